What follows belongs to an exercise in optimizing a design on an open flow for small area and a short achievable clock period; a production flow would make more cautious choices. At most, simulation tests tie the RTL to the original design; equivalence was not proved. Runs are listed by start time; runs that overlapped did not see each other's results, and the first one shown may already differ from the original design. Some runs may be left out. An edit can pass the tests and still lose a function that they never use. Only the layout flow was run in runs 1, 3, 5 and 7; the RTL was not checked for function there. Power and IR drop assume default switching activity.

**design/flow/run.sh**
```bash
#!/bin/bash
# synth_recipe.tcl (not shown) runs the flow's synth.tcl, then flattens the netlist and writes it again
# the make line also repeats each setting of config.mk as NAME=value (left out here)
make -C /OpenROAD-flow-scripts/flow DESIGN_CONFIG=/design/flow/config.mk WORK_HOME=/design/flow/orfs CLKGATE_MAP_FILE= SYNTH_SCRIPT=/design/flow/synth_recipe.tcl finish
```
**design/flow/config.mk**
```make
export PLATFORM = sky130hd
export DESIGN_NAME = mac
export DESIGN_NICKNAME = mac
export VERILOG_FILES = /design/flow/design.v
export SDC_FILE = /design/flow/constraint.sdc
export NUM_CORES = 4
export LEC_CHECK = 0
export CAP_MARGIN = 20
export CORE_MARGIN = 2
export CORE_UTILIZATION = 45
export PLACE_DENSITY = 0.6
export SLEW_MARGIN = 20
```
**design/flow/constraint.sdc**
```tcl
create_clock -name core_clock -period 5.5 [get_ports {clk}]
set_input_delay 1.1000 -clock core_clock [delete_from_list [all_inputs] [get_ports {clk}]]
set_output_delay 1.1000 -clock core_clock [all_outputs]
set_load 0.01 [all_outputs]
```
**design/flow/design.v**
```verilog
module mul9 (
    input  [ 8:0] a,
    input  [ 8:0] b,
    output [17:0] p
);
assign p = $signed(a) * $signed(b);
endmodule
module macu #(parameter DW = 8,
                        OW=19                   
)(
    input [DW-1:0]          xi          , 
    input [DW-1:0]          wi          ,
    input                   w_en        ,
    input [OW-1:0]          ci          , 
    output reg [OW-1 :0]    co          ,
    input clk,
    input rst_n
);
localparam SE =OW-16 ;
reg [DW-1 : 0] s_x;
reg  [DW-1 : 0] s_w;
wire [ 8 : 0] x,w;
wire [17 : 0] p;
wire [OW-1 : 0] p_e;
reg [OW-1   : 0] s_p;
reg [OW-1   : 0] s_c;
wire [  OW : 0] co_w;
always @(posedge clk or negedge rst_n) begin
    if(!rst_n)
        s_w <= 0;
    else if(w_en)
        s_w <= wi;
    else
        s_w <= s_w;
end
always @(posedge clk or negedge rst_n) begin
    if(!rst_n)
        s_x <= 0;
    else
        s_x <= xi;
end
assign x={s_x[7],s_x};
assign w={s_w[7],s_w};
mul9 i_mul (
.a ( x ),
.b ( w ),
.p ( p )
);
assign p_e = {{SE{p[15]}},p[15:0]};
always @(posedge clk or negedge rst_n) begin
    if(!rst_n) begin
        s_p <= 0;
    end
    else begin
        s_p <= p_e;
    end    
end
assign co_w= s_p+ci;
always @(posedge clk or negedge rst_n) begin
    if(!rst_n)
        co <= 0;
    else
        co <= co_w;
end
endmodule
module mac_row #(parameter DW=8,OW=19,COLUMN=7
) (
    input  [      DW-1 : 0]     xi,
    input  [  COLUMN*DW-1 : 0]  wi,
    input  [  COLUMN*OW-1 : 0]  ci,
    input                     w_en,
    output [ COLUMN*OW-1 : 0] co,
    input clk,
    input rst_n
);
genvar i;
generate
    for (i=0;i<COLUMN;i=i+1) begin: mac_row_gen
        macu #(.DW(DW),.OW(OW)) i_macu(
            .xi(xi),
            .wi(wi[i*DW +: DW]),
            .w_en(w_en),
            .ci(ci[i*OW +: OW]),
            .co(co[i*(OW) +: OW]),
            .clk(clk),
            .rst_n(rst_n)
        );
    end
endgenerate
endmodule
module mac #(parameter DW=8,CW=19,ROW=7,COLUMN=7,OW=26
) (
    input [ROW*DW-1     : 0]        mac_m_data  ,
    input [COLUMN*DW-1  : 0]        w           ,
    input [ROW-1        : 0]        w_en        ,
    input [COLUMN*CW-1  : 0]        ci          ,
    output [COLUMN*OW-1 : 0]        mac_s_data  ,     
    input clk,
    input rst_n
);
localparam EW = OW-CW;
wire [COLUMN*(CW)-1 : 0] co0;
wire [COLUMN*(CW)-1 : 0] co1;
wire [COLUMN*(CW)-1 : 0] co2;
wire [COLUMN*(CW)-1 : 0] co3;
wire [COLUMN*(CW)-1 : 0] co4;
wire [COLUMN*(CW)-1 : 0] co5;
wire [COLUMN*(CW)-1 : 0] co6;
mac_row #(.DW(DW),.OW(CW),.COLUMN(COLUMN)) i_mac_row0(
    .xi(mac_m_data[0*DW +: DW]),
    .wi(w),
    .ci(ci),
    .w_en(w_en[0]),
    .co(co0),
    .clk(clk),
    .rst_n(rst_n)
);
mac_row #(.DW(DW),.OW(CW),.COLUMN(COLUMN)) i_mac_row1(
    .xi(mac_m_data[1*DW +: DW]),
    .wi(w),
    .ci(co0),
    .w_en(w_en[1]),
    .co(co1),
    .clk(clk),
    .rst_n(rst_n)
);
mac_row #(.DW(DW),.OW(CW),.COLUMN(COLUMN)) i_mac_row2(
    .xi(mac_m_data[2*DW +: DW]),
    .wi(w),
    .ci(co1),
    .w_en(w_en[2]),
    .co(co2),
    .clk(clk),
    .rst_n(rst_n)
);
mac_row #(.DW(DW),.OW(CW),.COLUMN(COLUMN)) i_mac_row3(
    .xi(mac_m_data[3*DW +: DW]),
    .wi(w),
    .ci(co2),
    .w_en(w_en[3]),
    .co(co3),
    .clk(clk),
    .rst_n(rst_n)
);
mac_row #(.DW(DW),.OW(CW),.COLUMN(COLUMN)) i_mac_row4(
    .xi(mac_m_data[4*DW +: DW]),
    .wi(w),
    .ci(co3),
    .w_en(w_en[4]),
    .co(co4),
    .clk(clk),
    .rst_n(rst_n)
);
mac_row #(.DW(DW),.OW(CW),.COLUMN(COLUMN)) i_mac_row5(
    .xi(mac_m_data[5*DW +: DW]),
    .wi(w),
    .ci(co4),
    .w_en(w_en[5]),
    .co(co5),
    .clk(clk),
    .rst_n(rst_n)
);
mac_row #(.DW(DW),.OW(CW),.COLUMN(COLUMN)) i_mac_row6(
    .xi(mac_m_data[6*DW +: DW]),
    .wi(w),
    .ci(co5),
    .w_en(w_en[6]),
    .co(co6),
    .clk(clk),
    .rst_n(rst_n)
);
genvar i;
generate
    for (i = 0;i<COLUMN ;i=i+1 ) begin
        assign mac_s_data[i*OW +: OW] = {{EW{co6[(i+1)*CW-1]}},co6[i*CW +: CW]};
    end
endgenerate
endmodule
```
==> out/qor.yml, run 1 <==
timing:
  max_freq_mhz: 195
  timing.final.crit_share_pct: 93.1
  hold_violations: 0
  setup_viol: 0
  rsz0062_at_grt: "no"
  period_needed_ns: 5.12
  clock_skew_ns: 0.0451
  fin_setup_tns_ns: 0
  final_max_slew_viol_count: 0
  worst_slew_pin_slew_ns: 1.29
  relSlewSlack_pct: 13.7
drt:
  drt_pass1_iterations: 7
  viasPerCell: 5.10
  drt_iter0_drc: 8942
  wl_per_cell_um: 18.5
  num_vias: 150000
  wirelength_mm: 543
  drc: 0
  ant_nets: 0
setup_path:
  cp.arrival_ns: 5.93
  start_kind: "flop"
  crit_path_end_kind: "flop"
  worst-setup-path-type: "reg2reg"
  required_ns: 6.31
  worst-path-max-fanout: 16
synthesis:
  synth-async-reset-ratio_pct: 100
  dominantRegCellSynth: "dfrtp_1"
  synth_edf_count: 0
  synth_cell_types: 78
  syn_nets: 27500
  synth_seq_area_share_pct: 24.5
  yosysWarnings: 1
  synth_area_per_cell_sq_um: 9.97
  synth_area_sq_um: 221000
  syn_inst: 22200
  synth_seq_cells: 2163
finish:
  final_area_sq_um: 244000
  fin_nets: 28000
  area_growth_syn_to_layout_pct: 10.3
  drive_above_1_share_pct: 5.97
clocking:
  cts_resized: 0
  cts_tree: "yes"
  cts_root_buffer: "clkbuf_16"
  clock-sinks: 2163
  worstSkewPairLatency_ns: 0.96
  htreeDepth: 5
  clock_path_buffers: 4
  cts_setup_buffers: 0
  hold_buffers: 0
  cts.reportedPaths.clkPinSlew_ns: 0.06
  cts_buffers: 277
flow_run:
  drv_cap: 0
floorplanning:
  die_area_sq_um: 497000
  pin_count: 436
  core_sq_um: 490000
  start_util_pct: 45.1
  die_w_um: 705
  die_h_um: 705
  num_rows: 257
grt:
  first_global_vias: 155000
  use_met3_pct: 3.33
  antenna_found_initial: 76
  grt_pass1_wl_mm: 872
  grt_use_met2_pct: 34.3
  grt_max_degree: 149
  met1_usage_pct: 33.2
  grt_usage_pct: 22.3
  busiest_layer: "met2"
  grt_overflow_total: 0
placement:
  dp.final_hpwl_mm: 442
  routabilityCongestion: 0.881
  placed_area_sq_um: 234000
  port_buffers: 435
outcome:
  status: "no timing/DRC/antenna violations"
worst_hold_path:
  worstHoldPathType: "in2async"
## synth_stat cells, drive strengths merged, types with 15 or more instances
cell	count	area share, %
nand4	56	0.16
nor2b	531	1.5
o31ai	53	0.20
nor2	792	1.3
buf	68	0.20
mux2i	29	0.13
a221oi	48	0.19
nand2b	152	0.43
a21oi	931	2.1
a2111oi	16	0.086
o21ai	417	0.94
a41oi	15	0.059
a311oi	27	0.11
fa	2744	25
o21ba	22	0.10
xor2	251	0.99
and3	134	0.38
or3	43	0.12
a31oi	57	0.16
o2111ai	33	0.13
nor4	46	0.13
o31a	61	0.24
a21o	202	0.69
dfrtp	2163	24
mux2	439	2.2
a21boi	82	0.28
or4	33	0.11
or2	60	0.17
inv	4274	7.3
xnor2	1253	5.0
nand2	1133	1.9
nand3	226	0.51
a211oi	130	0.45
ha	2303	13
o21bai	143	0.49
clkbuf	397	0.67
nor3	246	0.56
o211ai	79	0.27
o21a	208	0.71
and2	2097	5.9
## through the flow
stage	hold slack (ns)	util (%)	setup WS [ns]	cells
detailed placement	0.456	47.8	0.408	28900
finish	0.194	49.8	0.379	29400
global placement	0.453	47.8	0.387	28900
floorplan	0.443	-	0.425	22200
CTS	0.130	49.8	0.374	29400
global route	0.175	49.8	0.0876	29400
## registers in the layout, summed over array words and instances, names as in the netlist, 112 cells and up
| name | count |
|---|---|
| i_mac_row0.mac_row_gen.i_macu.co | 133 |
| i_mac_row1.mac_row_gen.i_macu.co | 133 |
| i_mac_row2.mac_row_gen.i_macu.co | 133 |
| i_mac_row3.mac_row_gen.i_macu.co | 133 |
| i_mac_row4.mac_row_gen.i_macu.co | 133 |
| i_mac_row5.mac_row_gen.i_macu.co | 133 |
| i_mac_row6.mac_row_gen.i_macu.co | 133 |
| i_mac_row0.mac_row_gen.i_macu.s_p | 112 |
| i_mac_row1.mac_row_gen.i_macu.s_p | 112 |
| i_mac_row2.mac_row_gen.i_macu.s_p | 112 |
| i_mac_row3.mac_row_gen.i_macu.s_p | 112 |
| i_mac_row4.mac_row_gen.i_macu.s_p | 112 |
| i_mac_row5.mac_row_gen.i_macu.s_p | 112 |
| i_mac_row6.mac_row_gen.i_macu.s_p | 112 |
## final cells by class
cell class	instances	area, sq um
inverter	4276	16100
clock buffer	357	7910
multi-input combinational	15300	149000
antenna	29	72.6
clock inverter	149	1900
tap	6475	8100
sequential	2163	54200
timing repair buffer	691	6710
fill	45000	246000
## critical path, stage by stage (launching register included)
cell and delay [ns]:
dfrtp_2 0.45, buf_4 0.22, and2_1 0.17, fa_1 0.49
inv_1 0.05, fa_1 0.52, inv_1 0.05, fa_1 0.49
inv_1 0.06, fa_1 0.48, inv_1 0.04, ha_1 0.31
nand2_1 0.09, a2bb2oi_1 0.25, a21oi_1 0.13, and4_1 0.22
a2111oi_0 0.62, a21oi_1 0.17, xnor2_1 0.17
## cell families (layout without fill, tap and decap cells)
kind of cell	after synthesis	count (layout)	synth area share, %
compound gates	2633	2633	7.66
xor+xnor	1504	1504	5.96
fa+ha+maj	5047	5047	37.9
buf+inv	4741	5473	8.13
flops	2163	2163	24.5
mux	468	468	2.37
other cells	0	29	0
simple gates	5610	5610	13.5
## routing by layer
layer,share of wire [%],vias to the layer above
met5,0.0063,-
met4,2.4,6
met3,6.2,577
met2,44,3073
met1,48,75300
li1,-,70900
## final timing paths
path                                                          from                                       end  slack, ns  cells after the start
max                        i_mac_row5.mac_row_gen[4].i_macu.s_x[4]  i_mac_row5.mac_row_gen[1].i_macu.s_p[15]       0.38                     18
max reg2reg                i_mac_row5.mac_row_gen[4].i_macu.s_x[4]  i_mac_row5.mac_row_gen[1].i_macu.s_p[15]       0.38                     18
min reg2reg                i_mac_row0.mac_row_gen[2].i_macu.s_p[0]    i_mac_row0.mac_row_gen[2].i_macu.co[0]       0.47                      1
min                                                          rst_n    i_mac_row3.mac_row_gen[5].i_macu.co[2]       0.19                      1
min in group core_clock    i_mac_row0.mac_row_gen[2].i_macu.s_p[0]    i_mac_row0.mac_row_gen[2].i_macu.co[0]       0.47                      1
max in group asynchronous                                    rst_n   i_mac_row1.mac_row_gen[0].i_macu.s_x[3]       3.58                      2
## placed cells by master (no fill, tap or decap), types with 61 or more instances in the layout
cell type,n
a21oi_1,931
a21o_1,202
buf_4,217
clkbuf_16,291
clkdlybuf4s50_1,420
nand3_1,226
fa_1,2744
o21a_1,208
a21boi_0,82
o21bai_1,143
mux2_2,439
nor3_1,246
o21ai_0,413
o31a_1,61
nand2_1,1133
inv_1,4274
nor2_1,792
ha_1,2303
and2_1,2097
nand2b_1,152
xnor2_1,1253
xor2_1,251
and3_1,134
a211oi_1,128
dfrtp_1,2107
nor2b_1,531
o211ai_1,79
Power of run 1 is not shown: the default activity estimate is doubtful for this run.
==> run 2, diff against run 1 <==
==> design/flow/design.v (replaced) <==
module mac_fin (
    input  [18:0] si,
    input  [18:0] ci,
    input  [18:0] pi,
    input  [18:0] qi,
    output [18:0] sum
);
    wire s0 = si[0] ^ ci[0];
    wire c0 = si[0] & ci[0];
    wire s1 = si[1] ^ ci[1] ^ pi[1];
    wire c1 = (si[1] & ci[1]) | (si[1] & pi[1]) | (ci[1] & pi[1]);
    wire s2 = si[2] ^ ci[2] ^ pi[2];
    wire c2 = (si[2] & ci[2]) | (si[2] & pi[2]) | (ci[2] & pi[2]);
    wire s3 = si[3] ^ ci[3] ^ pi[3];
    wire c3 = (si[3] & ci[3]) | (si[3] & pi[3]) | (ci[3] & pi[3]);
    wire s4 = si[4] ^ ci[4] ^ pi[4];
    wire c4 = (si[4] & ci[4]) | (si[4] & pi[4]) | (ci[4] & pi[4]);
    wire s5 = si[5] ^ ci[5] ^ pi[5];
    wire c5 = (si[5] & ci[5]) | (si[5] & pi[5]) | (ci[5] & pi[5]);
    wire s6 = si[6] ^ ci[6] ^ pi[6];
    wire c6 = (si[6] & ci[6]) | (si[6] & pi[6]) | (ci[6] & pi[6]);
    wire s7 = si[7] ^ ci[7] ^ pi[7];
    wire c7 = (si[7] & ci[7]) | (si[7] & pi[7]) | (ci[7] & pi[7]);
    wire s8 = si[8] ^ ci[8] ^ pi[8];
    wire c8 = (si[8] & ci[8]) | (si[8] & pi[8]) | (ci[8] & pi[8]);
    wire s9 = si[9] ^ ci[9] ^ pi[9];
    wire c9 = (si[9] & ci[9]) | (si[9] & pi[9]) | (ci[9] & pi[9]);
    wire s10 = si[10] ^ ci[10] ^ pi[10];
    wire c10 = (si[10] & ci[10]) | (si[10] & pi[10]) | (ci[10] & pi[10]);
    wire s11 = si[11] ^ ci[11] ^ pi[11];
    wire c11 = (si[11] & ci[11]) | (si[11] & pi[11]) | (ci[11] & pi[11]);
    wire s12 = si[12] ^ ci[12] ^ pi[12];
    wire c12 = (si[12] & ci[12]) | (si[12] & pi[12]) | (ci[12] & pi[12]);
    wire s13 = si[13] ^ ci[13] ^ pi[13];
    wire c13 = (si[13] & ci[13]) | (si[13] & pi[13]) | (ci[13] & pi[13]);
    wire s14 = si[14] ^ ci[14] ^ pi[14];
    wire c14 = (si[14] & ci[14]) | (si[14] & pi[14]) | (ci[14] & pi[14]);
    wire s15 = si[15] ^ ci[15] ^ pi[15];
    wire c15 = (si[15] & ci[15]) | (si[15] & pi[15]) | (ci[15] & pi[15]);
    wire s16 = si[16] ^ ci[16] ^ pi[16];
    wire c16 = (si[16] & ci[16]) | (si[16] & pi[16]) | (ci[16] & pi[16]);
    wire s17 = si[17] ^ ci[17] ^ pi[17];
    wire c17 = (si[17] & ci[17]) | (si[17] & pi[17]) | (ci[17] & pi[17]);
    wire s18 = si[18] ^ ci[18] ^ pi[18];
    wire s19 = pi[0] ^ qi[0];
    wire c19 = pi[0] & qi[0];
    wire s20 = qi[1] ^ c0 ^ s1;
    wire c20 = (qi[1] & c0) | (qi[1] & s1) | (c0 & s1);
    wire s21 = qi[2] ^ c1 ^ s2;
    wire c21 = (qi[2] & c1) | (qi[2] & s2) | (c1 & s2);
    wire s22 = qi[3] ^ c2 ^ s3;
    wire c22 = (qi[3] & c2) | (qi[3] & s3) | (c2 & s3);
    wire s23 = qi[4] ^ c3 ^ s4;
    wire c23 = (qi[4] & c3) | (qi[4] & s4) | (c3 & s4);
    wire s24 = qi[5] ^ c4 ^ s5;
    wire c24 = (qi[5] & c4) | (qi[5] & s5) | (c4 & s5);
    wire s25 = qi[6] ^ c5 ^ s6;
    wire c25 = (qi[6] & c5) | (qi[6] & s6) | (c5 & s6);
    wire s26 = qi[7] ^ c6 ^ s7;
    wire c26 = (qi[7] & c6) | (qi[7] & s7) | (c6 & s7);
    wire s27 = qi[8] ^ c7 ^ s8;
    wire c27 = (qi[8] & c7) | (qi[8] & s8) | (c7 & s8);
    wire s28 = qi[9] ^ c8 ^ s9;
    wire c28 = (qi[9] & c8) | (qi[9] & s9) | (c8 & s9);
    wire s29 = qi[10] ^ c9 ^ s10;
    wire c29 = (qi[10] & c9) | (qi[10] & s10) | (c9 & s10);
    wire s30 = qi[11] ^ c10 ^ s11;
    wire c30 = (qi[11] & c10) | (qi[11] & s11) | (c10 & s11);
    wire s31 = qi[12] ^ c11 ^ s12;
    wire c31 = (qi[12] & c11) | (qi[12] & s12) | (c11 & s12);
    wire s32 = qi[13] ^ c12 ^ s13;
    wire c32 = (qi[13] & c12) | (qi[13] & s13) | (c12 & s13);
    wire s33 = qi[14] ^ c13 ^ s14;
    wire c33 = (qi[14] & c13) | (qi[14] & s14) | (c13 & s14);
    wire s34 = qi[15] ^ c14 ^ s15;
    wire c34 = (qi[15] & c14) | (qi[15] & s15) | (c14 & s15);
    wire s35 = qi[16] ^ c15 ^ s16;
    wire c35 = (qi[16] & c15) | (qi[16] & s16) | (c15 & s16);
    wire s36 = qi[17] ^ c16 ^ s17;
    wire c36 = (qi[17] & c16) | (qi[17] & s17) | (c16 & s17);
    wire s37 = qi[18] ^ c17 ^ s18;
    wire [18:0] ra = {c36, c35, c34, c33, c32, c31, c30, c29, c28, c27, c26, c25, c24, c23, c22, c21, c20, c19, s0};
    wire [18:0] rb = {s37, s36, s35, s34, s33, s32, s31, s30, s29, s28, s27, s26, s25, s24, s23, s22, s21, s20, s19};
    assign sum = ra + rb;
endmodule
module mac_cs (
    input  [3:0]  one,
    input  [3:0]  two,
    input  [3:0]  neg,
    input  [7:0]  w,
    input  [18:0] si,
    input  [18:0] ci,
    output [18:0] so,
    output [18:0] co
);
    wire pp0_0 = ((one[0] & w[0]) | (two[0] & 1'b0)) ^ neg[0];
    wire pp0_1 = ((one[0] & w[1]) | (two[0] & w[0])) ^ neg[0];
    wire pp0_2 = ((one[0] & w[2]) | (two[0] & w[1])) ^ neg[0];
    wire pp0_3 = ((one[0] & w[3]) | (two[0] & w[2])) ^ neg[0];
    wire pp0_4 = ((one[0] & w[4]) | (two[0] & w[3])) ^ neg[0];
    wire pp0_5 = ((one[0] & w[5]) | (two[0] & w[4])) ^ neg[0];
    wire pp0_6 = ((one[0] & w[6]) | (two[0] & w[5])) ^ neg[0];
    wire pp0_7 = ((one[0] & w[7]) | (two[0] & w[6])) ^ neg[0];
    wire pp0_8 = ~(((one[0] | two[0]) & w[7]) ^ neg[0]);
    wire pp1_0 = ((one[1] & w[0]) | (two[1] & 1'b0)) ^ neg[1];
    wire pp1_1 = ((one[1] & w[1]) | (two[1] & w[0])) ^ neg[1];
    wire pp1_2 = ((one[1] & w[2]) | (two[1] & w[1])) ^ neg[1];
    wire pp1_3 = ((one[1] & w[3]) | (two[1] & w[2])) ^ neg[1];
    wire pp1_4 = ((one[1] & w[4]) | (two[1] & w[3])) ^ neg[1];
    wire pp1_5 = ((one[1] & w[5]) | (two[1] & w[4])) ^ neg[1];
    wire pp1_6 = ((one[1] & w[6]) | (two[1] & w[5])) ^ neg[1];
    wire pp1_7 = ((one[1] & w[7]) | (two[1] & w[6])) ^ neg[1];
    wire pp1_8 = ~(((one[1] | two[1]) & w[7]) ^ neg[1]);
    wire pp2_0 = ((one[2] & w[0]) | (two[2] & 1'b0)) ^ neg[2];
    wire pp2_1 = ((one[2] & w[1]) | (two[2] & w[0])) ^ neg[2];
    wire pp2_2 = ((one[2] & w[2]) | (two[2] & w[1])) ^ neg[2];
    wire pp2_3 = ((one[2] & w[3]) | (two[2] & w[2])) ^ neg[2];
    wire pp2_4 = ((one[2] & w[4]) | (two[2] & w[3])) ^ neg[2];
    wire pp2_5 = ((one[2] & w[5]) | (two[2] & w[4])) ^ neg[2];
    wire pp2_6 = ((one[2] & w[6]) | (two[2] & w[5])) ^ neg[2];
    wire pp2_7 = ((one[2] & w[7]) | (two[2] & w[6])) ^ neg[2];
    wire pp2_8 = ~(((one[2] | two[2]) & w[7]) ^ neg[2]);
    wire pp3_0 = ((one[3] & w[0]) | (two[3] & 1'b0)) ^ neg[3];
    wire pp3_1 = ((one[3] & w[1]) | (two[3] & w[0])) ^ neg[3];
    wire pp3_2 = ((one[3] & w[2]) | (two[3] & w[1])) ^ neg[3];
    wire pp3_3 = ((one[3] & w[3]) | (two[3] & w[2])) ^ neg[3];
    wire pp3_4 = ((one[3] & w[4]) | (two[3] & w[3])) ^ neg[3];
    wire pp3_5 = ((one[3] & w[5]) | (two[3] & w[4])) ^ neg[3];
    wire pp3_6 = ((one[3] & w[6]) | (two[3] & w[5])) ^ neg[3];
    wire pp3_7 = ((one[3] & w[7]) | (two[3] & w[6])) ^ neg[3];
    wire pp3_8 = ~(((one[3] | two[3]) & w[7]) ^ neg[3]);
    wire s0 = si[6] ^ ci[6];
    wire c0 = si[6] & ci[6];
    wire s1 = si[7] ^ ci[7];
    wire c1 = si[7] & ci[7];
    wire s2 = si[8] ^ ci[8];
    wire c2 = si[8] & ci[8];
    wire s3 = si[2] ^ ci[2];
    wire c3 = si[2] & ci[2];
    wire s4 = si[3] ^ ci[3];
    wire c4 = si[3] & ci[3];
    wire s5 = si[4] ^ ci[4] ^ neg[2];
    wire c5 = (si[4] & ci[4]) | (si[4] & neg[2]) | (ci[4] & neg[2]);
    wire s6 = pp0_4 ^ pp1_2;
    wire c6 = pp0_4 & pp1_2;
    wire s7 = si[5] ^ ci[5] ^ pp0_5;
    wire c7 = (si[5] & ci[5]) | (si[5] & pp0_5) | (ci[5] & pp0_5);
    wire s8 = pp1_3 ^ pp2_1;
    wire c8 = pp1_3 & pp2_1;
    wire s9 = neg[3] ^ s0 ^ pp0_6;
    wire c9 = (neg[3] & s0) | (neg[3] & pp0_6) | (s0 & pp0_6);
    wire s10 = pp1_4 ^ pp2_2 ^ pp3_0;
    wire c10 = (pp1_4 & pp2_2) | (pp1_4 & pp3_0) | (pp2_2 & pp3_0);
    wire s11 = c0 ^ s1 ^ pp0_7;
    wire c11 = (c0 & s1) | (c0 & pp0_7) | (s1 & pp0_7);
    wire s12 = pp1_5 ^ pp2_3 ^ pp3_1;
    wire c12 = (pp1_5 & pp2_3) | (pp1_5 & pp3_1) | (pp2_3 & pp3_1);
    wire s13 = c1 ^ s2 ^ pp0_8;
    wire c13 = (c1 & s2) | (c1 & pp0_8) | (s2 & pp0_8);
    wire s14 = pp1_6 ^ pp2_4 ^ pp3_2;
    wire c14 = (pp1_6 & pp2_4) | (pp1_6 & pp3_2) | (pp2_4 & pp3_2);
    wire s15 = si[9] ^ ci[9] ^ c2;
    wire c15 = (si[9] & ci[9]) | (si[9] & c2) | (ci[9] & c2);
    wire s16 = pp1_7 ^ pp2_5 ^ pp3_3;
    wire c16 = (pp1_7 & pp2_5) | (pp1_7 & pp3_3) | (pp2_5 & pp3_3);
    wire s17 = si[10] ^ ci[10] ^ pp1_8;
    wire c17 = (si[10] & ci[10]) | (si[10] & pp1_8) | (ci[10] & pp1_8);
    wire s18 = pp2_6 ^ pp3_4;
    wire c18 = pp2_6 & pp3_4;
    wire s19 = si[11] ^ ci[11] ^ pp2_7;
    wire c19 = (si[11] & ci[11]) | (si[11] & pp2_7) | (ci[11] & pp2_7);
    wire s20 = si[12] ^ ci[12];
    wire c20 = si[12] & ci[12];
    wire s21 = si[0] ^ ci[0];
    wire c21 = si[0] & ci[0];
    wire s22 = si[1] ^ ci[1];
    wire c22 = si[1] & ci[1];
    wire s23 = neg[1] ^ s3 ^ pp0_2;
    wire c23 = (neg[1] & s3) | (neg[1] & pp0_2) | (s3 & pp0_2);
    wire s24 = c3 ^ s4 ^ pp0_3;
    wire c24 = (c3 & s4) | (c3 & pp0_3) | (s4 & pp0_3);
    wire s25 = c4 ^ pp2_0 ^ s5;
    wire c25 = (c4 & pp2_0) | (c4 & s5) | (pp2_0 & s5);
    wire s26 = c5 ^ c6 ^ s8;
    wire c26 = (c5 & c6) | (c5 & s8) | (c6 & s8);
    wire s27 = c8 ^ c7 ^ s9;
    wire c27 = (c8 & c7) | (c8 & s9) | (c7 & s9);
    wire s28 = c9 ^ c10 ^ s11;
    wire c28 = (c9 & c10) | (c9 & s11) | (c10 & s11);
    wire s29 = c11 ^ c12 ^ s13;
    wire c29 = (c11 & c12) | (c11 & s13) | (c12 & s13);
    wire s30 = s15 ^ c13 ^ c14;
    wire c30 = (s15 & c13) | (s15 & c14) | (c13 & c14);
    wire s31 = c15 ^ s18 ^ c16;
    wire c31 = (c15 & s18) | (c15 & c16) | (s18 & c16);
    wire s32 = pp3_5 ^ c18 ^ c17;
    wire c32 = (pp3_5 & c18) | (pp3_5 & c17) | (c18 & c17);
    wire s33 = s20 ^ pp2_8 ^ pp3_6;
    wire c33 = (s20 & pp2_8) | (s20 & pp3_6) | (pp2_8 & pp3_6);
    wire s34 = si[13] ^ ci[13] ^ c20;
    wire c34 = (si[13] & ci[13]) | (si[13] & c20) | (ci[13] & c20);
    wire s35 = si[14] ^ ci[14];
    wire c35 = si[14] & ci[14];
    wire s36 = neg[0] ^ s21;
    wire c36 = neg[0] & s21;
    wire s37 = c21 ^ s22 ^ pp0_1;
    wire c37 = (c21 & s22) | (c21 & pp0_1) | (s22 & pp0_1);
    wire s38 = c22 ^ pp1_0 ^ s23;
    wire c38 = (c22 & pp1_0) | (c22 & s23) | (pp1_0 & s23);
    wire s39 = pp1_1 ^ c23 ^ s24;
    wire c39 = (pp1_1 & c23) | (pp1_1 & s24) | (c23 & s24);
    wire s40 = s6 ^ c24 ^ s25;
    wire c40 = (s6 & c24) | (s6 & s25) | (c24 & s25);
    wire s41 = s7 ^ c25 ^ s26;
    wire c41 = (s7 & c25) | (s7 & s26) | (c25 & s26);
    wire s42 = s10 ^ c26 ^ s27;
    wire c42 = (s10 & c26) | (s10 & s27) | (c26 & s27);
    wire s43 = s12 ^ c27 ^ s28;
    wire c43 = (s12 & c27) | (s12 & s28) | (c27 & s28);
    wire s44 = s14 ^ c28 ^ s29;
    wire c44 = (s14 & c28) | (s14 & s29) | (c28 & s29);
    wire s45 = s16 ^ s30 ^ c29;
    wire c45 = (s16 & s30) | (s16 & c29) | (s30 & c29);
    wire s46 = s17 ^ c30 ^ s31;
    wire c46 = (s17 & c30) | (s17 & s31) | (c30 & s31);
    wire s47 = s19 ^ c31 ^ s32;
    wire c47 = (s19 & c31) | (s19 & s32) | (c31 & s32);
    wire s48 = c19 ^ s33 ^ c32;
    wire c48 = (c19 & s33) | (c19 & c32) | (s33 & c32);
    wire s49 = pp3_7 ^ s34 ^ c33;
    wire c49 = (pp3_7 & s34) | (pp3_7 & c33) | (s34 & c33);
    wire s50 = s35 ^ pp3_8 ^ c34;
    wire c50 = (s35 & pp3_8) | (s35 & c34) | (pp3_8 & c34);
    wire s51 = si[15] ^ ci[15] ^ c35;
    wire c51 = (si[15] & ci[15]) | (si[15] & c35) | (ci[15] & c35);
    wire s52 = si[16] ^ ci[16];
    wire c52 = si[16] & ci[16];
    wire s53 = si[17] ^ ci[17];
    wire c53 = si[17] & ci[17];
    wire s54 = si[18] ^ ci[18];
    assign so = {c53, c52, s52, s51, s50, s49, c47, c46, c45, c44, c43, c42, c41, c40, c39, c38, c37, c36, pp0_0};
    assign co = {s54, s53, c51, c50, c49, c48, s48, s47, s46, s45, s44, s43, s42, s41, s40, s39, s38, s37, s36};
endmodule
module mac_cs0 (
    input  [3:0]  one,
    input  [3:0]  two,
    input  [3:0]  neg,
    input  [7:0]  w,
    input  [18:0] ci,
    output [18:0] so,
    output [18:0] co
);
    wire pp0_0 = ((one[0] & w[0]) | (two[0] & 1'b0)) ^ neg[0];
    wire pp0_1 = ((one[0] & w[1]) | (two[0] & w[0])) ^ neg[0];
    wire pp0_2 = ((one[0] & w[2]) | (two[0] & w[1])) ^ neg[0];
    wire pp0_3 = ((one[0] & w[3]) | (two[0] & w[2])) ^ neg[0];
    wire pp0_4 = ((one[0] & w[4]) | (two[0] & w[3])) ^ neg[0];
    wire pp0_5 = ((one[0] & w[5]) | (two[0] & w[4])) ^ neg[0];
    wire pp0_6 = ((one[0] & w[6]) | (two[0] & w[5])) ^ neg[0];
    wire pp0_7 = ((one[0] & w[7]) | (two[0] & w[6])) ^ neg[0];
    wire pp0_8 = ~(((one[0] | two[0]) & w[7]) ^ neg[0]);
    wire pp1_0 = ((one[1] & w[0]) | (two[1] & 1'b0)) ^ neg[1];
    wire pp1_1 = ((one[1] & w[1]) | (two[1] & w[0])) ^ neg[1];
    wire pp1_2 = ((one[1] & w[2]) | (two[1] & w[1])) ^ neg[1];
    wire pp1_3 = ((one[1] & w[3]) | (two[1] & w[2])) ^ neg[1];
    wire pp1_4 = ((one[1] & w[4]) | (two[1] & w[3])) ^ neg[1];
    wire pp1_5 = ((one[1] & w[5]) | (two[1] & w[4])) ^ neg[1];
    wire pp1_6 = ((one[1] & w[6]) | (two[1] & w[5])) ^ neg[1];
    wire pp1_7 = ((one[1] & w[7]) | (two[1] & w[6])) ^ neg[1];
    wire pp1_8 = ~(((one[1] | two[1]) & w[7]) ^ neg[1]);
    wire pp2_0 = ((one[2] & w[0]) | (two[2] & 1'b0)) ^ neg[2];
    wire pp2_1 = ((one[2] & w[1]) | (two[2] & w[0])) ^ neg[2];
    wire pp2_2 = ((one[2] & w[2]) | (two[2] & w[1])) ^ neg[2];
    wire pp2_3 = ((one[2] & w[3]) | (two[2] & w[2])) ^ neg[2];
    wire pp2_4 = ((one[2] & w[4]) | (two[2] & w[3])) ^ neg[2];
    wire pp2_5 = ((one[2] & w[5]) | (two[2] & w[4])) ^ neg[2];
    wire pp2_6 = ((one[2] & w[6]) | (two[2] & w[5])) ^ neg[2];
    wire pp2_7 = ((one[2] & w[7]) | (two[2] & w[6])) ^ neg[2];
    wire pp2_8 = ~(((one[2] | two[2]) & w[7]) ^ neg[2]);
    wire pp3_0 = ((one[3] & w[0]) | (two[3] & 1'b0)) ^ neg[3];
    wire pp3_1 = ((one[3] & w[1]) | (two[3] & w[0])) ^ neg[3];
    wire pp3_2 = ((one[3] & w[2]) | (two[3] & w[1])) ^ neg[3];
    wire pp3_3 = ((one[3] & w[3]) | (two[3] & w[2])) ^ neg[3];
    wire pp3_4 = ((one[3] & w[4]) | (two[3] & w[3])) ^ neg[3];
    wire pp3_5 = ((one[3] & w[5]) | (two[3] & w[4])) ^ neg[3];
    wire pp3_6 = ((one[3] & w[6]) | (two[3] & w[5])) ^ neg[3];
    wire pp3_7 = ((one[3] & w[7]) | (two[3] & w[6])) ^ neg[3];
    wire pp3_8 = ~(((one[3] | two[3]) & w[7]) ^ neg[3]);
    wire s0 = ci[4] ^ neg[2];
    wire c0 = ci[4] & neg[2];
    wire s1 = ci[5] ^ pp0_5;
    wire c1 = ci[5] & pp0_5;
    wire s2 = ci[6] ^ neg[3] ^ pp0_6;
    wire c2 = (ci[6] & neg[3]) | (ci[6] & pp0_6) | (neg[3] & pp0_6);
    wire s3 = pp1_4 ^ pp2_2;
    wire c3 = pp1_4 & pp2_2;
    wire s4 = ci[7] ^ pp0_7 ^ pp1_5;
    wire c4 = (ci[7] & pp0_7) | (ci[7] & pp1_5) | (pp0_7 & pp1_5);
    wire s5 = pp2_3 ^ pp3_1;
    wire c5 = pp2_3 & pp3_1;
    wire s6 = 1'b1 ^ ci[8] ^ pp0_8;
    wire c6 = (1'b1 & ci[8]) | (1'b1 & pp0_8) | (ci[8] & pp0_8);
    wire s7 = pp1_6 ^ pp2_4 ^ pp3_2;
    wire c7 = (pp1_6 & pp2_4) | (pp1_6 & pp3_2) | (pp2_4 & pp3_2);
    wire s8 = ci[9] ^ pp1_7 ^ pp2_5;
    wire c8 = (ci[9] & pp1_7) | (ci[9] & pp2_5) | (pp1_7 & pp2_5);
    wire s9 = 1'b1 ^ ci[10] ^ pp1_8;
    wire c9 = (1'b1 & ci[10]) | (1'b1 & pp1_8) | (ci[10] & pp1_8);
    wire s10 = 1'b1 ^ ci[11];
    wire c10 = 1'b1 & ci[11];
    wire s11 = ci[2] ^ neg[1];
    wire c11 = ci[2] & neg[1];
    wire s12 = ci[3] ^ pp0_3;
    wire c12 = ci[3] & pp0_3;
    wire s13 = s0 ^ pp0_4 ^ pp1_2;
    wire c13 = (s0 & pp0_4) | (s0 & pp1_2) | (pp0_4 & pp1_2);
    wire s14 = c0 ^ pp1_3 ^ pp2_1;
    wire c14 = (c0 & pp1_3) | (c0 & pp2_1) | (pp1_3 & pp2_1);
    wire s15 = pp3_0 ^ c1 ^ s3;
    wire c15 = (pp3_0 & c1) | (pp3_0 & s3) | (c1 & s3);
    wire s16 = c3 ^ s5 ^ c2;
    wire c16 = (c3 & s5) | (c3 & c2) | (s5 & c2);
    wire s17 = c5 ^ c4 ^ s6;
    wire c17 = (c5 & c4) | (c5 & s6) | (c4 & s6);
    wire s18 = pp3_3 ^ c6 ^ c7;
    wire c18 = (pp3_3 & c6) | (pp3_3 & c7) | (c6 & c7);
    wire s19 = pp2_6 ^ pp3_4 ^ c8;
    wire c19 = (pp2_6 & pp3_4) | (pp2_6 & c8) | (pp3_4 & c8);
    wire s20 = s10 ^ pp2_7 ^ pp3_5;
    wire c20 = (s10 & pp2_7) | (s10 & pp3_5) | (pp2_7 & pp3_5);
    wire s21 = ci[12] ^ c10 ^ pp2_8;
    wire c21 = (ci[12] & c10) | (ci[12] & pp2_8) | (c10 & pp2_8);
    wire s22 = 1'b1 ^ ci[13];
    wire c22 = 1'b1 & ci[13];
    wire s23 = ci[0] ^ neg[0];
    wire c23 = ci[0] & neg[0];
    wire s24 = ci[1] ^ pp0_1;
    wire c24 = ci[1] & pp0_1;
    wire s25 = s11 ^ pp0_2 ^ pp1_0;
    wire c25 = (s11 & pp0_2) | (s11 & pp1_0) | (pp0_2 & pp1_0);
    wire s26 = c11 ^ pp1_1 ^ s12;
    wire c26 = (c11 & pp1_1) | (c11 & s12) | (pp1_1 & s12);
    wire s27 = pp2_0 ^ c12 ^ s13;
    wire c27 = (pp2_0 & c12) | (pp2_0 & s13) | (c12 & s13);
    wire s28 = s1 ^ c13 ^ s14;
    wire c28 = (s1 & c13) | (s1 & s14) | (c13 & s14);
    wire s29 = c14 ^ s2 ^ s15;
    wire c29 = (c14 & s2) | (c14 & s15) | (s2 & s15);
    wire s30 = s4 ^ c15 ^ s16;
    wire c30 = (s4 & c15) | (s4 & s16) | (c15 & s16);
    wire s31 = s7 ^ c16 ^ s17;
    wire c31 = (s7 & c16) | (s7 & s17) | (c16 & s17);
    wire s32 = s8 ^ s18 ^ c17;
    wire c32 = (s8 & s18) | (s8 & c17) | (s18 & c17);
    wire s33 = s9 ^ c18 ^ s19;
    wire c33 = (s9 & c18) | (s9 & s19) | (c18 & s19);
    wire s34 = c9 ^ s20 ^ c19;
    wire c34 = (c9 & s20) | (c9 & c19) | (s20 & c19);
    wire s35 = pp3_6 ^ c20 ^ s21;
    wire c35 = (pp3_6 & c20) | (pp3_6 & s21) | (c20 & s21);
    wire s36 = s22 ^ pp3_7 ^ c21;
    wire c36 = (s22 & pp3_7) | (s22 & c21) | (pp3_7 & c21);
    wire s37 = ci[14] ^ c22 ^ pp3_8;
    wire c37 = (ci[14] & c22) | (ci[14] & pp3_8) | (c22 & pp3_8);
    wire s38 = 1'b1 ^ ci[15];
    wire c38 = 1'b1 & ci[15];
    wire s39 = 1'b1 ^ ci[16];
    wire c39 = 1'b1 & ci[16];
    assign so = {1'b1, ci[17], c38, s38, s37, s36, s35, c33, c32, c31, c30, c29, c28, c27, c26, c25, c24, c23, s23};
    assign co = {ci[18], c39, s39, c37, c36, c35, c34, s34, s33, s32, s31, s30, s29, s28, s27, s26, s25, s24, pp0_0};
endmodule
module mac_p6 (
    input  [3:0]  one,
    input  [3:0]  two,
    input  [3:0]  neg,
    input  [7:0]  w,
    output [18:0] so,
    output [18:0] co
);
    wire pp0_0 = ((one[0] & w[0]) | (two[0] & 1'b0)) ^ neg[0];
    wire pp0_1 = ((one[0] & w[1]) | (two[0] & w[0])) ^ neg[0];
    wire pp0_2 = ((one[0] & w[2]) | (two[0] & w[1])) ^ neg[0];
    wire pp0_3 = ((one[0] & w[3]) | (two[0] & w[2])) ^ neg[0];
    wire pp0_4 = ((one[0] & w[4]) | (two[0] & w[3])) ^ neg[0];
    wire pp0_5 = ((one[0] & w[5]) | (two[0] & w[4])) ^ neg[0];
    wire pp0_6 = ((one[0] & w[6]) | (two[0] & w[5])) ^ neg[0];
    wire pp0_7 = ((one[0] & w[7]) | (two[0] & w[6])) ^ neg[0];
    wire pp0_8 = ~(((one[0] | two[0]) & w[7]) ^ neg[0]);
    wire pp1_0 = ((one[1] & w[0]) | (two[1] & 1'b0)) ^ neg[1];
    wire pp1_1 = ((one[1] & w[1]) | (two[1] & w[0])) ^ neg[1];
    wire pp1_2 = ((one[1] & w[2]) | (two[1] & w[1])) ^ neg[1];
    wire pp1_3 = ((one[1] & w[3]) | (two[1] & w[2])) ^ neg[1];
    wire pp1_4 = ((one[1] & w[4]) | (two[1] & w[3])) ^ neg[1];
    wire pp1_5 = ((one[1] & w[5]) | (two[1] & w[4])) ^ neg[1];
    wire pp1_6 = ((one[1] & w[6]) | (two[1] & w[5])) ^ neg[1];
    wire pp1_7 = ((one[1] & w[7]) | (two[1] & w[6])) ^ neg[1];
    wire pp1_8 = ~(((one[1] | two[1]) & w[7]) ^ neg[1]);
    wire pp2_0 = ((one[2] & w[0]) | (two[2] & 1'b0)) ^ neg[2];
    wire pp2_1 = ((one[2] & w[1]) | (two[2] & w[0])) ^ neg[2];
    wire pp2_2 = ((one[2] & w[2]) | (two[2] & w[1])) ^ neg[2];
    wire pp2_3 = ((one[2] & w[3]) | (two[2] & w[2])) ^ neg[2];
    wire pp2_4 = ((one[2] & w[4]) | (two[2] & w[3])) ^ neg[2];
    wire pp2_5 = ((one[2] & w[5]) | (two[2] & w[4])) ^ neg[2];
    wire pp2_6 = ((one[2] & w[6]) | (two[2] & w[5])) ^ neg[2];
    wire pp2_7 = ((one[2] & w[7]) | (two[2] & w[6])) ^ neg[2];
    wire pp2_8 = ~(((one[2] | two[2]) & w[7]) ^ neg[2]);
    wire pp3_0 = ((one[3] & w[0]) | (two[3] & 1'b0)) ^ neg[3];
    wire pp3_1 = ((one[3] & w[1]) | (two[3] & w[0])) ^ neg[3];
    wire pp3_2 = ((one[3] & w[2]) | (two[3] & w[1])) ^ neg[3];
    wire pp3_3 = ((one[3] & w[3]) | (two[3] & w[2])) ^ neg[3];
    wire pp3_4 = ((one[3] & w[4]) | (two[3] & w[3])) ^ neg[3];
    wire pp3_5 = ((one[3] & w[5]) | (two[3] & w[4])) ^ neg[3];
    wire pp3_6 = ((one[3] & w[6]) | (two[3] & w[5])) ^ neg[3];
    wire pp3_7 = ((one[3] & w[7]) | (two[3] & w[6])) ^ neg[3];
    wire pp3_8 = ~(((one[3] | two[3]) & w[7]) ^ neg[3]);
    wire s0 = neg[3] ^ pp0_6;
    wire c0 = neg[3] & pp0_6;
    wire s1 = pp0_7 ^ pp1_5;
    wire c1 = pp0_7 & pp1_5;
    wire s2 = pp0_8 ^ pp1_6;
    wire c2 = pp0_8 & pp1_6;
    wire s3 = neg[2] ^ pp0_4;
    wire c3 = neg[2] & pp0_4;
    wire s4 = pp0_5 ^ pp1_3;
    wire c4 = pp0_5 & pp1_3;
    wire s5 = pp1_4 ^ pp2_2 ^ pp3_0;
    wire c5 = (pp1_4 & pp2_2) | (pp1_4 & pp3_0) | (pp2_2 & pp3_0);
    wire s6 = pp2_3 ^ pp3_1 ^ c0;
    wire c6 = (pp2_3 & pp3_1) | (pp2_3 & c0) | (pp3_1 & c0);
    wire s7 = pp2_4 ^ pp3_2 ^ c1;
    wire c7 = (pp2_4 & pp3_2) | (pp2_4 & c1) | (pp3_2 & c1);
    wire s8 = pp1_7 ^ pp2_5 ^ pp3_3;
    wire c8 = (pp1_7 & pp2_5) | (pp1_7 & pp3_3) | (pp2_5 & pp3_3);
    wire s9 = pp1_8 ^ pp2_6;
    wire c9 = pp1_8 & pp2_6;
    wire s10 = neg[1] ^ pp0_2;
    wire c10 = neg[1] & pp0_2;
    wire s11 = pp0_3 ^ pp1_1;
    wire c11 = pp0_3 & pp1_1;
    wire s12 = pp1_2 ^ pp2_0 ^ s3;
    wire c12 = (pp1_2 & pp2_0) | (pp1_2 & s3) | (pp2_0 & s3);
    wire s13 = pp2_1 ^ c3 ^ s4;
    wire c13 = (pp2_1 & c3) | (pp2_1 & s4) | (c3 & s4);
    wire s14 = c4 ^ s0 ^ s5;
    wire c14 = (c4 & s0) | (c4 & s5) | (s0 & s5);
    wire s15 = s1 ^ c5 ^ s6;
    wire c15 = (s1 & c5) | (s1 & s6) | (c5 & s6);
    wire s16 = s2 ^ c6 ^ s7;
    wire c16 = (s2 & c6) | (s2 & s7) | (c6 & s7);
    wire s17 = c2 ^ s8 ^ c7;
    wire c17 = (c2 & s8) | (c2 & c7) | (s8 & c7);
    wire s18 = pp3_4 ^ s9 ^ c8;
    wire c18 = (pp3_4 & s9) | (pp3_4 & c8) | (s9 & c8);
    wire s19 = pp2_7 ^ pp3_5 ^ c9;
    wire c19 = (pp2_7 & pp3_5) | (pp2_7 & c9) | (pp3_5 & c9);
    wire s20 = pp2_8 ^ pp3_6;
    wire c20 = pp2_8 & pp3_6;
    assign so = {1'b0, 1'b0, 1'b0, 1'b0, pp3_8, pp3_7, s20, s19, s18, c16, c15, c14, c13, c12, c11, c10, pp1_0, pp0_1, neg[0]};
    assign co = {1'b0, 1'b0, 1'b0, 1'b0, 1'b0, c20, c19, c18, c17, s17, s16, s15, s14, s13, s12, s11, s10, 1'b0, pp0_0};
endmodule
module mac #(parameter DW=8,CW=19,ROW=7,COLUMN=7,OW=26
) (
    input [ROW*DW-1     : 0]        mac_m_data  ,
    input [COLUMN*DW-1  : 0]        w           ,
    input [ROW-1        : 0]        w_en        ,
    input [COLUMN*CW-1  : 0]        ci          ,
    output [COLUMN*OW-1 : 0]        mac_s_data  ,
    input clk,
    input rst_n
);
localparam [113:0] RV = {19'd502528, 19'd480768, 19'd459008, 19'd437248, 19'd415488, 19'd393728};
localparam [18:0]  RP = 19'd21760;
reg  [47:0]  xd1;        
reg  [55:0]  wd;         
reg  [5:0]   wed;        
reg  [6:0]   ld;         
reg  [27:0]  one, two, neg;   
reg  [391:0] wq;         
reg  [797:0] ss, sc;     
reg  [132:0] p6s, p6c;   
reg  [132:0] so;         
wire [797:0] ssn, scn;
wire [132:0] p6sn, p6cn, son;
always @(posedge clk) begin
    xd1 <= mac_m_data[47:0];
    wd  <= w;
end
always @(posedge clk or negedge rst_n) begin
    if (!rst_n) begin
        wed <= 6'd0;
        ld  <= 7'd0;
    end else begin
        wed <= w_en[5:0];
        ld  <= ld | {w_en[6], wed};
    end
end
genvar r, c, j;
generate
for (r = 0; r < 7; r = r + 1) begin : row
    wire       v  = (r < 6) ? (ld[r] | wed[r % 6]) : (ld[6] | w_en[6]);
    wire [8:0] xe = (r < 6) ? {xd1[8*(r % 6) +: 8], 1'b0} : {mac_m_data[55:48], 1'b0};
    for (j = 0; j < 4; j = j + 1) begin : dg
        wire b2 = xe[2*j+2], b1 = xe[2*j+1], b0 = xe[2*j];
        always @(posedge clk or negedge rst_n) begin
            if (!rst_n) begin
                one[4*r+j] <= 1'b0;
                two[4*r+j] <= 1'b0;
                neg[4*r+j] <= 1'b0;
            end else begin
                one[4*r+j] <= v & (b1 ^ b0);
                two[4*r+j] <= v & ((b2 & ~b1 & ~b0) | (~b2 & b1 & b0));
                neg[4*r+j] <= v & b2;
            end
        end
    end
    always @(posedge clk) begin
        if (r < 6) begin
            if (wed[r % 6]) wq[56*r +: 56] <= wd;
        end else begin
            if (w_en[6]) wq[56*r +: 56] <= w;
        end
    end
    for (c = 0; c < 7; c = c + 1) begin : col
        if (r == 0) begin : g0
            mac_cs0 u (.one(one[4*r +: 4]), .two(two[4*r +: 4]), .neg(neg[4*r +: 4]), .w(wq[56*r + 8*c +: 8]),
                       .ci(ci[19*c +: 19]), .so(ssn[133*r + 19*c +: 19]), .co(scn[133*r + 19*c +: 19]));
        end else if (r < 6) begin : gm
            mac_cs u (.one(one[4*r +: 4]), .two(two[4*r +: 4]), .neg(neg[4*r +: 4]), .w(wq[56*r + 8*c +: 8]),
                      .si(ss[133*(r-1) + 19*c +: 19]), .ci(sc[133*(r-1) + 19*c +: 19]),
                      .so(ssn[133*r + 19*c +: 19]), .co(scn[133*r + 19*c +: 19]));
        end else begin : gl
            mac_p6 u (.one(one[4*r +: 4]), .two(two[4*r +: 4]), .neg(neg[4*r +: 4]), .w(wq[56*r + 8*c +: 8]),
                      .so(p6sn[19*c +: 19]), .co(p6cn[19*c +: 19]));
            mac_fin f (.si(ss[133*5 + 19*c +: 19]), .ci(sc[133*5 + 19*c +: 19]),
                       .pi(p6s[19*c +: 19]), .qi(p6c[19*c +: 19]), .sum(son[19*c +: 19]));
        end
        if (r < 6) begin : acc
            always @(posedge clk or negedge rst_n) begin
                if (!rst_n) begin
                    ss[133*r + 19*c +: 19] <= RV[19*r +: 19];
                    sc[133*r + 19*c +: 19] <= 19'd0;
                end else begin
                    ss[133*r + 19*c +: 19] <= ssn[133*r + 19*c +: 19];
                    sc[133*r + 19*c +: 19] <= scn[133*r + 19*c +: 19];
                end
            end
        end else begin : res
            always @(posedge clk or negedge rst_n) begin
                if (!rst_n) begin
                    p6s[19*c +: 19] <= RP;
                    p6c[19*c +: 19] <= 19'd0;
                    so[19*c +: 19]  <= 19'd0;
                end else begin
                    p6s[19*c +: 19] <= p6sn[19*c +: 19];
                    p6c[19*c +: 19] <= p6cn[19*c +: 19];
                    so[19*c +: 19]  <= son[19*c +: 19];
                end
            end
        end
    end
end
for (c = 0; c < 7; c = c + 1) begin : outp
    assign mac_s_data[26*c +: 26] = {{7{so[19*c + 18]}}, so[19*c +: 19]};
end
endgenerate
endmodule
--- a/design/flow/config.mk
+++ b/design/flow/config.mk
@@ -11,2 +11,3 @@
 export PLACE_DENSITY = 0.6
+export SETUP_SLACK_MARGIN = 2.0
 export SLEW_MARGIN = 20
==> run 2 against run 1 <==
Die area down 29%. Final cell count is 41% lower. Largest cell class unchanged. Setup slack better by 1.5 ns. Synthesized cell count decreased by 43%. Flip-flop and latch count increased by 342. Highest routed layer unchanged. Routed wire length grew 1.6%. Global-route usage is 9.4 points higher. Via count shrank 36%. Critical endpoint is now so[93]. First-iteration DRC count decreased by 9.3%. Clock skew increased by 0.043 ns.
==> out/qor.yml, run 2 <==
placement:
  port_buffers: 435
  routabilityCongestion: 0.970
  placed_area_sq_um: 164000
  pre_cts_slack_ns: 1.48
  dp.final_hpwl_mm: 432
timing:
  timing.final.crit_share_pct: 66.3
  rsz0062_at_grt: "yes"
  hold_violations: 0
  setup_viol: 0
  clock_skew_ns: 0.0886
  fin_setup_tns_ns: 0
  period_needed_ns: 3.65
  relSlewSlack_pct: 24.2
  setup_ws_ns: 1.85
  final_max_slew_viol_count: 0
  worst_slew_pin_slew_ns: 1.13
  max_freq_mhz: 274
drt:
  drt_iter0_drc: 8109
  wl_per_cell_um: 31.6
  drt_pass1_iterations: 8
  viasPerCell: 5.50
  ant_nets: 0
  drc: 0
  num_vias: 96000
  wirelength_mm: 552
floorplanning:
  start_util_pct: 45.1
  num_rows: 216
  pin_count: 436
  die_w_um: 593
  die_area_sq_um: 351000
  die_h_um: 593
  core_sq_um: 345000
finish:
  final_common_cell: "inv_1"
  fin_nets: 15500
  area_growth_syn_to_layout_pct: 12.8
  largest_register_ffs: 798
  largest-register: "sc"
  multi_input_area_sq_um: 80800
  seq_area_sq_um: 64600
  drive_above_1_share_pct: 9.60
  final_area_sq_um: 176000
  layout_common_cells: "inv_1 (1936), fa_1 (1819), dfrtp_1 (1677), xnor2_1 (1621), a22oi_1 (1372)"
  largestRegisters: "sc x798, ss x791, wq x392"
  fill_cells: 29800
grt:
  antenna_found_initial: 70
  grt_max_degree: 138
  first_global_vias: 105000
  grt_pass1_wl_mm: 785
  grt_overflow_total: 0
  grt_usage_pct: 31.7
synthesis:
  syn_nets: 15500
  syn_inst: 12600
  yosysMostFrequentCell: "inv_1"
  synth_area_leader_cell: "dfrtp_1"
  netlist_top_cells_count: "inv_1 (1949), fa_1 (1820), dfrtp_1 (1743)"
  synth_seq_area_share_pct: 41.4
  synth_area_sq_um: 156000
  yosysWarnings: 1
  dominantRegCellSynth: "dfrtp_1"
  yosysTopAreaCellShare_pct: 28.0
  synth_edf_count: 392
  synth_area_per_cell_sq_um: 12.4
  synth_seq_cells: 2505
  synth-async-reset-ratio_pct: 80.2
  yosys-top-cells-area: "dfrtp_1 (28%), fa_1 (23%), xnor2_1 (9.1%), edfxtp_1 (7.6%), ha_1 (6.9%)"
  synth_cell_types: 73
clocking:
  worstSkewPairLatency_ns: 0.97
  htreeDepth: 5
  hold_buffers: 0
  cts_tree: "yes"
  clock-sinks: 2505
  clock_path_buffers: 4
  cts_root_buffer: "clkbuf_16"
  cts_buffers: 300
  cts.reportedPaths.clkPinSlew_ns: 0.06
setup_path:
  reg2reg_slack_ns: 1.85
  critical_path.slowest_cell: "o31ai_4"
  required_ns: 6.36
  path_delay_family: "compound AO/OA/AOI/OAI gates"
  critical_path.max_stage_delay_ns: 0.75
  worstPathCellList: "inv_2, fa_1, inv_2, fa_1, ha_4, o211ai_1, o211a_1, o31ai_4, a21oi_2, o21ai_2, a311o_1, xor2_1"
  worst-setup-path-type: "reg2reg"
  worst-path-max-fanout: 2
  crit_path_end_kind: "flop"
  start_kind: "flop"
  cp.arrival_ns: 4.50
  path_buf_inv: 2
worst_hold_path:
  worstHoldPathType: "in2async"
outcome:
  status: "no timing/DRC/antenna violations"
flow_run:
  drv_cap: 0
run 2: changes by cell type in the layout (fill, tap and decap cells not counted), moves of 392 or more:
cell / delta
a21oi_1: -832
a22oi_1: +1367
and2_1: -2092
dfrtp_1: -430
edfxtp_1: +392
fa_1: -925
ha_1: -1477
inv_1: -2338
mux2_2: -439
nand2_1: -676
nor2_1: -627
nor2b_1: -475
o21ai_0: -392
run 2: path summary, 6_finish.rpt:
path / from / cells past startpoint / end
min reg2reg: sc[75] / 1 / sc[208]
min: rst_n / 1 / sc[686]
max reg2reg: p6s[80] / 12 / so[93]
max: p6s[80] / 12 / so[93]
min in group core_clock: sc[75] / 1 / sc[208]
max in group asynchronous: rst_n / 2 / one[0]
run 2: layer usage:
layer	vias up	part of all wire (%)	GRT usage (%)	routed length, um
met1	51000	39	40.0	215000
met2	4132	48	52.5	265000
met4	18	7.1	18.7	39300
li1	39700	-	-	-
met3	1129	5.7	4.15	31400
met5	-	0.074	0	408
run 2: area by class of cell:
type                            instances  area share, %
Timing Repair Buffer                  699           3.90
Tap cell                             4578           3.26
Inverter                             1950           4.16
Multi-Input combinational cell       7112           45.9
Clock buffer                          416           4.94
Clock inverter                        139          0.957
Sequential cell                      2505           36.8
Antenna cell                           40         0.0569
run 2: cells by family (layout without fill, tap and decap cells):
logic type / after synthesis / in the layout / synth area share [%]
other: 0 / 40 / 0
XOR/XNOR: 1937 / 1937 / 10.9
multiplexers: 5 / 5 / 0.0321
buffers and inverters: 2938 / 3204 / 7.34
flip-flops: 2505 / 2505 / 41.4
AND/OR/NAND/NOR: 813 / 813 / 2.24
AO/OA/AOI/OAI: 1683 / 1683 / 7.91
adder cells (fa/ha/maj): 2674 / 2674 / 30.2
run 2: timing repair:
item | in CTS | in global routing
setup endpoints to repair | 46 | 35
resized for setup | 80 | 49
setup buffers | 21 | 23
pin swaps | 48 | 66
run 2: stage by stage:
step	cells	hold WS (ns)	util, %
4_1_cts	17400	0.127	50.7
2_1_floorplan	12600	0.352	-
3_3_place_gp	16800	0.372	47.5
3_5_place_dp	16800	0.375	47.5
5_1_grt	17400	0.152	50.9
6_report	17400	0.163	50.9
Power of run 2 is not shown: the default activity estimate is doubtful for this run.
==> run 3, diff against run 2 <==
--- a/design/flow/design.v
+++ b/design/flow/design.v
@@ -3,4 +3,3 @@
     input  [18:0] ci,
-    input  [18:0] pi,
-    input  [18:0] qi,
+    input  [15:0] pi,
     output [18:0] sum
@@ -39,46 +38,9 @@
     wire c15 = (si[15] & ci[15]) | (si[15] & pi[15]) | (ci[15] & pi[15]);
-    wire s16 = si[16] ^ ci[16] ^ pi[16];
-    wire c16 = (si[16] & ci[16]) | (si[16] & pi[16]) | (ci[16] & pi[16]);
-    wire s17 = si[17] ^ ci[17] ^ pi[17];
-    wire c17 = (si[17] & ci[17]) | (si[17] & pi[17]) | (ci[17] & pi[17]);
-    wire s18 = si[18] ^ ci[18] ^ pi[18];
-    wire s19 = pi[0] ^ qi[0];
-    wire c19 = pi[0] & qi[0];
-    wire s20 = qi[1] ^ c0 ^ s1;
-    wire c20 = (qi[1] & c0) | (qi[1] & s1) | (c0 & s1);
-    wire s21 = qi[2] ^ c1 ^ s2;
-    wire c21 = (qi[2] & c1) | (qi[2] & s2) | (c1 & s2);
-    wire s22 = qi[3] ^ c2 ^ s3;
-    wire c22 = (qi[3] & c2) | (qi[3] & s3) | (c2 & s3);
-    wire s23 = qi[4] ^ c3 ^ s4;
-    wire c23 = (qi[4] & c3) | (qi[4] & s4) | (c3 & s4);
-    wire s24 = qi[5] ^ c4 ^ s5;
-    wire c24 = (qi[5] & c4) | (qi[5] & s5) | (c4 & s5);
-    wire s25 = qi[6] ^ c5 ^ s6;
-    wire c25 = (qi[6] & c5) | (qi[6] & s6) | (c5 & s6);
-    wire s26 = qi[7] ^ c6 ^ s7;
-    wire c26 = (qi[7] & c6) | (qi[7] & s7) | (c6 & s7);
-    wire s27 = qi[8] ^ c7 ^ s8;
-    wire c27 = (qi[8] & c7) | (qi[8] & s8) | (c7 & s8);
-    wire s28 = qi[9] ^ c8 ^ s9;
-    wire c28 = (qi[9] & c8) | (qi[9] & s9) | (c8 & s9);
-    wire s29 = qi[10] ^ c9 ^ s10;
-    wire c29 = (qi[10] & c9) | (qi[10] & s10) | (c9 & s10);
-    wire s30 = qi[11] ^ c10 ^ s11;
-    wire c30 = (qi[11] & c10) | (qi[11] & s11) | (c10 & s11);
-    wire s31 = qi[12] ^ c11 ^ s12;
-    wire c31 = (qi[12] & c11) | (qi[12] & s12) | (c11 & s12);
-    wire s32 = qi[13] ^ c12 ^ s13;
-    wire c32 = (qi[13] & c12) | (qi[13] & s13) | (c12 & s13);
-    wire s33 = qi[14] ^ c13 ^ s14;
-    wire c33 = (qi[14] & c13) | (qi[14] & s14) | (c13 & s14);
-    wire s34 = qi[15] ^ c14 ^ s15;
-    wire c34 = (qi[15] & c14) | (qi[15] & s15) | (c14 & s15);
-    wire s35 = qi[16] ^ c15 ^ s16;
-    wire c35 = (qi[16] & c15) | (qi[16] & s16) | (c15 & s16);
-    wire s36 = qi[17] ^ c16 ^ s17;
-    wire c36 = (qi[17] & c16) | (qi[17] & s17) | (c16 & s17);
-    wire s37 = qi[18] ^ c17 ^ s18;
-    wire [18:0] ra = {c36, c35, c34, c33, c32, c31, c30, c29, c28, c27, c26, c25, c24, c23, c22, c21, c20, c19, s0};
-    wire [18:0] rb = {s37, s36, s35, s34, s33, s32, s31, s30, s29, s28, s27, s26, s25, s24, s23, s22, s21, s20, s19};
+    wire s16 = si[16] ^ ci[16];
+    wire c16 = si[16] & ci[16];
+    wire s17 = si[17] ^ ci[17];
+    wire c17 = si[17] & ci[17];
+    wire s18 = si[18] ^ ci[18];
+    wire [18:0] ra = {c17, c16, s16, c14, c13, c12, c11, c10, c9, c8, c7, c6, c5, c4, c3, c2, c1, c0, pi[0]};
+    wire [18:0] rb = {s18, s17, c15, s15, s14, s13, s12, s11, s10, s9, s8, s7, s6, s5, s4, s3, s2, s1, s0};
     assign sum = ra + rb;
@@ -372,5 +334,3 @@
 module mac_p6 (
-    input  [3:0]  one,
-    input  [3:0]  two,
-    input  [3:0]  neg,
+    input  [7:0]  x,
     input  [7:0]  w,
@@ -379,2 +339,16 @@
 );
+    wire [8:0] xe = {x, 1'b0};
+    wire [3:0] one, two, neg;
+    assign one[0] = xe[1] ^ xe[0];
+    assign two[0] = (xe[2] & ~xe[1] & ~xe[0]) | (~xe[2] & xe[1] & xe[0]);
+    assign neg[0] = xe[2];
+    assign one[1] = xe[3] ^ xe[2];
+    assign two[1] = (xe[4] & ~xe[3] & ~xe[2]) | (~xe[4] & xe[3] & xe[2]);
+    assign neg[1] = xe[4];
+    assign one[2] = xe[5] ^ xe[4];
+    assign two[2] = (xe[6] & ~xe[5] & ~xe[4]) | (~xe[6] & xe[5] & xe[4]);
+    assign neg[2] = xe[6];
+    assign one[3] = xe[7] ^ xe[6];
+    assign two[3] = (xe[8] & ~xe[7] & ~xe[6]) | (~xe[8] & xe[7] & xe[6]);
+    assign neg[3] = xe[8];
     wire pp0_0 = ((one[0] & w[0]) | (two[0] & 1'b0)) ^ neg[0];
@@ -476,3 +450,3 @@
 reg  [6:0]   ld;         
-reg  [27:0]  one, two, neg;   
+reg  [71:0]  one, two, neg;   
 reg  [391:0] wq;         
@@ -480,2 +454,3 @@
 reg  [132:0] p6s, p6c;   
+reg  [111:0] p6r;        
 reg  [132:0] so;         
@@ -483,2 +458,3 @@
 wire [132:0] p6sn, p6cn, son;
+wire [132:0] p6rn;
 always @(posedge clk) begin
@@ -496,18 +472,21 @@
 end
-genvar r, c, j;
+wire [55:0] w6 = w_en[6] ? w : (wq[391:336] & {56{ld[6]}});
+genvar r, c, j, g;
 generate
-for (r = 0; r < 7; r = r + 1) begin : row
-    wire       v  = (r < 6) ? (ld[r] | wed[r % 6]) : (ld[6] | w_en[6]);
-    wire [8:0] xe = (r < 6) ? {xd1[8*(r % 6) +: 8], 1'b0} : {mac_m_data[55:48], 1'b0};
-    for (j = 0; j < 4; j = j + 1) begin : dg
-        wire b2 = xe[2*j+2], b1 = xe[2*j+1], b0 = xe[2*j];
-        always @(posedge clk or negedge rst_n) begin
-            if (!rst_n) begin
-                one[4*r+j] <= 1'b0;
-                two[4*r+j] <= 1'b0;
-                neg[4*r+j] <= 1'b0;
-            end else begin
-                one[4*r+j] <= v & (b1 ^ b0);
-                two[4*r+j] <= v & ((b2 & ~b1 & ~b0) | (~b2 & b1 & b0));
-                neg[4*r+j] <= v & b2;
+for (r = 0; r < 6; r = r + 1) begin : row
+    wire       v  = ld[r] | wed[r];
+    wire [8:0] xe = {xd1[8*r +: 8], 1'b0};
+    for (g = 0; g < 3; g = g + 1) begin : grp
+        for (j = 0; j < 4; j = j + 1) begin : dg
+            wire b2 = xe[2*j+2], b1 = xe[2*j+1], b0 = xe[2*j];
+            always @(posedge clk or negedge rst_n) begin
+                if (!rst_n) begin
+                    one[12*r+4*g+j] <= 1'b0;
+                    two[12*r+4*g+j] <= 1'b0;
+                    neg[12*r+4*g+j] <= 1'b0;
+                end else begin
+                    one[12*r+4*g+j] <= v & (b1 ^ b0);
+                    two[12*r+4*g+j] <= v & ((b2 & ~b1 & ~b0) | (~b2 & b1 & b0));
+                    neg[12*r+4*g+j] <= v & b2;
+                end
             end
@@ -516,43 +495,23 @@
     always @(posedge clk) begin
-        if (r < 6) begin
-            if (wed[r % 6]) wq[56*r +: 56] <= wd;
-        end else begin
-            if (w_en[6]) wq[56*r +: 56] <= w;
-        end
+        if (wed[r]) wq[56*r +: 56] <= wd;
     end
     for (c = 0; c < 7; c = c + 1) begin : col
+        localparam integer G = (c < 3) ? 0 : (c < 5) ? 1 : 2;
         if (r == 0) begin : g0
-            mac_cs0 u (.one(one[4*r +: 4]), .two(two[4*r +: 4]), .neg(neg[4*r +: 4]), .w(wq[56*r + 8*c +: 8]),
+            mac_cs0 u (.one(one[12*r+4*G +: 4]), .two(two[12*r+4*G +: 4]), .neg(neg[12*r+4*G +: 4]),
+                       .w(wq[56*r + 8*c +: 8]),
                        .ci(ci[19*c +: 19]), .so(ssn[133*r + 19*c +: 19]), .co(scn[133*r + 19*c +: 19]));
-        end else if (r < 6) begin : gm
-            mac_cs u (.one(one[4*r +: 4]), .two(two[4*r +: 4]), .neg(neg[4*r +: 4]), .w(wq[56*r + 8*c +: 8]),
+        end else begin : gm
+            mac_cs u (.one(one[12*r+4*G +: 4]), .two(two[12*r+4*G +: 4]), .neg(neg[12*r+4*G +: 4]),
+                      .w(wq[56*r + 8*c +: 8]),
                       .si(ss[133*(r-1) + 19*c +: 19]), .ci(sc[133*(r-1) + 19*c +: 19]),
                       .so(ssn[133*r + 19*c +: 19]), .co(scn[133*r + 19*c +: 19]));
-        end else begin : gl
-            mac_p6 u (.one(one[4*r +: 4]), .two(two[4*r +: 4]), .neg(neg[4*r +: 4]), .w(wq[56*r + 8*c +: 8]),
-                      .so(p6sn[19*c +: 19]), .co(p6cn[19*c +: 19]));
-            mac_fin f (.si(ss[133*5 + 19*c +: 19]), .ci(sc[133*5 + 19*c +: 19]),
-                       .pi(p6s[19*c +: 19]), .qi(p6c[19*c +: 19]), .sum(son[19*c +: 19]));
         end
-        if (r < 6) begin : acc
-            always @(posedge clk or negedge rst_n) begin
-                if (!rst_n) begin
-                    ss[133*r + 19*c +: 19] <= RV[19*r +: 19];
-                    sc[133*r + 19*c +: 19] <= 19'd0;
-                end else begin
-                    ss[133*r + 19*c +: 19] <= ssn[133*r + 19*c +: 19];
-                    sc[133*r + 19*c +: 19] <= scn[133*r + 19*c +: 19];
-                end
-            end
-        end else begin : res
-            always @(posedge clk or negedge rst_n) begin
-                if (!rst_n) begin
-                    p6s[19*c +: 19] <= RP;
-                    p6c[19*c +: 19] <= 19'd0;
-                    so[19*c +: 19]  <= 19'd0;
-                end else begin
-                    p6s[19*c +: 19] <= p6sn[19*c +: 19];
-                    p6c[19*c +: 19] <= p6cn[19*c +: 19];
-                    so[19*c +: 19]  <= son[19*c +: 19];
-                end
+        always @(posedge clk or negedge rst_n) begin
+            if (!rst_n) begin
+                ss[133*r + 19*c +: 19] <= RV[19*r +: 19];
+                sc[133*r + 19*c +: 19] <= 19'd0;
+            end else begin
+                ss[133*r + 19*c +: 19] <= ssn[133*r + 19*c +: 19];
+                sc[133*r + 19*c +: 19] <= scn[133*r + 19*c +: 19];
             end
@@ -561,3 +520,23 @@
 end
-for (c = 0; c < 7; c = c + 1) begin : outp
+always @(posedge clk) begin
+    if (w_en[6]) wq[391:336] <= w;
+end
+for (c = 0; c < 7; c = c + 1) begin : last
+    mac_p6 u (.x(mac_m_data[55:48]), .w(w6[8*c +: 8]), .so(p6sn[19*c +: 19]), .co(p6cn[19*c +: 19]));
+    assign p6rn[19*c +: 19] = p6s[19*c +: 19] + p6c[19*c +: 19];
+    mac_fin f (.si(ss[133*5 + 19*c +: 19]), .ci(sc[133*5 + 19*c +: 19]), .pi(p6r[16*c +: 16]),
+               .sum(son[19*c +: 19]));
+    always @(posedge clk or negedge rst_n) begin
+        if (!rst_n) begin
+            p6s[19*c +: 19] <= RP;
+            p6c[19*c +: 19] <= 19'd0;
+            p6r[16*c +: 16] <= RP[15:0];
+            so[19*c +: 19]  <= 19'd0;
+        end else begin
+            p6s[19*c +: 19] <= p6sn[19*c +: 19];
+            p6c[19*c +: 19] <= p6cn[19*c +: 19];
+            p6r[16*c +: 16] <= p6rn[19*c +: 16];
+            so[19*c +: 19]  <= son[19*c +: 19];
+        end
+    end
     assign mac_s_data[26*c +: 26] = {{7{so[19*c + 18]}}, so[19*c +: 19]};
--- a/design/flow/config.mk
+++ b/design/flow/config.mk
@@ -11,3 +11,3 @@
 export PLACE_DENSITY = 0.6
-export SETUP_SLACK_MARGIN = 2.0
+export SETUP_SLACK_MARGIN = 2.3
 export SLEW_MARGIN = 20
==> run 3 against run 2 <==
Still clean on timing, DRC and antenna. Clock-buffer cell count grew 15. Design area is 5.2% higher. Hold slack lost 0.028 ns. Synthesized cell count grew 7.9%. First-iteration DRC count is 62% higher. Global-route usage fell by 1.0 points. Non-clock buffer count rose by 224. Routed wire length grew 2.5%. Final cell count grew 8.0%. Sequential share of layout area decreased by 0.42 points. Critical path depth shrank 5. Via count increased by 11%.
==> out/qor.yml, run 3 <==
finish:
  largest_register_ffs: 798
  area_growth_syn_to_layout_pct: 13.8
  largest-register: "sc"
  final_common_cell: "fa_1"
  fill_cells: 31400
  drive_above_1_share_pct: 11.3
  layout_common_cells: "fa_1 (1739), dfrtp_1 (1738), inv_1 (1720), a22oi_1 (1299), xnor2_1 (979)"
  largestRegisters: "sc x798, ss x791, wq x392"
  fin_nets: 16600
synthesis:
  synthAdderAreaFrac_pct: 28.5
  synth_edf_count: 392
  synth_area_sq_um: 163000
  yosys.area_share.simple_pct: 3.03
  yosysMostFrequentCell: "dfrtp_1"
  synth_seq_cells: 2605
  netlist_top_cells_count: "dfrtp_1 (1815), fa_1 (1743), inv_1 (1722)"
  yosysTopAreaCellShare_pct: 27.9
  synth_area_leader_cell: "dfrtp_1"
  yosys-top-cells-area: "dfrtp_1 (28%), fa_1 (21%), edfxtp_1 (7.2%), ha_1 (6.9%), a22oi_1 (6.2%)"
  dominantRegCellSynth: "dfrtp_1"
  synth-compound-area-share_pct: 10.8
  synth_seq_area_share_pct: 41.2
  synth_mux_area_share_pct: 0.0931
  syn_nets: 16400
  syn_inst: 13500
  synth_top_family_by_area: "adder cells"
  synth_area_per_cell_sq_um: 12.0
  synth-async-reset-ratio_pct: 81.0
  synth_xor_area_share_pct: 9.64
  synth_cell_types: 85
  yosysWarnings: 1
timing:
  max_freq_mhz: 313
  worst_slew_pin_slew_ns: 1.37
  fin_setup_tns_ns: 0
  final_max_slew_viol_count: 0
  setup_viol: 0
  clock_skew_ns: 0.0435
  timing.final.crit_share_pct: 58.0
  relSlewSlack_pct: 8.19
  hold_violations: 0
  rsz0062_at_grt: "yes"
  period_needed_ns: 3.19
setup_path:
  reg2reg_slack_ns: 2.31
  crit_path_end_kind: "flop"
  reg2reg_to: "sc[711]"
  rr_worst_depth: 7
  r2r-start: "one[61]"
  start_kind: "flop"
  cp.arrival_ns: 3.98
  required_ns: 6.29
  worst-path-max-fanout: 35
  worst-setup-path-type: "reg2reg"
drt:
  num_vias: 107000
  drc: 0
  ant_nets: 0
  drt_pass1_iterations: 6
  wirelength_mm: 565
  drt_iter0_drc: 13200
  wl_per_cell_um: 30.0
  viasPerCell: 5.67
floorplanning:
  die_w_um: 605
  start_util_pct: 45.2
  pin_count: 436
  die_area_sq_um: 366000
  num_rows: 220
  die_h_um: 605
  core_sq_um: 359000
flow_run:
  drv_cap: 0
grt:
  grt_max_degree: 181
  antenna_found_initial: 117
  first_global_vias: 106000
  grt_pass1_wl_mm: 801
  grt_usage_pct: 30.7
  grt_overflow_total: 0
outcome:
  status: "no timing/DRC/antenna violations"
clocking:
  cts_root_buffer: "clkbuf_16"
  clock_path_buffers: 4
  cts_tree: "yes"
  cts.reportedPaths.clkPinSlew_ns: 0.06
  hold_buffers: 0
  htreeDepth: 5
  cts_buffers: 304
  clock-sinks: 2605
  worstSkewPairLatency_ns: 0.96
placement:
  routabilityCongestion: 0.944
  port_buffers: 435
  dp.final_hpwl_mm: 424
worst_hold_path:
  worstHoldPathType: "in2async"
-- run 3: cells by family (layout without fill, tap and decap cells) --
group / count (synthesis) / count (layout)
other: 0 / 127
DFF: 2605 / 2605
muxes: 14 / 14
and+or+nand+nor: 1155 / 1155
buffers and inverters: 2822 / 3212
adders and majority gates: 2655 / 2655
xor gates and xnor gates: 1789 / 1789
AOI/OAI and AO/OA: 2502 / 2503
-- run 3: layout make-up --
type                    count  area (sq um)  share of cell area [%]
multi-input cells        8116         85700                    46.3
flip-flops and latches   2605         67200                    36.3
repair buffers            923          9160                    4.95
clock buffers             431          8930                    4.83
inverters                1725          6480                    3.50
well taps                4773          5970                    3.23
clock inverters           133          1230                   0.664
diodes                    127           318                   0.172
-- run 3: critical path, stage by stage, from the launching register on --
cell     delay (ns)
dfrtp_4        0.66
buf_12         0.29
a22oi_1        0.13
xor2_1         0.19
fa_1           0.55
fa_1           0.55
inv_1          0.12
fa_1           0.52
-- run 3: worst max path at each step --
stage / from / end / cells past startpoint
finish: one[61] / sc[711] / 7
global route: ld[6] / p6c[122] / 10
CTS: p6s[0] / p6r[93] / 8
detailed placement: w_en[6] / p6c[27] / 13
global placement: w_en[6] / p6c[65] / 13
floorplan: w_en[6] / p6c[121] / 15
-- run 3: layer usage --
| layer | GRT usage [%] | vias to the layer above | routed length, um |
|---|---|---|---|
| met5 | 0 | - | 193 |
| met4 | 13.8 | 30 | 29100 |
| met3 | 6.67 | 997 | 58400 |
| met2 | 44.1 | 6027 | 242000 |
| met1 | 44.6 | 55100 | 236000 |
| li1 | - | 44600 | - |
-- run 3: what timing repair did --
action / in CTS / in global routing
setup endpoints to repair: 400 / 162
gates resized for setup: 109 / 70
gates cloned: 0 / 4
pin swaps: 26 / 39
buffers inserted: 50 / 99
endpoints found under the hold margin: 0 / 0
-- run 3: per-stage QoR --
step                      hold slack, ns  util (%)  instance area (sq um)  std cells  setup slack (ns)
final                              0.135      51.5                 185000      18800              2.31
after global routing               0.144      51.4                 185000      18700              2.22
after CTS                          0.118      51.0                 183000      18600              2.18
after detailed placement           0.374      47.8                 172000      18000             0.821
after global placement             0.373      47.8                 172000      18000             0.760
after floorplan                    0.370         -                 163000      13500              2.02
Power of run 3 is not shown: the default activity estimate is doubtful for this run.
==> run 4, diff against run 3 <==
--- a/design/flow/design.v
+++ b/design/flow/design.v
@@ -450,3 +450,3 @@
 reg  [6:0]   ld;         
-reg  [71:0]  one, two, neg;   
+reg  [47:0]  one, two, neg;   
 reg  [391:0] wq;         
@@ -478,14 +478,17 @@
     wire [8:0] xe = {xd1[8*r +: 8], 1'b0};
-    for (g = 0; g < 3; g = g + 1) begin : grp
+    for (g = 0; g < 2; g = g + 1) begin : grp
         for (j = 0; j < 4; j = j + 1) begin : dg
             wire b2 = xe[2*j+2], b1 = xe[2*j+1], b0 = xe[2*j];
+            wire d1 = v & (b1 ^ b0);
+            wire d2 = v & ((b2 & ~b1 & ~b0) | (~b2 & b1 & b0));
+            wire d3 = v & b2;
             always @(posedge clk or negedge rst_n) begin
                 if (!rst_n) begin
-                    one[12*r+4*g+j] <= 1'b0;
-                    two[12*r+4*g+j] <= 1'b0;
-                    neg[12*r+4*g+j] <= 1'b0;
+                    one[8*r+4*g+j] <= g[0];
+                    two[8*r+4*g+j] <= g[0];
+                    neg[8*r+4*g+j] <= g[0];
                 end else begin
-                    one[12*r+4*g+j] <= v & (b1 ^ b0);
-                    two[12*r+4*g+j] <= v & ((b2 & ~b1 & ~b0) | (~b2 & b1 & b0));
-                    neg[12*r+4*g+j] <= v & b2;
+                    one[8*r+4*g+j] <= d1 ^ g[0];
+                    two[8*r+4*g+j] <= d2 ^ g[0];
+                    neg[8*r+4*g+j] <= d3 ^ g[0];
                 end
@@ -498,5 +501,8 @@
     for (c = 0; c < 7; c = c + 1) begin : col
-        localparam integer G = (c < 3) ? 0 : (c < 5) ? 1 : 2;
+        localparam integer G = (c < 4) ? 0 : 1;
+        wire [3:0] d_one = one[8*r+4*G +: 4] ^ {4{G[0]}};
+        wire [3:0] d_two = two[8*r+4*G +: 4] ^ {4{G[0]}};
+        wire [3:0] d_neg = neg[8*r+4*G +: 4] ^ {4{G[0]}};
         if (r == 0) begin : g0
-            mac_cs0 u (.one(one[12*r+4*G +: 4]), .two(two[12*r+4*G +: 4]), .neg(neg[12*r+4*G +: 4]),
+            mac_cs0 u (.one(d_one), .two(d_two), .neg(d_neg),
                        .w(wq[56*r + 8*c +: 8]),
@@ -504,3 +510,3 @@
         end else begin : gm
-            mac_cs u (.one(one[12*r+4*G +: 4]), .two(two[12*r+4*G +: 4]), .neg(neg[12*r+4*G +: 4]),
+            mac_cs u (.one(d_one), .two(d_two), .neg(d_neg),
                       .w(wq[56*r + 8*c +: 8]),
--- a/design/flow/config.mk
+++ b/design/flow/config.mk
@@ -11,3 +11,3 @@
 export PLACE_DENSITY = 0.6
-export SETUP_SLACK_MARGIN = 2.3
+export SETUP_SLACK_MARGIN = 2.5
 export SLEW_MARGIN = 20
==> run 4 against run 3 <==
Still clean on timing, DRC and antenna. Routed wire length decreased by 15%. Register-to-register slack improved by 0.09 ns. Final cell count increased by 3.4%. Synthesized area increased by 1.9%. Synthesized cell count increased by 3.6%. Via count decreased by 2.1%. Design area increased by 2.6%. Setup slack improved by 0.085 ns. Flip-flop and latch count increased by 72. Hold slack improved by 0.010 ns. Critical endpoint is now p6c[65]. Highest routed layer unchanged.
==> out/qor.yml, run 4 <==
outcome:
  status: "no timing/DRC/antenna violations"
clocking:
  hold_buffers: 0
  clock_path_buffers: 4
  cts_tree: "yes"
  cts_root_buffer: "clkbuf_16"
  worstSkewPairLatency_ns: 0.94
  cts_buffers: 311
  clock-sinks: 2677
  htreeDepth: 5
  cts.reportedPaths.clkPinSlew_ns: 0.06
grt:
  grt_max_degree: 177
  grt_pass1_wl_mm: 711
  antenna_found_initial: 60
  met1_usage_pct: 38.3
  grt_overflow_total: 0
  first_global_vias: 106000
  busiest_layer: "met1"
  use_met3_pct: 3.69
  grt_use_met2_pct: 37.9
  grt_usage_pct: 25.4
drt:
  drt_pass1_iterations: 5
  num_vias: 104000
  drt_iter0_drc: 10600
  viasPerCell: 5.36
  ant_nets: 0
  wl_per_cell_um: 24.5
  wirelength_mm: 478
  drc: 0
synthesis:
  synth-async-reset-ratio_pct: 81.5
  dominantRegCellSynth: "dfrtp_1"
  yosysMostFrequentCell: "inv_1"
  syn_nets: 16900
  yosysWarnings: 1
  synth_area_per_cell_sq_um: 11.8
  synth_cell_types: 76
  yosysTopAreaCellShare_pct: 27.4
  yosys-top-cells-area: "dfrtp_1 (27%), fa_1 (21%), edfxtp_1 (7.1%), ha_1 (6.8%), dfstp_2 (5.8%)"
  synth_area_sq_um: 166000
  synth_seq_area_share_pct: 41.6
  synth_seq_cells: 2677
  synth_edf_count: 392
  syn_inst: 14000
  synth_area_leader_cell: "dfrtp_1"
  netlist_top_cells_count: "inv_1 (2024), dfrtp_1 (1815), fa_1 (1743)"
timing:
  rsz0062_at_grt: "yes"
  hold_violations: 0
  timing.final.crit_share_pct: 56.4
  setup_viol: 0
  whs_ns: 0.145
  relSlewSlack_pct: 17.7
  setup_ws_ns: 2.40
  period_needed_ns: 3.10
  final_max_slew_viol_count: 0
  fin_setup_tns_ns: 0
  clock_skew_ns: 0.0428
  worst_slew_pin_slew_ns: 1.23
  max_freq_mhz: 322
floorplanning:
  start_util_pct: 45.3
  core_sq_um: 366000
  num_rows: 222
  die_area_sq_um: 373000
  die_w_um: 611
  pin_count: 436
  die_h_um: 611
finish:
  layout_common_cells: "inv_1 (2005), dfrtp_1 (1737), fa_1 (1712), xnor2_1 (1055), ha_1 (864)"
  seq_area_sq_um: 69400
  multi_input_area_sq_um: 87000
  largest-register: "sc"
  largestRegisters: "sc x798, ss x791, wq x392"
  final_common_cell: "inv_1"
  fill_cells: 31700
  drive_above_1_share_pct: 12.4
  fin_nets: 17200
  largest_register_ffs: 798
  area_growth_syn_to_layout_pct: 14.5
setup_path:
  reg2reg_slack_ns: 2.40
  start_kind: "flop"
  crit_path_end_kind: "flop"
  cp.arrival_ns: 3.97
  critical_path.slowest_cell: "fa_1"
  worstPathCellList: "nor2b_4, buf_12, buf_4, buf_8, a22oi_2, nor2_1, a21oi_1, o22ai_1, a21oi_1, ha_2, inv_2, fa_1, inv_2, fa_2"
  worst-setup-path-type: "reg2reg"
  worst-path-max-fanout: 9
  required_ns: 6.36
  critical_path.max_stage_delay_ns: 0.52
placement:
  routabilityCongestion: 0.876
  pre_cts_slack_ns: 1.17
  dp.final_hpwl_mm: 351
  port_buffers: 435
worst_hold_path:
  worstHoldPathType: "in2async"
flow_run:
  drv_cap: 0
[run 4: cell types whose count changed after synthesis, moves of 98 or more]
cell	change
o22ai_1	+553
maj3_1	+138
inv_1	+302
nor2_1	+126
buf_1	-98
a22oi_1	-625
a21oi_1	+123
[run 4: logic make-up (layout without fill, tap and decap cells)]
kind of cell / Yosys count / count (layout) / synth area share (%)
AO/OA/AOI/OAI: 2540 / 2540 / 10.1
XOR/XNOR: 1803 / 1803 / 9.53
adder cells (fa/ha/maj): 2793 / 2793 / 28.8
buffers and inverters: 2952 / 3518 / 6.91
flip-flops: 2677 / 2677 / 41.6
multiplexers: 7 / 7 / 0.0423
other: 0 / 67 / 0
AND/OR/NAND/NOR: 1257 / 1257 / 3.12
[run 4: through the flow]
| stage | utilization, % | std cells | cell area [sq um] |
|---|---|---|---|
| floorplan | - | 14000 | 167000 |
| global placement | 47.7 | 18600 | 175000 |
| detailed placement | 47.7 | 18600 | 175000 |
| CTS | 51.2 | 19300 | 187000 |
| global route | 51.8 | 19500 | 190000 |
| finish | 51.9 | 19500 | 190000 |
[run 4: area by class of cell]
type                    count  share of cell area [%]
repair buffers            901                    4.63
diodes                     67                  0.0883
clock buffers             431                    4.75
multi-input cells        8400                    45.8
clock inverters           150                   0.928
flip-flops and latches   2677                    36.5
well taps                4816                    3.17
inverters                2036                    4.04
[run 4: metal layers]
layer  share of wire, %  vias up
met2                 44     4045
li1                   -    46300
met5             0.0048        -
met1                 46    53600
met3                6.8      633
met4                3.4        4
[run 4: repair_timing]
action / in CTS / in global routing
buffers inserted: 103 / 144
endpoints found under the setup margin: 644 / 261
resized for setup: 311 / 223
pin swaps: 82 / 110
cloned: 1 / 2
[run 4: path summary, 6_finish.rpt]
check                      startpoint  cells after the start      end
max                             ld[6]                     14  p6c[65]
min                             rst_n                      1   so[85]
min in group core_clock       sc[132]                      1  sc[265]
max reg2reg                     ld[6]                     14  p6c[65]
min reg2reg                   sc[132]                      1  sc[265]
max in group asynchronous       rst_n                      3  one[19]
[run 4: worst max-delay path: cells and delay by family (launching register included)]
family          cells  cell delay (ns)
buf+inv             5             0.52
fa+ha+maj           3             1.24
simple gates        2             0.24
compound gates      4             0.65
flops               1             0.38
Power of run 4 is not shown: the default activity estimate is doubtful for this run.
==> run 5, diff against run 4 <==
--- a/design/flow/design.v
+++ b/design/flow/design.v
@@ -527,3 +527,3 @@
 always @(posedge clk) begin
-    if (w_en[6]) wq[391:336] <= w;
+    wq[391:336] <= w6;
 end
==> design/flow/flow/run.sh (new file) <==
#!/bin/bash
# Own layout flow: the standard synthesis, then the full adders of the
# netlist are re-polarised to drop inverters (flow/polopt.py), then the standard flow's
# standard layout of that netlist, with plain buffers on the ports.
set -euo pipefail
cd "$(dirname "$0")/.."
RES=orfs/results/${FLOW_PLATFORM:-sky130hd}/mac/base
bash standard.sh synth > synth.log 2>&1
cp "$RES/1_2_yosys.v" "$RES/1_2_yosys_std.v"
python3 flow/polopt.py "$RES/1_2_yosys_std.v" "$RES/1_2_yosys.v" > polopt.log 2>&1
touch "$RES/1_2_yosys.v"
rm -f "$RES/1_synth.odb" "$RES/1_synth.sdc"
bash standard.sh synth > synth_odb.log 2>&1
bash standard.sh "BUFFER_PORTS_ARGS=-buffer_cell sky130_fd_sc_hd__buf_2" finish > layout.log 2>&1
test -s out/final.def
==> design/flow/flow/polopt.py (new file) <==
#!/usr/bin/env python3
"""Re-polarise the full adders of a mapped sky130 netlist to remove inverters.

A full adder with all three inputs inverted gives both outputs inverted, so
each fa_* cell may be fed complemented inputs, and its outputs then carry the
complement of the original signals.  This picks, per full adder, whether to do
so (greedy local search) to minimise the number of inverters, then rewires:
every inverter chain is replaced by at most one inv_1 per driving net.
Usage: polopt.py IN.v OUT.v
"""
import re, sys, collections

src = open(sys.argv[1]).read()
INST = re.compile(r'^(\s*)(sky130_fd_sc_hd__\w+)\s+(\S+)\s*\((.*?)\);\n', re.M | re.S)
PIN = re.compile(r'\.(\w+)\(([^()]*)\)')
OUTP = {'X', 'Y', 'Q', 'Q_N', 'SUM', 'COUT', 'HI', 'LO'}

m0 = re.search(r'^module\s+(\w+)\s*\((.*?)\);', src, re.M | re.S)
ports = set()
for d in re.finditer(r'^\s*(input|output)\s*(\[[^\]]*\])?\s*([^;]+);', src, re.M):
    for nm in d.group(3).split(','):
        nm = nm.strip()
        if d.group(2):
            hi, lo = [int(x) for x in d.group(2)[1:-1].split(':')]
            for i in range(min(hi, lo), max(hi, lo) + 1):
                ports.add(f"{nm}[{i}]")
        else:
            ports.add(nm)

insts = []
for m in INST.finditer(src):
    pins = [(p, n.strip()) for p, n in PIN.findall(m.group(4))]
    insts.append([m.group(2), m.group(3), pins])
first = INST.search(src).start()
last = list(INST.finditer(src))[-1].end()
head, tail = src[:first], src[last:]

def isinv(t): return re.match(r'sky130_fd_sc_hd__(inv|clkinv)_\d+$', t) is not None
def isfa(t): return re.match(r'sky130_fd_sc_hd__fa_\d+$', t) is not None

drv = {}
for i, (t, nm, pins) in enumerate(insts):
    for p, n in pins:
        if p in OUTP and n:
            drv[n] = (i, p)

def root(n):
    par = 0
    seen = 0
    while n in drv and isinv(insts[drv[n][0]][0]):
        n = dict(insts[drv[n][0]][2])['A']
        par ^= 1
        seen += 1
        assert seen < 100
    return n, par

fas = [i for i, x in enumerate(insts) if isfa(x[0])]
flip = {i: 0 for i in fas}
conns = []   # (root, sink inst, pin, parity)
locked = set()
for i, (t, nm, pins) in enumerate(insts):
    if isinv(t):
        y = dict(pins)['Y']
        if y in ports:       # keep inverters that drive ports: lock the chain's source
            r, _ = root(y)
            if r in drv: locked.add(drv[r][0])
        continue
    for p, n in pins:
        if p in OUTP or not n:
            continue
        r, par = root(n)
        conns.append((r, i, p, par))

def srcfa(r):
    if r in drv and drv[r][0] in flip:
        return drv[r][0]
    return None

rootsinks = collections.defaultdict(list)
byfa = collections.defaultdict(set)
for k, (r, i, p, par) in enumerate(conns):
    rootsinks[r].append(k)
    s = srcfa(r)
    if s is not None: byfa[s].add(r)
    if i in flip: byfa[i].add(r)

def eff(k):
    r, i, p, par = conns[k]
    s = srcfa(r)
    return par ^ (flip[s] if s is not None else 0) ^ (flip[i] if i in flip else 0)

def rootcost(r):
    return 1 if any(eff(k) for k in rootsinks[r]) else 0

def total():
    return sum(rootcost(r) for r in rootsinks)

before = sum(1 for x in insts if isinv(x[0]))
for it in range(30):
    changed = 0
    for f in fas:
        if f in locked: continue
        rs = byfa[f]
        b = sum(rootcost(r) for r in rs)
        flip[f] ^= 1
        a = sum(rootcost(r) for r in rs)
        if a < b: changed += 1
        else: flip[f] ^= 1
    if not changed: break

# rebuild
out_insts = []
invnet = {}
newwires = []
k_of = {}
for k, (r, i, p, par) in enumerate(conns):
    k_of[(i, p)] = k
nid = 0
for i, (t, nm, pins) in enumerate(insts):
    if isinv(t) and dict(pins)['Y'] not in ports:
        continue
    newpins = []
    for p, n in pins:
        if (i, p) in k_of:
            k = k_of[(i, p)]
            r = conns[k][0]
            if eff(k):
                if r not in invnet:
                    w = f"_polinv_{nid}_"; nid += 1
                    invnet[r] = w
                    newwires.append(w)
                    out_insts.append(("sky130_fd_sc_hd__inv_1", f"_polinvc_{nid}_", [("A", r), ("Y", w)]))
                n = invnet[r]
            else:
                n = r
        newpins.append((p, n))
    out_insts.append((t, nm, newpins))

def fmt(t, nm, pins):
    esc = lambda n: n + " " if n.startswith("\\") else n
    return f"  {t} {esc(nm)} (\n" + ",\n".join(f"    .{p}({esc(n)})" for p, n in pins) + "\n  );\n"

head = head.rstrip('\n') + "\n" + "".join(f"  wire {w};\n" for w in newwires)
open(sys.argv[2], 'w').write(head + "".join(fmt(*x) for x in out_insts) + tail)
after = len(invnet) + sum(1 for x in insts if isinv(x[0]) and dict(x[2])['Y'] in ports)
print(f"polopt: {before} inverters -> {after}; {sum(flip.values())} of {len(fas)} full adders flipped", file=sys.stderr)
==> design/flow/standard.sh (new file) <==
#!/bin/bash
# synth_recipe.tcl (not shown) runs the flow's synth.tcl, then flattens the netlist and writes it again
# the make line also repeats each setting of config.mk as NAME=value (left out here)
make -C /OpenROAD-flow-scripts/flow DESIGN_CONFIG=/design/flow/config.mk WORK_HOME=/design/flow/orfs CLKGATE_MAP_FILE= SYNTH_SCRIPT=/design/flow/synth_recipe.tcl "${@:-finish}"
--- a/design/flow/config.mk
+++ b/design/flow/config.mk
@@ -9,4 +9,4 @@
 export CORE_MARGIN = 2
-export CORE_UTILIZATION = 45
-export PLACE_DENSITY = 0.6
+export CORE_UTILIZATION = 60
+export PLACE_DENSITY = 0.72
 export SETUP_SLACK_MARGIN = 2.5
removed: design/flow/run.sh
==> run 5 against run 4 <==
The layout now fails its checks (antenna rules). Sequential share of layout area grew 1.4 points. Utilization grew 16 points. Design area shrank 4.5%. Global-route usage grew 6.9 points. Synthesized area shrank 3.2%. Non-clock buffer count grew 72. Largest cell class unchanged. First-iteration DRC count grew 8.9%.
==> out/qor.yml, run 5 <==
outcome:
  status: "finished with violations"
  so_faults: "antenna rules"
grt:
  grt_overflow_total: 0
  grt_usage_pct: 32.3
  first_global_vias: 105000
  grt_max_degree: 138
  grt_pass1_wl_mm: 663
  antenna_found_initial: 46
timing:
  final_max_slew_viol_count: 0
  relSlewSlack_pct: 29.5
  clock_skew_ns: 0.0621
  rsz0062_at_grt: "yes"
  timing.final.crit_share_pct: 57.6
  worst_slew_pin_slew_ns: 1.06
  hold_violations: 0
  max_freq_mhz: 316
  period_needed_ns: 3.17
  fin_setup_tns_ns: 0
  setup_viol: 0
setup_path:
  cp_common_cell: "buf_12"
  critical_path.slowest_cell: "fa_2"
  worst-path-max-fanout: 8
  required_ns: 6.33
  cp.arrival_ns: 4.00
  critical_path.max_stage_delay_ns: 0.53
  worstPathCellList: "nor2b_4, buf_12, buf_12, buf_16, buf_12, a22oi_4, buf_6, nor3_2, a311o_1, o21ai_2, o21ai_2, inv_1, fa_2, fa_2"
  start_kind: "flop"
  crit_path_end_kind: "flop"
  worst-setup-path-type: "reg2reg"
placement:
  port_buffers: 435
  routabilityCongestion: 0.920
  dp.final_hpwl_mm: 312
finish:
  area_growth_syn_to_layout_pct: 13.0
  fin_nets: 15900
  fill_cells: 18800
  largestRegisters: "sc x798, ss x791, wq x392"
  layout_common_cells: "dfrtp_1 (1754), fa_1 (1713), xnor2_1 (1109), inv_1 (934), ha_1 (871)"
  largest-register: "sc"
  largest_register_ffs: 798
  final_common_cell: "dfrtp_1"
  drive_above_1_share_pct: 17.8
synthesis:
  syn_nets: 15500
  syn_inst: 12600
  synth_area_sq_um: 160000
  synth_area_per_cell_sq_um: 12.7
  yosysWarnings: 1
clocking:
  cts_root_buffer: "clkbuf_16"
  hold_buffers: 0
  clock-sinks: 2677
  worstSkewPairLatency_ns: 0.95
  clock_path_buffers: 4
  cts_tree: "yes"
  cts_buffers: 298
  cts.reportedPaths.clkPinSlew_ns: 0.06
  htreeDepth: 5
drt:
  drc: 0
  viasPerCell: 6.04
  ant_nets: 1
  drt_iter0_drc: 11500
  drt_pass1_iterations: 7
  wirelength_mm: 438
  num_vias: 101000
  wl_per_cell_um: 26.1
floorplanning:
  start_util_pct: 60.4
  pin_count: 436
  die_w_um: 521
  num_rows: 189
  die_h_um: 521
  core_sq_um: 266000
  die_area_sq_um: 272000
flow_run:
  drv_cap: 0
worst_hold_path:
  worstHoldPathType: "in2reg"
## run 5: worst paths after layout
check | startpoint | to | slack, ns | cells after the start
max in group asynchronous | rst_n | sc[203] | 3.78 | 2
worst max register to register | ld[6] | p6c[46] | 2.33 | 14
min in group asynchronous | rst_n | so[84] | 0.30 | 1
worst min register to register | sc[132] | sc[265] | 0.38 | 1
worst min-delay path | mac_m_data[0] | xd1[0] | 0.25 | 1
worst max-delay path | ld[6] | p6c[46] | 2.33 | 14
## run 5: metrics by stage
stage	std cells	cell area, sq um	hold WS [ns]	setup WS [ns]	utilization [%]
CTS	16600	179000	0.187	2.35	67.4
finish	16800	181000	0.245	2.33	68.2
floorplan	12600	161000	0.364	1.99	-
global placement	15800	165000	0.373	1.03	62.2
global route	16800	181000	0.209	2.24	68.2
detailed placement	15800	165000	0.374	0.962	62.2
## run 5: what timing repair did
action | 4_1_cts | 5_1_grt
setup buffers | 228 | 120
resized for setup | 347 | 258
setup endpoints to repair | 738 | 249
cloned | 2 | 4
pin swaps | 128 | 139
## run 5: layer usage
layer  wire length [um]  vias to the layer above  part of all wire [%]  track usage [%]
met2             190000                     5245                    43             46.8
met3              41100                      864                   9.4             5.80
met1             190000                    52200                    43             49.5
met4              17400                       10                   4.0             11.1
met5                 63                        -                 0.014                0
li1                   -                    43000                     -                -
## run 5: critical path, delay by kind of cell, from the launching register on
family | cells | cell delay, ns
adder cells (fa/ha/maj) | 2 | 0.98
buffers and inverters | 6 | 0.79
AO/OA/AOI/OAI | 4 | 0.71
flip-flops | 1 | 0.41
AND/OR/NAND/NOR | 2 | 0.19
## run 5: layout make-up
class	instances	area, sq um	share of cell area [%]
Sequential cell	2677	68700	37.9
Tap cell	3533	4420	2.44
Timing Repair Buffer	973	7480	4.13
Timing Repair inverter	4	30.0	0.0166
Clock inverter	139	1910	1.05
Multi-Input combinational cell	8013	86200	47.6
Inverter	1002	3880	2.14
Clock buffer	413	8580	4.74
Antenna cell	19	47.5	0.0262
Power of run 5 is not shown: the default activity estimate is doubtful for this run.
==> run 6, diff against run 5 <==
--- a/design/flow/design.v
+++ b/design/flow/design.v
@@ -527,3 +527,3 @@
 always @(posedge clk) begin
-    wq[391:336] <= w6;
+    if (w_en[6]) wq[391:336] <= w;
 end
==> design/flow/run.sh (new file) <==
#!/bin/bash
# synth_recipe.tcl (not shown) runs the flow's synth.tcl, then flattens the netlist and writes it again
# the make line also repeats each setting of config.mk as NAME=value (left out here)
make -C /OpenROAD-flow-scripts/flow DESIGN_CONFIG=/design/flow/config.mk WORK_HOME=/design/flow/orfs CLKGATE_MAP_FILE= SYNTH_SCRIPT=/design/flow/synth_recipe.tcl finish
removed: design/flow/flow/run.sh
removed: design/flow/flow/polopt.py
removed: design/flow/standard.sh
==> run 6 against run 5 <==
Now clean on timing, DRC and antenna. Critical path depth is the same. Routed wire length grew 8.6%. Clock-buffer cell count grew 18. Non-clock buffer count shrank 68. Fmax grew 1.5%. Utilization grew 0.44 points. Critical path type unchanged. Largest cell class unchanged.
==> out/qor.yml, run 6 <==
synthesis:
  syn_inst: 14000
  synth_seq_area_share_pct: 41.6
  synth-compound-area-share_pct: 10.1
  synth_area_leader_cell: "dfrtp_1"
  yosysWarnings: 1
  synth_cell_types: 76
  synth_seq_cells: 2677
  yosysMostFrequentCell: "inv_1"
  yosysTopAreaCellShare_pct: 27.4
  synth-async-reset-ratio_pct: 81.5
  syn_nets: 16900
  dominantRegCellSynth: "dfrtp_1"
  synthAdderAreaFrac_pct: 28.8
  synth_area_sq_um: 166000
  yosys.area_share.simple_pct: 3.12
  synth_area_per_cell_sq_um: 11.8
  synth_mux_area_share_pct: 0.0423
  yosys-top-cells-area: "dfrtp_1 (27%), fa_1 (21%), edfxtp_1 (7.1%), ha_1 (6.8%), dfstp_2 (5.8%)"
  synth_xor_area_share_pct: 9.53
  synth_top_family_by_area: "adder cells"
  synth_edf_count: 392
  netlist_top_cells_count: "inv_1 (2024), dfrtp_1 (1815), fa_1 (1743)"
setup_path:
  worst-setup-path-type: "reg2reg"
  start_kind: "flop"
  worst-path-max-fanout: 6
  r2r-start: "ld[6]"
  crit_path_end_kind: "flop"
  required_ns: 6.27
  critPathLaunch: "ld[6]"
  cp.arrival_ns: 3.89
finish:
  drive_above_1_share_pct: 12.2
  final_area_sq_um: 188000
  largest-register: "sc"
  fin_nets: 17200
  final_util_pct: 68.7
  layout_common_cells: "inv_1 (2006), dfrtp_1 (1734), fa_1 (1714), xnor2_1 (1058), ha_1 (873)"
  largestRegisters: "sc x798, ss x791, wq x392"
  largest_register_ffs: 798
  final_common_cell: "inv_1"
  area_growth_syn_to_layout_pct: 13.6
drt:
  num_vias: 108000
  drc: 0
  viasPerCell: 5.89
  wirelength_mm: 476
  wl_per_cell_um: 26.0
  drt_iter0_drc: 11300
  drt_pass1_iterations: 7
  ant_nets: 0
clocking:
  hold_buffers: 0
  cts_buffers: 299
  cts_root_buffer: "clkbuf_16"
  worstSkewPairLatency_ns: 0.93
  htreeDepth: 5
  cts.reportedPaths.clkPinSlew_ns: 0.06
  cts_tree: "yes"
  clock_path_buffers: 4
  clock-sinks: 2677
placement:
  pre_cts_slack_ns: 0.975
  dp.final_hpwl_mm: 338
  routabilityCongestion: 0.936
  port_buffers: 435
  placed_area_sq_um: 173000
grt:
  grt_pass1_wl_mm: 709
  grt_overflow_total: 0
  grt_max_degree: 167
  grt_usage_pct: 33.8
  first_global_vias: 111000
  antenna_found_initial: 61
timing:
  hold_violations: 0
  final_max_slew_viol_count: 0
  timing.final.crit_share_pct: 56.8
  setup_ws_ns: 2.38
  period_needed_ns: 3.12
  rsz0062_at_grt: "yes"
  worst_slew_pin_slew_ns: 1.17
  fin_setup_tns_ns: 0
  max_freq_mhz: 320
  clock_skew_ns: 0.0392
  relSlewSlack_pct: 22.1
  setup_viol: 0
floorplanning:
  core_sq_um: 274000
  die_h_um: 530
  num_rows: 192
  die_w_um: 530
  start_util_pct: 60.5
  pin_count: 436
  die_area_sq_um: 280000
worst_hold_path:
  worstHoldPathType: "in2async"
flow_run:
  drv_cap: 0
outcome:
  status: "no timing/DRC/antenna violations"
## run 6: area by class of cell
type | instances | area (sq um)
multi-input cells | 8402 | 87000
fillers | 19500 | 85800
flip-flops and latches | 2677 | 69400
repair buffers | 905 | 9070
clock buffers | 431 | 8830
inverters | 2036 | 7670
well taps | 3686 | 4610
clock inverters | 125 | 1680
diodes | 32 | 80.1
## run 6: worst max-delay path, cell delays in order, from the launching register on
cell and delay [ns]:
dfrtp_1 0.36, nor2b_4 0.33, buf_12 0.19, buf_4 0.13
clkbuf_16 0.18, a22oi_2 0.07, buf_6 0.16, buf_4 0.14
nand2_1 0.05, o21ai_0 0.07, nand2_1 0.09, o221ai_1 0.13
fa_1 0.56, inv_1 0.05, fa_1 0.43
## run 6: path summary, 6_finish.rpt
| path | endpoint | slack [ns] | depth (start not counted) |
|---|---|---|---|
| worst min-delay path | p6s[96] | 0.16 | 1 |
| min in group core_clock | sc[265] | 0.38 | 1 |
| worst max register to register | p6c[27] | 2.38 | 14 |
| worst max-delay path | p6c[27] | 2.38 | 14 |
| max in group asynchronous | ss[48] | 3.68 | 3 |
| worst min register to register | sc[265] | 0.38 | 1 |
## run 6: metal layers
layer | up-vias | part of all wire (%) | wire length [um] | global-route usage [%]
met5 | - | 0.032 | 153 | 0
met4 | 24 | 4.3 | 20500 | 11.9
met2 | 5601 | 45 | 213000 | 50.8
met3 | 1010 | 8.9 | 42600 | 6.24
li1 | 46200 | - | - | -
met1 | 55000 | 42 | 200000 | 49.6
## run 6: stage by stage
step                instances  hold WS (ns)
floorplan               14000         0.364
global placement        17400         0.371
detailed placement      17400         0.374
CTS                     18100         0.136
global route            18300         0.171
finish                  18300         0.157
## run 6: what timing repair did
action / 4_1_cts / 5_1_grt
cloned: 10 / 9
buffers inserted: 132 / 125
pin swaps: 61 / 105
endpoints found under the setup margin: 713 / 220
resized for setup: 354 / 200
hold endpoints to repair: 0 / 0
## run 6: cell families after synthesis
logic type	after synthesis
AND/OR/NAND/NOR	1257
adder cells (fa/ha/maj)	2793
multiplexers	7
flip-flops	2677
AO/OA/AOI/OAI	2540
buffers and inverters	2952
XOR/XNOR	1803
Power of run 6 is not shown: the default activity estimate is doubtful for this run.
==> run 7, diff against run 6 <==
--- a/design/flow/design.v
+++ b/design/flow/design.v
@@ -3,4 +3,8 @@
     input  [18:0] ci,
-    input  [15:0] pi,
-    output [18:0] sum
+    input  [18:0] pi,
+    input  [18:0] qi,
+    output [9:0]  lo,
+    output [8:0]  h0,
+    output [8:0]  h1,
+    output        cy
 );
@@ -38,10 +42,49 @@
     wire c15 = (si[15] & ci[15]) | (si[15] & pi[15]) | (ci[15] & pi[15]);
-    wire s16 = si[16] ^ ci[16];
-    wire c16 = si[16] & ci[16];
-    wire s17 = si[17] ^ ci[17];
-    wire c17 = si[17] & ci[17];
-    wire s18 = si[18] ^ ci[18];
-    wire [18:0] ra = {c17, c16, s16, c14, c13, c12, c11, c10, c9, c8, c7, c6, c5, c4, c3, c2, c1, c0, pi[0]};
-    wire [18:0] rb = {s18, s17, c15, s15, s14, s13, s12, s11, s10, s9, s8, s7, s6, s5, s4, s3, s2, s1, s0};
-    assign sum = ra + rb;
+    wire s16 = si[16] ^ ci[16] ^ pi[16];
+    wire c16 = (si[16] & ci[16]) | (si[16] & pi[16]) | (ci[16] & pi[16]);
+    wire s17 = si[17] ^ ci[17] ^ pi[17];
+    wire c17 = (si[17] & ci[17]) | (si[17] & pi[17]) | (ci[17] & pi[17]);
+    wire s18 = si[18] ^ ci[18] ^ pi[18];
+    wire s19 = pi[0] ^ qi[0];
+    wire c19 = pi[0] & qi[0];
+    wire s20 = qi[1] ^ c0 ^ s1;
+    wire c20 = (qi[1] & c0) | (qi[1] & s1) | (c0 & s1);
+    wire s21 = qi[2] ^ c1 ^ s2;
+    wire c21 = (qi[2] & c1) | (qi[2] & s2) | (c1 & s2);
+    wire s22 = qi[3] ^ c2 ^ s3;
+    wire c22 = (qi[3] & c2) | (qi[3] & s3) | (c2 & s3);
+    wire s23 = qi[4] ^ c3 ^ s4;
+    wire c23 = (qi[4] & c3) | (qi[4] & s4) | (c3 & s4);
+    wire s24 = qi[5] ^ c4 ^ s5;
+    wire c24 = (qi[5] & c4) | (qi[5] & s5) | (c4 & s5);
+    wire s25 = qi[6] ^ c5 ^ s6;
+    wire c25 = (qi[6] & c5) | (qi[6] & s6) | (c5 & s6);
+    wire s26 = qi[7] ^ c6 ^ s7;
+    wire c26 = (qi[7] & c6) | (qi[7] & s7) | (c6 & s7);
+    wire s27 = qi[8] ^ c7 ^ s8;
+    wire c27 = (qi[8] & c7) | (qi[8] & s8) | (c7 & s8);
+    wire s28 = qi[9] ^ c8 ^ s9;
+    wire c28 = (qi[9] & c8) | (qi[9] & s9) | (c8 & s9);
+    wire s29 = qi[10] ^ c9 ^ s10;
+    wire c29 = (qi[10] & c9) | (qi[10] & s10) | (c9 & s10);
+    wire s30 = qi[11] ^ c10 ^ s11;
+    wire c30 = (qi[11] & c10) | (qi[11] & s11) | (c10 & s11);
+    wire s31 = qi[12] ^ c11 ^ s12;
+    wire c31 = (qi[12] & c11) | (qi[12] & s12) | (c11 & s12);
+    wire s32 = qi[13] ^ c12 ^ s13;
+    wire c32 = (qi[13] & c12) | (qi[13] & s13) | (c12 & s13);
+    wire s33 = qi[14] ^ c13 ^ s14;
+    wire c33 = (qi[14] & c13) | (qi[14] & s14) | (c13 & s14);
+    wire s34 = qi[15] ^ c14 ^ s15;
+    wire c34 = (qi[15] & c14) | (qi[15] & s15) | (c14 & s15);
+    wire s35 = qi[16] ^ c15 ^ s16;
+    wire c35 = (qi[16] & c15) | (qi[16] & s16) | (c15 & s16);
+    wire s36 = qi[17] ^ c16 ^ s17;
+    wire c36 = (qi[17] & c16) | (qi[17] & s17) | (c16 & s17);
+    wire s37 = qi[18] ^ c17 ^ s18;
+    wire [18:0] ra = {c36, c35, c34, c33, c32, c31, c30, c29, c28, c27, c26, c25, c24, c23, c22, c21, c20, c19, s0};
+    wire [18:0] rb = {s37, s36, s35, s34, s33, s32, s31, s30, s29, s28, s27, s26, s25, s24, s23, s22, s21, s20, s19};
+    assign {cy, lo} = ra[9:0] + rb[9:0];
+    assign h0 = ra[18:10] + rb[18:10];
+    assign h1 = ra[18:10] + rb[18:10] + 9'd1;
 endmodule
@@ -334,3 +377,5 @@
 module mac_p6 (
-    input  [7:0]  x,
+    input  [3:0]  one,
+    input  [3:0]  two,
+    input  [3:0]  neg,
     input  [7:0]  w,
@@ -339,16 +384,2 @@
 );
-    wire [8:0] xe = {x, 1'b0};
-    wire [3:0] one, two, neg;
-    assign one[0] = xe[1] ^ xe[0];
-    assign two[0] = (xe[2] & ~xe[1] & ~xe[0]) | (~xe[2] & xe[1] & xe[0]);
-    assign neg[0] = xe[2];
-    assign one[1] = xe[3] ^ xe[2];
-    assign two[1] = (xe[4] & ~xe[3] & ~xe[2]) | (~xe[4] & xe[3] & xe[2]);
-    assign neg[1] = xe[4];
-    assign one[2] = xe[5] ^ xe[4];
-    assign two[2] = (xe[6] & ~xe[5] & ~xe[4]) | (~xe[6] & xe[5] & xe[4]);
-    assign neg[2] = xe[6];
-    assign one[3] = xe[7] ^ xe[6];
-    assign two[3] = (xe[8] & ~xe[7] & ~xe[6]) | (~xe[8] & xe[7] & xe[6]);
-    assign neg[3] = xe[8];
     wire pp0_0 = ((one[0] & w[0]) | (two[0] & 1'b0)) ^ neg[0];
@@ -449,4 +480,4 @@
 reg  [5:0]   wed;        
-reg  [6:0]   ld;         
-reg  [47:0]  one, two, neg;   
+reg  [5:0]   ld;         
+reg  [55:0]  one, two, neg;   
 reg  [391:0] wq;         
@@ -454,7 +485,10 @@
 reg  [132:0] p6s, p6c;   
-reg  [111:0] p6r;        
-reg  [132:0] so;         
+reg  [69:0]  slo;        
+reg  [62:0]  sh0, sh1;   
+reg  [6:0]   scy;        
 wire [797:0] ssn, scn;
-wire [132:0] p6sn, p6cn, son;
-wire [132:0] p6rn;
+wire [132:0] p6sn, p6cn;
+wire [69:0]  slon;
+wire [62:0]  sh0n, sh1n;
+wire [6:0]   scyn;
 always @(posedge clk) begin
@@ -466,14 +500,13 @@
         wed <= 6'd0;
-        ld  <= 7'd0;
+        ld  <= 6'd0;
     end else begin
         wed <= w_en[5:0];
-        ld  <= ld | {w_en[6], wed};
+        ld  <= ld | wed;
     end
 end
-wire [55:0] w6 = w_en[6] ? w : (wq[391:336] & {56{ld[6]}});
 genvar r, c, j, g;
 generate
-for (r = 0; r < 6; r = r + 1) begin : row
-    wire       v  = ld[r] | wed[r];
-    wire [8:0] xe = {xd1[8*r +: 8], 1'b0};
+for (r = 0; r < 7; r = r + 1) begin : dig
+    wire       v  = (r < 6) ? (ld[r % 6] | wed[r % 6]) : 1'b1;
+    wire [8:0] xe = (r < 6) ? {xd1[8*(r % 6) +: 8], 1'b0} : {mac_m_data[55:48], 1'b0};
     for (g = 0; g < 2; g = g + 1) begin : grp
@@ -497,2 +530,4 @@
     end
+end
+for (r = 0; r < 6; r = r + 1) begin : row
     always @(posedge clk) begin
@@ -526,10 +561,18 @@
 end
-always @(posedge clk) begin
-    if (w_en[6]) wq[391:336] <= w;
+always @(posedge clk or negedge rst_n) begin
+    if (!rst_n)
+        wq[391:336] <= 56'd0;
+    else if (w_en[6])
+        wq[391:336] <= w;
 end
 for (c = 0; c < 7; c = c + 1) begin : last
-    mac_p6 u (.x(mac_m_data[55:48]), .w(w6[8*c +: 8]), .so(p6sn[19*c +: 19]), .co(p6cn[19*c +: 19]));
-    assign p6rn[19*c +: 19] = p6s[19*c +: 19] + p6c[19*c +: 19];
-    mac_fin f (.si(ss[133*5 + 19*c +: 19]), .ci(sc[133*5 + 19*c +: 19]), .pi(p6r[16*c +: 16]),
-               .sum(son[19*c +: 19]));
+    localparam integer G = (c < 4) ? 0 : 1;
+    wire [3:0] d_one = one[8*6+4*G +: 4] ^ {4{G[0]}};
+    wire [3:0] d_two = two[8*6+4*G +: 4] ^ {4{G[0]}};
+    wire [3:0] d_neg = neg[8*6+4*G +: 4] ^ {4{G[0]}};
+    mac_p6 u (.one(d_one), .two(d_two), .neg(d_neg), .w(wq[336 + 8*c +: 8]),
+              .so(p6sn[19*c +: 19]), .co(p6cn[19*c +: 19]));
+    mac_fin f (.si(ss[133*5 + 19*c +: 19]), .ci(sc[133*5 + 19*c +: 19]),
+               .pi(p6s[19*c +: 19]), .qi(p6c[19*c +: 19]),
+               .lo(slon[10*c +: 10]), .h0(sh0n[9*c +: 9]), .h1(sh1n[9*c +: 9]), .cy(scyn[c]));
     always @(posedge clk or negedge rst_n) begin
@@ -538,4 +581,6 @@
             p6c[19*c +: 19] <= 19'd0;
-            p6r[16*c +: 16] <= RP[15:0];
-            so[19*c +: 19]  <= 19'd0;
+            slo[10*c +: 10] <= 10'd0;
+            sh0[9*c +: 9]   <= 9'd0;
+            sh1[9*c +: 9]   <= 9'd0;
+            scy[c]          <= 1'b0;
         end else begin
@@ -543,7 +588,10 @@
             p6c[19*c +: 19] <= p6cn[19*c +: 19];
-            p6r[16*c +: 16] <= p6rn[19*c +: 16];
-            so[19*c +: 19]  <= son[19*c +: 19];
+            slo[10*c +: 10] <= slon[10*c +: 10];
+            sh0[9*c +: 9]   <= sh0n[9*c +: 9];
+            sh1[9*c +: 9]   <= sh1n[9*c +: 9];
+            scy[c]          <= scyn[c];
         end
     end
-    assign mac_s_data[26*c +: 26] = {{7{so[19*c + 18]}}, so[19*c +: 19]};
+    wire [18:0] res = {scy[c] ? sh1[9*c +: 9] : sh0[9*c +: 9], slo[10*c +: 10]};
+    assign mac_s_data[26*c +: 26] = {{7{res[18]}}, res};
 end
==> design/flow/flow/run.sh (new file) <==
#!/bin/bash
# Own layout flow: the standard synthesis, then the full adders of the
# netlist are re-polarised to drop inverters (flow/polopt.py), then the standard flow's
# standard layout of that netlist, with plain buffers on the ports.
set -euo pipefail
cd "$(dirname "$0")/.."
RES=orfs/results/${FLOW_PLATFORM:-sky130hd}/mac/base
bash standard.sh synth > synth.log 2>&1
cp "$RES/1_2_yosys.v" "$RES/1_2_yosys_std.v"
python3 flow/polopt.py "$RES/1_2_yosys_std.v" "$RES/1_2_yosys.v" > polopt.log 2>&1
touch "$RES/1_2_yosys.v"
rm -f "$RES/1_synth.odb" "$RES/1_synth.sdc"
bash standard.sh synth > synth_odb.log 2>&1
bash standard.sh "BUFFER_PORTS_ARGS=-buffer_cell sky130_fd_sc_hd__buf_2" finish > layout.log 2>&1
test -s out/final.def
==> design/flow/flow/polopt.py: back to that of run 5 <==
==> design/flow/standard.sh (new file) <==
#!/bin/bash
# synth_recipe.tcl (not shown) runs the flow's synth.tcl, then flattens the netlist and writes it again
# the make line also repeats each setting of config.mk as NAME=value (left out here)
make -C /OpenROAD-flow-scripts/flow DESIGN_CONFIG=/design/flow/config.mk WORK_HOME=/design/flow/orfs CLKGATE_MAP_FILE= SYNTH_SCRIPT=/design/flow/synth_recipe.tcl "${@:-finish}"
--- a/design/flow/config.mk
+++ b/design/flow/config.mk
@@ -9,5 +9,5 @@
 export CORE_MARGIN = 2
-export CORE_UTILIZATION = 60
-export PLACE_DENSITY = 0.72
-export SETUP_SLACK_MARGIN = 2.5
+export CORE_UTILIZATION = 50
+export PLACE_DENSITY = 0.65
+export SETUP_SLACK_MARGIN = 2.6
 export SLEW_MARGIN = 20
removed: design/flow/run.sh
==> run 7 against run 6 <==
Global-route usage shrank 6.0 points. Design area shrank 6.6%. Sequential share of layout area grew 2.2 points. Flip-flop and latch count shrank 18. Critical path depth shrank 4. Setup slack lost 0.25 ns. First-iteration DRC count shrank 13%. Routed wire length shrank 7.5%. Die area grew 12%. Critical path type unchanged. Fmax shrank 7.4%.
==> out/qor.yml, run 7 <==
floorplanning:
  die_area_sq_um: 314000
  die_h_um: 560
  pin_count: 436
  die_w_um: 560
  num_rows: 204
  start_util_pct: 50.1
  core_sq_um: 308000
clocking:
  worstSkewPairLatency_ns: 0.93
  cts_root_buffer: "clkbuf_16"
  cts_tree: "yes"
  cts.reportedPaths.clkPinSlew_ns: 0.06
  clock_path_buffers: 4
  cts_buffers: 296
  htreeDepth: 5
  clock-sinks: 2659
synthesis:
  synth_area_sq_um: 155000
  syn_inst: 11300
  synth_area_per_cell_sq_um: 13.7
  yosysWarnings: 1
  syn_nets: 14200
drt:
  drt_pass1_iterations: 7
  viasPerCell: 5.74
  ant_nets: 0
  wl_per_cell_um: 27.5
  num_vias: 92100
  wirelength_mm: 440
  drt_iter0_drc: 9886
  drc: 0
finish:
  largest_register_ffs: 798
  layout_common_cells: "fa_1 (1807), dfrtp_1 (1782), xnor2_1 (1658), ha_1 (833), a22oi_1 (784)"
  fin_nets: 14600
  largest-register: "sc"
  area_growth_syn_to_layout_pct: 13.8
  fill_cells: 24700
  final_cells: 16000
  multi_input_area_sq_um: 82000
  seq_area_sq_um: 68700
  final_common_cell: "fa_1"
  largestRegisters: "sc x798, ss x791, wq x392"
  final_area_sq_um: 176000
  final_util_pct: 57.0
  drive_above_1_share_pct: 17.8
setup_path:
  start_kind: "flop"
  cp.arrival_ns: 4.15
  cp.depth: 10
  required_ns: 6.28
  worst-setup-path-type: "reg2reg"
  path_buf_inv: 0
  worst-path-max-fanout: 4
  rr_worst_depth: 10
  critical_path.slowest_cell: "dfstp_2"
  worstPathCellList: "fa_1, fa_2, ha_4, fa_2, a211o_4, a2111oi_4, nand3b_1, and2_4, nand4_1, xnor2_1"
  critical_path.max_stage_delay_ns: 0.53
  crit_path_end_kind: "flop"
  path_delay_family: "adder cells"
  cp_common_cell: "fa_2"
timing:
  max_freq_mhz: 297
  rsz0062_at_grt: "yes"
  fin_setup_tns_ns: 0
  setup_viol: 0
  hold_violations: 0
  timing.final.crit_share_pct: 61.3
  relSlewSlack_pct: 32.5
  period_needed_ns: 3.37
  clock_skew_ns: 0.0515
  worst_slew_pin_slew_ns: 1.01
  final_max_slew_viol_count: 0
grt:
  antenna_found_initial: 51
  grt_max_degree: 166
  grt_pass1_wl_mm: 650
  grt_use_met2_pct: 41.8
  grt_usage_pct: 27.8
  use_met3_pct: 3.88
  met1_usage_pct: 42.4
  grt_overflow_total: 0
  first_global_vias: 97700
  busiest_layer: "met1"
placement:
  dp_cells: 15200
  dp.final_hpwl_mm: 320
  routabilityCongestion: 0.911
  placed_area_sq_um: 160000
  port_buffers: 435
worst_hold_path:
  worstHoldPathType: "in2async"
outcome:
  status: "no timing/DRC/antenna violations"
flow_run:
  drv_cap: 0
-- run 7: cell types whose count changed in the layout (fill, tap and decap cells not counted), sizes merged, moves of 324 or more --
cell,before,now
nand2,705,381
clkdlybuf4s50,344,0
a21oi,430,60
xnor2,1072,1684
inv,2051,678
buf,463,868
xor2,731,286
-- run 7: per-layer routing --
metal | wire length (um) | share of wire, % | vias to the layer above
met4 | 14900 | 3.4 | 26
met5 | 147 | 0.033 | -
met2 | 197000 | 45 | 4292
met1 | 195000 | 44 | 48700
met3 | 33500 | 7.6 | 811
li1 | - | - | 38300
-- run 7: final cells by class --
type	instances	area share (%)
Antenna cell	7	0.00996
Multi-Input combinational cell	7170	46.6
Tap cell	4120	2.93
Sequential cell	2659	39.1
Clock buffer	408	4.83
Inverter	662	1.43
Clock inverter	141	1.04
Timing Repair Buffer	869	4.06
-- run 7: final timing paths --
check | start | endpoint | slack (ns)
setup / recovery | last[3].f.pi[10] | sh1[35] | 2.13
hold / removal | rst_n | wq[338] | 0.11
setup reg to reg | last[3].f.pi[10] | sh1[35] | 2.13
hold reg to reg | sc[132] | sc[265] | 0.38
max in group asynchronous | rst_n | sc[132] | 3.81
min in group core_clock | mac_m_data[44] | xd1[44] | 0.27
-- run 7: what timing repair did --
action / 4_1_cts / 5_1_grt
gates resized for setup: 413 / 188
pin swaps: 84 / 99
setup endpoints to repair: 919 / 449
gates cloned: 0 / 0
setup buffers: 133 / 153
hold buffers: 0 / 0
-- run 7: worst register-to-register path, cell delays in order, from the launching register on --
cell and delay, ns:
dfstp_2 0.53, fa_1 0.40, fa_2 0.46, ha_4 0.21, fa_2 0.39, a211o_4 0.40
a2111oi_4 0.28, nand3b_1 0.18, and2_4 0.16, nand4_1 0.11, xnor2_1 0.14
-- run 7: metrics by stage --
| stage | setup WS [ns] | hold slack, ns |
|---|---|---|
| after global placement | 1.93 | 0.371 |
| after global routing | 2.04 | 0.109 |
| final | 2.13 | 0.113 |
| after floorplan | 2.26 | 0.352 |
| after detailed placement | 1.91 | 0.376 |
| after CTS | 2.16 | 0.0709 |
Power of run 7 is not shown: the default activity estimate is doubtful for this run.
==> run 8, diff against run 7 <==
--- a/design/flow/design.v
+++ b/design/flow/design.v
@@ -3,8 +3,4 @@
     input  [18:0] ci,
-    input  [18:0] pi,
-    input  [18:0] qi,
-    output [9:0]  lo,
-    output [8:0]  h0,
-    output [8:0]  h1,
-    output        cy
+    input  [15:0] pi,
+    output [18:0] sum
 );
@@ -42,49 +38,10 @@
     wire c15 = (si[15] & ci[15]) | (si[15] & pi[15]) | (ci[15] & pi[15]);
-    wire s16 = si[16] ^ ci[16] ^ pi[16];
-    wire c16 = (si[16] & ci[16]) | (si[16] & pi[16]) | (ci[16] & pi[16]);
-    wire s17 = si[17] ^ ci[17] ^ pi[17];
-    wire c17 = (si[17] & ci[17]) | (si[17] & pi[17]) | (ci[17] & pi[17]);
-    wire s18 = si[18] ^ ci[18] ^ pi[18];
-    wire s19 = pi[0] ^ qi[0];
-    wire c19 = pi[0] & qi[0];
-    wire s20 = qi[1] ^ c0 ^ s1;
-    wire c20 = (qi[1] & c0) | (qi[1] & s1) | (c0 & s1);
-    wire s21 = qi[2] ^ c1 ^ s2;
-    wire c21 = (qi[2] & c1) | (qi[2] & s2) | (c1 & s2);
-    wire s22 = qi[3] ^ c2 ^ s3;
-    wire c22 = (qi[3] & c2) | (qi[3] & s3) | (c2 & s3);
-    wire s23 = qi[4] ^ c3 ^ s4;
-    wire c23 = (qi[4] & c3) | (qi[4] & s4) | (c3 & s4);
-    wire s24 = qi[5] ^ c4 ^ s5;
-    wire c24 = (qi[5] & c4) | (qi[5] & s5) | (c4 & s5);
-    wire s25 = qi[6] ^ c5 ^ s6;
-    wire c25 = (qi[6] & c5) | (qi[6] & s6) | (c5 & s6);
-    wire s26 = qi[7] ^ c6 ^ s7;
-    wire c26 = (qi[7] & c6) | (qi[7] & s7) | (c6 & s7);
-    wire s27 = qi[8] ^ c7 ^ s8;
-    wire c27 = (qi[8] & c7) | (qi[8] & s8) | (c7 & s8);
-    wire s28 = qi[9] ^ c8 ^ s9;
-    wire c28 = (qi[9] & c8) | (qi[9] & s9) | (c8 & s9);
-    wire s29 = qi[10] ^ c9 ^ s10;
-    wire c29 = (qi[10] & c9) | (qi[10] & s10) | (c9 & s10);
-    wire s30 = qi[11] ^ c10 ^ s11;
-    wire c30 = (qi[11] & c10) | (qi[11] & s11) | (c10 & s11);
-    wire s31 = qi[12] ^ c11 ^ s12;
-    wire c31 = (qi[12] & c11) | (qi[12] & s12) | (c11 & s12);
-    wire s32 = qi[13] ^ c12 ^ s13;
-    wire c32 = (qi[13] & c12) | (qi[13] & s13) | (c12 & s13);
-    wire s33 = qi[14] ^ c13 ^ s14;
-    wire c33 = (qi[14] & c13) | (qi[14] & s14) | (c13 & s14);
-    wire s34 = qi[15] ^ c14 ^ s15;
-    wire c34 = (qi[15] & c14) | (qi[15] & s15) | (c14 & s15);
-    wire s35 = qi[16] ^ c15 ^ s16;
-    wire c35 = (qi[16] & c15) | (qi[16] & s16) | (c15 & s16);
-    wire s36 = qi[17] ^ c16 ^ s17;
-    wire c36 = (qi[17] & c16) | (qi[17] & s17) | (c16 & s17);
-    wire s37 = qi[18] ^ c17 ^ s18;
-    wire [18:0] ra = {c36, c35, c34, c33, c32, c31, c30, c29, c28, c27, c26, c25, c24, c23, c22, c21, c20, c19, s0};
-    wire [18:0] rb = {s37, s36, s35, s34, s33, s32, s31, s30, s29, s28, s27, s26, s25, s24, s23, s22, s21, s20, s19};
-    assign {cy, lo} = ra[9:0] + rb[9:0];
-    assign h0 = ra[18:10] + rb[18:10];
-    assign h1 = ra[18:10] + rb[18:10] + 9'd1;
+    wire s16 = si[16] ^ ci[16];
+    wire c16 = si[16] & ci[16];
+    wire s17 = si[17] ^ ci[17];
+    wire c17 = si[17] & ci[17];
+    wire s18 = si[18] ^ ci[18];
+    wire [18:0] ra = {c17, c16, s16, c14, c13, c12, c11, c10, c9, c8, c7, c6, c5, c4, c3, c2, c1, c0, pi[0]};
+    wire [18:0] rb = {s18, s17, c15, s15, s14, s13, s12, s11, s10, s9, s8, s7, s6, s5, s4, s3, s2, s1, s0};
+    assign sum = ra + rb;
 endmodule
@@ -377,5 +334,3 @@
 module mac_p6 (
-    input  [3:0]  one,
-    input  [3:0]  two,
-    input  [3:0]  neg,
+    input  [7:0]  x,
     input  [7:0]  w,
@@ -384,2 +339,16 @@
 );
+    wire [8:0] xe = {x, 1'b0};
+    wire [3:0] one, two, neg;
+    assign one[0] = xe[1] ^ xe[0];
+    assign two[0] = (xe[2] & ~xe[1] & ~xe[0]) | (~xe[2] & xe[1] & xe[0]);
+    assign neg[0] = xe[2];
+    assign one[1] = xe[3] ^ xe[2];
+    assign two[1] = (xe[4] & ~xe[3] & ~xe[2]) | (~xe[4] & xe[3] & xe[2]);
+    assign neg[1] = xe[4];
+    assign one[2] = xe[5] ^ xe[4];
+    assign two[2] = (xe[6] & ~xe[5] & ~xe[4]) | (~xe[6] & xe[5] & xe[4]);
+    assign neg[2] = xe[6];
+    assign one[3] = xe[7] ^ xe[6];
+    assign two[3] = (xe[8] & ~xe[7] & ~xe[6]) | (~xe[8] & xe[7] & xe[6]);
+    assign neg[3] = xe[8];
     wire pp0_0 = ((one[0] & w[0]) | (two[0] & 1'b0)) ^ neg[0];
@@ -481,3 +450,3 @@
 reg  [5:0]   ld;         
-reg  [55:0]  one, two, neg;   
+reg  [47:0]  one, two, neg;   
 reg  [391:0] wq;         
@@ -485,10 +454,7 @@
 reg  [132:0] p6s, p6c;   
-reg  [69:0]  slo;        
-reg  [62:0]  sh0, sh1;   
-reg  [6:0]   scy;        
+reg  [111:0] p6r;        
+reg  [132:0] so;         
 wire [797:0] ssn, scn;
-wire [132:0] p6sn, p6cn;
-wire [69:0]  slon;
-wire [62:0]  sh0n, sh1n;
-wire [6:0]   scyn;
+wire [132:0] p6sn, p6cn, son;
+wire [132:0] p6rn;
 always @(posedge clk) begin
@@ -506,7 +472,8 @@
 end
+wire [55:0] w6 = w_en[6] ? w : wq[391:336];
 genvar r, c, j, g;
 generate
-for (r = 0; r < 7; r = r + 1) begin : dig
-    wire       v  = (r < 6) ? (ld[r % 6] | wed[r % 6]) : 1'b1;
-    wire [8:0] xe = (r < 6) ? {xd1[8*(r % 6) +: 8], 1'b0} : {mac_m_data[55:48], 1'b0};
+for (r = 0; r < 6; r = r + 1) begin : row
+    wire       v  = ld[r] | wed[r];
+    wire [8:0] xe = {xd1[8*r +: 8], 1'b0};
     for (g = 0; g < 2; g = g + 1) begin : grp
@@ -530,4 +497,2 @@
     end
-end
-for (r = 0; r < 6; r = r + 1) begin : row
     always @(posedge clk) begin
@@ -564,15 +529,10 @@
         wq[391:336] <= 56'd0;
-    else if (w_en[6])
-        wq[391:336] <= w;
+    else
+        wq[391:336] <= w6;
 end
 for (c = 0; c < 7; c = c + 1) begin : last
-    localparam integer G = (c < 4) ? 0 : 1;
-    wire [3:0] d_one = one[8*6+4*G +: 4] ^ {4{G[0]}};
-    wire [3:0] d_two = two[8*6+4*G +: 4] ^ {4{G[0]}};
-    wire [3:0] d_neg = neg[8*6+4*G +: 4] ^ {4{G[0]}};
-    mac_p6 u (.one(d_one), .two(d_two), .neg(d_neg), .w(wq[336 + 8*c +: 8]),
-              .so(p6sn[19*c +: 19]), .co(p6cn[19*c +: 19]));
-    mac_fin f (.si(ss[133*5 + 19*c +: 19]), .ci(sc[133*5 + 19*c +: 19]),
-               .pi(p6s[19*c +: 19]), .qi(p6c[19*c +: 19]),
-               .lo(slon[10*c +: 10]), .h0(sh0n[9*c +: 9]), .h1(sh1n[9*c +: 9]), .cy(scyn[c]));
+    mac_p6 u (.x(mac_m_data[55:48]), .w(w6[8*c +: 8]), .so(p6sn[19*c +: 19]), .co(p6cn[19*c +: 19]));
+    assign p6rn[19*c +: 19] = p6s[19*c +: 19] + p6c[19*c +: 19];
+    mac_fin f (.si(ss[133*5 + 19*c +: 19]), .ci(sc[133*5 + 19*c +: 19]), .pi(p6r[16*c +: 16]),
+               .sum(son[19*c +: 19]));
     always @(posedge clk or negedge rst_n) begin
@@ -581,6 +541,4 @@
             p6c[19*c +: 19] <= 19'd0;
-            slo[10*c +: 10] <= 10'd0;
-            sh0[9*c +: 9]   <= 9'd0;
-            sh1[9*c +: 9]   <= 9'd0;
-            scy[c]          <= 1'b0;
+            p6r[16*c +: 16] <= RP[15:0];
+            so[19*c +: 19]  <= 19'd0;
         end else begin
@@ -588,10 +546,7 @@
             p6c[19*c +: 19] <= p6cn[19*c +: 19];
-            slo[10*c +: 10] <= slon[10*c +: 10];
-            sh0[9*c +: 9]   <= sh0n[9*c +: 9];
-            sh1[9*c +: 9]   <= sh1n[9*c +: 9];
-            scy[c]          <= scyn[c];
+            p6r[16*c +: 16] <= p6rn[19*c +: 16];
+            so[19*c +: 19]  <= son[19*c +: 19];
         end
     end
-    wire [18:0] res = {scy[c] ? sh1[9*c +: 9] : sh0[9*c +: 9], slo[10*c +: 10]};
-    assign mac_s_data[26*c +: 26] = {{7{res[18]}}, res};
+    assign mac_s_data[26*c +: 26] = {{7{so[19*c + 18]}}, so[19*c +: 19]};
 end
--- a/design/flow/config.mk
+++ b/design/flow/config.mk
@@ -9,4 +9,4 @@
 export CORE_MARGIN = 2
-export CORE_UTILIZATION = 50
-export PLACE_DENSITY = 0.65
+export CORE_UTILIZATION = 55
+export PLACE_DENSITY = 0.68
 export SETUP_SLACK_MARGIN = 2.6
==> run 8 against run 7 <==
Still clean on timing, DRC and antenna. Critical path depth fell by 1. Clock-buffer cell count rose by 3. Fmax rose by 8.9%. Die area fell by 5.2%. Setup slack improved by 0.27 ns. Non-clock buffer count rose by 76. Design area rose by 3.7%. Critical path type unchanged. Largest cell class unchanged.
==> out/qor.yml, run 8 <==
timing:
  setup_viol: 0
  final_max_slew_viol_count: 0
  period_needed_ns: 3.10
  relSlewSlack_pct: 19.1
  hold_violations: 0
  rsz0062_at_grt: "yes"
  max_freq_mhz: 323
  worst_slew_pin_slew_ns: 1.21
  clock_skew_ns: 0.0479
  timing.final.crit_share_pct: 56.3
  fin_setup_tns_ns: 0
  setup_ws_ns: 2.40
flow_run:
  drv_cap: 0
worst_hold_path:
  worstHoldPathType: "in2async"
finish:
  drive_above_1_share_pct: 16.8
  final_util_pct: 62.7
  fill_cells: 22200
  fin_nets: 16200
  largestRegisters: "sc x798, ss x791, wq x392"
  final_area_sq_um: 182000
  largest-register: "sc"
  largest_register_ffs: 798
  area_growth_syn_to_layout_pct: 13.3
  layout_common_cells: "dfrtp_1 (1801), fa_1 (1710), xnor2_1 (1044), inv_1 (942), ha_1 (877)"
  final_common_cell: "dfrtp_1"
drt:
  drc: 0
  wl_per_cell_um: 26.3
  ant_nets: 0
  num_vias: 103000
  drt_pass1_iterations: 9
  wirelength_mm: 459
  viasPerCell: 5.89
  drt_iter0_drc: 10700
power:
  internal-power_mw: 71.2
  p_switching_mw: 51.4
  p_per_area_nw_per_um2: 672
  sw_frac_of_total_pct: 41.9
  leakage_nw: 79.1
  finalPower_mw: 123
  pwr-share-comb_pct: 55.0
  peakVddDrop_uv: 566
  power_frac_seq_pct: 27.9
  clkPwrFrac_pct: 17.1
placement:
  routabilityCongestion: 0.932
  port_buffers: 435
  dp.final_hpwl_mm: 330
  pre_cts_slack_ns: 1.11
  placed_area_sq_um: 167000
setup_path:
  start_kind: "flop"
  worst-setup-path-type: "reg2reg"
  required_ns: 6.26
  cp.arrival_ns: 3.86
  crit_path_end_kind: "flop"
  worst-path-max-fanout: 5
grt:
  antenna_found_initial: 41
  grt_pass1_wl_mm: 688
  grt_usage_pct: 30.6
  first_global_vias: 106000
  grt_overflow_total: 0
  grt_max_degree: 174
synthesis:
  synth_area_sq_um: 161000
  syn_nets: 15800
  yosysWarnings: 1
  syn_inst: 12900
  synth_area_per_cell_sq_um: 12.5
floorplanning:
  pin_count: 436
  die_w_um: 545
  die_h_um: 545
  core_sq_um: 291000
  start_util_pct: 55.3
  die_area_sq_um: 297000
  num_rows: 198
clocking:
  cts_root_buffer: "clkbuf_16"
  htreeDepth: 5
  worstSkewPairLatency_ns: 0.92
  cts_buffers: 300
  cts_tree: "yes"
  clock_path_buffers: 4
  cts.reportedPaths.clkPinSlew_ns: 0.06
  hold_buffers: 0
  clock-sinks: 2676
outcome:
  status: "no timing/DRC/antenna violations"
==> run 8: through the flow <==
stage	hold WS, ns	std cells
after floorplan	0.364	12900
after global placement	0.370	16500
final	0.0935	17400
after global routing	0.102	17400
after CTS	0.0510	17200
after detailed placement	0.377	16500
==> run 8: power by group through the flow <==
stage / logic, mW / clock network [mW] / registers (mW)
final: 67.5 / 21.0 / 34.2
after global placement: 61.3 / 0 / 34.4
after CTS: 65.6 / 21.4 / 34.2
after detailed placement: 63.2 / 0 / 34.5
after global routing: 75.2 / 22.2 / 34.8
after floorplan: 42.1 / 0 / 32.3
==> run 8: final cells by class <==
cell class	instances	area [sq um]	share of cell area, %
Tap cell	3900	4880	2.68
Clock inverter	144	1810	0.994
Multi-Input combinational cell	8335	86900	47.7
Timing Repair Buffer	945	7310	4.01
Antenna cell	8	20.0	0.0110
Inverter	996	3860	2.12
Sequential cell	2676	69000	37.9
Clock buffer	411	8530	4.67
Timing Repair inverter	1	7.51	0.00412
==> run 8: layer usage <==
metal	global-route usage (%)	routed length (um)	share of wire (%)	vias to the layer above
met5	0	11	0.0024	-
met4	9.77	16700	3.6	2
met3	5.03	38600	8.4	795
met2	45.4	203000	44	4840
met1	46.4	200000	44	53100
li1	-	-	-	43800
==> run 8: path summary, 6_finish.rpt <==
| path | from | endpoint | slack [ns] | depth (start not counted) |
|---|---|---|---|---|
| max | p6r[18] | so[34] | 2.40 | 9 |
| min | rst_n | p6r[85] | 0.09 | 1 |
| max reg2reg | p6r[18] | so[34] | 2.40 | 9 |
| min reg2reg | sc[113] | sc[246] | 0.39 | 1 |
| max in group asynchronous | rst_n | sc[10] | 3.72 | 3 |
| min in group core_clock | mac_m_data[22] | xd1[22] | 0.28 | 1 |
==> run 8: timing repair <==
action,in CTS,in global routing
gates cloned,2,4
buffers inserted,151,169
setup endpoints to repair,881,335
gates resized for setup,288,229
pin swaps,43,98
==> run 8: worst max-delay path, stage by stage (launching register included) <==
cell and delay (ns):
dfrtp_2 0.43, fa_1 0.59, ha_4 0.23, o21a_4 0.22
a2111oi_4 0.38, o32ai_2 0.16, o21ai_2 0.21, o22ai_2 0.15
o41ai_4 0.36, xnor2_4 0.22
==> run 9, diff against run 8 <==
--- a/design/flow/config.mk
+++ b/design/flow/config.mk
@@ -9,5 +9,5 @@
 export CORE_MARGIN = 2
-export CORE_UTILIZATION = 55
-export PLACE_DENSITY = 0.68
-export SETUP_SLACK_MARGIN = 2.6
+export CORE_UTILIZATION = 50
+export PLACE_DENSITY = 0.65
+export SETUP_SLACK_MARGIN = 2.7
 export SLEW_MARGIN = 20
==> run 9 against run 8 <==
Via count increased by 2.3%. Clock-buffer cell count increased by 12. Synthesized area did not move. Clock skew is 0.0038 ns higher. Hold slack improved by 0.039 ns. Critical endpoint unchanged. Utilization decreased by 4.5 points. Setup slack worse by 0.084 ns. Critical path depth is the same.
==> out/qor.yml, run 9 <==
setup_path:
  worst-path-max-fanout: 2
  critical_path.max_stage_delay_ns: 0.57
  required_ns: 6.25
  worstPathCellList: "fa_1, ha_4, a211o_1, a2111oi_4, o32ai_2, o21ai_2, o22ai_2, o41ai_4, xnor2_2"
  worst-setup-path-type: "reg2reg"
  path_buf_inv: 0
  reg2reg_to: "so[34]"
  reg2reg_slack_ns: 2.32
  critical_path.slowest_cell: "fa_1"
  path_delay_family: "compound AO/OA/AOI/OAI gates"
  r2r-start: "p6r[17]"
  crit_path_end_kind: "flop"
  cp.arrival_ns: 3.93
  start_kind: "flop"
  rr_worst_depth: 9
timing:
  rsz0062_at_grt: "yes"
  fin_setup_tns_ns: 0
  worst_slew_pin_slew_ns: 1.24
  setup_viol: 0
  relSlewSlack_pct: 17.0
  hold_violations: 0
  final_max_slew_viol_count: 0
  period_needed_ns: 3.18
  max_freq_mhz: 314
  clock_skew_ns: 0.0517
  timing.final.crit_share_pct: 57.8
clocking:
  worstSkewPairLatency_ns: 0.95
  cts.reportedPaths.clkPinSlew_ns: 0.07
  clock_path_buffers: 4
  cts_buffers: 305
  cts_root_buffer: "clkbuf_16"
  htreeDepth: 5
  cts_tree: "yes"
  clock-sinks: 2676
drt:
  drc: 0
  wl_per_cell_um: 27.8
  drt_pass1_iterations: 7
  drt_iter0_drc: 11500
  num_vias: 105000
  wirelength_mm: 502
  ant_nets: 0
  viasPerCell: 5.82
placement:
  routabilityCongestion: 0.918
  dp_cells: 17000
  port_buffers: 435
  dp.final_hpwl_mm: 359
grt:
  antenna_found_initial: 78
  grt_pass1_wl_mm: 727
  grt_max_degree: 173
  grt_usage_pct: 30.2
  first_global_vias: 107000
  grt_overflow_total: 0
finish:
  drive_above_1_share_pct: 19.3
  fill_cells: 25500
  fin_nets: 16300
  final_cells: 18000
  largestRegisters: "sc x798, ss x791, wq x392"
  area_growth_syn_to_layout_pct: 15.9
  final_common_cell: "dfrtp_1"
  largest_register_ffs: 798
  largest-register: "sc"
  layout_common_cells: "dfrtp_1 (1803), fa_1 (1672), xnor2_1 (1010), inv_1 (930), ha_1 (860)"
floorplanning:
  die_h_um: 572
  num_rows: 208
  core_sq_um: 321000
  start_util_pct: 50.2
  die_w_um: 572
  die_area_sq_um: 327000
  pin_count: 436
worst_hold_path:
  worstHoldPathType: "in2async"
outcome:
  status: "no timing/DRC/antenna violations"
synthesis:
  syn_nets: 15800
  synth_area_per_cell_sq_um: 12.5
  synth_area_sq_um: 161000
  yosysWarnings: 1
  syn_inst: 12900
flow_run:
  drv_cap: 0
[run 9: cell types whose count changed in the layout (fill, tap and decap cells not counted), sizes merged, moves of 4 or more]
cell,delta
buf,+169
clkbuf,+19
diode,+41
bufinv,-4
inv,-9
clkinvlp,+6
[run 9: repair_timing]
| item | 4_1_cts | 5_1_grt |
|---|---|---|
| gates cloned | 3 | 5 |
| pin swaps | 178 | 356 |
| endpoints found under the setup margin | 877 | 408 |
| setup buffers | 245 | 211 |
| resized for setup | 451 | 399 |
| hold buffers | 0 | 0 |
[run 9: final cells by class]
type                            instances  area [sq um]  area share, %
Tap cell                             4305          5390           2.89
Timing Repair Buffer                 1121          9530           5.10
Antenna cell                           49           123         0.0657
Sequential cell                      2676         69000           37.0
Timing Repair inverter                  1          7.51        0.00402
Clock inverter                        139          1590          0.849
Multi-Input combinational cell       8335         88400           47.3
Inverter                              996          3880           2.08
Clock buffer                          423          8750           4.69
[run 9: how the worst max path moves through the flow]
stage                     depth (start not counted)     from      end
final                                             9  p6r[17]   so[34]
after global routing                             10  p6r[17]   so[36]
after global placement                            9  w_en[6]  p6c[25]
after CTS                                         9  p6r[17]   so[34]
after floorplan                                  12  w_en[6]  p6c[65]
after detailed placement                          9  w_en[6]  p6c[28]
[run 9: routing by layer]
metal  vias to the layer above  global-route usage, %  wire (um)
met2                      5562                   44.6     220000
met1                     54100                   44.3     211000
met4                         6                   11.8      25100
met3                      1017                   5.62      45500
li1                      44300                      -          -
met5                         -                      0         40
[run 9: through the flow]
stage / util [%] / hold WS, ns / instance area (sq um) / setup WS [ns]
after floorplan: - / 0.364 / 162000 / 1.99
after global placement: 52.3 / 0.374 / 168000 / 1.16
after detailed placement: 52.3 / 0.377 / 168000 / 1.16
after CTS: 56.9 / 0.176 / 182000 / 2.22
after global routing: 58.2 / 0.200 / 187000 / 2.23
final: 58.2 / 0.132 / 187000 / 2.32
Power of run 9 is not shown: the default activity estimate is doubtful for this run.

[afterwards: timing with drivers on the ports]
No port has a modelled driver above. Below, the same layouts with a new extraction and two added sets of constraints. Step 1: set_driving_cell puts a clkbuf_16 on clk and a buf_2 on each other input, an assumption about the parent block. Step 2 also shifts input and output timing later by t, the mid clock arrival at the registers, as if the neighbouring blocks saw the same clock. Three values: no drivers, after step 1, after step 2; two values: the first two.
| run | shift t [ns] | setup slack, ns | worst setup path after step 2 |
|---|---|---|---|
| run 1 | 1.063 | 0.379 / 0.379 / 0.379 | register to register |
| run 2 | 1.032 | 1.855 / 1.855 / 1.855 | register to register |
| run 3 | 1.034 | 2.310 / 2.307 / 1.335 | input to register |
| run 4 | 1.026 | 2.396 / 2.396 / 1.457 | input to register |
| run 5 | 1.007 | 2.332 / 2.332 / 1.476 | input to register |
| run 6 | 1.020 | 2.379 / 2.379 / 1.364 | input to register |
| run 7 | 1.002 | 2.129 / 2.129 / 2.129 | register to register |
| run 8 | 0.997 | 2.404 / 2.404 / 1.533 | input to register |
| run 9 | 1.036 | 2.320 / 2.320 / 1.384 | input to register |
The setup slack of run 6, which loses most, moves by 0.000 ns with the drivers and by -1.015 ns with both steps.
